This is an optimization exercise on Yosys and OpenROAD, whose aim is small area, not a production implementation.
Only simulation tests tie the RTL to the original design; equivalence was not proved.
Runs are listed by start time; runs that overlapped did not see each other's results, and the first one shown may already differ from the original design.
Not every run is shown, and edits may drop behaviour that the tests do not exercise.
No driver is modelled on the clock port, so clocking that relies on it looks cheaper here than on a real chip.
Power and IR drop assume default switching activity.

**config.mk**
```make
export PLATFORM = sky130hd
export DESIGN_NAME = Single_cycle_CPU
export DESIGN_NICKNAME = Single_cycle_CPU
export VERILOG_FILES = /design/flow/design.v
export SDC_FILE = /design/flow/constraint.sdc
export NUM_CORES = 4
export LEC_CHECK = 0
export CAP_MARGIN = 20
export CORE_MARGIN = 2
export CORE_UTILIZATION = 30
export SETUP_SLACK_MARGIN = 0.3
export SLEW_MARGIN = 20
```
**constraint.sdc**
```tcl
create_clock -name core_clock -period 13.0 [get_ports {Clk}]
set_input_delay 2.6000 -clock core_clock [delete_from_list [all_inputs] [get_ports {Clk}]]
set_output_delay 2.6000 -clock core_clock [all_outputs]
set_load 0.01 [all_outputs]
```
**design.v**
```verilog
`timescale 1ns / 1ps
module Extend(immediate,Se,out);
    input [15:0]immediate;
    input Se;
    output [31:0]out;
    assign out[15:0] = immediate;
    assign out[31:16] = Se ?(immediate[15] ? 16'hffff : 16'h0000) : 16'h0000;
endmodule
`timescale 1ns / 1ps
module SHIFTER_32(X,Sa,Arith,Right,Sh);
    input [31:0]X;
    input [4:0]Sa;
    input Arith,Right;
    output [31:0]Sh;
    wire [31:0]T4,S4,T3,S3,T2,S2,T1,S1,T0;
    wire a = X[31] & Arith;
    wire [15:0]e = {16{a}};
    parameter z = 16'b0;
    wire [31:0]L1u,L1d,L2u,L2d,L3u,L3d,L4u,L4d,L5u,L5d;
    assign L1u = {X[15:0],z};
    assign L1d = {e,X[31:16]};
    MUX2X32 M1l(L1u,L1d,Right,T4);
    MUX2X32 M1r(X,T4,Sa[4],S4);
    assign L2u = {S4[23:0],z[7:0]};
    assign L2d = {e[7:0],S4[31:8]};
    MUX2X32 M2l(L2u,L2d,Right,T3);
    MUX2X32 M2r(S4,T3,Sa[3],S3);
    assign L3u = {S3[27:0],z[3:0]};
    assign L3d = {e[3:0],S3[31:4]};
    MUX2X32 M3l(L3u,L3d,Right,T2);
    MUX2X32 M3r(S3,T2,Sa[2],S2);
    assign L4u = {S2[29:0],z[1:0]};
    assign L4d = {e[1:0],S2[31:2]};
    MUX2X32 M4l(L4u,L4d,Right,T1);
    MUX2X32 M4r(S2,T1,Sa[1],S1);
    assign L5u = {S1[30:0],z[0]};
    assign L5d = {e[0],S1[31:1]};
    MUX2X32 M5l(L5u,L5d,Right,T0);
    MUX2X32 M5r(S1,T0,Sa[0],Sh);
endmodule
`timescale 1ns / 1ps
module controlUnit(Op,Func,Z,Regrt,Se,Wreg,Aluqb,Aluc,Wmem,Pcsrc,Reg2reg);
    input [5:0]Op,Func;
    input Z;
    output Regrt,Se,Wreg,Aluqb,Wmem,Reg2reg;
    output [1:0]Pcsrc,Aluc;
    wire R_type = ~|Op;
    wire I_add = R_type & Func[5] & ~Func[4] & ~Func[3] & ~Func[2] & ~Func[1] & ~Func[0];
    wire I_sub = R_type & Func[5] & ~Func[4] & ~Func[3] & ~Func[2] &  Func[1] & ~Func[0];
    wire I_and = R_type & Func[5] & ~Func[4] & ~Func[3] &  Func[2] & ~Func[1] & ~Func[0];
    wire I_or  = R_type & Func[5] & ~Func[4] & ~Func[3] &  Func[2] & ~Func[1] &  Func[0];
    wire I_addi = ~Op[5] & ~Op[4] &  Op[3] & ~Op[2] & ~Op[1] & ~Op[0];
    wire I_andi = ~Op[5] & ~Op[4] &  Op[3] &  Op[2] & ~Op[1] & ~Op[0];
    wire I_ori  = ~Op[5] & ~Op[4] &  Op[3] &  Op[2] & ~Op[1] &  Op[0];
    wire I_lw   =  Op[5] & ~Op[4] & ~Op[3] & ~Op[2] &  Op[1] &  Op[0];
    wire I_sw   =  Op[5] & ~Op[4] &  Op[3] & ~Op[2] &  Op[1] &  Op[0];
    wire I_beq  = ~Op[5] & ~Op[4] & ~Op[3] &  Op[2] & ~Op[1] & ~Op[0];
    wire I_bne  = ~Op[5] & ~Op[4] & ~Op[3] &  Op[2] & ~Op[1] &  Op[0];
    wire I_J = ~Op[5] & ~Op[4] & ~Op[3] & ~Op[2] &  Op[1] & ~Op[0];
    assign Regrt = I_addi | I_andi | I_ori | I_lw | I_sw | I_beq | I_bne | I_J;
    assign Se = I_addi |  I_lw | I_sw | I_beq | I_bne;
    assign Wreg = I_add | I_sub | I_or | I_and | I_addi | I_andi | I_ori | I_lw ;
    assign Aluqb = I_addi | I_andi | I_ori |  I_J | I_lw | I_sw;
    assign Wmem = I_sw;
    assign Reg2reg = I_and | I_add | I_sub | I_addi | I_andi | I_ori | I_sw | I_beq | I_bne | I_J | I_or;
    assign Pcsrc[1] = I_beq & Z | I_bne & ~Z | I_J;
    assign Pcsrc[0] = I_J;
    assign Aluc[1] = I_and | I_or | I_andi | I_ori;
    assign Aluc[0] = I_sub | I_or | I_ori | I_beq | I_bne;
endmodule
`timescale 1ns / 1ps
module MUX2X5(A0,A1,S,Y);
    input [4:0]A0,A1;
    input S;
    output [4:0]Y;
    assign Y=S?A1:A0;
endmodule
`timescale 1ns / 1ps
module MUX2X32(a0,a1,s,y);
    input [31:0]a0,a1;
    input s;
    output [31:0]y;
    assign y = s ? a1:a0;
endmodule
`timescale 1ns / 1ps
module MUX4X32_D(A0,A1,A2,A3,S,Y);
input [31:0]A0,A1,A2,A3;
input [1:0] S;
output [31:0] Y;
function [31:0] select;    
    input [31:0] A0,A1,A2,A3;
    input [1:0] S;
    case (S)
        2'b00:select=A0;
        2'b01:select=A1;
        2'b10:select=A2;
        2'b11:select=A3;
        endcase
 endfunction
 assign Y=select(A0,A1,A2,A3,S);   
endmodule
`timescale 1ns / 1ps
module CLA32(X,Y,Sub,S);
    input [31:0]X,Y;
    input Sub;
    output [31:0]S;
    assign S = X + Y + Sub;
endmodule
`timescale 1ns / 1ps
module ADDSUB_32(X,Y,Sub,S);
    input [31:0]X,Y;
    input Sub;
    output [31:0]S;
    CLA32 as32(X,Y^{32{Sub}},Sub,S);
endmodule
`timescale 1ns / 1ps
module ALU(X,Y,Aluc,R,Z);
    input [31:0]X,Y;
    input [1:0]Aluc;
    output [31:0]R;
    output Z;
    wire [31:0]d_as,d_and,d_or,d_and_or;
    ADDSUB_32 addsub0(X,Y,Aluc[0],d_as);
    assign d_and = X & Y;
    assign d_or = X | Y;
    MUX2X32 select1(d_and,d_or,Aluc[0],d_and_or);
    MUX2X32 select2(d_as,d_and_or,Aluc[1],R);
    assign Z = ~| R;
endmodule
`timescale 1ns / 1ps
module DEC5T32E(I,En,Y);
input [4:0] I;
input En;
output [31:0] Y;
function [31:0] select;
    input [4:0] I;
    input En;
    if(En==1'b0)
    select=32'h00000000;
    else 
    begin
    case (I)
       5'b00000:select = 32'h00000001;
       5'b00001:select = 32'h00000002;
       5'b00010:select = 32'h00000004;
       5'b00011:select = 32'h00000008;
       5'b00100:select = 32'h00000010;
       5'b00101:select = 32'h00000020;
       5'b00110:select = 32'h00000040;
       5'b00111:select = 32'h00000080;
       5'b01000:select = 32'h00000100;
       5'b01001:select = 32'h00000200;
       5'b01010:select = 32'h00000400;
       5'b01011:select = 32'h00000800;
       5'b01100:select = 32'h00001000;
       5'b01101:select = 32'h00002000;
       5'b01110:select = 32'h00004000;
       5'b01111:select = 32'h00008000;
       5'b10000:select = 32'h00010000;
       5'b10001:select = 32'h00020000;
       5'b10010:select = 32'h00040000;
       5'b10011:select = 32'h00080000;
       5'b10100:select = 32'h00100000;
       5'b10101:select = 32'h00200000;
       5'b10110:select = 32'h00400000;
       5'b10111:select = 32'h00800000;
       5'b11000:select = 32'h01000000;
       5'b11001:select = 32'h02000000;
       5'b11010:select = 32'h04000000;
       5'b11011:select = 32'h08000000;
       5'b11100:select = 32'h10000000;
       5'b11101:select = 32'h20000000;
       5'b11110:select = 32'h40000000;
       5'b11111:select = 32'h80000000;
    endcase
    end
  endfunction
  assign Y=select(I,En);
endmodule
`timescale 1ns / 1ps
module dffe32(D,Clk,Clrn,e,q);
    input [31:0]D;
    input Clk,Clrn,e;
    output [31:0]q;
    reg[31:0]q;
    always @(negedge Clrn or posedge Clk)
        if (Clrn ==0)
        begin 
            q<= 0;
        end
        else begin 
        if(e) q <= D;
        end
endmodule
`timescale 1ns / 1ps
module Dff_32(Inst_addr,Clk,Clrn,laddr);
    input [31:0]Inst_addr;
    input   Clk,Clrn;
    output  reg[31:0]laddr;
    always @ (negedge Clrn or posedge Clk)
    begin
        if (Clrn == 0) 
        begin 
            laddr <= 0;
        end 
        else 
        begin
            laddr <= Inst_addr;
        end
    end
endmodule
`timescale 1ns / 1ps
module Regfilee(Ra,Rb,D,Wr,We,Clk,Clrn,Qa,Qb);
    input [4:0]Ra,Rb,Wr;
    input [31:0]D;
    input We,Clk,Clrn;
    output [31:0]Qa,Qb;
    wire [31:0]e;
    wire [31:0]r00,r01,r02,r03,r04,r05,r06,r07;
    wire [31:0]r08,r09,r10,r11,r12,r13,r14,r15;
    wire [31:0]r16,r17,r18,r19,r20,r21,r22,r23;
    wire [31:0]r24,r25,r26,r27,r28,r29,r30,r31;
    DEC5T32E decoder(Wr,We,e);
    assign r00 = 0;
    dffe32 reg01(D,Clk,Clrn,e[01],r01);
    dffe32 reg02(D,Clk,Clrn,e[02],r02);
    dffe32 reg03(D,Clk,Clrn,e[03],r03);
    dffe32 reg04(D,Clk,Clrn,e[04],r04);
    dffe32 reg05(D,Clk,Clrn,e[05],r05);
    dffe32 reg06(D,Clk,Clrn,e[06],r06);
    dffe32 reg07(D,Clk,Clrn,e[07],r07);
    dffe32 reg08(D,Clk,Clrn,e[08],r08);
    dffe32 reg09(D,Clk,Clrn,e[09],r09);
    dffe32 reg10(D,Clk,Clrn,e[10],r10);
    dffe32 reg11(D,Clk,Clrn,e[11],r11);
    dffe32 reg12(D,Clk,Clrn,e[12],r12);
    dffe32 reg13(D,Clk,Clrn,e[13],r13);
    dffe32 reg14(D,Clk,Clrn,e[14],r14);
    dffe32 reg15(D,Clk,Clrn,e[15],r15);
    dffe32 reg16(D,Clk,Clrn,e[16],r16);
    dffe32 reg17(D,Clk,Clrn,e[17],r17);
    dffe32 reg18(D,Clk,Clrn,e[18],r18);
    dffe32 reg19(D,Clk,Clrn,e[19],r19);
    dffe32 reg20(D,Clk,Clrn,e[20],r20);
    dffe32 reg21(D,Clk,Clrn,e[21],r21);
    dffe32 reg22(D,Clk,Clrn,e[22],r22);
    dffe32 reg23(D,Clk,Clrn,e[23],r23);
    dffe32 reg24(D,Clk,Clrn,e[24],r24);
    dffe32 reg25(D,Clk,Clrn,e[25],r25);
    dffe32 reg26(D,Clk,Clrn,e[26],r26);
    dffe32 reg27(D,Clk,Clrn,e[27],r27);
    dffe32 reg28(D,Clk,Clrn,e[28],r28);
    dffe32 reg29(D,Clk,Clrn,e[29],r29);
    dffe32 reg30(D,Clk,Clrn,e[30],r30);
    dffe32 reg31(D,Clk,Clrn,e[31],r31);
    assign Qa = select(r00,r01,r02,r03,r04,r05,r06,r07,r08,r09,r10,r11,r12,r13,r14,r15,r16,r17,r18,r19,r20,r21,r22,r23,r24,r25,r26,r27,r28,r29,r30,r31,Ra);
    assign Qb = select(r00,r01,r02,r03,r04,r05,r06,r07,r08,r09,r10,r11,r12,r13,r14,r15,r16,r17,r18,r19,r20,r21,r22,r23,r24,r25,r26,r27,r28,r29,r30,r31,Rb);
    function [31:0]select;
        input [31:0]r00,r01,r02,r03,r04,r05,r06,r07,
                    r08,r09,r10,r11,r12,r13,r14,r15,
                    r16,r17,r18,r19,r20,r21,r22,r23,
                    r24,r25,r26,r27,r28,r29,r30,r31;
        input [4:0] s;
        case (s)
            5'd00:select = r00;
            5'd01:select = r01;
            5'd02:select = r02;
            5'd03:select = r03;
            5'd04:select = r04;
            5'd05:select = r05;
            5'd06:select = r06;
            5'd07:select = r07;
            5'd08:select = r08;
            5'd09:select = r09;
            5'd10:select = r10;
            5'd11:select = r11;
            5'd12:select = r12;
            5'd13:select = r13;
            5'd14:select = r14;
            5'd15:select = r15;
            5'd16:select = r16;
            5'd17:select = r17;
            5'd18:select = r18;
            5'd19:select = r19;
            5'd20:select = r20;
            5'd21:select = r21;
            5'd22:select = r22;
            5'd23:select = r23;
            5'd24:select = r24;
            5'd25:select = r25;
            5'd26:select = r26;
            5'd27:select = r27;
            5'd28:select = r28;
            5'd29:select = r29;
            5'd30:select = r30;
            5'd31:select = r31;
        endcase
    endfunction
endmodule
`timescale 1ns / 1ps
module Single_cycle_CPU(Clk,Clrn,Inst,Date_out,PC,We,R,Date_in,X,Y);
    input [31:0]Inst,Date_out;
    input Clk,Clrn;
    output We;
    output [31:0]R ,Date_in ,PC,X,Y;
    wire  [31:0] PC_plus4 , Next_PC , address ,Qa,Qb,Alu_a , Alu_b ,D;
    wire  [1:0] Aluc;
    wire  [4:0] Wr;
    wire  [1:0] Pcsrc;
    wire  Z, Wmem, Wreg, Regrt, Reg2reg, Aluqb, Se; 
    wire [15:0]immediate = {Inst[15:0]};
    wire [31:0]ExtL_immediate;
    wire [31:0] Ext_immediate;
    Extend EX1(Inst[15:0],Se,Ext_immediate);
    SHIFTER_32 Shifter_imm0(Ext_immediate,5'b00010,1'b1,1'b0,ExtL_immediate);
    controlUnit ctrl1(Inst[31:26] , Inst[5:0] ,Z, Regrt, Se , Wreg ,Aluqb, Aluc, Wmem ,Pcsrc, Reg2reg);
    assign We = Wmem; 
    MUX2X5 Reg_Wr(Inst[15:11],Inst[20:16],Regrt,Wr); 
    MUX2X32 ALU2(Qb,Ext_immediate,Aluqb,Alu_b); 
    assign Alu_a = Qa; 
    ALU Alu0(Alu_a,Alu_b,Aluc,R,Z); 
    MUX2X32 Result0(Date_out,R,Reg2reg,D); 
    Regfilee Regfile0(Inst[25:21],Inst[20:16],D,Wr,Wreg,Clk,Clrn,Qa,Qb);
    Dff_32 PC0(Next_PC,Clk,Clrn,PC); 
    CLA32 PC_plus(PC,32'h4,1'b0,PC_plus4); 
    CLA32 Addr1(PC_plus4,ExtL_immediate,1'b0,address); 
    wire [31:0]J_PC = {PC_plus4[31:28],Inst[25:0],2'b00}; 
    MUX4X32_D NextPC(PC_plus4,32'h00000000,address,J_PC,Pcsrc,Next_PC); 
    assign Date_in = Qb; 
    assign X=Alu_a;
    assign Y=Alu_b;
endmodule
```
**run.sh**
```bash
#!/bin/bash
# synth_recipe.tcl (not shown) runs the flow's synth.tcl, then flattens the netlist and writes it again
# the make line also repeats each setting of config.mk as NAME=value (left out here)
make -C /OpenROAD-flow-scripts/flow DESIGN_CONFIG=/design/flow/config.mk WORK_HOME=/design/flow/orfs CLKGATE_MAP_FILE= SYNTH_SCRIPT=/design/flow/synth_recipe.tcl finish
```
==> results of run 1 <==
worst paths after layout:
check,depth (start not counted),startpoint,endpoint,slack (ns)
worst min register to register,2,Regfile0.reg04.q[12],Regfile0.reg04.q[12],0.50
min in group asynchronous,1,Clrn,Regfile0.reg11.q[9],1.88
worst max register to register,23,Regfile0.reg06.q[0],PC0.laddr[26],4.79
max in group asynchronous,3,Clrn,Regfile0.reg04.q[29],8.73
worst min-delay path,2,Regfile0.reg04.q[12],Regfile0.reg04.q[12],0.50
worst max-delay path,22,Inst[25],R[30],0.40
through the flow:
stage | instance area (sq um) | cells | total power (uW)
5_1_grt | 65100 | 8922 | 9060
6_report | 65100 | 8931 | 8780
2_1_floorplan | 55000 | 6384 | 4510
3_3_place_gp | 61000 | 8706 | 5330
3_5_place_dp | 61100 | 8706 | 5350
4_1_cts | 64900 | 8910 | 8740
cell usage after synthesis (all sizes together) (15+ instances only):
master / n
nand2: 1249
o21ai: 1037
dfrtp: 1022
a22oi: 654
clkbuf: 483
nand3: 360
nor2: 180
nand4: 166
and3: 123
buf: 103
a21oi: 91
xnor2: 77
ha: 60
nor3: 59
inv: 52
a222oi: 41
nor4: 40
mux2i: 38
a22o: 37
and2: 31
or4: 30
a2111oi: 27
a221oi: 27
a21o: 25
maj3: 25
nor2b: 23
xor2: 21
a31oi: 20
or3: 20
o211ai: 19
o21a: 18
nor3b: 17
a211oi: 16
nand2b: 15
nand3b: 15
critical path, cell delays in order:
cell,delay [ns]
clkdlybuf4s50_1,0.46
buf_4,0.30
nand2b_2,0.42
nor2_4,0.18
buf_4,0.31
a222oi_1,0.81
o21ai_0,0.41
or4_1,0.80
ha_1,0.31
a21oi_1,0.19
o21bai_1,0.09
a21oi_1,0.15
o21ai_0,0.19
a31o_2,0.33
a41o_1,0.28
a211oi_1,0.38
o31ai_1,0.16
or4_1,0.42
o311ai_0,0.14
xor2_1,0.12
a21oi_1,0.28
clkdlybuf4s50_1,0.59
routing by layer:
| layer | part of all wire | vias up | wire (microns) |
|---|---|---|---|
| li1 | - | 23500 | - |
| met1 | 0.38 | 28000 | 121000 |
| met2 | 0.40 | 4848 | 127000 |
| met3 | 0.14 | 1395 | 44800 |
| met4 | 0.089 | 18 | 28600 |
| met5 | 0.00039 | - | 127 |
layout make-up:
cell class,instances,area [sq um],share of cell area
multi-input cells,4724,27700,0.426
flip-flops and latches,1022,25600,0.393
repair buffers,533,4770,0.0732
clock buffers,144,3020,0.0464
well taps,2385,2980,0.0458
clock inverters,60,833,0.0128
inverters,52,195,0.00300
diodes,11,27.5,0.000423
kinds of logic after synthesis:
logic type,after synthesis,synth area share
compound gates,2104,0.243
xor+xnor,98,0.0156
fa+ha+maj,87,0.0190
buf+inv,638,0.0464
flops,1022,0.465
mux,49,0.00938
other cells,1,0.0000682
simple gates,2384,0.201
repair_timing:
action / CTS / global route
resized for setup: 0 / 11
setup endpoints to repair: 0 / 6
setup buffers: 0 / 6
power breakdown:
group | internal, uW | switching (uW)
sequential | 3410 | 288
clock | 1950 | 1490
combinational | 608 | 1040
==> out/results.tsv, run 1 <==
stage	metric	value	unit
status	outcome	timing/DRC/antenna clean	
yosys	ys flop type	dfrtp_1	
yosys	Post-synth EDFFs	0	
timing	RSZ-0062 raised after global routing	no	
detailed_routing	Initial DRC Count	11000	
global_route	vias in the first global route	53700	
global_route	routing usage on met3	0.119	
run	maxcap violations	0	
yosys	Synth Warn #	5	
yosys	post-synthesis cell type with the largest combined area	dfrtp_1	
timing	Fin. Hold Viols	0	
setup_path	kind of critical path	in2out	
floorplanning	Core ar.	182000	sq um
global_route	grt met1 use	0.432	
detailed_routing	post-route ant nets	0	
detailed_routing	drc violations	0	
timing	setup tns final	0	ns
yosys	cells after synthesis	6383	
setup_path	critical path arrival	10.00	ns
floorplanning	Starting Density	0.301	
placed_design	port bufs	224	
layout	fill count	18600	
detailed_routing	drt first pass iters	13	
detailed_routing	DR vias/cell	6.46	
detailed_routing	Via Count	57700	
timing	fin. max-slew vios	0	
clocking	hold_buf cts	0	
placed_design	setup slack at placement	0.394	ns
global_route	total global routing overflow	0	
global_route	GRT met2 Usage	0.460	
yosys	Seq/Total Area, Yosys	0.465	
global_route	GRT Max-Usage Layer	met2	
layout	fin util	0.357	
clocking	TritonCTS Buffers	109	
setup_path	WP data required	10.40	ns
yosys	Synth Register Bits	1022	
setup_path	Worst Setup Start Kind	input pin	
clocking	Clock transition at path regs	0.06	ns
clocking	TritonCTS sink count	1022	
timing	final setup fails	0	
floorplanning	num rows	157	
timing	Worst Slack Setup Final	0.401	ns
layout	share of cells above drive strength 1	0.106	
global_route	largest net degree at the start of global routing	181	
yosys	Synth cell types	95	
clocking	Max clock buf depth	3	
yosys	Yosys top cell area share	0.465	
detailed_routing	drt wl/cell	36.0	microns
clocking	Worst-Skew Late Latency	0.80	ns
layout	Layout area overhead	18.5	%
yosys	Synth async-reset ratio	1.00	
pwr	maximum vdd drop	138	uV
placed_design	Post-DP HPWL	210000	microns
timing	Worst Skew	0.0559	ns
global_route	first-pass GRT wire length	440000	microns
floorplanning	boundary pin count	227	
yosys	Synth Cell Area	55000	sq um
floorplanning	Vert. Die Dim	432	microns
global_route	antenna violations before repair	27	
layout	most frequent cells in the layout	nand2_1, o21ai_0, dfrtp_1	
setup_path	CP Max Fanout	21	
layout	Nets	6570	
yosys	main area contributors after synthesis	dfrtp_1, o21ai_0, a22oi_1, nand2_1, clkbuf_1	
min_path	HP Class	reg2reg	
timing	Highest Clock Rate	79.4	MHz
clocking	CTS HTree Levels	3	
floorplanning	die footprint	187000	sq um
layout	most common cell after layout, fill and taps aside	nand2_1	
detailed_routing	Routed WL	322000	microns
timing	final hold slack	0.500	ns
setup_path	element type at the critical path end	output port	
global_route	Total Routing Usage GR	0.335	
pwr	power per cell area	135	nW/um^2
yosys	Mean Syn Cell Area	8.61	sq um
floorplanning	Die Width	432	microns
timing	Worst-Margin Slew	1.33	ns
pwr	leakage	0.0282	uW
placed_design	GPL Wtd Cong	1.04	
timing	Min Clock Period, post-route	12.60	ns
clocking	CTS tree	built	
clocking	Root Driver	clkbuf_16	
timing	Slew HR	0.113	
timing	final period utilization	0.969	
==> run 2: changes to the inputs <==
==> design.v (replaced) <==
module AOI222(a0,s0,a1,s1,a2,s2,y);
    input  a0,s0,a1,s1,a2,s2;
    output y;
    assign y = ~((a0 & s0) | (a1 & s1) | (a2 & s2));
endmodule
module dffe32(D,Clk,e,e_n,q);
    input  [31:0] D;
    input         Clk,e,e_n;
    output reg [31:0] q;
    always @(posedge Clk)
        q <= ({32{e}} & D) | ({32{e_n}} & q);
endmodule
module Regfilee(Ra,Rb,D,Wr,We,Clk,Clrn,Qa,Qb);
    input  [4:0]  Ra,Rb,Wr;
    input  [31:0] D;
    input         We,Clk,Clrn;
    output [31:0] Qa,Qb;
    wire [31:0] r [1:31];
    reg  [31:1] valid;
    wire [31:1] wen;
    wire [31:1] sa, sb;
    genvar i, b;
    generate
        for (i = 1; i < 32; i = i + 1) begin : g
            assign wen[i] = We & (Wr == i);
            assign sa[i]  = valid[i] & (Ra == i);
            assign sb[i]  = valid[i] & (Rb == i);
            dffe32 w(D, Clk, wen[i], ~wen[i], r[i]);
        end
    endgenerate
    always @(posedge Clk or negedge Clrn)
        if (!Clrn) valid <= 31'b0;
        else       valid <= valid | wen;
    generate
        for (b = 0; b < 32; b = b + 1) begin : rb
            wire [10:0] ta, tb;
            for (i = 0; i < 10; i = i + 1) begin : t
                AOI222 ua(r[3*i+1][b], sa[3*i+1], r[3*i+2][b], sa[3*i+2], r[3*i+3][b], sa[3*i+3], ta[i]);
                AOI222 ub(r[3*i+1][b], sb[3*i+1], r[3*i+2][b], sb[3*i+2], r[3*i+3][b], sb[3*i+3], tb[i]);
            end
            assign ta[10] = ~(r[31][b] & sa[31]);
            assign tb[10] = ~(r[31][b] & sb[31]);
            assign Qa[b] = ~&ta;
            assign Qb[b] = ~&tb;
        end
    endgenerate
endmodule
module Single_cycle_CPU(Clk,Clrn,Inst,Date_out,PC,We,R,Date_in,X,Y);
    input  [31:0] Inst,Date_out;
    input         Clk,Clrn;
    output        We;
    output [31:0] R,Date_in,PC,X,Y;
    wire [5:0] op = Inst[31:26];
    wire [5:0] fn = Inst[5:0];
    wire is_R   = ~op[5] & ~op[3] & ~op[2] & ~op[1];
    wire is_br  = ~op[3] & op[2];                   
    wire is_j   = ~op[5] & op[1];
    wire logi   = op[3] & op[2];                    
    wire aluqb  = op[5] | op[3] | op[1];            
    wire se     = op[5] | ~op[2] & ~op[1];          
    wire wreg   = ~op[5] & ~op[1] & ~(op[2] & ~op[3]) | op[5] & ~op[3];
    wire regrt  = op[5] | op[3];
    wire do_sub = is_R & fn[1] | is_br;
    wire do_log = is_R & fn[2] | logi;
    wire do_or  = is_R ? fn[0] : op[0];
    wire [31:0] qa, qb;
    wire [31:0] imm = {{16{se & Inst[15]}}, Inst[15:0]};
    wire [31:0] y   = aluqb ? imm : qb;
    wire [31:0] as  = do_sub ? qa - y : qa + y;
    wire [31:0] lg  = do_or ? (qa | y) : (qa & y);
    wire [31:0] r   = do_log ? lg : as;
    wire        z   = ~|r;
    wire [31:0] d   = op[5] ? Date_out : r;
    wire [4:0]  wr  = regrt ? Inst[20:16] : Inst[15:11];
    Regfilee rf(Inst[25:21], Inst[20:16], d, wr, wreg, Clk, Clrn, qa, qb);
    reg  [31:2] pc;
    wire [31:2] pc4   = pc + 30'd1;
    wire [31:2] btgt  = pc4 + {{14{Inst[15]}}, Inst[15:0]};
    wire        taken = is_br & (z ^ op[0]);
    wire [31:2] npc   = is_j ? {pc4[31:28], Inst[25:0]} : taken ? btgt : pc4;
    always @(posedge Clk or negedge Clrn)
        if (!Clrn) pc <= 30'b0;
        else       pc <= npc;
    assign PC      = {pc, 2'b00};
    assign We      = op[5] & op[3];
    assign R       = r;
    assign X       = qa;
    assign Y       = y;
    assign Date_in = qb;
endmodule
--- a/config.mk
+++ b/config.mk
@@ -12 +12,2 @@
 export SLEW_MARGIN = 20
+export SYNTH_HIERARCHICAL = 1
==> run 2 against run 1 <==
Via count shrank 17%; worst setup slack better by 0.074 ns; clock-buffer cell count grew 20; first-iteration DRC count fell by 5.0%; fmax up 0.59%; die area down 11%; global-route usage is 6.3 points lower; still clean.
==> out/results.tsv, run 2 <==
stage	metric	value	unit	change
status	outcome	timing/DRC/antenna clean		
global_route	vias in the first global route	45600		-15%
detailed_routing	drt wl/cell	34.0	microns	-5.7%
floorplanning	die footprint	166000	sq um	-11%
setup_path	element type at the critical path end	output port		
pwr	maximum vdd drop	134	uV	-3.2%
floorplanning	boundary pin count	227		unchanged
yosys	cells after synthesis	4389		-31%
floorplanning	Core ar.	161000	sq um	-12%
placed_design	GPL Wtd Cong	1.01		-2.8%
run	maxcap violations	0		unchanged
timing	Slew HR	0.167		+0.0537
yosys	Synth cell types	83		-13%
global_route	antenna violations before repair	12		-56%
layout	Reg with most FFs	rf.g.w.q		
layout	Layout area overhead	18.6	%	about the same
floorplanning	num rows	147		-6.4%
clocking	TritonCTS Buffers	110		+0.92%
yosys	Synth Register Bits	1053		+3.0%
yosys	main area contributors after synthesis	dfxtp_1, a22o_1, a222oi_1, buf_6, dfrtp_1		
yosys	ys flop type	dfxtp_1		
global_route	total global routing overflow	0		unchanged
setup_path	Critical path buffers and inverters	6		+2
setup_path	R2R Path End	pc[2]		
pwr	Power Internal	7660	uW	+28%
setup_path	crit path from	Inst[19]		
floorplanning	Die Width	407	microns	-5.7%
timing	final setup fails	0		unchanged
clocking	CTS tree	built		
detailed_routing	Initial DRC Count	10500		-5.0%
clocking	TritonCTS sink count	1053		+3.0%
timing	RSZ-0062 raised after global routing	no		
layout	max FFs per register	992		
detailed_routing	DR vias/cell	6.81		+5.3%
detailed_routing	post-route ant nets	0		unchanged
pwr	sequential share of power	0.439		+0.018
timing	final hold slack	0.480	ns	-0.0197 ns
setup_path	r2r setup slk	4.55	ns	-0.24 ns
clocking	Worst-Skew Late Latency	0.78	ns	-0.02 ns
yosys	Mean Syn Cell Area	11.1	sq um	+29%
timing	Worst-Margin Slew	1.24	ns	-0.0835 ns
timing	fin. max-slew vios	0		unchanged
clocking	Clock transition at path regs	0.06	ns	about the same
yosys	Seq/Total Area, Yosys	0.438		-0.0268
setup_path	CP top delay family	compound AO/OA/AOI/OAI gates		
setup_path	CP Capture Point	R[29]		
yosys	post-synthesis cell type with the largest combined area	dfxtp_1		
setup_path	slowest stage cell on the critical path	dlygate4sd2_1		
clocking	Max clock buf depth	3		unchanged
setup_path	Reg2Reg Launch Point	rf.valid[10]		
yosys	most common cell in the synthesized netlist	dfxtp_1		
detailed_routing	drc violations	0		unchanged
yosys	Yosys top cell area share	0.407		-0.0581
timing	Worst Skew	0.0542	ns	-0.00167 ns
layout	share of cells above drive strength 1	0.155		+0.0492
yosys	Synth async-reset ratio	0.0579		-0.942
detailed_routing	Routed WL	239000	microns	-26%
floorplanning	Starting Density	0.303		+0.00189
timing	Min Clock Period, post-route	12.53	ns	-0.0741 ns
min_path	HP Class	reg2reg		
setup_path	Worst Reg-to-Reg Cells	32		+39%
setup_path	WP data required	10.40	ns	about the same
timing	Fin. Hold Viols	0		unchanged
setup_path	CP Max Fanout	13		-38%
placed_design	port bufs	223		-0.45%
setup_path	kind of critical path	in2out		
floorplanning	Vert. Die Dim	407	microns	-5.7%
yosys	Synth Warn #	9		+4
layout	biggest regs	rf.g.w.q (992), rf.valid (31), pc (30)		
setup_path	critical path depth	30		+36%
clocking	CTS HTree Levels	3		unchanged
pwr	Switch Pwr	4220	uW	+50%
placed_design	Post-DP HPWL	159000	microns	-24%
placed_design	setup slack at placement	-0.306	ns	-0.700 ns
timing	Highest Clock Rate	79.8	MHz	+0.59%
setup_path	Worst Setup Start Kind	input pin		
timing	final period utilization	0.963		-0.00570
pwr	leakage	0.0239	uW	-15%
global_route	largest net degree at the start of global routing	62		-66%
pwr	share of total power in the clock network	0.276		-0.115
pwr	Logic pwr share	0.285		+0.097
yosys	Synth top cells by count	dfxtp_1, a22o_1, a222oi_1		
yosys	Post-synth EDFFs	0		unchanged
detailed_routing	drt first pass iters	13		unchanged
global_route	Total Routing Usage GR	0.271		-0.0632
layout	Nets	4924		-25%
clocking	Root Driver	clkbuf_16		
yosys	Synth Cell Area	48800	sq um	-11%
pwr	power per cell area	205	nW/um^2	+52%
global_route	first-pass GRT wire length	334000	microns	-24%
layout	most common cell after layout, fill and taps aside	dfxtp_1		
timing	Worst Slack Setup Final	0.475	ns	+0.0741 ns
detailed_routing	Via Count	48000		-17%
setup_path	critical path arrival	9.93	ns	-0.07 ns
setup_path	critical path's largest stage delay	0.54	ns	-0.27 ns
layout	most frequent cells in the layout	dfxtp_1, a22o_1, a222oi_1		
pwr	Sw Ratio	0.355		+0.0346
[run 2: changes by cell type after synthesis, moves of 184 or more]
cell / previous run / this run
nand2_1: 1249 / 195
dfxtp_1: 0 / 992
o21ai_0: 1033 / 69
dfrtp_1: 1022 / 61
a22o_1: 37 / 933
a22oi_1: 654 / 2
a222oi_1: 41 / 640
clkbuf_1: 482 / 40
nand3_1: 359 / 23
buf_6: 9 / 193
[run 2: worst min-delay path by stage]
stage / end / start / cells after the start
2_1_floorplan: rf.valid[10] / rf.valid[10] / 1
3_3_place_gp: rf.valid[18] / rf.valid[18] / 1
3_5_place_dp: rf.valid[1] / rf.valid[1] / 1
4_1_cts: rf.valid[1] / rf.valid[1] / 1
5_1_grt: rf.valid[23] / rf.valid[23] / 1
6_report: rf.valid[7] / rf.valid[7] / 1
[run 2: final cells by class]
cell class	instances	area, sq um
diodes	4	10.0
clock buffers	164	3320
clock inverters	36	410
fillers	15900	103000
inverters	81	304
multi-input cells	3006	25000
flip-flops and latches	1053	21400
well taps	2160	2700
repair buffers	540	4700
[run 2: layer usage]
metal | track usage | routed length, microns | up-vias
met5 | 0 | 64 | -
met4 | 0.189 | 18700 | 10
met3 | 0.100 | 34300 | 757
met2 | 0.389 | 97500 | 3999
met1 | 0.336 | 88800 | 23400
li1 | - | - | 19800
[run 2: per-module statistics from Yosys, one instance, submodules excluded]
module | flip-flops and latches | cells | copies in the design
AOI222 | 0 | 1 | 640
Regfilee | 31 | 499 | 1
Single_cycle_CPU | 30 | 1080 | 1
dffe32 | 32 | 70 | 31
[run 2: through the flow]
stage / cells / setup TNS (ns) / cell area (sq um) / util / power (uW)
floorplan: 4390 / 0 / 48800 / - / 6910
global placement: 6826 / -0.965 / 53800 / 0.334 / 8350
detailed placement: 6828 / -0.868 / 53800 / 0.334 / 8430
CTS: 7028 / 0 / 57600 / 0.358 / 11700
global route: 7040 / 0 / 57800 / 0.359 / 12300
finish: 7044 / 0 / 57800 / 0.359 / 11900
[run 2: cells by family (layout without fill, tap and decap cells)]
family	after synthesis	count (layout)	synth area share
AO/OA/AOI/OAI	2035	2035	0.374
flip-flops	1053	1053	0.438
AND/OR/NAND/NOR	732	733	0.0795
buffers and inverters	332	821	0.0569
XOR/XNOR	100	100	0.0180
adder cells (fa/ha/maj)	82	82	0.0205
multiplexers	54	54	0.0127
other	1	6	0.0000769
[run 2: worst reg2reg max path, delay by kind of cell (launching register included)]
family / cells / cell delay [ns]
AOI/OAI and AO/OA: 10 / 2.90
and+or+nand+nor: 10 / 2.60
buffers and inverters: 9 / 1.81
DFF: 1 / 0.49
adders and majority gates: 1 / 0.25
xor gates and xnor gates: 1 / 0.17
muxes: 1 / 0.12
[run 2: timing repair]
| action | CTS | global route |
|---|---|---|
| setup endpoints to repair | 7 | 6 |
| pin swaps | 3 | 27 |
| gates cloned | 0 | 1 |
| gates resized for setup | 20 | 34 |
| hold buffers | 0 | 0 |
| buffers inserted | 0 | 10 |
[run 2: power by group through the flow]
stage	Sequential (uW)	Combinational, uW	Clock [uW]
6_report	5210	3380	3280
5_1_grt	5320	3560	3420
4_1_cts	5150	3260	3290
3_5_place_dp	5190	3240	0
3_3_place_gp	5160	3190	0
2_1_floorplan	5000	1910	0
==> run 3: changes to the inputs <==
==> design.v (replaced) <==
module controlUnit(op,fn,aluqb,se,wreg,regrt,wmem,lw,sub,lg,lgo,j,br,bne);
    input  [5:0] op,fn;
    output aluqb,se,wreg,regrt,wmem,lw,sub,lg,lgo,j,br,bne;
    wire is_R = ~op[5] & ~op[3] & ~op[2] & ~op[1];
    assign br    = ~op[3] & op[2];                  
    assign bne   = op[0];
    assign j     = ~op[5] & op[1];
    assign aluqb = op[5] | op[3] | op[1];           
    assign se    = op[5] | ~op[2] & ~op[1];         
    assign wreg  = ~op[5] & ~op[1] & ~(op[2] & ~op[3]) | op[5] & ~op[3];
    assign regrt = op[5] | op[3];
    assign wmem  = op[5] & op[3];
    assign lw    = op[5];                           
    assign sub   = is_R & fn[1] | br;
    assign lg    = is_R & fn[2] | op[3] & op[2];
    assign lgo   = is_R & fn[2] & fn[0] | op[3] & op[2] & op[0];
endmodule
module G_INV(a,y);          input a; output y; assign y = ~a; endmodule
module G_NAND2(a,b,y);      input a,b; output y; assign y = ~(a & b); endmodule
module G_NOR2(a,b,y);       input a,b; output y; assign y = ~(a | b); endmodule
module G_AND3(a,b,c,y);     input a,b,c; output y; assign y = a & b & c; endmodule
module G_NAND3(a,b,c,y);    input a,b,c; output y; assign y = ~(a & b & c); endmodule
module G_NAND4(a,b,c,d,y);  input a,b,c,d; output y; assign y = ~(a & b & c & d); endmodule
module G_NOR4(a,b,c,d,y);   input a,b,c,d; output y; assign y = ~(a | b | c | d); endmodule
module G_OR3(a,b,c,y);      input a,b,c; output y; assign y = a | b | c; endmodule
module G_XOR2(a,b,y);       input a,b; output y; assign y = a ^ b; endmodule
module G_XNOR2(a,b,y);      input a,b; output y; assign y = ~(a ^ b); endmodule
module G_A21O(a1,a2,b1,y);  input a1,a2,b1; output y; assign y = (a1 & a2) | b1; endmodule
module G_O21AI(a1,a2,b1,y); input a1,a2,b1; output y; assign y = ~((a1 | a2) & b1); endmodule
module G_A22O(a1,a2,b1,b2,y);  input a1,a2,b1,b2; output y; assign y = (a1 & a2) | (b1 & b2); endmodule
module G_A22OI(a1,a2,b1,b2,y); input a1,a2,b1,b2; output y; assign y = ~((a1 & a2) | (b1 & b2)); endmodule
module G_A221OI(a1,a2,b1,b2,c1,y); input a1,a2,b1,b2,c1; output y; assign y = ~((a1 & a2) | (b1 & b2) | c1); endmodule
module G_A222OI(a1,a2,b1,b2,c1,c2,y); input a1,a2,b1,b2,c1,c2; output y; assign y = ~((a1 & a2) | (b1 & b2) | (c1 & c2)); endmodule
module G_MUX2(a0,a1,s,y);   input a0,a1,s; output y; assign y = s ? a1 : a0; endmodule
module G_HA(a,b,s,co);      input a,b; output s,co; assign s = a ^ b; assign co = a & b; endmodule
module G_FA(a,b,c,s,co);    input a,b,c; output s,co; assign s = a ^ b ^ c; assign co = (a & b) | (c & (a ^ b)); endmodule
module G_A211O(a1,a2,b1,c1,y); input a1,a2,b1,c1; output y; assign y = (a1 & a2) | b1 | c1; endmodule
module G_A221O(a1,a2,b1,b2,c1,y); input a1,a2,b1,b2,c1; output y; assign y = (a1 & a2) | (b1 & b2) | c1; endmodule
module G_OR2(a,b,y);       input a,b; output y; assign y = a | b; endmodule
module G_A21OI(a1,a2,b1,y); input a1,a2,b1; output y; assign y = ~((a1 & a2) | b1); endmodule
module CLA4P(a,b,G,P);
    input [3:0] a,b; output G,P;
    wire [3:0] g = a & b, t = a | b;
    assign G = g[3] | t[3] & (g[2] | t[2] & (g[1] | t[1] & g[0]));
    assign P = &t;
endmodule
module CLA4N(a,b,Gn,Pn);
    input [3:0] a,b; output Gn,Pn;
    wire [3:0] g = a & b, t = a | b;
    assign Gn = ~(g[3] | t[3] & (g[2] | t[2] & (g[1] | t[1] & g[0])));
    assign Pn = ~&t;
endmodule
module RDBIT(d,s,y);
    input  [31:1] d,s;
    output y;
    wire [10:0] t;
    genvar i;
    generate
        for (i = 0; i < 10; i = i + 1) begin : a
            G_A222OI u(d[3*i+1], s[3*i+1], d[3*i+2], s[3*i+2], d[3*i+3], s[3*i+3], t[i]);
        end
    endgenerate
    G_NAND2 u10(d[31], s[31], t[10]);
    wire o0, o1, o2;
    G_NAND4 n0(t[0], t[1], t[2], t[3], o0);
    G_NAND4 n1(t[4], t[5], t[6], t[7], o1);
    G_NAND3 n2(t[8], t[9], t[10], o2);
    G_OR3   n3(o0, o1, o2, y);
endmodule
module NPC(pc,imm,ji,j,taken,npc);
    input  [29:0] pc;
    input  [15:0] imm;
    input  [25:0] ji;
    input         j,taken;
    output [29:0] npc;
    wire [29:0] p4;
    wire [30:0] ci;
    G_INV u0(pc[0], p4[0]);
    assign ci[1] = pc[0];
    genvar k;
    generate
        for (k = 1; k < 30; k = k + 1) begin : inc
            G_HA u(pc[k], ci[k], p4[k], ci[k+1]);
        end
    endgenerate
    wire [15:0] bt;
    wire [16:0] bc;
    G_HA b0(p4[0], imm[0], bt[0], bc[1]);
    generate
        for (k = 1; k < 16; k = k + 1) begin : lo
            G_FA u(p4[k], imm[k], bc[k], bt[k], bc[k+1]);
        end
    endgenerate
    wire [29:16] hi_inc, hi_dec;
    wire [30:16] ic, nb;      
    assign ic[16] = 1'b1;
    G_INV ui(p4[16], hi_inc[16]);
    assign ic[17] = p4[16];
    G_INV ud(p4[16], hi_dec[16]);
    assign nb[17] = p4[16];
    generate
        for (k = 17; k < 30; k = k + 1) begin : hi
            G_HA   u(p4[k], ic[k], hi_inc[k], ic[k+1]);
            G_XNOR2 d(p4[k], nb[k], hi_dec[k]);
            if (k < 29) begin : o
                G_OR2 b(p4[k], nb[k], nb[k+1]);
            end
        end
    endgenerate
    wire s_inc = bc[16] & ~imm[15];
    wire s_dec = ~bc[16] & imm[15];
    wire s_same = ~(bc[16] ^ imm[15]);
    wire ntj = ~j & ~taken;
    generate
        for (k = 0; k < 16; k = k + 1) begin : nlo
            wire t;
            G_A222OI u(ji[k], j, bt[k], taken, p4[k], ntj, t);
            G_INV    v(t, npc[k]);
        end
        for (k = 16; k < 30; k = k + 1) begin : nhi
            wire t, up;
            G_A222OI u(hi_inc[k], s_inc, hi_dec[k], s_dec, p4[k], s_same, t);
            G_INV    w(t, up);
            if (k < 26) begin : jj
                wire t2;
                G_A222OI x(ji[k], j, up, taken, p4[k], ntj, t2);
                G_INV    v(t2, npc[k]);
            end else begin : nj
                G_MUX2   x(p4[k], up, taken, npc[k]);
            end
        end
    endgenerate
endmodule
module ALU(a,b,sub,lg,lgn,lgo,lgon,r,z);
    input  [31:0] a,b;
    input         sub,lg,lgn,lgo,lgon;
    output [31:0] r;
    output        z;
    wire [31:0] bb, s;
    wire [8:0]  cb;       
    assign cb[0] = sub;
    genvar i, k;
    generate
        for (i = 0; i < 32; i = i + 1) begin : x
            G_XOR2 ub(b[i], sub, bb[i]);
        end
        for (k = 0; k < 8; k = k + 1) begin : blk
            wire [3:0] ci;
            assign ci[0] = cb[k];
            for (i = 0; i < 4; i = i + 1) begin : bt
                localparam integer n = 4*k + i;
                if ((k + i) % 2 == 0) begin : t
                    wire p, gl;
                    G_XOR2 up(a[n], bb[n], p);
                    if (i < 3) begin : c
                        G_A22OI uc(a[n], bb[n], p, ci[i], ci[i+1]);
                    end
                    G_XOR2  us(p, ci[i], s[n]);
                    G_AND3  ug(a[n], bb[n], lg, gl);
                    G_A221O ur(s[n], lgn, p, lgo, gl, r[n]);
                end else begin : f
                    wire pn, gn, gl, po;
                    G_XNOR2 up(a[n], bb[n], pn);
                    G_NAND2 ug(a[n], bb[n], gn);
                    if (i < 3) begin : c
                        G_O21AI uc(pn, ci[i], gn, ci[i+1]);
                    end
                    G_XOR2  us(pn, ci[i], s[n]);
                    G_NOR2  ul(gn, lgn, gl);
                    G_NOR2  uo(pn, lgon, po);
                    G_A211O ur(s[n], lgn, po, gl, r[n]);
                end
            end
            if (k < 7) begin : la
                if (k % 2 == 0) begin : e
                    wire G, P;
                    CLA4P  u(a[4*k+3:4*k], bb[4*k+3:4*k], G, P);
                    G_A21OI c(P, cb[k], G, cb[k+1]);
                end else begin : o
                    wire Gn, Pn;
                    CLA4N  u(a[4*k+3:4*k], bb[4*k+3:4*k], Gn, Pn);
                    G_O21AI c(Pn, cb[k], Gn, cb[k+1]);
                end
            end
        end
    endgenerate
    wire [7:0] n;
    generate
        for (i = 0; i < 8; i = i + 1) begin : zt
            G_NOR4 u(r[4*i], r[4*i+1], r[4*i+2], r[4*i+3], n[i]);
        end
    endgenerate
    wire z0, z1;
    G_NAND4 uz0(n[0], n[1], n[2], n[3], z0);
    G_NAND4 uz1(n[4], n[5], n[6], n[7], z1);
    G_NOR2  uz2(z0, z1, z);
endmodule
module dffe32(D,Clk,e,e_n,q);
    input  [31:0] D;
    input         Clk,e,e_n;
    output reg [31:0] q;
    always @(posedge Clk)
        q <= ({32{e}} & D) | ({32{e_n}} & q);
endmodule
module Regfilee(Ra,Rb,D,Wr,We,Clk,Clrn,Qa,Qb);
    input  [4:0]  Ra,Rb,Wr;
    input  [31:0] D;
    input         We,Clk,Clrn;
    output [31:0] Qa,Qb;
    wire [31:0] r [1:31];
    reg  [31:1] valid;
    wire [31:1] wen;
    wire [31:1] sa, sb;
    genvar i, b;
    generate
        for (i = 1; i < 32; i = i + 1) begin : g
            assign wen[i] = We & (Wr == i);
            assign sa[i]  = valid[i] & (Ra == i);
            assign sb[i]  = valid[i] & (Rb == i);
            dffe32 w(D, Clk, wen[i], ~wen[i], r[i]);
        end
    endgenerate
    always @(posedge Clk or negedge Clrn)
        if (!Clrn) valid <= 31'b0;
        else       valid <= valid | wen;
    generate
        for (b = 0; b < 32; b = b + 1) begin : rb
            wire [31:1] col;
            for (i = 1; i < 32; i = i + 1) begin : c
                assign col[i] = r[i][b];
            end
            RDBIT pa(col, sa, Qa[b]);
            RDBIT pb(col, sb, Qb[b]);
        end
    endgenerate
endmodule
module Single_cycle_CPU(Clk,Clrn,Inst,Date_out,PC,We,R,Date_in,X,Y);
    input  [31:0] Inst,Date_out;
    input         Clk,Clrn;
    output        We;
    output [31:0] R,Date_in,PC,X,Y;
    wire aluqb, se, wreg, regrt, wmem, lw, sub, lg, lgo, j, br, bne;
    controlUnit cu(Inst[31:26], Inst[5:0], aluqb, se, wreg, regrt, wmem, lw, sub, lg, lgo, j, br, bne);
    wire [31:0] qa, qb, y, r, d;
    wire        z;
    wire aluqbn = ~aluqb;
    wire sx = aluqb & se & Inst[15];
    genvar k;
    generate
        for (k = 0; k < 16; k = k + 1) begin : ylo
            G_A22O u(Inst[k], aluqb, qb[k], aluqbn, y[k]);
        end
        for (k = 16; k < 32; k = k + 1) begin : yhi
            G_A21O u(qb[k], aluqbn, sx, y[k]);
        end
    endgenerate
    ALU alu(qa, y, sub, lg, ~lg, lgo, ~lgo, r, z);
    wire lwn = ~lw;
    generate
        for (k = 0; k < 32; k = k + 1) begin : dm
            G_A22O u(Date_out[k], lw, r[k], lwn, d[k]);
        end
    endgenerate
    wire [4:0] wr = regrt ? Inst[20:16] : Inst[15:11];
    Regfilee rf(Inst[25:21], Inst[20:16], d, wr, wreg, Clk, Clrn, qa, qb);
    reg  [31:2] pc;
    wire [31:2] npc;
    wire taken = br & (z ^ bne);
    NPC un(pc, Inst[15:0], Inst[25:0], j, taken, npc);
    always @(posedge Clk or negedge Clrn)
        if (!Clrn) pc <= 30'b0;
        else       pc <= npc;
    assign PC      = {pc, 2'b00};
    assign We      = wmem;
    assign R       = r;
    assign X       = qa;
    assign Y       = y;
    assign Date_in = qb;
endmodule
==> run 3 against run 2 <==
Combinational power is 24% lower; largest cell class unchanged; highest routed layer is now met4; worst hold slack worse by 0.018 ns; via count is 5.8% lower.
==> out/results.tsv, run 3 <==
stage	metric	value	unit	change
clocking	TritonCTS Buffers	109		-0.91%
timing	Slew HR	0.169		+0.00199
placed_design	GPL Wtd Cong	0.974		-3.3%
layout	max FFs per register	992		unchanged
setup_path	critical path arrival	10.07	ns	+0.14 ns
yosys	Synth top cells by count	dfxtp_1, a22o_1, a222oi_1		
pwr	Pwr Total	10800	uW	-9.0%
timing	Highest Clock Rate	78.9	MHz	-1.2%
layout	fill count	15200		-4.0%
yosys	most common cell in the synthesized netlist	dfxtp_1		
run	maxcap violations	0		unchanged
detailed_routing	post-route ant nets	0		unchanged
pwr	Switch Pwr	3560	uW	-16%
pwr	sequential share of power	0.466		+0.027
setup_path	CP top delay family	compound AO/OA/AOI/OAI gates		
setup_path	Worst Setup Start Kind	input pin		
detailed_routing	DR vias/cell	7.01		+2.9%
global_route	vias in the first global route	42600		-6.6%
layout	design area	54700	sq um	-5.4%
timing	Worst-Margin Slew	1.24	ns	-0.00297 ns
clocking	Max clock buf depth	3		unchanged
clocking	TritonCTS sink count	1053		unchanged
global_route	antenna violations before repair	7		-5
floorplanning	die footprint	158000	sq um	-4.8%
timing	RSZ-0062 raised after global routing	no		
timing	Min Clock Period, post-route	12.67	ns	+0.147 ns
status	outcome	timing/DRC/antenna clean		
yosys	Synth async-reset ratio	0.0579		unchanged
yosys	Mean Syn Cell Area	11.7	sq um	+5.1%
layout	most frequent cells in the layout	dfxtp_1, a22o_1, a222oi_1		
clocking	CTS tree	built		
placed_design	Post-DP Area	50900	sq um	-5.4%
floorplanning	Die Width	397	microns	-2.4%
yosys	cells after synthesis	3976		-9.4%
floorplanning	boundary pin count	227		unchanged
yosys	post-synthesis cell type with the largest combined area	dfxtp_1		
global_route	first-pass GRT wire length	309000	microns	-7.5%
setup_path	CP Max Fanout	19		+6
pwr	share of total power in the clock network	0.296		+0.020
yosys	Synth cell types	62		-25%
clocking	Post CTS Setup Buffer Count	0		unchanged
timing	Fin. Hold Viols	0		unchanged
clocking	Clock transition at path regs	0.06	ns	about the same
layout	biggest regs	rf.g.w.q (992), rf.valid (31), pc (30)		
timing	Worst Skew	0.0327	ns	-0.0215 ns
global_route	total global routing overflow	0		unchanged
layout	most common cell after layout, fill and taps aside	dfxtp_1		
layout	Reg area	21400	sq um	unchanged
placed_design	dpl cells	6232		-8.7%
pwr	power per cell area	198	nW/um^2	-3.8%
detailed_routing	drt first pass iters	13		unchanged
yosys	main area contributors after synthesis	dfxtp_1, a22o_1, a222oi_1, buf_6, dfrtp_1		
global_route	largest net degree at the start of global routing	62		unchanged
detailed_routing	Routed WL	220000	microns	-8.0%
pwr	Power Internal	7250	uW	-5.4%
placed_design	Post-DP HPWL	135000	microns	-15%
detailed_routing	drc violations	0		unchanged
clocking	CTS HTree Levels	3		unchanged
yosys	Synth Register Bits	1053		unchanged
timing	fin. max-slew vios	0		unchanged
setup_path	slowest stage cell on the critical path	clkdlybuf4s50_1		
clocking	Worst-Skew Late Latency	0.72	ns	-0.06 ns
yosys	ys flop type	dfxtp_1		
clocking	post-CTS sizing	0		-100%
yosys	Seq/Total Area, Yosys	0.461		+0.0222
layout	fin util	0.356		-0.00378
yosys	Synth Warn #	9		unchanged
pwr	Sw Ratio	0.330		-0.0256
pwr	Logic pwr share	0.238		-0.047
clocking	Root Driver	clkbuf_16		
setup_path	kind of critical path	in2out		
layout	Layout area overhead	17.9	%	
layout	share of cells above drive strength 1	0.139		-0.0159
timing	final period utilization	0.975		+0.0113
placed_design	port bufs	223		unchanged
setup_path	Critical path buffers and inverters	5		-1
floorplanning	Core ar.	154000	sq um	-4.4%
yosys	Synth Cell Area	46400	sq um	-4.8%
setup_path	critical path's largest stage delay	0.61	ns	+0.07 ns
detailed_routing	Initial DRC Count	10300		-1.1%
layout	Cell Count, Final, Fillers Out	6450		-8.4%
layout	Nets	4431		-10%
floorplanning	Starting Density	0.302		-0.00137
global_route	Total Routing Usage GR	0.263		-0.00893
clocking	hold_buf cts	0		unchanged
yosys	Yosys top cell area share	0.428		+0.0206
floorplanning	num rows	144		-2.0%
yosys	Post-synth EDFFs	0		unchanged
setup_path	most used cell, CP	o21ai_1		
timing	final setup fails	0		unchanged
detailed_routing	Via Count	45200		-5.8%
layout	Reg with most FFs	rf.g.w.q		
min_path	HP Class	reg2reg		
layout	Multi-input gate area	23000	sq um	-8.0%
floorplanning	Vert. Die Dim	397	microns	-2.4%
pwr	leakage	0.0222	uW	-7.3%
setup_path	element type at the critical path end	output port		
timing	setup tns final	0	ns	unchanged
setup_path	WP data required	10.40	ns	about the same
pwr	maximum vdd drop	127	uV	-5.0%
detailed_routing	drt wl/cell	34.1	microns	+0.43%
-- run 3: cell count changes after synthesis, moves of 47 or more --
cell / change
nand2_1: -81
a21oi_1: -71
o21ai_0: -69
a2111o_1: -64
or3_1: +51
xor2_1: +50
nand3_1: +47
-- run 3: layout make-up --
class                           count  share of cell area
Sequential cell                  1053               0.391
Timing Repair Buffer              431              0.0720
Inverter                           50             0.00343
Clock buffer                      162              0.0589
Tap cell                         2044              0.0467
Clock inverter                     39             0.00702
Multi-Input combinational cell   2660               0.421
Antenna cell                       11            0.000503
-- run 3: power by group through the flow --
stage / combinational (uW) / sequential (uW) / clock (uW)
after floorplan: 1580 / 4860 / 0
after global placement: 2450 / 5000 / 0
after detailed placement: 2510 / 5030 / 0
after CTS: 2520 / 4980 / 3210
after global routing: 2720 / 5140 / 3340
final: 2570 / 5040 / 3200
-- run 3: worst paths after layout --
check	startpoint	end	slack, ns	cells after the start
min in group asynchronous	Clrn	pc[10]	2.09	2
max reg2reg	rf.valid[1]	pc[23]	4.35	32
max	Inst[19]	R[31]	0.33	26
max in group asynchronous	Clrn	rf.valid[7]	10.25	2
min reg2reg	rf.valid[24]	rf.valid[24]	0.46	1
min	rf.valid[24]	rf.valid[24]	0.46	1
-- run 3: metrics by stage --
stage	setup WS (ns)	hold WS, ns
2_1_floorplan	1.97	0.433
3_3_place_gp	0.326	0.448
3_5_place_dp	0.346	0.449
4_1_cts	0.305	0.463
5_1_grt	0.314	0.472
6_report	0.328	0.462
-- run 3: logic make-up after synthesis --
| logic type | count (synthesis) | share of synthesized area |
|---|---|---|
| AO/OA/AOI/OAI | 1874 | 0.372 |
| flip-flops | 1053 | 0.461 |
| AND/OR/NAND/NOR | 605 | 0.0725 |
| buffers and inverters | 264 | 0.0524 |
| XOR/XNOR | 110 | 0.0208 |
| adder cells (fa/ha/maj) | 60 | 0.0186 |
| multiplexers | 9 | 0.00251 |
| other | 1 | 0.0000808 |
-- run 3: Yosys stat by module (local to each module, per instance), a selection --
module | area (sq um) | flip-flops and latches | cells inside
CLA4N | 50.0 | 0 | 5
CLA4P | 57.6 | 0 | 8
G_A221O | 10.0 | 0 | 1
G_A222OI | 10.0 | 0 | 1
G_A22O | 8.76 | 0 | 1
G_AND3 | 6.26 | 0 | 1
G_NAND2 | 3.75 | 0 | 1
G_NAND3 | 5.00 | 0 | 1
G_NOR4 | 12.5 | 0 | 1
G_XOR2 | 8.76 | 0 | 1
NPC | 36.3 | 0 | 5
Regfilee | 2150 | 31 | 261
controlUnit | 118 | 0 | 20
dffe32 | 991 | 32 | 70
-- run 3: per-layer routing --
| layer | GRT usage | part of all wire | vias to the layer above |
|---|---|---|---|
| met1 | 0.331 | 0.37 | 22300 |
| li1 | - | - | 18200 |
| met2 | 0.380 | 0.42 | 3975 |
| met4 | 0.183 | 0.075 | 0 |
| met5 | 0.00151 | 0 | - |
| met3 | 0.0817 | 0.13 | 750 |
==> run 4: changes to the inputs <==
--- a/design.v
+++ b/design.v
@@ -197,4 +197,4 @@
 endmodule
-module dffe32(D,Clk,e,e_n,q);
-    input  [31:0] D;
+module dffe32(Dn,Clk,e,e_n,q);
+    input  [31:0] Dn;
     input         Clk,e,e_n;
@@ -202,7 +202,7 @@
     always @(posedge Clk)
-        q <= ({32{e}} & D) | ({32{e_n}} & q);
-endmodule
-module Regfilee(Ra,Rb,D,Wr,We,Clk,Clrn,Qa,Qb);
+        q <= ~(({32{e}} | q) & ({32{e_n}} | Dn));
+endmodule
+module Regfilee(Ra,Rb,Dn,Wr,We,Clk,Clrn,Qa,Qb);
     input  [4:0]  Ra,Rb,Wr;
-    input  [31:0] D;
+    input  [31:0] Dn;       
     input         We,Clk,Clrn;
@@ -211,2 +211,3 @@
     reg  [31:1] valid;
+    reg  [31:1] pol;
     wire [31:1] wen;
@@ -219,3 +220,3 @@
             assign sb[i]  = valid[i] & (Rb == i);
-            dffe32 w(D, Clk, wen[i], ~wen[i], r[i]);
+            dffe32 w(Dn, Clk, wen[i], ~wen[i], r[i]);
         end
@@ -225,2 +226,8 @@
         else       valid <= valid | wen;
+    always @(posedge Clk)
+        pol <= ~(pol | wen);
+    wire pa, pb;
+    RDBIT ppa(pol, sa, pa);
+    RDBIT ppb(pol, sb, pb);
+    wire [31:0] ra, rbv;
     generate
@@ -231,4 +238,6 @@
             end
-            RDBIT pa(col, sa, Qa[b]);
-            RDBIT pb(col, sb, Qb[b]);
+            RDBIT ua(col, sa, ra[b]);
+            RDBIT ub(col, sb, rbv[b]);
+            G_XOR2 xa(ra[b], pa, Qa[b]);
+            G_XOR2 xb(rbv[b], pb, Qb[b]);
         end
@@ -243,3 +252,3 @@
     controlUnit cu(Inst[31:26], Inst[5:0], aluqb, se, wreg, regrt, wmem, lw, sub, lg, lgo, j, br, bne);
-    wire [31:0] qa, qb, y, r, d;
+    wire [31:0] qa, qb, y, r;
     wire        z;
@@ -258,5 +267,6 @@
     wire lwn = ~lw;
+    wire [31:0] dn;
     generate
         for (k = 0; k < 32; k = k + 1) begin : dm
-            G_A22O u(Date_out[k], lw, r[k], lwn, d[k]);
+            G_A22OI u(Date_out[k], lw, r[k], lwn, dn[k]);
         end
@@ -264,3 +274,3 @@
     wire [4:0] wr = regrt ? Inst[20:16] : Inst[15:11];
-    Regfilee rf(Inst[25:21], Inst[20:16], d, wr, wreg, Clk, Clrn, qa, qb);
+    Regfilee rf(Inst[25:21], Inst[20:16], dn, wr, wreg, Clk, Clrn, qa, qb);
     reg  [31:2] pc;
--- a/config.mk
+++ b/config.mk
@@ -9,3 +9,5 @@
 export CORE_MARGIN = 2
-export CORE_UTILIZATION = 30
+export CORE_UTILIZATION = 40
+export CTS_CLUSTER_DIAMETER = 150
+export CTS_CLUSTER_SIZE = 20
 export SETUP_SLACK_MARGIN = 0.3
==> run 4 against run 3 <==
Area after synthesis decreased by 3.0%; first-iteration DRC count increased by 5.7%; critical path type unchanged; power increased by 15%; clock-buffer cell count decreased by 97; sequential share of layout area increased by 3.8 points; via count increased by 1.7%; critical path depth increased by 1; sequential cell count increased by 31; global-route usage increased by 7.7 points; worst hold slack got worse by 0.020 ns; clock power decreased by 38%; clock skew decreased by 0.00061 ns.
==> out/results.tsv, run 4 <==
stage	metric	value	unit	change
status	outcome	timing/DRC/antenna clean		
yosys	Mean Syn Cell Area	10.9	sq um	-6.7%
placed_design	GPL Wtd Cong	0.983		+0.95%
layout	biggest regs	rf.g.w.q (992), rf.pol (31), rf.valid (31)		
pwr	maximum vdd drop	259	uV	+100%
layout	Layout area overhead	13.9	%	
timing	setup tns final	0	ns	unchanged
layout	Cell Count, Final, Fillers Out	5933		-8.0%
setup_path	WP data required	10.40	ns	about the same
floorplanning	Die Width	339	microns	-15%
global_route	Total Routing Usage GR	0.339		+0.0768
clocking	Root Driver	clkbuf_16		
clocking	Clock transition at path regs	0.09	ns	+0.03 ns
detailed_routing	post-route ant nets	0		unchanged
min_path	Min-Delay Startpoint	rf.pol[31]		
pwr	Sw Ratio	0.387		+0.0576
global_route	first-pass GRT wire length	295000	microns	-4.3%
clocking	TritonCTS sink count	1084		+2.9%
timing	RSZ-0062 raised after global routing	no		
detailed_routing	Via Count	45900		+1.7%
floorplanning	boundary pin count	227		unchanged
clocking	CTS HTree Levels	2		-1
detailed_routing	drt wl/cell	35.0	microns	+2.6%
floorplanning	Core ar.	112000	sq um	-27%
setup_path	element type at the critical path end	output port		
yosys	post-synthesis cell type with the largest combined area	dfxtp_1		
timing	Highest Clock Rate	80.0	MHz	+1.4%
setup_path	kind of critical path	in2out		
yosys	Synth Cell Area	45000	sq um	-3.0%
global_route	total global routing overflow	0		unchanged
yosys	most common cell in the synthesized netlist	dfxtp_1		
pwr	power per cell area	242	nW/um^2	+22%
clocking	CTS tree	built		
pwr	Switch Pwr	4800	uW	+35%
layout	most common cell after layout, fill and taps aside	dfxtp_1		
placed_design	dpl cells	5857		-6.0%
floorplanning	Vert. Die Dim	339	microns	-15%
global_route	vias in the first global route	42400		-0.30%
floorplanning	Starting Density	0.402		+0.100
clocking	Worst-Skew Late Latency	0.71	ns	about the same
yosys	Synth cell types	60		-3.2%
layout	fill count	10600		-30%
pwr	Logic pwr share	0.358		+0.120
yosys	Post-synth EDFFs	0		unchanged
floorplanning	die footprint	115000	sq um	-27%
timing	Worst Slack Setup Final	0.507	ns	+0.179 ns
timing	Worst Skew	0.0321	ns	-0.000615 ns
setup_path	crit path from	Inst[19]		
layout	share of cells above drive strength 1	0.104		-0.0357
yosys	Synth Register Bits	1084		+2.9%
clocking	Max clock buf depth	3		unchanged
layout	Nets	4553		+2.8%
pwr	leakage	0.0192	uW	-13%
yosys	cells after synthesis	4134		+4.0%
detailed_routing	Routed WL	208000	microns	-5.6%
timing	Fin. Hold Viols	0		unchanged
placed_design	Post-DP HPWL	128000	microns	-5.5%
yosys	ys flop type	dfxtp_1		
min_path	HP Class	reg2reg		
pwr	sequential share of power	0.483		+0.017
floorplanning	num rows	123		-15%
layout	most frequent cells in the layout	dfxtp_1, o22ai_1, a222oi_1		
timing	final setup fails	0		unchanged
layout	Reg with most FFs	rf.g.w.q		
placed_design	setup slack at placement	0.286	ns	-0.0597 ns
setup_path	Worst Setup Start Kind	input pin		
yosys	Seq/Total Area, Yosys	0.489		+0.0282
setup_path	Reg2Reg Launch Point	rf.valid[16]		
detailed_routing	drt first pass iters	16		+3
clocking	hold_buf cts	0		unchanged
layout	max FFs per register	992		unchanged
detailed_routing	Initial DRC Count	10900		+5.7%
pwr	Power Internal	7590	uW	+4.7%
setup_path	CP Max Fanout	10		-9
timing	final hold slack	0.442	ns	-0.0200 ns
yosys	main area contributors after synthesis	dfxtp_1, a222oi_1, o22ai_1, dfrtp_1, xor2_1		
timing	Slew HR	0.201		+0.0317
yosys	Yosys top cell area share	0.455		+0.0272
timing	Min Clock Period, post-route	12.49	ns	-0.179 ns
global_route	largest net degree at the start of global routing	62		unchanged
timing	final period utilization	0.961		-0.0137
global_route	antenna violations before repair	5		-2
run	maxcap violations	0		unchanged
detailed_routing	DR vias/cell	7.74		+11%
layout	n_diodes	0		-11
yosys	Synth top cells by count	dfxtp_1, o22ai_1, a222oi_1		
yosys	Synth Warn #	9		unchanged
detailed_routing	drc violations	0		unchanged
placed_design	port bufs	223		unchanged
pwr	share of total power in the clock network	0.159		-0.137
timing	Worst-Margin Slew	1.20	ns	-0.0460 ns
setup_path	critical path arrival	9.89	ns	-0.18 ns
clocking	TritonCTS Buffers	60		-45%
timing	fin. max-slew vios	0		unchanged
yosys	Synth async-reset ratio	0.0563		-0.00166
[run 4: cell types whose count changed after synthesis, moves of 7 or more]
cell	change
a22o_1	-962
a21oi_1	+31
buf_4	+7
buf_2	+96
dfxtp_1	+31
a22o_2	-62
a22oi_2	+32
xor2_1	+64
o22ai_1	+992
a222oi_1	+20
buf_6	-94
[run 4: path summary, 6_finish.rpt]
| path | to | slack [ns] | depth (start not counted) |
|---|---|---|---|
| setup / recovery | R[31] | 0.51 | 27 |
| hold / removal | rf.pol[31] | 0.44 | 1 |
| setup reg to reg | pc[22] | 4.03 | 34 |
| hold reg to reg | rf.pol[31] | 0.44 | 1 |
| max in group asynchronous | rf.valid[9] | 10.36 | 2 |
| min in group asynchronous | pc[26] | 2.08 | 2 |
[run 4: per-stage QoR]
| step | total power, uW | utilization | cell area (sq um) |
|---|---|---|---|
| floorplan | 8340 | - | 45000 |
| global route | 12900 | 0.458 | 51300 |
| detailed placement | 10300 | 0.441 | 49400 |
| global placement | 10200 | 0.440 | 49300 |
| finish | 12400 | 0.458 | 51300 |
| CTS | 12200 | 0.455 | 51000 |
[run 4: power groups by stage]
| stage | registers (uW) | clock network (uW) | logic, uW |
|---|---|---|---|
| floorplan | 5740 | 0 | 2600 |
| global placement | 5920 | 0 | 4240 |
| detailed placement | 5980 | 0 | 4320 |
| CTS | 5920 | 1970 | 4340 |
| global route | 6160 | 2090 | 4680 |
| finish | 5980 | 1970 | 4430 |
[run 4: worst max-delay path: stages]
cell and delay [ns]:
clkdlybuf4s50_1 0.62, nor2_1 0.20, and3_1 0.44, buf_4 0.29, a222oi_1 0.38, nand4_1 0.43, or3_1 0.59, xor2_1 0.19
a22o_1 0.26, xor2_2 0.20, a22oi_1 0.26, o22ai_2 0.11, a21oi_2 0.26, o21ai_1 0.12, buf_4 0.18, a21oi_2 0.21
buf_4 0.24, o21ai_1 0.15, a21oi_2 0.25, o21ai_2 0.14, a21oi_2 0.20, o21ai_1 0.14, a22oi_2 0.19, o21ai_1 0.12
xor2_1 0.17, a221o_1 0.43, clkdlybuf4s50_1 0.51
[run 4: kinds of logic (layout without fill, tap and decap cells)]
kind of cell               Yosys count  count (layout)  share of synthesized area
xor gates and xnor gates           174             174                     0.0339
muxes                                9               9                    0.00259
AOI/OAI and AO/OA                 1925            1925                      0.338
adders and majority gates           60              60                     0.0192
buffers and inverters              267             565                     0.0418
DFF                               1084            1084                      0.489
other                                1               2                  0.0000833
and+or+nand+nor                    614             614                     0.0758
[run 4: modules after synthesis, one instance, submodules excluded, a selection]
| module | flip-flops and latches | copies in the design | area (sq um) |
|---|---|---|---|
| G_A222OI | 0 | 700 | 10.0 |
| G_NAND3 | 0 | 66 | 5.00 |
| G_NOR2 | 0 | 33 | 3.75 |
| Regfilee | 62 | 1 | 2950 |
| G_A22OI | 0 | 44 | 12.5 |
| controlUnit | 0 | 1 | 118 |
| G_NAND2 | 0 | 82 | 3.75 |
| G_A21O | 0 | 16 | 7.51 |
| G_HA | 0 | 43 | 12.5 |
| dffe32 | 32 | 31 | 890 |
| G_MUX2 | 0 | 4 | 15.0 |
| G_A211O | 0 | 16 | 8.76 |
| Single_cycle_CPU | 30 | 1 | 862 |
| G_A21OI | 0 | 4 | 8.76 |
| G_NOR4 | 0 | 8 | 12.5 |
[run 4: per-layer routing]
metal / vias up / track usage / part of all wire
met5: - / 0.000817 / 0.000063
met4: 2 / 0.202 / 0.071
met3: 736 / 0.107 / 0.15
met2: 3990 / 0.477 / 0.40
met1: 22500 / 0.453 / 0.38
li1: 18700 / - / -
[run 4: what timing repair did]
item | CTS | global route
pin swaps | 0 | 3
setup buffers | 0 | 0
setup endpoints to repair | 1 | 4
resized for setup | 1 | 13
[run 4: cell type report]
cell class                      instances  area [sq um]  area share
Clock inverter                          3          41.3    0.000805
Sequential cell                      1084         22000       0.429
Tap cell                             1500          1880      0.0366
Clock buffer                           65          1520      0.0297
Multi-Input combinational cell       2784         21500       0.418
Inverter                               50           188     0.00366
Timing Repair Buffer                  447          4180      0.0816
==> run 5: changes to the inputs <==
--- a/design.v
+++ b/design.v
@@ -204,5 +204,5 @@
 endmodule
-module Regfilee(Ra,Rb,Dn,Wr,We,Clk,Clrn,Qa,Qb);
+module Regfilee(Ra,Rb,D,Wr,We,Clk,Clrn,Qa,Qb);
     input  [4:0]  Ra,Rb,Wr;
-    input  [31:0] Dn;       
+    input  [31:0] D;
     input         We,Clk,Clrn;
@@ -211,6 +211,14 @@
     reg  [31:1] valid;
-    reg  [31:1] pol;
+    reg         ph;
+    always @(posedge Clk)
+        ph <= ~ph;
+    wire [31:0] Dn;
+    genvar i, b;
+    generate
+        for (b = 0; b < 32; b = b + 1) begin : wd
+            G_XOR2 u(D[b], ph, Dn[b]);
+        end
+    endgenerate
     wire [31:1] wen;
     wire [31:1] sa, sb;
-    genvar i, b;
     generate
@@ -226,8 +234,4 @@
         else       valid <= valid | wen;
-    always @(posedge Clk)
-        pol <= ~(pol | wen);
-    wire pa, pb;
-    RDBIT ppa(pol, sa, pa);
-    RDBIT ppb(pol, sb, pb);
-    wire [31:0] ra, rbv;
+    wire sela = |sa, selb = |sb;
+    wire pa = ph & sela, pb = ph & selb;
     generate
@@ -235,2 +239,3 @@
             wire [31:1] col;
+            wire ra, rbv;
             for (i = 1; i < 32; i = i + 1) begin : c
@@ -238,6 +243,6 @@
             end
-            RDBIT ua(col, sa, ra[b]);
-            RDBIT ub(col, sb, rbv[b]);
-            G_XOR2 xa(ra[b], pa, Qa[b]);
-            G_XOR2 xb(rbv[b], pb, Qb[b]);
+            RDBIT ua(col, sa, ra);
+            RDBIT ub(col, sb, rbv);
+            G_XOR2 xa(ra, pa, Qa[b]);
+            G_XOR2 xb(rbv, pb, Qb[b]);
         end
@@ -267,6 +272,6 @@
     wire lwn = ~lw;
-    wire [31:0] dn;
+    wire [31:0] d;
     generate
         for (k = 0; k < 32; k = k + 1) begin : dm
-            G_A22OI u(Date_out[k], lw, r[k], lwn, dn[k]);
+            G_A22O u(Date_out[k], lw, r[k], lwn, d[k]);
         end
@@ -274,3 +279,3 @@
     wire [4:0] wr = regrt ? Inst[20:16] : Inst[15:11];
-    Regfilee rf(Inst[25:21], Inst[20:16], dn, wr, wreg, Clk, Clrn, qa, qb);
+    Regfilee rf(Inst[25:21], Inst[20:16], d, wr, wreg, Clk, Clrn, qa, qb);
     reg  [31:2] pc;
==> flow/run.sh (new file) <==
#!/bin/bash
# Layout flow: the standard flow (standard synthesis included), with
#  - one sky130_fd_sc_hd__buf_1 on each input and output port instead of the
#    default port buffer cell;
#  - clock tree synthesis without dummy loads, with sinks clustered in
#    groups of up to 20 within 150 um.
# make's full output goes to make_finish.log in the work folder; ORFS keeps
# each step's log under orfs/logs/.
set -euo pipefail
bash standard.sh \
  'BUFFER_PORTS_ARGS=-buffer_cell sky130_fd_sc_hd__buf_1' \
  'CTS_ARGS=-sink_clustering_enable -repair_clock_nets -dont_use_dummy_load -sink_clustering_size 20 -sink_clustering_max_diameter 150' \
  finish > make_finish.log 2>&1
==> standard.sh (new file) <==
#!/bin/bash
# synth_recipe.tcl (not shown) runs the flow's synth.tcl, then flattens the netlist and writes it again
# the make line also repeats each setting of config.mk as NAME=value (left out here)
make -C /OpenROAD-flow-scripts/flow DESIGN_CONFIG=/design/flow/config.mk WORK_HOME=/design/flow/orfs CLKGATE_MAP_FILE= SYNTH_SCRIPT=/design/flow/synth_recipe.tcl "${@:-finish}"
--- a/config.mk
+++ b/config.mk
@@ -9,5 +9,3 @@
 export CORE_MARGIN = 2
-export CORE_UTILIZATION = 40
-export CTS_CLUSTER_DIAMETER = 150
-export CTS_CLUSTER_SIZE = 20
+export CORE_UTILIZATION = 50
 export SETUP_SLACK_MARGIN = 0.3
removed: run.sh
==> run 5 against run 4 <==
Still clean on timing, DRC and antenna; clock skew rose by 0.0076 ns; fmax fell by 1.0%; sequential share of layout area rose by 1.2 points; non-clock buffer count fell by 21; design area fell by 5.4%; cell count fell by 6.2%; via count fell by 2.5%; global-route usage rose by 7.9 points; die area fell by 21%.
==> out/results.tsv, run 5 <==
stage	metric	value	unit	change
layout	Cell Count, Final, Fillers Out	5566		-6.2%
yosys	Synth Cell Area	44300	sq um	-1.5%
timing	Worst Skew	0.0397	ns	+0.00763 ns
global_route	vias in the first global route	40900		-3.5%
floorplanning	Vert. Die Dim	302	microns	-11%
yosys	main area contributors after synthesis	dfxtp_1, a222oi_1, o22ai_1, xor2_1, dfrtp_1		
setup_path	critical path arrival	10.02	ns	+0.13 ns
pwr	power per cell area	225	nW/um^2	-7.1%
clocking	CTS HTree Levels	2		unchanged
yosys	Mean Syn Cell Area	10.8	sq um	-1.1%
pwr	maximum vdd drop	138	uV	-47%
setup_path	kind of critical path	in2out		
setup_path	WP data required	10.40	ns	about the same
placed_design	port bufs	223		unchanged
pwr	Power Internal	6740	uW	-11%
setup_path	slowest stage cell on the critical path	a222oi_1		
timing	Slew HR	0.164		-0.0372
yosys	most common cell in the synthesized netlist	dfxtp_1		
yosys	Synth Warn #	9		unchanged
global_route	Total Routing Usage GR	0.419		+0.0795
timing	Worst Slack Setup Final	0.377	ns	-0.130 ns
placed_design	Post-DP HPWL	126000	microns	-1.9%
pwr	share of total power in the clock network	0.171		+0.012
layout	Layout area overhead	9.36	%	
clocking	Post CTS Setup Buffer Count	0		unchanged
detailed_routing	post-route ant nets	0		unchanged
clocking	TritonCTS Buffers	58		-3.3%
global_route	first-pass GRT wire length	284000	microns	-3.9%
placed_design	GPL Wtd Cong	1.02		+4.2%
yosys	cells after synthesis	4116		-0.44%
layout	Nets	4523		-0.66%
detailed_routing	drc violations	0		unchanged
yosys	Synth top cells by count	dfxtp_1, o22ai_1, a222oi_1		
clocking	post-CTS sizing	0		-1
placed_design	setup slack at placement	0.563	ns	+0.277 ns
setup_path	element type at the critical path end	output port		
detailed_routing	Via Count	44800		-2.5%
floorplanning	Die Width	302	microns	-11%
layout	biggest regs	rf.g.w.q (992), rf.valid (31), pc (30)		
yosys	ys flop type	dfxtp_1		
yosys	Post-synth EDFFs	0		unchanged
floorplanning	Core ar.	88100	sq um	-21%
setup_path	CP Max Fanout	13		+3
floorplanning	boundary pin count	227		unchanged
pwr	Sw Ratio	0.381		-0.00646
layout	most frequent cells in the layout	o22ai_1, dfxtp_1, a222oi_1		
global_route	total global routing overflow	0		unchanged
layout	Reg with most FFs	rf.g.w.q		
timing	Min Clock Period, post-route	12.62	ns	+0.130 ns
detailed_routing	Routed WL	200000	microns	-3.6%
layout	max FFs per register	992		unchanged
clocking	hold_buf cts	0		unchanged
setup_path	most used cell, CP	o21ai_1		
detailed_routing	drt first pass iters	12		-4
yosys	Yosys top cell area share	0.449		-0.00646
yosys	Seq/Total Area, Yosys	0.483		-0.00593
clocking	Root Driver	clkbuf_16		
clocking	Worst-Skew Late Latency	0.68	ns	-0.03 ns
timing	final period utilization	0.971		+0.0100
timing	setup tns final	0	ns	unchanged
pwr	Switch Pwr	4140	uW	-14%
setup_path	Worst Setup Start Kind	input pin		
status	outcome	timing/DRC/antenna clean		
timing	Worst-Margin Slew	1.25	ns	+0.0586 ns
pwr	Pwr Total	10900	uW	-12%
yosys	post-synthesis cell type with the largest combined area	dfxtp_1		
pwr	leakage	0.0187	uW	-3.0%
pwr	Logic pwr share	0.303		-0.055
detailed_routing	drt wl/cell	36.0	microns	+2.7%
clocking	CTS tree	built		
setup_path	critical path's largest stage delay	0.65	ns	+0.03 ns
clocking	Max clock buf depth	3		unchanged
timing	fin. max-slew vios	0		unchanged
yosys	Synth async-reset ratio	0.0579		+0.00160
min_path	HP Class	reg2reg		
setup_path	critical-path cell list	buf_1 > nor2_1 > and3_1 > a222oi_1 > nand4_1 > or3_1 > xor2_1 > a22o_1 > xor2_1 > o221ai_1 > o21ai_2 > a21oi_4 > o21ai_1 > a21oi_2 > o21ai_1 > a21oi_2 > o21ai_1 > a22oi_2 > o21ai_1 > xor2_1 > a221o_1 > buf_1		
global_route	largest net degree at the start of global routing	62		unchanged
yosys	Synth cell types	67		+12%
timing	RSZ-0062 raised after global routing	no		
pwr	sequential share of power	0.526		+0.043
floorplanning	die footprint	91000	sq um	-21%
floorplanning	Starting Density	0.503		+0.101
detailed_routing	DR vias/cell	8.05		+3.9%
timing	final setup fails	0		unchanged
run	maxcap violations	0		unchanged
clocking	TritonCTS sink count	1054		-2.8%
global_route	antenna violations before repair	3		-2
timing	Highest Clock Rate	79.2	MHz	-1.0%
floorplanning	num rows	109		-11%
placed_design	dpl cells	5501		-6.1%
clocking	Clock transition at path regs	0.08	ns	about the same
yosys	Synth Register Bits	1054		-2.8%
layout	share of cells above drive strength 1	0.0972		-0.00639
timing	Fin. Hold Viols	0		unchanged
detailed_routing	Initial DRC Count	10500		-3.8%
-- run 5: changes by cell type in the layout (fill, tap and decap cells not counted), sizes merged, moves of 12 or more --
cell / before / now
a22oi: 51 / 21
a21o: 47 / 16
a21oi: 40 / 11
dfxtp: 1023 / 993
nand2b: 2 / 30
xor2: 145 / 177
a22o: 16 / 54
nand2: 116 / 128
clkdlybuf4s50: 218 / 0
a222oi: 700 / 680
inv: 51 / 82
buf: 226 / 424
-- run 5: final timing paths --
path                       cells after the start               to       startpoint  slack (ns)
max                                           22            R[31]         Inst[20]        0.38
min                                            1  rf.g[31].w.q[3]  rf.g[31].w.q[3]        0.47
max in group asynchronous                      2      rf.valid[8]             Clrn       10.29
min in group asynchronous                      2           pc[31]             Clrn        2.11
max reg2reg                                   31            pc[3]     rf.valid[16]        3.21
min reg2reg                                    1  rf.g[31].w.q[3]  rf.g[31].w.q[3]        0.47
-- run 5: per-module statistics from Yosys, one instance, submodules excluded, a selection --
module / flip-flops and latches / cells inside
Regfilee: 32 / 305
controlUnit: 0 / 20
CLA4P: 0 / 8
G_HA: 0 / 1
G_AND3: 0 / 1
G_NAND3: 0 / 1
-- run 5: cells by family after synthesis --
family                     synth area share
muxes                               0.00407
buffers and inverters                0.0436
DFF                                   0.483
xor gates and xnor gates             0.0407
adders and majority gates            0.0195
other                             0.0000846
AOI/OAI and AO/OA                     0.331
and+or+nand+nor                      0.0784
-- run 5: routing by layer --
metal,vias to the layer above,wire [microns],global-route usage
met5,-,0,0
met4,0,15500,0.278
met3,679,27800,0.0985
met2,3772,80600,0.589
met1,21900,76200,0.572
li1,18500,-,-
-- run 5: cell type report --
type,instances,area [sq um]
multi-input cells,2775,21400
inverters,82,308
fillers,8028,39600
diodes,6,15.0
repair buffers,426,2380
clock buffers,58,1450
flip-flops and latches,1054,21400
well taps,1165,1460
-- run 5: per-stage QoR --
step,utilization,cell area (sq um),hold slack (ns)
CTS,0.549,48400,0.473
global route,0.550,48500,0.485
global placement,0.533,46900,0.451
detailed placement,0.533,46900,0.459
floorplan,-,44300,0.440
finish,0.550,48500,0.472
-- run 5: power by group through the flow --
stage          Clock, uW  Sequential [uW]  Combinational (uW)
2_1_floorplan          0             5500                2130
5_1_grt             1980             5880                3500
3_5_place_dp           0             5720                3200
4_1_cts             1870             5660                3200
3_3_place_gp           0             5680                3120
6_report            1870             5720                3300
-- run 5: critical path: cells and delay by family --
family,cells,cell delay [ns]
XOR/XNOR,3,0.86
AO/OA/AOI/OAI,13,4.13
AND/OR/NAND/NOR,4,1.81
buffers and inverters,2,0.62
==> run 6: changes to the inputs <==
--- a/design.v
+++ b/design.v
@@ -75,9 +75,9 @@
     output [29:0] npc;
-    wire [29:0] p4;
-    wire [30:0] ci;
+    genvar k;
+    wire [15:0] p4;
+    wire [16:0] ci;
     G_INV u0(pc[0], p4[0]);
     assign ci[1] = pc[0];
-    genvar k;
-    generate
-        for (k = 1; k < 30; k = k + 1) begin : inc
+    generate
+        for (k = 1; k < 16; k = k + 1) begin : inc
             G_HA u(pc[k], ci[k], p4[k], ci[k+1]);
@@ -95,20 +95,24 @@
     wire [30:16] ic, nb;      
-    assign ic[16] = 1'b1;
-    G_INV ui(p4[16], hi_inc[16]);
-    assign ic[17] = p4[16];
-    G_INV ud(p4[16], hi_dec[16]);
-    assign nb[17] = p4[16];
+    G_INV ui(pc[16], hi_inc[16]);
+    assign hi_dec[16] = hi_inc[16];
+    assign ic[17] = pc[16];
+    assign nb[17] = pc[16];
     generate
         for (k = 17; k < 30; k = k + 1) begin : hi
-            G_HA   u(p4[k], ic[k], hi_inc[k], ic[k+1]);
-            G_XNOR2 d(p4[k], nb[k], hi_dec[k]);
+            G_HA    u(pc[k], ic[k], hi_inc[k], ic[k+1]);
+            G_XNOR2 d(pc[k], nb[k], hi_dec[k]);
             if (k < 29) begin : o
-                G_OR2 b(p4[k], nb[k], nb[k+1]);
-            end
-        end
-    endgenerate
-    wire s_inc = bc[16] & ~imm[15];
-    wire s_dec = ~bc[16] & imm[15];
-    wire s_same = ~(bc[16] ^ imm[15]);
-    wire ntj = ~j & ~taken;
+                G_OR2 b(pc[k], nb[k], nb[k+1]);
+            end
+        end
+    endgenerate
+    wire cy    = ci[16] | bc[16];
+    wire b_inc = cy & ~imm[15];
+    wire b_dec = ~cy & imm[15];
+    wire s_inc = taken ? b_inc : ci[16];     
+    wire s_dec = taken & b_dec;
+    wire s_pc  = ~(s_inc | s_dec);
+    wire t_inc = ~j & s_inc;                 
+    wire t_pc  = ~j & s_pc;
+    wire ntj   = ~j & ~taken;
     generate
@@ -120,11 +124,11 @@
         for (k = 16; k < 30; k = k + 1) begin : nhi
-            wire t, up;
-            G_A222OI u(hi_inc[k], s_inc, hi_dec[k], s_dec, p4[k], s_same, t);
-            G_INV    w(t, up);
+            wire t;
             if (k < 26) begin : jj
                 wire t2;
-                G_A222OI x(ji[k], j, up, taken, p4[k], ntj, t2);
-                G_INV    v(t2, npc[k]);
+                G_A222OI u(hi_inc[k], t_inc, hi_dec[k], s_dec, pc[k], t_pc, t);
+                G_NAND2  w(ji[k], j, t2);
+                G_NAND2  v(t, t2, npc[k]);
             end else begin : nj
-                G_MUX2   x(p4[k], up, taken, npc[k]);
+                G_A222OI u(hi_inc[k], s_inc, hi_dec[k], s_dec, pc[k], s_pc, t);
+                G_INV    v(t, npc[k]);
             end
==> run 6 against run 5 <==
Still clean on timing, DRC and antenna; combinational power decreased by 2%; area after synthesis fell by 0.68%; via count shrank 0.67%; worst hold slack got worse by 0.0019 ns; routed wire length fell by 0.22%; sequential power about the same; power decreased by 0.42%; clock skew is 0.024 ns higher; design area is 0.69% lower; core utilization up 0.30 points; non-clock buffer count shrank 7; synthesized cell count is 0.61% lower.
==> out/results.tsv, run 6 <==
stage	metric	value	unit	change
clocking	Root Driver	clkbuf_16		
yosys	Seq/Total Area, Yosys	0.486		+0.00332
detailed_routing	drt wl/cell	36.1	microns	+0.48%
clocking	hold_buf cts	0		unchanged
global_route	largest net degree at the start of global routing	62		unchanged
yosys	Post-synth EDFFs	0		unchanged
floorplanning	Starting Density	0.506		+0.00276
yosys	most common cell in the synthesized netlist	dfxtp_1		
detailed_routing	post-route ant nets	0		unchanged
timing	fin. max-slew vios	0		unchanged
clocking	Clock transition at path regs	0.08	ns	about the same
yosys	Synth Warn #	9		unchanged
layout	max FFs per register	992		unchanged
timing	final period utilization	0.950		-0.0215
yosys	Synth cell types	69		+3.0%
detailed_routing	Via Count	44500		-0.67%
global_route	antenna violations before repair	6		+3
timing	Min Clock Period, post-route	12.34	ns	-0.280 ns
timing	Fin. Hold Viols	0		unchanged
global_route	Total Routing Usage GR	0.417		-0.00158
detailed_routing	Routed WL	200000	microns	-0.22%
layout	Nets	4477		-1.0%
setup_path	Worst Reg-to-Reg Cells	32		+3.2%
yosys	Yosys top cell area share	0.452		+0.00309
pwr	leakage	0.0183	uW	-1.7%
yosys	Synth Cell Area	44000	sq um	-0.68%
setup_path	CP Max Fanout	20		+7
pwr	maximum vdd drop	159	uV	+15%
timing	RSZ-0062 raised after global routing	no		
placed_design	Post-DP HPWL	124000	microns	-1.5%
timing	Highest Clock Rate	81.0	MHz	+2.3%
min_path	Worst Hold Depth	1		unchanged
placed_design	GPL Wtd Cong	0.974		-4.9%
yosys	ys flop type	dfxtp_1		
yosys	cells after synthesis	4091		-0.61%
floorplanning	num rows	108		-0.92%
timing	Worst-Margin Slew	1.14	ns	-0.119 ns
clocking	CTS HTree Levels	2		unchanged
layout	fill count	7952		-0.95%
layout	biggest regs	rf.g.w.q (992), rf.valid (31), pc (30)		
timing	Worst Skew	0.0639	ns	+0.0242 ns
yosys	Mean Syn Cell Area	10.8	sq um	about the same
setup_path	Reg2Reg Launch Point	rf.valid[16]		
global_route	vias in the first global route	40500		-1.1%
pwr	power per cell area	225	nW/um^2	+0.27%
floorplanning	Vert. Die Dim	301	microns	-0.34%
detailed_routing	Initial DRC Count	10600		+0.42%
setup_path	WP data required	10.40	ns	about the same
floorplanning	die footprint	90400	sq um	-0.67%
setup_path	critical path arrival	9.74	ns	-0.28 ns
detailed_routing	drt first pass iters	12		unchanged
clocking	TritonCTS sink count	1054		unchanged
layout	fin util	0.553		+0.00298
yosys	Synth top cells by count	dfxtp_1, o22ai_1, a222oi_1		
yosys	post-synthesis cell type with the largest combined area	dfxtp_1		
timing	setup tns final	0	ns	unchanged
setup_path	R2R Path End	pc[25]		
detailed_routing	DR vias/cell	8.05		about the same
clocking	TritonCTS Buffers	58		unchanged
timing	final setup fails	0		unchanged
yosys	main area contributors after synthesis	dfxtp_1, a222oi_1, o22ai_1, xor2_1, dfrtp_1		
setup_path	Worst Setup Start Kind	input pin		
clocking	CTS tree	built		
detailed_routing	drc violations	0		unchanged
yosys	Synth async-reset ratio	0.0579		unchanged
floorplanning	Die Width	301	microns	-0.34%
layout	share of cells above drive strength 1	0.0985		+0.00136
clocking	Worst-Skew Late Latency	0.69	ns	about the same
global_route	total global routing overflow	0		unchanged
run	maxcap violations	0		unchanged
timing	Slew HR	0.240		+0.0767
min_path	Min-Delay Startpoint	rf.g[31].w.q[7]		
clocking	Max clock buf depth	3		unchanged
min_path	hold endpoint	rf.g[31].w.q[7]		
placed_design	port bufs	223		unchanged
floorplanning	boundary pin count	227		unchanged
global_route	first-pass GRT wire length	281000	microns	-1.1%
layout	Reg with most FFs	rf.g.w.q		
layout	most frequent cells in the layout	o22ai_1, dfxtp_1, a222oi_1		
min_path	HP Class	reg2reg		
status	outcome	timing/DRC/antenna clean		
layout	Layout area overhead	9.35	%	about the same
setup_path	kind of critical path	in2out		
floorplanning	Core ar.	87000	sq um	-1.2%
setup_path	element type at the critical path end	output port		
setup_path	r2r setup slk	3.35	ns	+0.14 ns
yosys	Synth Register Bits	1054		unchanged
run 6: changes by cell type after synthesis, moves of 4 or more:
cell / delta
a222oi_1: -10
ha_1: -16
inv_1: -23
mux2_4: -4
nand2_1: +21
run 6: worst max-delay path by stage:
stage / start / to / cells after the start
6_report: Inst[22] / R[31] / 25
5_1_grt: Inst[18] / R[31] / 25
4_1_cts: Inst[19] / R[31] / 25
3_5_place_dp: Inst[19] / pc[25] / 34
3_3_place_gp: Inst[19] / pc[20] / 34
2_1_floorplan: Inst[19] / R[31] / 24
run 6: layout make-up:
cell class,count,area [sq um],share of cell area
multi-input cells,2775,21300,0.442
inverters,59,221,0.00460
well taps,1155,1450,0.0300
repair buffers,419,2330,0.0483
flip-flops and latches,1054,21400,0.445
diodes,7,17.5,0.000364
clock buffers,58,1450,0.0302
run 6: repair_timing:
item | 4_1_cts | 5_1_grt
resized for setup | 0 | 8
setup buffers | 0 | 2
endpoints found under the setup margin | 0 | 11
run 6: per-module statistics from Yosys, one instance, submodules excluded, excerpt:
module            flops+latches  cells  cell area (sq um)
G_HA                          0      1               12.5
controlUnit                   0     20                118
G_NAND2                       0      1               3.75
CLA4N                         0      5               50.0
G_NAND3                       0      1               5.00
G_XOR2                        0      1               8.76
G_XNOR2                       0      1               8.76
G_FA                          0      1               20.0
G_NAND4                       0      1               6.26
Single_cycle_CPU             30     45                862
run 6: report_power, final:
part	switching [uW]	internal, uW	leakage, uW
registers	1080	4640	0.00923
logic	1970	1280	0.00840
clock network	1070	790	0.000715
total	4120	6720	0.0183
run 6: logic make-up after synthesis:
| family | synth area share |
|---|---|
| AO/OA/AOI/OAI | 0.332 |
| other | 0.0000852 |
| AND/OR/NAND/NOR | 0.0813 |
| flip-flops | 0.486 |
| adder cells (fa/ha/maj) | 0.0151 |
| XOR/XNOR | 0.0410 |
| buffers and inverters | 0.0419 |
| multiplexers | 0.00273 |
run 6: worst max-delay path: stages:
cell and delay (ns):
buf_1 0.27, nor2_1 0.74, nand2_1 0.20, nor2_4 0.53, buf_4 0.43, a222oi_1 0.15
nand4_1 0.29, or3_1 0.23, xor2_1 0.51, o22a_2 0.23, o21ai_2 0.06, o22ai_2 0.19
a21oi_2 0.07, o21ai_1 0.46, a21oi_4 0.26, o21ai_1 0.40, a21oi_2 0.14, o21ai_1 0.35
a21oi_2 0.13, o21ai_2 0.36, a22oi_2 0.11, o21ai_1 0.23, xor2_1 0.09, a221o_1 0.49
buf_1 0.18
run 6: metal layers:
metal	part of all wire	vias up	wire length [microns]	global-route usage
li1	-	18300	-	-
met1	0.37	21600	74400	0.557
met2	0.41	3827	81500	0.598
met3	0.15	671	30000	0.118
met4	0.069	8	13800	0.252
met5	0.00057	-	113	0
run 6: stage by stage:
stage	power [uW]	hold slack [ns]	setup WS [ns]	instances	cell area, sq um
after floorplan	7590	0.440	1.16	4092	44000
after global placement	8770	0.451	0.305	5458	46600
after detailed placement	8890	0.459	0.186	5458	46600
after CTS	10700	0.471	0.558	5516	48000
after global routing	11300	0.482	0.453	5520	48100
final	10800	0.470	0.656	5527	48100
==> run 7: changes to the inputs <==
--- a/design.v
+++ b/design.v
@@ -216,4 +216,5 @@
     reg         ph;
-    always @(posedge Clk)
-        ph <= ~ph;
+    always @(posedge Clk or negedge Clrn)
+        if (!Clrn) ph <= 1'b0;
+        else       ph <= ~ph;
     wire [31:0] Dn;
--- a/flow/run.sh
+++ b/flow/run.sh
@@ -5,3 +5,3 @@
 #  - clock tree synthesis without dummy loads, with sinks clustered in
-#    groups of up to 20 within 150 um.
+#    groups of up to 24 within 150 um.
 # make's full output goes to make_finish.log in the work folder; ORFS keeps
@@ -11,3 +11,3 @@
   'BUFFER_PORTS_ARGS=-buffer_cell sky130_fd_sc_hd__buf_1' \
-  'CTS_ARGS=-sink_clustering_enable -repair_clock_nets -dont_use_dummy_load -sink_clustering_size 20 -sink_clustering_max_diameter 150' \
+  'CTS_ARGS=-sink_clustering_enable -repair_clock_nets -dont_use_dummy_load -sink_clustering_size 24 -sink_clustering_max_diameter 150' \
   finish > make_finish.log 2>&1
==> run 7 against run 6 <==
Worst hold slack better by 0.0057 ns; combinational power increased by 34%; global-route usage down 0.39 points; via count fell by 0.43%; routed wire length down 1.6%; critical endpoint unchanged; highest routed layer unchanged.
==> out/results.tsv, run 7 <==
stage	metric	value	unit	change
setup_path	element type at the critical path end	output port		
setup_path	critical path arrival	9.81	ns	+0.07 ns
floorplanning	num rows	108		unchanged
setup_path	WP data required	10.40	ns	about the same
global_route	first-pass GRT wire length	280000	microns	-0.44%
layout	most frequent cells in the layout	o22ai_1, dfxtp_1, a222oi_1		
pwr	sequential share of power	0.487		-0.042
setup_path	CP Max Fanout	13		-35%
timing	Fin. Hold Viols	0		unchanged
layout	share of cells above drive strength 1	0.0969		-0.00161
run	maxcap violations	0		unchanged
placed_design	Post-DP HPWL	126000	microns	+2.2%
yosys	Synth Register Bits	1054		unchanged
floorplanning	Core ar.	87000	sq um	unchanged
global_route	largest net degree at the start of global routing	63		+1.6%
timing	final setup fails	0		unchanged
global_route	total global routing overflow	0		unchanged
pwr	leakage	0.0180	uW	-1.9%
min_path	HP Class	reg2reg		
yosys	Synth async-reset ratio	0.0588		+0.000949
yosys	Synth Cell Area	44000	sq um	about the same
clocking	TritonCTS sink count	1054		unchanged
setup_path	Worst Setup Start Kind	input pin		
yosys	Synth top cells by count	dfxtp_1, o22ai_1, a222oi_1		
yosys	Mean Syn Cell Area	10.8	sq um	about the same
yosys	ys flop type	dfxtp_1		
clocking	CTS tree	built		
timing	final hold slack	0.475	ns	+0.00567 ns
yosys	Synth cell types	69		unchanged
layout	biggest regs	rf.g.w.q (992), rf.valid (31), pc (30)		
clocking	CTS HTree Levels	2		unchanged
clocking	Clock transition at path regs	0.11	ns	+0.03 ns
clocking	post-CTS sizing	0		unchanged
layout	fin util	0.550		-0.00275
global_route	Total Routing Usage GR	0.413		-0.00392
yosys	main area contributors after synthesis	dfxtp_1, a222oi_1, o22ai_1, dfrtp_1, xor2_1		
floorplanning	Vert. Die Dim	301	microns	about the same
detailed_routing	Initial DRC Count	10300		-2.2%
placed_design	port bufs	223		unchanged
detailed_routing	drt wl/cell	35.6	microns	-1.4%
clocking	Worst-Skew Late Latency	0.66	ns	-0.03 ns
yosys	post-synthesis cell type with the largest combined area	dfxtp_1		
detailed_routing	post-route ant nets	0		unchanged
pwr	Logic pwr share	0.368		+0.068
placed_design	GPL Wtd Cong	1.07		+9.6%
detailed_routing	Routed WL	197000	microns	-1.6%
yosys	cells after synthesis	4091		unchanged
global_route	vias in the first global route	40600		+0.17%
global_route	GRT Max-Usage Layer	met2		
clocking	Post CTS Setup Buffer Count	0		unchanged
pwr	power per cell area	248	nW/um^2	+10%
timing	fin. max-slew vios	0		unchanged
floorplanning	Starting Density	0.506		about the same
global_route	routing usage on met3	0.123		+0.00563
timing	Highest Clock Rate	80.6	MHz	-0.56%
detailed_routing	drt first pass iters	14		+2
clocking	Root Driver	clkbuf_16		
layout	Layout area overhead	8.80	%	
pwr	Power Internal	7000	uW	+4.2%
clocking	Max clock buf depth	3		unchanged
timing	RSZ-0062 raised after global routing	no		
timing	Worst-Margin Slew	1.19	ns	+0.0554 ns
layout	max FFs per register	992		unchanged
yosys	Post-synth EDFFs	0		unchanged
timing	Worst Skew	0.0334	ns	-0.0305 ns
detailed_routing	drc violations	0		unchanged
timing	final period utilization	0.955		+0.00536
layout	Nets	4467		-0.22%
detailed_routing	DR vias/cell	8.03		-0.23%
floorplanning	boundary pin count	227		unchanged
status	outcome	timing/DRC/antenna clean		
yosys	Seq/Total Area, Yosys	0.486		about the same
pwr	maximum vdd drop	276	uV	+74%
clocking	TritonCTS Buffers	49		-16%
pwr	share of total power in the clock network	0.145		-0.026
timing	Min Clock Period, post-route	12.41	ns	+0.0697 ns
timing	setup tns final	0	ns	unchanged
floorplanning	Die Width	301	microns	about the same
global_route	antenna violations before repair	8		+2
layout	Reg with most FFs	rf.g.w.q		
pwr	Switch Pwr	4880	uW	+18%
detailed_routing	Via Count	44300		-0.43%
yosys	Yosys top cell area share	0.451		-0.000506
floorplanning	die footprint	90400	sq um	about the same
yosys	Synth Warn #	9		unchanged
global_route	grt met1 use	0.553		-0.00446
global_route	GRT met2 Usage	0.578		-0.0196
pwr	Sw Ratio	0.411		+0.0305
timing	Slew HR	0.206		-0.0343
clocking	hold_buf cts	0		unchanged
setup_path	kind of critical path	in2out		
-- run 7: power by group through the flow --
stage / clock network, uW / logic (uW) / registers, uW
after floorplan: 0 / 2770 / 5560
after global placement: 0 / 4160 / 5750
after detailed placement: 0 / 4240 / 5790
after CTS: 1730 / 4240 / 5730
after global routing: 1830 / 4620 / 5950
final: 1720 / 4370 / 5790
-- run 7: routing by layer --
layer | vias up | routed length (microns)
li1 | 18300 | -
met1 | 21600 | 74300
met2 | 3701 | 79300
met3 | 636 | 28400
met4 | 2 | 14600
met5 | - | 12
-- run 7: metrics by stage --
| step | setup WS, ns | total power (uW) | area, sq um | std cells |
|---|---|---|---|---|
| floorplan | 1.16 | 8330 | 44000 | 4092 |
| global placement | 0.678 | 9910 | 46600 | 5460 |
| detailed placement | 0.450 | 10000 | 46600 | 5460 |
| CTS | 0.646 | 11700 | 47800 | 5509 |
| global route | 0.294 | 12400 | 47900 | 5511 |
| finish | 0.587 | 11900 | 47900 | 5516 |
-- run 7: cell families (layout without fill, tap and decap cells) --
family                   Yosys count  count (layout)  share of synthesized area
AO/OA/AOI/OAI                   1858            1858                      0.332
other                              1               8                  0.0000852
multiplexers                      11              11                    0.00273
XOR/XNOR                         206             206                     0.0410
AND/OR/NAND/NOR                  652             652                     0.0813
buffers and inverters            265             528                     0.0419
flip-flops                      1054            1054                      0.486
adder cells (fa/ha/maj)           44              44                     0.0151
-- run 7: worst paths after layout --
path / to / depth (start not counted) / slack (ns) / startpoint
min in group asynchronous: pc[28] / 2 / 2.16 / Clrn
hold / removal: rf.g[31].w.q[22] / 1 / 0.48 / rf.g[31].w.q[22]
hold reg to reg: rf.g[31].w.q[22] / 1 / 0.48 / rf.g[31].w.q[22]
setup reg to reg: pc[18] / 31 / 3.23 / rf.valid[13]
setup / recovery: R[31] / 25 / 0.59 / Inst[19]
max in group asynchronous: rf.ph / 2 / 10.17 / Clrn
-- run 7: cell type report --
class                           instances  area, sq um
Multi-Input combinational cell       2773        21200
Inverter                               59          221
Sequential cell                      1054        21400
Antenna cell                            6         15.0
Fill cell                            7917        39100
Timing Repair Buffer                  420         2330
Clock buffer                           49         1230
Tap cell                             1155         1450
-- run 7: worst max-delay path, stage by stage --
cell and delay, ns:
buf_1 0.44, and3b_4 0.30, and3_1 0.33, buf_4 0.28, a222oi_1 0.36, nand4_1 0.34, or3_1 0.53, xor2_1 0.30
a22o_1 0.23, xor2_1 0.43, o21ai_2 0.14, o22ai_2 0.19, a21oi_2 0.07, o21ai_1 0.41, a21oi_2 0.32, o21ai_1 0.43
a21oi_2 0.15, o21ai_1 0.34, a21oi_2 0.13, o21ai_2 0.36, a22oi_2 0.12, o21ai_1 0.22, xor2_1 0.09, a221o_1 0.49
buf_1 0.18
-- run 7: per-module statistics from Yosys (local to each module, per instance), a selection --
module	flops+latches	cell area (sq um)	times used
Single_cycle_CPU	30	862	1
controlUnit	0	118	1
NPC	0	72.6	1
CLA4P	0	57.6	4
G_A22O	0	8.76	48
G_AND3	0	6.26	16
G_OR3	0	6.26	64
G_NAND4	0	6.26	130
G_O21AI	0	5.00	15
==> run 8: changes to the inputs <==
--- a/design.v
+++ b/design.v
@@ -52,2 +52,3 @@
 endmodule
+module G_NOR3(a,b,c,y);     input a,b,c; output y; assign y = ~(a | b | c); endmodule
 module RDBIT(d,s,y);
@@ -152,2 +153,3 @@
             wire [3:0] ci;
+            wire [3:0] bp, bpn, bgn;    
             assign ci[0] = cb[k];
@@ -158,2 +160,5 @@
                     G_XOR2 up(a[n], bb[n], p);
+                    assign bp[i] = p;
+                    assign bpn[i] = 1'b0;   
+                    assign bgn[i] = 1'b0;   
                     if (i < 3) begin : c
@@ -168,2 +173,5 @@
                     G_NAND2 ug(a[n], bb[n], gn);
+                    assign bp[i] = 1'b0;    
+                    assign bpn[i] = pn;
+                    assign bgn[i] = gn;
                     if (i < 3) begin : c
@@ -179,8 +187,18 @@
                 if (k % 2 == 0) begin : e
-                    wire G, P;
-                    CLA4P  u(a[4*k+3:4*k], bb[4*k+3:4*k], G, P);
+                    wire g0n, x1, x2n, G, pp, P;
+                    G_NAND2 n0(a[4*k], bb[4*k], g0n);
+                    G_O21AI n1(bpn[1], g0n, bgn[1], x1);
+                    G_A22OI n2(a[4*k+2], bb[4*k+2], bp[2], x1, x2n);
+                    G_O21AI n3(bpn[3], x2n, bgn[3], G);
+                    G_NAND2 n4(bp[0], bp[2], pp);
+                    G_NOR3  n5(pp, bpn[1], bpn[3], P);
                     G_A21OI c(P, cb[k], G, cb[k+1]);
                 end else begin : o
-                    wire Gn, Pn;
-                    CLA4N  u(a[4*k+3:4*k], bb[4*k+3:4*k], Gn, Pn);
+                    wire g0, x1n, x2, Gn, pp, Pn;
+                    G_INV   n0(bgn[0], g0);
+                    G_A22OI n1(a[4*k+1], bb[4*k+1], bp[1], g0, x1n);
+                    G_O21AI n2(bpn[2], x1n, bgn[2], x2);
+                    G_A22OI n3(a[4*k+3], bb[4*k+3], bp[3], x2, Gn);
+                    G_NAND2 n4(bp[1], bp[3], pp);
+                    G_OR3   n5(bpn[0], bpn[2], pp, Pn);
                     G_O21AI c(Pn, cb[k], Gn, cb[k+1]);
--- a/flow/run.sh
+++ b/flow/run.sh
@@ -5,3 +5,3 @@
 #  - clock tree synthesis without dummy loads, with sinks clustered in
-#    groups of up to 24 within 150 um.
+#    groups of up to 20 within 150 um.
 # make's full output goes to make_finish.log in the work folder; ORFS keeps
@@ -11,3 +11,3 @@
   'BUFFER_PORTS_ARGS=-buffer_cell sky130_fd_sc_hd__buf_1' \
-  'CTS_ARGS=-sink_clustering_enable -repair_clock_nets -dont_use_dummy_load -sink_clustering_size 24 -sink_clustering_max_diameter 150' \
+  'CTS_ARGS=-sink_clustering_enable -repair_clock_nets -dont_use_dummy_load -sink_clustering_size 20 -sink_clustering_max_diameter 150' \
   finish > make_finish.log 2>&1
==> run 8 against run 7 <==
Critical path type unchanged; area after synthesis decreased by 0.20%; largest cell class unchanged; global-route usage increased by 0.98 points; critical path depth decreased by 2; via count increased by 0.24%; first-iteration DRC count increased by 1.7%; design area increased by 0.62%; largest power group unchanged; clock power increased by 9%; combinational power about the same; worst hold slack got worse by 0.0033 ns; sequential power about the same; die area decreased by 0.20%; power increased by 1.4%.
==> out/results.tsv, run 8 <==
stage	metric	value	unit	change
detailed_routing	Routed WL	201000	microns	+2.2%
layout	Reg with most FFs	rf.g.w.q		
setup_path	R2R Path End	pc[26]		
setup_path	Worst Reg-to-Reg Cells	33		+6.5%
pwr	leakage	0.0182	uW	+1.2%
layout	fill count	7877		-0.51%
clocking	Clock transition at path regs	0.09	ns	-0.02 ns
layout	Reg area	21400	sq um	unchanged
clocking	Worst-Skew Late Latency	0.69	ns	+0.03 ns
clocking	CTS HTree Levels	2		unchanged
clocking	TritonCTS sink count	1054		unchanged
layout	Layout area overhead	9.70	%	
yosys	post-synthesis cell type with the largest combined area	dfxtp_1		
timing	Worst-Margin Slew	1.24	ns	+0.0467 ns
global_route	vias in the first global route	40500		-0.067%
placed_design	port bufs	223		unchanged
timing	Min Clock Period, post-route	12.43	ns	+0.0156 ns
setup_path	Reg2Reg Launch Point	rf.valid[24]		
setup_path	critical path arrival	9.83	ns	+0.02 ns
timing	final hold slack	0.472	ns	-0.00329 ns
pwr	power per cell area	250	nW/um^2	+0.77%
detailed_routing	post-route ant nets	0		unchanged
timing	Highest Clock Rate	80.5	MHz	-0.13%
min_path	HP Class	reg2reg		
min_path	Worst Hold Depth	1		unchanged
yosys	Synth Warn #	9		unchanged
yosys	Yosys top cell area share	0.452		+0.000912
timing	setup tns final	0	ns	unchanged
clocking	Post CTS Setup Buffer Count	0		unchanged
yosys	Post-synth EDFFs	0		unchanged
yosys	Synth Cell Area	43900	sq um	-0.20%
yosys	main area contributors after synthesis	dfxtp_1, a222oi_1, o22ai_1, dfrtp_1, xor2_1		
timing	RSZ-0062 raised after global routing	no		
setup_path	WP data required	10.40	ns	about the same
status	outcome	timing/DRC/antenna clean		
global_route	antenna violations before repair	6		-2
timing	fin. max-slew vios	0		unchanged
detailed_routing	drc violations	0		unchanged
placed_design	Post-DP HPWL	127000	microns	+0.17%
min_path	hold endpoint	rf.g[31].w.q[31]		
timing	Fin. Hold Viols	0		unchanged
floorplanning	num rows	108		unchanged
yosys	Seq/Total Area, Yosys	0.487		+0.000983
setup_path	Worst Setup Start Kind	input pin		
global_route	largest net degree at the start of global routing	63		unchanged
detailed_routing	Via Count	44400		+0.24%
global_route	first-pass GRT wire length	284000	microns	+1.5%
global_route	total global routing overflow	0		unchanged
floorplanning	Starting Density	0.506		about the same
setup_path	CP Max Fanout	19		+6
yosys	Synth cell types	63		-8.7%
setup_path	kind of critical path	in2out		
yosys	Synth Register Bits	1054		unchanged
yosys	Synth async-reset ratio	0.0588		unchanged
clocking	CTS tree	built		
timing	final period utilization	0.956		+0.00120
floorplanning	Vert. Die Dim	300	microns	about the same
floorplanning	Core ar.	86900	sq um	-0.16%
layout	biggest regs	rf.g.w.q (992), rf.valid (31), pc (30)		
layout	share of cells above drive strength 1	0.103		+0.00632
layout	Nets	4491		+0.54%
timing	Worst Skew	0.0596	ns	+0.0262 ns
clocking	Max clock buf depth	3		unchanged
setup_path	element type at the critical path end	output port		
layout	max FFs per register	992		unchanged
yosys	Synth top cells by count	dfxtp_1, o22ai_1, a222oi_1		
floorplanning	boundary pin count	227		unchanged
layout	most frequent cells in the layout	o22ai_1, dfxtp_1, a222oi_1		
clocking	TritonCTS Buffers	58		+18%
floorplanning	Die Width	300	microns	about the same
detailed_routing	drt wl/cell	36.3	microns	+1.9%
global_route	Total Routing Usage GR	0.423		+0.00982
clocking	Root Driver	clkbuf_16		
pwr	maximum vdd drop	237	uV	-14%
yosys	Mean Syn Cell Area	10.8	sq um	about the same
floorplanning	die footprint	90300	sq um	-0.20%
min_path	Min-Delay Startpoint	rf.g[31].w.q[31]		
yosys	ys flop type	dfxtp_1		
detailed_routing	drt first pass iters	13		-1
timing	final setup fails	0		unchanged
setup_path	r2r setup slk	3.17	ns	-0.06 ns
layout	Multi-input gate area	21200	sq um	-0.44%
detailed_routing	DR vias/cell	8.02		-0.14%
detailed_routing	Initial DRC Count	10500		+1.7%
yosys	cells after synthesis	4086		-0.12%
run	maxcap violations	0		unchanged
timing	Slew HR	0.172		-0.0340
placed_design	GPL Wtd Cong	0.984		-7.8%
## run 8: changes by cell type after synthesis, sizes merged, moves of 4 or more
cell   delta
a21oi     -4
a31oi     -4
nand2    +11
nor2      -8
nor3      +4
o21ai     +7
o22a      -7
o22ai     -4
## run 8: area by class of cell
class	instances	share of cell area
flip-flops and latches	1054	0.444
multi-input cells	2765	0.439
repair buffers	440	0.0516
clock buffers	58	0.0301
well taps	1155	0.0300
inverters	62	0.00483
diodes	3	0.000156
## run 8: how the worst max path moves through the flow
stage	start	to	slack, ns	cells after the start
finish	Inst[21]	R[31]	0.57	23
global route	Inst[18]	R[31]	0.32	27
CTS	Inst[17]	R[31]	0.43	25
detailed placement	Inst[19]	pc[26]	-0.06	35
global placement	Inst[19]	pc[21]	-0.02	35
floorplan	Inst[19]	R[31]	0.93	24
## run 8: timing repair
action | in CTS | in global routing
hold buffers | 0 | 0
setup endpoints to repair | 1 | 14
resized for setup | 2 | 7
cloned | 0 | 0
## run 8: per-stage QoR
stage | power [uW] | setup WS, ns | instance area, sq um | utilization | std cells
floorplan | 8280 | 0.932 | 43900 | - | 4087
global placement | 9930 | -0.0222 | 46700 | 0.537 | 5476
detailed placement | 10000 | -0.0627 | 46700 | 0.537 | 5476
CTS | 11900 | 0.426 | 48100 | 0.554 | 5534
global route | 12500 | 0.316 | 48200 | 0.555 | 5534
finish | 12000 | 0.571 | 48200 | 0.555 | 5537
## run 8: report_power, final
part / internal (uW) / leakage (uW) / switching (uW) / total, uW
sequential: 4680 / 0.00922 / 1120 / 5800
combinational: 1640 / 0.00828 / 2740 / 4370
clock: 790 / 0.000715 / 1080 / 1870
total: 7110 / 0.0182 / 4940 / 12000
## run 8: critical path: stages
cell and delay, ns:
clkdlybuf4s15_1 0.55, and2_0 0.61, and3_2 0.57, a222oi_1 0.43
nand4_1 0.37, or3_1 0.56, xor2_1 0.26, xor2_1 0.44
nand2_1 0.12, nor3_2 0.19, a21oi_2 0.11, o21ai_2 0.35
a21oi_4 0.20, o21ai_1 0.37, a21oi_2 0.14, o21ai_1 0.37
a21oi_2 0.14, o21ai_2 0.32, a22oi_2 0.12, o21ai_1 0.20
xor2_1 0.09, a221o_1 0.49, buf_1 0.19
## run 8: cells by family (layout without fill, tap and decap cells)
group	Yosys count	in the layout	share of synthesized area
AOI/OAI and AO/OA	1840	1840	0.328
xor gates and xnor gates	206	206	0.0411
adders and majority gates	44	44	0.0151
buffers and inverters	268	560	0.0423
DFF	1054	1054	0.487
muxes	11	11	0.00273
other	1	5	0.0000854
and+or+nand+nor	662	662	0.0830
## run 8: modules after synthesis (local to each module, per instance), excerpt
module    times used  cells inside
G_A22OI           22             1
G_NAND2          111             1
G_OR3             67             1
G_XNOR2           29             1
G_HA              29             1
G_OR2             12             1
G_NAND4          130             1
G_A21OI            4             1
G_XOR2           176             1
G_A211O           16             1
G_A222OI         670             1
## run 8: routing by layer
layer | vias to the layer above | global-route usage | routed length [microns]
li1 | 18300 | - | -
met1 | 21500 | 0.565 | 75100
met2 | 3824 | 0.587 | 80000
met3 | 730 | 0.128 | 30300
met4 | 4 | 0.281 | 15500
met5 | - | 0.00212 | 53
==> run 9: changes to the inputs <==
--- a/flow/run.sh
+++ b/flow/run.sh
@@ -5,3 +5,5 @@
 #  - clock tree synthesis without dummy loads, with sinks clustered in
-#    groups of up to 20 within 150 um.
+#    groups of up to 24 within 150 um;
+#  - after global-route timing repair, gates on paths with positive slack
+#    are sized down (ORFS's RECOVER_POWER step).
 # make's full output goes to make_finish.log in the work folder; ORFS keeps
@@ -11,3 +13,4 @@
   'BUFFER_PORTS_ARGS=-buffer_cell sky130_fd_sc_hd__buf_1' \
-  'CTS_ARGS=-sink_clustering_enable -repair_clock_nets -dont_use_dummy_load -sink_clustering_size 20 -sink_clustering_max_diameter 150' \
+  'CTS_ARGS=-sink_clustering_enable -repair_clock_nets -dont_use_dummy_load -sink_clustering_size 24 -sink_clustering_max_diameter 150' \
+  'RECOVER_POWER=100' \
   finish > make_finish.log 2>&1
--- a/config.mk
+++ b/config.mk
@@ -10,2 +10,3 @@
 export CORE_UTILIZATION = 50
+export PLACE_DENSITY = 0.75
 export SETUP_SLACK_MARGIN = 0.3
==> run 9 against run 8 <==
Now fails the layout checks on capacitance limit, slew limit; worst hold slack hardly changed; routed wire length is 4.3% lower; clock skew is 0.0041 ns lower; via count is 3.0% higher; power is 2.0% lower; die area stayed put; first-iteration DRC count is 28% higher; clock power is 9% lower; sequential cell count stayed put; sequential power hardly changed; cell count hardly changed; sequential share of layout area is 0.57 points higher; critical endpoint unchanged.
==> out/results.tsv, run 9 <==
stage	metric	value	unit	change
status	outcome	finished with violations		
status	Layout Check Fails	capacitance limit, slew limit		
yosys	Post-synth EDFFs	0		unchanged
timing	final period utilization	0.980		+0.0237
clocking	hold_buf cts	0		unchanged
layout	Reg with most FFs	rf.g.w.q		
setup_path	critical-path cell list	clkbuf_1 > nor2b_1 > and3_2 > nor4_1 > nand4_1 > o31a_1 > buf_4 > clkbuf_1 > xor2_1 > xnor2_1 > o21ai_1 > a22oi_2 > o21ai_1 > a21oi_2 > o21ai_1 > a21oi_2 > o21ai_2 > a22oi_1 > o21ai_1 > xor2_1 > a221o_1 > buf_1		
setup_path	slowest stage cell on the critical path	clkbuf_1		
layout	fill count	7787		-1.1%
layout	Layout area overhead	8.30	%	
global_route	first-pass GRT wire length	275000	microns	-3.2%
yosys	Synth cell types	63		unchanged
detailed_routing	Routed WL	192000	microns	-4.3%
layout	most frequent cells in the layout	o22ai_1, dfxtp_1, a222oi_1		
pwr	leakage	0.0179	uW	-1.9%
global_route	Total Routing Usage GR	0.401		-0.0217
timing	final setup fails	0		unchanged
setup_path	WP data required	10.40	ns	about the same
yosys	cells after synthesis	4086		unchanged
global_route	antenna violations before repair	4		-2
timing	final hold slack	0.472	ns	-0.0000320 ns
clocking	Root Driver	clkbuf_16		
clocking	Post CTS Setup Buffer Count	0		unchanged
global_route	total global routing overflow	0		unchanged
setup_path	kind of critical path	in2out		
yosys	post-synthesis cell type with the largest combined area	dfxtp_1		
placed_design	port bufs	223		unchanged
floorplanning	Starting Density	0.506		unchanged
detailed_routing	drt wl/cell	34.7	microns	-4.4%
yosys	post-synthesis simple-gate area fraction	0.0830		unchanged
setup_path	Worst Setup Start Kind	input pin		
yosys	Synth top cells by count	dfxtp_1, o22ai_1, a222oi_1		
yosys	post-synthesis adder-cell area fraction	0.0151		unchanged
layout	Multi-input gate area	21000	sq um	-0.83%
detailed_routing	Via Count	45700		+3.0%
detailed_routing	drt first pass iters	15		+2
placed_design	GPL Wtd Cong	0.990		+0.69%
clocking	CTS tree	built		
timing	Fin. Hold Viols	0		unchanged
timing	Highest Clock Rate	78.5	MHz	-2.4%
yosys	post-synthesis xor/xnor area fraction	0.0411		unchanged
layout	Reg area	21400	sq um	unchanged
floorplanning	num rows	108		unchanged
layout	max FFs per register	992		unchanged
layout	Nets	4496		+0.11%
yosys	ys flop type	dfxtp_1		
timing	Min Clock Period, post-route	12.74	ns	+0.308 ns
floorplanning	Vert. Die Dim	300	microns	unchanged
floorplanning	die footprint	90300	sq um	unchanged
clocking	CTS HTree Levels	2		unchanged
timing	RSZ-0062 raised after global routing	no		
placed_design	Post-DP HPWL	121000	microns	-4.5%
clocking	Clock transition at path regs	0.10	ns	about the same
setup_path	element type at the critical path end	output port		
setup_path	CP top delay family	compound AO/OA/AOI/OAI gates		
floorplanning	Die Width	300	microns	unchanged
pwr	maximum vdd drop	284	uV	+20%
yosys	Synth async-reset ratio	0.0588		unchanged
detailed_routing	Initial DRC Count	13400		+28%
yosys	Seq/Total Area, Yosys	0.487		unchanged
floorplanning	boundary pin count	227		unchanged
global_route	vias in the first global route	42100		+3.8%
clocking	TritonCTS Buffers	49		-16%
setup_path	most used cell, CP	o21ai_1		
layout	biggest regs	rf.g.w.q (992), rf.valid (31), pc (30)		
yosys	Compound-Gate Fraction of Synth Area	0.328		unchanged
min_path	HP Class	reg2reg		
timing	Slew HR	-1.34		-1.52
setup_path	Critical path buffers and inverters	4		+2
setup_path	critical path arrival	10.14	ns	+0.31 ns
yosys	Yosys top cell area share	0.452		unchanged
clocking	Max clock buf depth	3		unchanged
yosys	Synth Cell Area	43900	sq um	unchanged
yosys	post-synthesis mux area share	0.00273		unchanged
clocking	TritonCTS sink count	1054		unchanged
layout	share of cells above drive strength 1	0.0703		-0.0330
timing	Worst-Margin Slew	3.51	ns	+2.28 ns
yosys	Synth Warn #	9		unchanged
timing	Worst Skew	0.0555	ns	-0.00410 ns
setup_path	critical path's largest stage delay	0.88	ns	+0.27 ns
pwr	power per cell area	248	nW/um^2	-0.73%
floorplanning	Core ar.	86900	sq um	unchanged
yosys	Mean Syn Cell Area	10.8	sq um	unchanged
timing	setup tns final	0	ns	unchanged
yosys	Synth Register Bits	1054		unchanged
detailed_routing	DR vias/cell	8.25		+2.9%
yosys	largest family of logic cells by synthesized area	compound AO/OA/AOI/OAI gates		
setup_path	CP Max Fanout	17		-2
detailed_routing	post-route ant nets	0		unchanged
timing	fin. max-slew vios	2249		+2249
global_route	largest net degree at the start of global routing	63		unchanged
clocking	Worst-Skew Late Latency	0.67	ns	-0.02 ns
run	maxcap violations	68		+68
detailed_routing	drc violations	0		unchanged
yosys	main area contributors after synthesis	dfxtp_1, a222oi_1, o22ai_1, dfrtp_1, xor2_1		
-- run 9: modules after synthesis, one instance, submodules excluded, excerpt --
module	cell area, sq um	cells inside
G_NAND2	3.75	1
G_OR3	6.26	1
G_A211O	8.76	1
dffe32	890	70
NPC	72.6	9
G_INV	3.75	1
G_NOR2	3.75	1
G_O21AI	5.00	1
G_A21OI	8.76	1
G_OR2	6.26	1
G_XNOR2	8.76	1
-- run 9: stage by stage --
step / area [sq um] / std cells / setup WS, ns / total power [uW] / utilization
floorplan: 43900 / 4087 / 0.932 / 8280 / -
global placement: 46700 / 5490 / 0.515 / 9780 / 0.537
detailed placement: 46700 / 5490 / 0.278 / 9960 / 0.537
CTS: 47900 / 5539 / 0.605 / 11600 / 0.551
global route: 47600 / 5540 / 0.178 / 12200 / 0.548
finish: 47600 / 5542 / 0.263 / 11800 / 0.548
-- run 9: cells by family after synthesis --
group	Yosys count
buffers and inverters	268
adders and majority gates	44
and+or+nand+nor	662
xor gates and xnor gates	206
DFF	1054
muxes	11
AOI/OAI and AO/OA	1840
other	1
-- run 9: cell type report --
class,count,share of cell area
Sequential cell,1054,0.450
Inverter,62,0.00489
Timing Repair Buffer,454,0.0478
Tap cell,1155,0.0304
Antenna cell,3,0.000158
Multi-Input combinational cell,2765,0.441
Clock buffer,49,0.0258
-- run 9: final timing paths --
path | start | to | slack (ns) | cells after the start
min in group asynchronous | Clrn | pc[22] | 3.22 | 2
min | rf.g[31].w.q[13] | rf.g[31].w.q[13] | 0.47 | 1
max in group asynchronous | Clrn | rf.ph | 7.29 | 2
max | Inst[22] | R[31] | 0.26 | 22
min reg2reg | rf.g[31].w.q[13] | rf.g[31].w.q[13] | 0.47 | 1
max reg2reg | rf.valid[19] | pc[4] | 2.68 | 32
-- run 9: what timing repair did --
item / in CTS / in global routing
resized for setup: 0 / 5
endpoints found under the hold margin: 0 / 0
setup endpoints to repair: 0 / 12
-- run 9: per-layer routing --
| metal | up-vias | track usage | routed length, microns |
|---|---|---|---|
| met5 | - | 0.0175 | 245 |
| met4 | 6 | 0.269 | 15800 |
| met3 | 974 | 0.154 | 35500 |
| met2 | 4781 | 0.551 | 75000 |
| met1 | 21600 | 0.519 | 65800 |
| li1 | 18300 | - | - |
-- run 9: report_power, final --
part / switching [uW] / internal, uW / total (uW)
Sequential: 1140 / 4690 / 5820
Combinational: 2710 / 1560 / 4270
Clock: 1040 / 675 / 1710
==> run 10: changes to the inputs <==
==> flow/run.sh (replaced) <==
#!/bin/bash
# Layout flow: the standard flow (standard synthesis included), with
#  - one sky130_fd_sc_hd__buf_1 on each input and output port instead of the
#    default port buffer cell;
#  - clock tree synthesis without dummy loads, with sinks clustered in
#    groups of up to 24 within 150 um;
#  - after clock tree synthesis, logic cells the flow sized up are sized
#    back down where timing and slew allow (flow/downsize.tcl).
# Each tool's full output goes to a log in the work folder (make_cts.log,
# downsize.log, make_finish.log); ORFS keeps each step's log under orfs/logs/.
set -euo pipefail
VARS=(
  'BUFFER_PORTS_ARGS=-buffer_cell sky130_fd_sc_hd__buf_1'
  'CTS_ARGS=-sink_clustering_enable -repair_clock_nets -dont_use_dummy_load -sink_clustering_size 24 -sink_clustering_max_diameter 150'
)
bash standard.sh "${VARS[@]}" cts > make_cts.log 2>&1
RESULTS="$PWD/orfs/results/sky130hd/Single_cycle_CPU/base" \
  openroad -no_init -exit flow/downsize.tcl > downsize.log 2>&1
bash standard.sh "${VARS[@]}" finish > make_finish.log 2>&1
==> flow/downsize.tcl (new file) <==
# Size down logic cells that the flow drove up (drive strength 2 or more)
# where timing and slew allow: each candidate is swapped to the _1 (or _0)
# size of the same cell and kept only if setup slack stays at least the
# margin, hold slack stays positive, and no max-slew (with a 20% margin) or
# max-capacitance limit is broken. Flip-flops, buffers, inverters and
# clock cells are left alone. Reads and rewrites results/4_cts.odb.
set R $::env(RESULTS)
set P $::env(FLOW_HOME)/platforms/sky130hd
read_liberty $P/lib/sky130_fd_sc_hd__tt_025C_1v80.lib
read_db $R/4_cts.odb
read_sdc $R/4_cts.sdc
source $P/setRC.tcl
set_propagated_clock [all_clocks]
estimate_parasitics -placement
set_max_transition 1.2 [current_design]

set wns0 [sta::worst_slack -max]
set setup_min [expr {min($wns0, 0.3)}]
set slew0 [sta::max_slew_violation_count]
set cap0 [sta::max_capacitance_violation_count]
puts "start: area [format %.1f [expr {[rsz::design_area]*1e12}]] wns $wns0 hold [sta::worst_slack -min] slew_viol $slew0 cap_viol $cap0"

set n 0
set tried 0
foreach inst [get_cells *] {
  set ref [get_property $inst ref_name]
  if {![regexp {^sky130_fd_sc_hd__([a-z0-9]+)_([0-9]+)$} $ref -> base size]} { continue }
  if {$size <= 1} { continue }
  if {[regexp {^(buf|clkbuf|inv|clkinv|bufinv|bufbuf|df|edf|sdf|sedf|dl|conb|tap|fill|decap|diode|clkdly|dlygate|dlymetal|lpflow|probe|ebuf|einv)} $base]} { continue }
  set small ""
  foreach s {1 0} {
    set c [get_lib_cells -quiet sky130_fd_sc_hd__${base}_$s]
    if {$c != ""} { set small $c; break }
  }
  if {$small == ""} { continue }
  incr tried
  set old [get_lib_cells $ref]
  replace_cell $inst $small
  if {[sta::worst_slack -max] < $setup_min || [sta::worst_slack -min] < 0.05 ||
      [sta::max_slew_violation_count] > $slew0 || [sta::max_capacitance_violation_count] > $cap0} {
    replace_cell $inst $old
  } else {
    incr n
  }
}
puts "downsized $n of $tried candidates"
puts "end: area [format %.1f [expr {[rsz::design_area]*1e12}]] wns [sta::worst_slack -max] hold [sta::worst_slack -min] slew_viol [sta::max_slew_violation_count] cap_viol [sta::max_capacitance_violation_count]"
check_placement -verbose
write_db $R/4_cts.odb
==> run 10 against run 9 <==
The run now finishes clean; power down 0.45%; clock power about the same; clock-buffer cell count unchanged; largest cell class unchanged; largest power group unchanged.
==> out/results.tsv, run 10 <==
stage	metric	value	unit	change
timing	final setup fails	0		unchanged
timing	Fin. Hold Viols	0		unchanged
setup_path	R2R Path End	pc[27]		
timing	Slew HR	0.103		+1.45
yosys	Synth Warn #	9		unchanged
floorplanning	Vert. Die Dim	300	microns	unchanged
status	outcome	timing/DRC/antenna clean		
yosys	post-synthesis adder-cell area fraction	0.0151		unchanged
yosys	Yosys top cell area share	0.452		unchanged
placed_design	GPL Wtd Cong	0.990		unchanged
floorplanning	Starting Density	0.506		unchanged
yosys	post-synthesis xor/xnor area fraction	0.0411		unchanged
yosys	ys flop type	dfxtp_1		
yosys	Post-synth EDFFs	0		unchanged
timing	Worst-Margin Slew	1.34	ns	-2.17 ns
yosys	largest family of logic cells by synthesized area	compound AO/OA/AOI/OAI gates		
setup_path	CP Max Fanout	11		-6
clocking	Clock transition at path regs	0.09	ns	about the same
min_path	HP Class	reg2reg		
setup_path	Reg2Reg Launch Point	rf.valid[20]		
global_route	first-pass GRT wire length	275000	microns	+0.16%
setup_path	WP data required	10.40	ns	about the same
yosys	Synth cell types	63		unchanged
setup_path	crit path from	Inst[20]		
floorplanning	die footprint	90300	sq um	unchanged
setup_path	r2r setup slk	2.76	ns	+0.08 ns
pwr	power per cell area	248	nW/um^2	-0.17%
global_route	vias in the first global route	42100		+0.11%
yosys	main area contributors after synthesis	dfxtp_1, a222oi_1, o22ai_1, dfrtp_1, xor2_1		
clocking	Worst-Skew Late Latency	0.67	ns	about the same
setup_path	element type at the critical path end	output port		
setup_path	critical path arrival	9.99	ns	-0.15 ns
yosys	post-synthesis cell type with the largest combined area	dfxtp_1		
clocking	TritonCTS sink count	1054		unchanged
floorplanning	Core ar.	86900	sq um	unchanged
layout	fin util	0.546		-0.00154
timing	Highest Clock Rate	79.4	MHz	+1.2%
timing	Worst Skew	0.0579	ns	+0.00237 ns
floorplanning	Die Width	300	microns	unchanged
pwr	maximum vdd drop	274	uV	-3.5%
clocking	TritonCTS Buffers	49		unchanged
detailed_routing	post-route ant nets	0		unchanged
clocking	Max clock buf depth	3		unchanged
layout	Reg with most FFs	rf.g.w.q		
floorplanning	boundary pin count	227		unchanged
timing	final period utilization	0.969		-0.0113
setup_path	Worst Reg-to-Reg Cells	32		unchanged
yosys	Synth async-reset ratio	0.0588		unchanged
clocking	Root Driver	clkbuf_16		
timing	fin. max-slew vios	0		-100%
layout	max FFs per register	992		unchanged
detailed_routing	drt wl/cell	34.7	microns	about the same
pwr	Pwr Total	11800	uW	-0.45%
placed_design	port bufs	223		unchanged
setup_path	Worst Setup Start Kind	input pin		
layout	Layout area overhead	7.99	%	
layout	Nets	4496		unchanged
layout	most frequent cells in the layout	o22ai_1, dfxtp_1, a222oi_1		
clocking	CTS tree	built		
detailed_routing	Routed WL	192000	microns	about the same
yosys	Mean Syn Cell Area	10.8	sq um	unchanged
layout	share of cells above drive strength 1	0.0696		-0.000684
placed_design	Post-DP HPWL	121000	microns	unchanged
clocking	CTS HTree Levels	2		unchanged
setup_path	kind of critical path	in2out		
global_route	Total Routing Usage GR	0.402		about the same
floorplanning	num rows	108		unchanged
timing	RSZ-0062 raised after global routing	no		
layout	Cell Count, Final, Fillers Out	5541		-0.018%
yosys	post-synthesis mux area share	0.00273		unchanged
yosys	Synth Cell Area	43900	sq um	unchanged
placed_design	dpl cells	5490		unchanged
pwr	leakage	0.0181	uW	+1.2%
global_route	total global routing overflow	0		unchanged
run	maxcap violations	0		-100%
yosys	Synth top cells by count	dfxtp_1, o22ai_1, a222oi_1		
yosys	Synth Register Bits	1054		unchanged
global_route	largest net degree at the start of global routing	63		unchanged
layout	biggest regs	rf.g.w.q (992), rf.valid (31), pc (30)		
setup_path	CP Capture Point	R[31]		
detailed_routing	Initial DRC Count	13400		-0.10%
timing	setup tns final	0	ns	unchanged
yosys	post-synthesis simple-gate area fraction	0.0830		unchanged
global_route	antenna violations before repair	2		-2
detailed_routing	drt first pass iters	14		-1
yosys	Compound-Gate Fraction of Synth Area	0.328		unchanged
yosys	cells after synthesis	4086		unchanged
timing	Min Clock Period, post-route	12.59	ns	-0.146 ns
yosys	Seq/Total Area, Yosys	0.487		unchanged
detailed_routing	Via Count	45600		-0.29%
detailed_routing	drc violations	0		unchanged
layout	fill count	7795		+0.10%
detailed_routing	DR vias/cell	8.23		-0.27%
run 10: logic make-up (layout without fill, tap and decap cells):
kind of cell / after synthesis / in the layout
simple gates: 662 / 662
xor+xnor: 206 / 206
other cells: 1 / 4
fa+ha+maj: 44 / 44
compound gates: 1840 / 1840
mux: 11 / 11
buf+inv: 268 / 565
flops: 1054 / 1054
run 10: what timing repair did:
action / 4_1_cts / 5_1_grt
endpoints found under the hold margin: 0 / 0
buffers inserted: 0 / 0
hold buffers: 0 / 0
resized for setup: 0 / 12
setup endpoints to repair: 0 / 44
run 10: through the flow:
step / hold slack (ns) / area (sq um) / setup WS, ns
6_report: 0.474 / 47400 / 0.409
5_1_grt: 0.488 / 47400 / 0.310
4_1_cts: 0.474 / 47900 / 0.605
3_5_place_dp: 0.459 / 46700 / 0.278
3_3_place_gp: 0.451 / 46700 / 0.515
2_1_floorplan: 0.440 / 43900 / 0.932
run 10: power by group:
part           switching, uW  internal (uW)
registers               1130           4680
clock network           1040            675
logic                   2660           1560
run 10: worst min path at each step:
stage	start	endpoint	slack, ns	cells past startpoint
6_report	rf.g[31].w.q[0]	rf.g[31].w.q[0]	0.47	1
5_1_grt	rf.g[7].w.q[12]	rf.g[7].w.q[12]	0.49	1
4_1_cts	rf.g[31].w.q[14]	rf.g[31].w.q[14]	0.47	1
3_5_place_dp	rf.g[13].w.q[19]	rf.g[13].w.q[19]	0.46	1
3_3_place_gp	rf.g[19].w.q[21]	rf.g[19].w.q[21]	0.45	1
2_1_floorplan	rf.valid[17]	rf.valid[17]	0.44	1
run 10: per-layer routing:
metal | GRT usage | routed length (microns) | vias up
met1 | 0.520 | 66500 | 21600
li1 | - | - | 18400
met2 | 0.550 | 74900 | 4695
met5 | 0.0169 | 214 | -
met3 | 0.155 | 35200 | 937
met4 | 0.269 | 15400 | 2
run 10: Yosys stat by module, one instance, submodules excluded, excerpt:
module            flip-flops and latches  area, sq um  copies in the design  cells inside
G_NAND3                                0         5.00                    64             1
G_A22O                                 0         8.76                    48             1
G_A21OI                                0         8.76                     4             1
Single_cycle_CPU                      30          862                     1            45
G_XOR2                                 0         8.76                   176             1
Regfilee                              32         2360                     1           305
G_NAND2                                0         3.75                   111             1
run 10: final cells by class:
| class | count | area (sq um) | area share |
|---|---|---|---|
| Antenna cell | 2 | 5.00 | 0.000105 |
| Clock buffer | 49 | 1230 | 0.0258 |
| Inverter | 62 | 233 | 0.00490 |
| Multi-Input combinational cell | 2765 | 20500 | 0.433 |
| Sequential cell | 1054 | 21400 | 0.451 |
| Tap cell | 1155 | 1450 | 0.0305 |
| Timing Repair Buffer | 454 | 2580 | 0.0543 |
run 10: worst max-delay path, stage by stage:
cell and delay, ns:
buf_1 0.21, buf_4 0.24, and3b_1 0.22, and3_1 0.42, or4_1 0.63, a2111oi_4 0.35
a41oi_4 0.36, xor2_1 0.39, a22o_1 0.22, xor2_1 0.32, xor2_1 0.21, a22oi_1 0.24
o21ai_1 0.10, a21oi_1 0.36, o21ai_2 0.19, a21oi_4 0.47, o21ai_1 0.23, a21oi_1 0.31
o21ai_1 0.18, a21oi_1 0.28, o21ai_2 0.20, a22oi_1 0.26, o21ai_1 0.13, xor2_1 0.17
a221o_1 0.49, buf_1 0.18
==> run 11: changes to the inputs <==
--- a/flow/run.sh
+++ b/flow/run.sh
@@ -6,4 +6,4 @@
 #    groups of up to 24 within 150 um;
-#  - after clock tree synthesis, logic cells the flow sized up are sized
-#    back down where timing and slew allow (flow/downsize.tcl).
+#  - after clock tree synthesis, cells the flow sized up (buffers included)
+#    are sized back down where timing and slew allow (flow/downsize.tcl).
 # Each tool's full output goes to a log in the work folder (make_cts.log,
==> flow/downsize.tcl (replaced) <==
# Size down cells that the flow drove up (drive strength 2 or more) where
# timing and slew allow: each candidate is swapped to the smallest size of
# the same cell and kept only if setup slack stays at least the
# margin, hold slack stays positive, and no max-slew (with a 20% margin) or
# max-capacitance limit is broken. Flip-flops and clock cells are left
# alone (the port buffers are already the smallest buffer).
# Reads and rewrites results/4_cts.odb.
set R $::env(RESULTS)
set P $::env(FLOW_HOME)/platforms/sky130hd
read_liberty $P/lib/sky130_fd_sc_hd__tt_025C_1v80.lib
read_db $R/4_cts.odb
read_sdc $R/4_cts.sdc
source $P/setRC.tcl
set_propagated_clock [all_clocks]
estimate_parasitics -placement
set_max_transition 1.2 [current_design]

set wns0 [sta::worst_slack -max]
set setup_min [expr {min($wns0, 0.3)}]
set slew0 [sta::max_slew_violation_count]
set cap0 [sta::max_capacitance_violation_count]
puts "start: area [format %.1f [expr {[rsz::design_area]*1e12}]] wns $wns0 hold [sta::worst_slack -min] slew_viol $slew0 cap_viol $cap0"

set n 0
set tried 0
foreach inst [get_cells *] {
  set ref [get_property $inst ref_name]
  if {![regexp {^sky130_fd_sc_hd__([a-z0-9]+)_([0-9]+)$} $ref -> base size]} { continue }
  if {$size <= 1} { continue }
  if {[regexp {^(clkbuf|clkinv|bufinv|bufbuf|df|edf|sdf|sedf|dl|conb|tap|fill|decap|diode|clkdly|dlygate|dlymetal|lpflow|probe|ebuf|einv)} $base]} { continue }
  set old [get_lib_cells $ref]
  set done 0
  foreach s {0 1 2} {
    if {$done || $s >= $size} { continue }
    set c [get_lib_cells -quiet sky130_fd_sc_hd__${base}_$s]
    if {$c == ""} { continue }
    incr tried
    replace_cell $inst $c
    if {[sta::worst_slack -max] < $setup_min || [sta::worst_slack -min] < 0.05 ||
        [sta::max_slew_violation_count] > $slew0 || [sta::max_capacitance_violation_count] > $cap0} {
      replace_cell $inst $old
    } else {
      incr n
      set done 1
    }
  }
}
puts "downsized $n of $tried candidates"
puts "end: area [format %.1f [expr {[rsz::design_area]*1e12}]] wns [sta::worst_slack -max] hold [sta::worst_slack -min] slew_viol [sta::max_slew_violation_count] cap_viol [sta::max_capacitance_violation_count]"
check_placement -verbose
write_db $R/4_cts.odb
==> run 11 against run 10 <==
Clock power is essentially flat; combinational power down 0.9%; via count is 0.34% higher; power decreased by 0.28%; highest routed layer unchanged; critical path type unchanged; sequential cell count did not move; die area did not move; synthesized cell count unchanged; still clean; design area decreased by 0.98%; critical path depth is 2 lower; cell count grew 0.18%; register-to-register slack about the same.
==> out/results.tsv, run 11 <==
stage	metric	value	unit	change
status	outcome	timing/DRC/antenna clean		
layout	biggest regs	rf.g.w.q (992), rf.valid (31), pc (30)		
detailed_routing	drt first pass iters	15		+1
detailed_routing	drt wl/cell	34.6	microns	-0.16%
placed_design	Post-DP HPWL	121000	microns	unchanged
floorplanning	Core ar.	86900	sq um	unchanged
global_route	Total Routing Usage GR	0.402		about the same
setup_path	WP data required	10.40	ns	about the same
floorplanning	Die Width	300	microns	unchanged
setup_path	critical path's largest stage delay	0.64	ns	about the same
floorplanning	Starting Density	0.506		unchanged
layout	Nets	4501		+0.11%
yosys	Synth Register Bits	1054		unchanged
floorplanning	Vert. Die Dim	300	microns	unchanged
yosys	Yosys top cell area share	0.452		unchanged
timing	fin. max-slew vios	0		unchanged
setup_path	Reg2Reg Launch Point	rf.valid[15]		
clocking	TritonCTS Buffers	49		unchanged
run	maxcap violations	0		unchanged
layout	max FFs per register	992		unchanged
clocking	CTS HTree Levels	2		unchanged
timing	final setup fails	0		unchanged
timing	RSZ-0062 raised after global routing	no		
global_route	first-pass GRT wire length	275000	microns	about the same
setup_path	element type at the critical path end	output port		
yosys	Synth async-reset ratio	0.0588		unchanged
floorplanning	num rows	108		unchanged
clocking	Clock transition at path regs	0.09	ns	about the same
setup_path	Worst Reg-to-Reg Cells	32		unchanged
yosys	ys flop type	dfxtp_1		
global_route	total global routing overflow	0		unchanged
yosys	main area contributors after synthesis	dfxtp_1, a222oi_1, o22ai_1, dfrtp_1, xor2_1		
layout	Layout area overhead	6.93	%	
setup_path	crit path from	Inst[25]		
layout	most frequent cells in the layout	o22ai_1, dfxtp_1, a222oi_1		
min_path	HP Class	reg2reg		
yosys	Synth cell types	63		unchanged
placed_design	dpl cells	5490		unchanged
setup_path	slowest stage cell on the critical path	o31a_1		
timing	Min Clock Period, post-route	12.57	ns	-0.0203 ns
yosys	Post-synth EDFFs	0		unchanged
detailed_routing	Via Count	45800		+0.34%
timing	final period utilization	0.967		-0.00156
pwr	maximum vdd drop	273	uV	-0.49%
yosys	Mean Syn Cell Area	10.8	sq um	unchanged
global_route	largest net degree at the start of global routing	63		unchanged
clocking	CTS tree	built		
yosys	Synth Cell Area	43900	sq um	unchanged
timing	Fin. Hold Viols	0		unchanged
layout	Reg with most FFs	rf.g.w.q		
layout	Cell Count, Final, Fillers Out	5551		+0.18%
global_route	antenna violations before repair	4		+2
yosys	cells after synthesis	4086		unchanged
yosys	Synth Warn #	9		unchanged
floorplanning	boundary pin count	227		unchanged
global_route	vias in the first global route	42100		-0.095%
setup_path	Worst Setup Start Kind	input pin		
setup_path	kind of critical path	in2out		
floorplanning	die footprint	90300	sq um	unchanged
clocking	Max clock buf depth	3		unchanged
detailed_routing	DR vias/cell	8.24		+0.16%
detailed_routing	Initial DRC Count	13900		+3.9%
timing	Slew HR	0.138		+0.0352
yosys	Seq/Total Area, Yosys	0.487		unchanged
detailed_routing	drc violations	0		unchanged
min_path	Min-Delay Startpoint	rf.g[8].w.q[16]		
setup_path	critical-path cell list	buf_1 > buf_1 > nor3b_1 > and3_1 > nor3_1 > nand2_1 > o31a_1 > buf_1 > buf_6 > clkbuf_2 > xor2_1 > xnor2_1 > o21ai_1 > a22oi_1 > o21ai_1 > a21oi_1 > o21ai_1 > a21oi_1 > o21ai_2 > a22oi_1 > o21ai_1 > xor2_1 > a221o_1 > buf_1		
placed_design	port bufs	223		unchanged
detailed_routing	Routed WL	192000	microns	about the same
timing	Worst-Margin Slew	1.29	ns	-0.0527 ns
setup_path	critical path arrival	9.97	ns	-0.02 ns
timing	Worst Skew	0.0555	ns	-0.00237 ns
setup_path	CP Max Fanout	13		+2
yosys	Synth top cells by count	dfxtp_1, o22ai_1, a222oi_1		
pwr	power per cell area	249	nW/um^2	+0.71%
layout	share of cells above drive strength 1	0.0617		-0.00783
timing	setup tns final	0	ns	unchanged
clocking	Root Driver	clkbuf_16		
pwr	leakage	0.0178	uW	-1.6%
clocking	hold_buf cts	0		unchanged
clocking	TritonCTS sink count	1054		unchanged
detailed_routing	post-route ant nets	0		unchanged
placed_design	GPL Wtd Cong	0.990		unchanged
layout	fill count	7917		+1.6%
timing	Highest Clock Rate	79.6	MHz	+0.16%
clocking	Worst-Skew Late Latency	0.67	ns	about the same
min_path	Worst Hold Depth	1		unchanged
yosys	post-synthesis cell type with the largest combined area	dfxtp_1		
## run 11: cell counts after synthesis
No cell type changed its count.
## run 11: timing repair
| item | CTS | global route |
|---|---|---|
| setup endpoints to repair | 0 | 44 |
| buffers inserted | 0 | 0 |
| gates resized for setup | 0 | 120 |
## run 11: through the flow
| stage | hold WS [ns] | total power, uW | setup slack (ns) | util | cell area [sq um] |
|---|---|---|---|---|---|
| 2_1_floorplan | 0.440 | 8280 | 0.932 | - | 43900 |
| 3_3_place_gp | 0.451 | 9780 | 0.515 | 0.537 | 46700 |
| 3_5_place_dp | 0.459 | 9960 | 0.278 | 0.537 | 46700 |
| 4_1_cts | 0.474 | 11600 | 0.605 | 0.551 | 47900 |
| 5_1_grt | 0.488 | 12200 | 0.276 | 0.541 | 47000 |
| 6_report | 0.477 | 11700 | 0.429 | 0.541 | 47000 |
## run 11: layout make-up
| type | instances | area, sq um | share of cell area |
|---|---|---|---|
| timing repair buffer | 459 | 2040 | 0.0435 |
| multi-input combinational | 2765 | 20600 | 0.439 |
| sequential | 1054 | 21400 | 0.456 |
| inverter | 62 | 233 | 0.00495 |
| clock buffer | 49 | 1230 | 0.0261 |
| tap | 1155 | 1450 | 0.0308 |
| antenna | 7 | 17.5 | 0.000373 |
## run 11: path summary, 6_finish.rpt
check	end	slack, ns
max	R[31]	0.43
max reg2reg	pc[27]	2.77
min reg2reg	rf.g[8].w.q[16]	0.48
min in group asynchronous	pc[22]	2.10
max in group asynchronous	rf.ph	10.22
min	rf.g[8].w.q[16]	0.48
## run 11: where the power goes
group	internal, uW	total [uW]	switching, uW
Combinational	1520	4190	2670
Clock	675	1710	1040
Sequential	4680	5820	1140
Total	6880	11700	4840
## run 11: routing by layer
metal	vias to the layer above	track usage	part of all wire
met4	6	0.267	0.080
met3	946	0.155	0.18
li1	18400	-	-
met1	21600	0.521	0.35
met2	4826	0.552	0.39
met5	-	0.0169	0.0013
## run 11: cells by family after synthesis
logic type	after synthesis	share of synthesized area
AO/OA/AOI/OAI	1840	0.328
flip-flops	1054	0.487
AND/OR/NAND/NOR	662	0.0830
buffers and inverters	268	0.0423
XOR/XNOR	206	0.0411
adder cells (fa/ha/maj)	44	0.0151
multiplexers	11	0.00273
other	1	0.0000854
## run 11: per-module statistics from Yosys (local to each module, per instance), excerpt
module,cells,area [sq um],times used
G_OR3,1,6.26,67
G_A211O,1,8.76,16
Single_cycle_CPU,45,862,1
G_NAND3,1,5.00,64
dffe32,70,890,31
G_HA,1,12.5,29
G_NAND4,1,6.26,130
G_NOR2,1,3.75,33
NPC,9,72.6,1
G_XNOR2,1,8.76,29
G_NAND2,1,3.75,111
G_A21OI,1,8.76,4
G_NOR4,1,12.5,8
## run 11: worst max-delay path: cells and delay by family
| family | cells | cell delay (ns) |
|---|---|---|
| AOI/OAI and AO/OA | 11 | 2.81 |
| xor gates and xnor gates | 3 | 1.05 |
| buffers and inverters | 6 | 2.03 |
| and+or+nand+nor | 4 | 1.45 |
==> run 12: changes to the inputs <==
--- a/flow/downsize.tcl
+++ b/flow/downsize.tcl
@@ -18,3 +18,3 @@
 set wns0 [sta::worst_slack -max]
-set setup_min [expr {min($wns0, 0.3)}]
+set setup_min [expr {min($wns0, 0.2)}]
 set slew0 [sta::max_slew_violation_count]
--- a/config.mk
+++ b/config.mk
@@ -11,3 +11,3 @@
 export PLACE_DENSITY = 0.75
-export SETUP_SLACK_MARGIN = 0.3
+export SETUP_SLACK_MARGIN = 0.2
 export SLEW_MARGIN = 20
==> run 12 against run 11 <==
Clock power about the same; power about the same; first-iteration DRC count down 0.69%; critical endpoint unchanged; critical path type unchanged.
==> out/results.tsv, run 12 <==
stage	metric	value	unit	change
status	outcome	timing/DRC/antenna clean		
placed_design	Post-DP HPWL	121000	microns	unchanged
floorplanning	Die Width	300	microns	unchanged
yosys	Mean Syn Cell Area	10.8	sq um	unchanged
global_route	total global routing overflow	0		unchanged
detailed_routing	drc violations	0		unchanged
detailed_routing	drt first pass iters	17		+2
setup_path	critical path's largest stage delay	0.68	ns	+0.04 ns
pwr	Switch Pwr	4850	uW	about the same
floorplanning	Vert. Die Dim	300	microns	unchanged
min_path	Worst Hold Depth	1		unchanged
pwr	share of total power in the clock network	0.146		about the same
setup_path	R2R Path End	pc[27]		
setup_path	critical path arrival	10.16	ns	+0.19 ns
timing	Worst Skew	0.0591	ns	+0.00352 ns
layout	design area	47000	sq um	about the same
yosys	Synth Warn #	9		unchanged
timing	Highest Clock Rate	78.4	MHz	-1.5%
yosys	Post-synth EDFFs	0		unchanged
timing	setup tns final	0	ns	unchanged
layout	Nets	4501		unchanged
pwr	maximum vdd drop	275	uV	+0.73%
layout	biggest regs	rf.g.w.q (992), rf.valid (31), pc (30)		
yosys	cells after synthesis	4086		unchanged
floorplanning	boundary pin count	227		unchanged
yosys	Synth Register Bits	1054		unchanged
run	maxcap violations	0		unchanged
layout	Reg with most FFs	rf.g.w.q		
setup_path	Critical path buffers and inverters	3		-3
min_path	hold endpoint	rf.g[31].w.q[13]		
global_route	antenna violations before repair	4		unchanged
yosys	Yosys top cell area share	0.452		unchanged
layout	share of cells above drive strength 1	0.0602		-0.00159
setup_path	Worst Setup Start Kind	input pin		
layout	Layout area overhead	6.88	%	about the same
detailed_routing	Initial DRC Count	13800		-0.69%
detailed_routing	DR vias/cell	8.23		-0.12%
setup_path	Reg2Reg Launch Point	rf.valid[8]		
setup_path	slowest stage cell on the critical path	buf_2		
detailed_routing	Via Count	45700		-0.085%
floorplanning	Core ar.	86900	sq um	unchanged
global_route	largest net degree at the start of global routing	63		unchanged
timing	Fin. Hold Viols	0		unchanged
setup_path	most used cell, CP	o21ai_1		
layout	most frequent cells in the layout	o22ai_1, dfxtp_1, a222oi_1		
clocking	Clock transition at path regs	0.10	ns	about the same
timing	Min Clock Period, post-route	12.76	ns	+0.187 ns
pwr	sequential share of power	0.496		about the same
min_path	Min-Delay Startpoint	rf.g[31].w.q[13]		
timing	final period utilization	0.981		+0.0143
yosys	Seq/Total Area, Yosys	0.487		unchanged
clocking	Max clock buf depth	3		unchanged
clocking	TritonCTS Buffers	49		unchanged
setup_path	element type at the critical path end	output port		
yosys	ys flop type	dfxtp_1		
yosys	main area contributors after synthesis	dfxtp_1, a222oi_1, o22ai_1, dfrtp_1, xor2_1		
min_path	HP Class	reg2reg		
placed_design	port bufs	223		unchanged
pwr	power per cell area	250	nW/um^2	about the same
pwr	leakage	0.0178	uW	about the same
yosys	Synth Cell Area	43900	sq um	unchanged
floorplanning	num rows	108		unchanged
clocking	CTS HTree Levels	2		unchanged
clocking	TritonCTS sink count	1054		unchanged
clocking	CTS tree	built		
timing	RSZ-0062 raised after global routing	no		
detailed_routing	drt wl/cell	34.7	microns	+0.12%
floorplanning	Starting Density	0.506		unchanged
timing	Slew HR	0.142		+0.00356
pwr	Sw Ratio	0.414		about the same
global_route	first-pass GRT wire length	275000	microns	unchanged
global_route	vias in the first global route	42100		unchanged
setup_path	kind of critical path	in2out		
timing	fin. max-slew vios	0		unchanged
yosys	Synth async-reset ratio	0.0588		unchanged
clocking	Worst-Skew Late Latency	0.67	ns	about the same
yosys	post-synthesis cell type with the largest combined area	dfxtp_1		
floorplanning	die footprint	90300	sq um	unchanged
pwr	Logic pwr share	0.358		about the same
detailed_routing	Routed WL	193000	microns	+0.16%
setup_path	CP top delay family	compound AO/OA/AOI/OAI gates		
setup_path	WP data required	10.40	ns	about the same
setup_path	r2r setup slk	2.77	ns	about the same
timing	Worst-Margin Slew	1.28	ns	-0.00532 ns
clocking	Root Driver	clkbuf_16		
placed_design	Post-DP Area	46700	sq um	unchanged
yosys	Synth cell types	63		unchanged
timing	final setup fails	0		unchanged
global_route	Total Routing Usage GR	0.402		unchanged
pwr	Power Internal	6870	uW	about the same
placed_design	GPL Wtd Cong	0.990		unchanged
setup_path	Worst Reg-to-Reg Cells	33		+3.1%
yosys	Synth top cells by count	dfxtp_1, o22ai_1, a222oi_1		
detailed_routing	post-route ant nets	0		unchanged
layout	max FFs per register	992		unchanged
setup_path	CP Max Fanout	20		+7
==> run 12: cell types whose count changed in the layout (fill, tap and decap cells not counted), moves of 2 or more <==
| cell | delta |
|---|---|
| buf_2 | -3 |
| clkbuf_4 | -3 |
| clkbuf_2 | +5 |
| diode_2 | +2 |
==> run 12: power by group through the flow <==
stage | clock (uW) | sequential, uW | combinational, uW
floorplan | 0 | 5560 | 2730
global placement | 0 | 5730 | 4060
detailed placement | 0 | 5800 | 4160
CTS | 1690 | 5740 | 4160
global route | 1800 | 5960 | 4390
finish | 1710 | 5820 | 4190
==> run 12: cell families (layout without fill, tap and decap cells) <==
group,after synthesis,in the layout,synth area share
compound gates,1840,1840,0.328
fa+ha+maj,44,44,0.0151
mux,11,11,0.00273
buf+inv,268,570,0.0423
other cells,1,11,0.0000854
simple gates,662,662,0.0830
flops,1054,1054,0.487
xor+xnor,206,206,0.0411
==> run 12: Yosys stat by module, one instance, submodules excluded, a selection <==
| module | cells inside | times used |
|---|---|---|
| G_O21AI | 1 | 26 |
| G_NOR3 | 1 | 4 |
| G_NOR2 | 1 | 33 |
| G_A21O | 1 | 16 |
| G_A222OI | 1 | 670 |
| G_A21OI | 1 | 4 |
| G_A211O | 1 | 16 |
| Regfilee | 305 | 1 |
| G_OR3 | 1 | 67 |
| Single_cycle_CPU | 45 | 1 |
| G_AND3 | 1 | 16 |
| G_XOR2 | 1 | 176 |
| G_A221O | 1 | 16 |
| dffe32 | 70 | 31 |
==> run 12: metal layers <==
metal / vias up / GRT usage / part of all wire
li1: 18400 / - / -
met1: 21700 / 0.521 / 0.34
met2: 4773 / 0.552 / 0.39
met3: 903 / 0.155 / 0.18
met4: 6 / 0.267 / 0.078
met5: - / 0.0169 / 0.0013
==> run 12: per-stage QoR <==
step	std cells	hold slack, ns	utilization	total power, uW	setup slack, ns
after floorplan	4087	0.440	-	8280	0.932
after detailed placement	5490	0.459	0.537	9960	0.278
after global placement	5490	0.451	0.537	9780	0.515
after global routing	5550	0.488	0.540	12200	0.196
final	5553	0.475	0.540	11700	0.243
after CTS	5539	0.474	0.551	11600	0.605
==> run 12: timing repair <==
| item | in CTS | in global routing |
|---|---|---|
| buffers inserted | 0 | 0 |
| gates resized for setup | 0 | 103 |
| hold buffers | 0 | 0 |
| endpoints found under the setup margin | 0 | 44 |
==> run 12: worst max-delay path by stage <==
stage             start  slack, ns  cells past startpoint     end
2_1_floorplan  Inst[19]       0.93                     24   R[31]
3_3_place_gp   Inst[19]       0.51                     36  pc[27]
3_5_place_dp   Inst[19]       0.28                     34  pc[27]
4_1_cts        Inst[19]       0.61                     25   R[31]
5_1_grt        Inst[17]       0.20                     26   R[31]
6_report       Inst[22]       0.24                     26   R[31]
==> run 12: final cells by class <==
class	count	area, sq um
fill	7921	39900
sequential	1054	21400
multi-input combinational	2765	20600
timing repair buffer	459	2040
tap	1155	1450
clock buffer	49	1230
inverter	62	233
antenna	9	22.5

[re-timing with driven ports]
In the flow no input, the clock included, has a driving cell. The finished layouts below were timed again as built, in two steps. Step 1: set_driving_cell puts a clkbuf_16 on Clk and a buf_2 on each other input, an assumption about the parent block. Step 2 moves the port delays by t, midway between the first and last clock arrival at a register: inputs arrive t later, outputs are due t later. That takes back most of the time a late clock gives input paths. Slacks: no drivers / after step 1 / after step 2; pairs: no drivers / after step 1.
run	t (ns)	setup slack, ns	worst data-port slew with drivers (ns)
run 1	0.867	0.401 / 0.378 / 0.378	0.09
run 2	0.828	0.475 / 0.439 / 0.439	0.13
run 3	0.776	0.328 / 0.304 / 0.304	0.07
run 4	0.775	0.507 / 0.479 / 0.479	0.06
run 5	0.730	0.377 / 0.345 / 0.250	0.10
run 6	0.732	0.656 / 0.628 / 0.419	0.06
run 7	0.716	0.587 / 0.525 / 0.241	0.07
run 8	0.738	0.571 / 0.545 / 0.158	0.05
run 9	0.715	0.263 / 0.229 / -0.309	0.05
run 10	0.713	0.409 / 0.387 / -0.173	0.06
run 11	0.712	0.429 / 0.405 / -0.106	0.05
run 12	0.710	0.243 / 0.216 / -0.153	0.05
For run 10, which loses most, drivers alone change the setup slack by -0.022 ns; drivers and shift together by -0.582 ns.
